Source: an optimization exercise on an open RTL-to-GDS flow (aim: small area). Production flows keep margins and buffers that such runs may drop. Function was checked by simulation only, so behaviour that the tests miss may differ from the original. Runs are listed by start time; runs that overlapped did not see each other's results, and the first one shown may already differ from the original design. Some runs may be left out. An edit can pass the tests and still lose a function that they never use. No activity file was given, so power comes from the tool's default toggle rates.

==> flow/design.v <==
module converter (
    input wire [15:0] fixed_in,     
    output reg [15:0] float_out     
);
    reg sign;                       
    reg [4:0] exponent;             
    reg [10:0] mantissa;            
    reg [15:0] magnitude;           
    reg [4:0] leading_one;          
    always @(*) begin
        sign = fixed_in[15];                        
        magnitude = sign ? (~fixed_in + 1) : fixed_in;  
        casez (magnitude)
            16'b1???????????????: leading_one = 5'd15;
            16'b01??????????????: leading_one = 5'd14;
            16'b001?????????????: leading_one = 5'd13;
            16'b0001????????????: leading_one = 5'd12;
            16'b00001???????????: leading_one = 5'd11;
            16'b000001??????????: leading_one = 5'd10;
            16'b0000001?????????: leading_one = 5'd9;
            16'b00000001????????: leading_one = 5'd8;
            16'b000000001???????: leading_one = 5'd7;
            16'b0000000001??????: leading_one = 5'd6;
            16'b00000000001?????: leading_one = 5'd5;
            16'b000000000001????: leading_one = 5'd4;
            16'b0000000000001???: leading_one = 5'd3;
            16'b00000000000001??: leading_one = 5'd2;
            16'b000000000000001?: leading_one = 5'd1;
            16'b0000000000000001: leading_one = 5'd0;
            default: leading_one = 5'd0;
        endcase
        if (magnitude == 16'b0) begin
            exponent = 5'd0;     
            mantissa = 10'd0;
        end else begin
            exponent = 5'd15 + leading_one;  
            mantissa = (magnitude << (15 - leading_one)) >> 5; 
        end
        float_out = {sign, exponent, mantissa[9:0]};
    end
endmodule
`timescale 1ns / 1ps
module fifo #(
    parameter DATA_WIDTH = 8,
    parameter FIFO_DEPTH = 16
) (
    input wire clk,               
    input wire write_reset,      
    input wire write_enable,
    input wire [DATA_WIDTH-1:0] write_data,
    input wire fast_clk,          
    input wire read_reset,
    input wire read_enable,
    output reg [DATA_WIDTH-1:0] read_data,
    output reg empty_flag,
    output reg full_flag
);
    localparam POINTER_WIDTH = $clog2(FIFO_DEPTH);
    reg [DATA_WIDTH-1:0] memory[FIFO_DEPTH-1:0];
    reg [POINTER_WIDTH:0] write_pointer;
    reg [POINTER_WIDTH:0] write_pointer_gray;
    reg [POINTER_WIDTH:0] read_pointer_gray_sync_w;
    reg [POINTER_WIDTH:0] read_pointer;
    reg [POINTER_WIDTH:0] read_pointer_gray;
    reg [POINTER_WIDTH:0] write_pointer_gray_sync_r;
    always @(posedge clk or posedge write_reset) begin
        if (write_reset) begin
            write_pointer <= 0;
            write_pointer_gray <= 0;
        end else if (write_enable && !full_flag) begin
            memory[write_pointer[POINTER_WIDTH-1:0]] <= write_data;
            write_pointer <= write_pointer + 1;
            write_pointer_gray <= (write_pointer + 1) ^ ((write_pointer + 1) >> 1);  
        end
    end
    always @(posedge fast_clk or posedge read_reset) begin
        if (read_reset) begin
            read_pointer <= 0;
            read_pointer_gray <= 0;
        end else if (read_enable && !empty_flag) begin
            read_data <= memory[read_pointer[POINTER_WIDTH-1:0]];
            read_pointer <= read_pointer + 1;
            read_pointer_gray <= (read_pointer + 1) ^ ((read_pointer + 1) >> 1);  
        end
    end
    always @(posedge clk) begin
        read_pointer_gray_sync_w <= read_pointer_gray;  
    end
    always @(posedge fast_clk) begin
        write_pointer_gray_sync_r <= write_pointer_gray;  
    end
    always @(*) begin
        empty_flag = (read_pointer_gray == write_pointer_gray_sync_r);
        full_flag = (write_pointer_gray == {~read_pointer_gray_sync_w[POINTER_WIDTH:POINTER_WIDTH-1], read_pointer_gray_sync_w[POINTER_WIDTH-2:0]});
    end
endmodule
module imem (
    input wire clk,                        
    input wire rst,                        
    input wire shift_enable,               
    input wire [15:0] new_value,           
    output reg [1023:0] data_out           
);
    reg [15:0] memory [0:63];
    integer i;
    always @(posedge clk or posedge rst) begin
        if (rst) begin
            for (i = 0; i < 64; i = i + 1) begin
                memory[i] <= 16'b0;
            end
        end else if (shift_enable) begin
            for (i = 63; i > 0; i = i - 1) begin
                memory[i] <= memory[i-1];
            end
            memory[0] <= new_value;
        end
    end
    always @(posedge clk or posedge rst) begin
        if (rst) begin
            data_out <= 1024'b0;
        end else begin
            for (i = 0; i < 64; i = i + 1) begin
                data_out[(i*16) +: 16] <= memory[i];
            end
        end
    end
endmodule
module multiplier (
	input wire [15:0] a,
	input wire [15:0] b,
	output reg [31:0] product
);
	always @(*) begin
    	product = a * b;   
	end
endmodule
module alu_mac (
	input wire clk,
	input wire reset,
	input wire [1023:0] d,    	 
	input wire [1023:0] cmem, 	 
	output reg [31:0] out,    	 
	output reg done           	 
);
	reg [5:0] tap_index;      	 
	reg [31:0] sum;           	 
	wire [31:0] product;      	 
	wire [15:0] d_element;    	 
	wire [15:0] cmem_element; 	 
	assign d_element = d[(tap_index * 16) +: 16];
	assign cmem_element = cmem[(tap_index * 16) +: 16];
	multiplier mult_inst (
    	.a(d_element),
    	.b(cmem_element),
    	.product(product)
	);
	always @(posedge clk or posedge reset) begin
    	if (reset) begin
        	sum <= 32'b0;            
        	tap_index <= 6'b0;      
        	out <= 32'b0;           
        	done <= 1'b0;           
    	end else begin
        	if (tap_index < 63) begin
            	sum <= sum + product;   
            	tap_index <= tap_index + 1;  
            	done <= 1'b0;          
        	end else begin
            	sum <= sum + product;   
            	out <= sum;             
            	tap_index <= 6'b0;      
            	sum <= 32'b0;           
            	done <= 1'b1;           
        	end
    	end
	end
endmodule
module control (
    input wire clk,                  
    input wire fast_clk,             
    input wire reset,                
    input wire fifo_full,            
    input wire fifo_empty,           
    input wire mac_done,             
    output reg write_enable,         
    output reg read_enable,          
    output reg shift_enable,         
    output reg start_mac,            
    output reg done                  
);
    reg reset_sync1_clk, reset_sync2_clk;
    always @(posedge clk) begin
        reset_sync1_clk <= reset;
        reset_sync2_clk <= reset_sync1_clk;
    end
    wire synced_reset_clk = reset_sync2_clk;
    reg reset_sync1_fast, reset_sync2_fast;
    always @(posedge fast_clk) begin
        reset_sync1_fast <= reset;
        reset_sync2_fast <= reset_sync1_fast;
    end
    wire synced_reset_fast = reset_sync2_fast;
    typedef enum logic [1:0] {
        WRITE_IDLE,    
        FIFO_WRITE     
    } write_state_t;
    write_state_t write_state, next_write_state;
    typedef enum logic [2:0] {
        READ_IDLE,     
        FIFO_READ,     
        IMEM_SHIFT,    
        START_MAC,     
        WAIT_DONE      
    } read_state_t;
    read_state_t read_state, next_read_state;
    always @(posedge clk or posedge synced_reset_clk) begin
        if (synced_reset_clk) begin
            write_state <= WRITE_IDLE;
        end else begin
            write_state <= next_write_state;
        end
    end
    always @(*) begin
        case (write_state)
            WRITE_IDLE: begin
                if (!fifo_full)
                    next_write_state = FIFO_WRITE;  
                else
                    next_write_state = WRITE_IDLE;
            end
            FIFO_WRITE: begin
                if (fifo_full)
                    next_write_state = WRITE_IDLE;  
                else
                    next_write_state = FIFO_WRITE;
            end
            default: next_write_state = WRITE_IDLE;
        endcase
    end
    always @(posedge clk or posedge synced_reset_clk) begin
        if (synced_reset_clk) begin
            write_enable <= 1'b0;
        end else begin
            write_enable <= (write_state == FIFO_WRITE);
        end
    end
    always @(posedge fast_clk or posedge synced_reset_fast) begin
        if (synced_reset_fast) begin
            read_state <= READ_IDLE;
        end else begin
            read_state <= next_read_state;
        end
    end
    always @(*) begin
        case (read_state)
            READ_IDLE: begin
                if (!fifo_empty)
                    next_read_state = FIFO_READ;  
                else
                    next_read_state = READ_IDLE;
            end
            FIFO_READ: begin
                next_read_state = IMEM_SHIFT;     
            end
            IMEM_SHIFT: begin
                next_read_state = START_MAC;      
            end
            START_MAC: begin
                next_read_state = WAIT_DONE;      
            end
            WAIT_DONE: begin
                if (mac_done)
                    next_read_state = READ_IDLE;  
                else
                    next_read_state = WAIT_DONE;
            end
            default: next_read_state = READ_IDLE;
        endcase
    end
    always @(posedge fast_clk or posedge synced_reset_fast) begin
        if (synced_reset_fast) begin
            read_enable <= 1'b0;
            shift_enable <= 1'b0;
            start_mac <= 1'b0;
            done <= 1'b0;
        end else begin
            read_enable <= (read_state == FIFO_READ);
            shift_enable <= (read_state == IMEM_SHIFT);
            start_mac <= (read_state == START_MAC);
            done <= (read_state == WAIT_DONE && mac_done);
        end
    end
endmodule
module datapath (
    input wire clk,                   
    input wire fast_clk,              
    input wire reset,                 
    input wire write_enable,          
    input wire read_enable,           
    input wire shift_enable,          
    input wire cen,                   
    input wire wen,                   
    input wire [5:0] addr,            
    input wire [15:0] input_data,     
    input wire [1023:0] cmem_data_in,  
    output wire [31:0] result,        
    output wire fifo_empty,           
    output wire fifo_full,            
    output wire done                  
);
    wire [15:0] fifo_out;             
    wire [15:0] float_data;           
    wire [1023:0] imem_data;          
    wire [1023:0] cmem_flat_data;     
    wire [31:0] alu_out;              
    wire mac_done;                    
    fifo #(
        .DATA_WIDTH(16),
        .FIFO_DEPTH(64)
    ) fifo_inst (
        .clk(clk),
        .write_reset(reset),
        .write_enable(write_enable),
        .write_data(input_data),
        .fast_clk(fast_clk),
        .read_reset(reset),
        .read_enable(read_enable),
        .read_data(fifo_out),
        .empty_flag(fifo_empty),
        .full_flag(fifo_full)
    );
    converter converter_inst (
        .fixed_in(fifo_out),        
        .float_out(float_data)      
    );
    imem imem_inst (
        .clk(clk),
        .rst(reset),
        .shift_enable(shift_enable),
        .new_value(float_data),     
        .data_out(imem_data)
    );
    assign cmem_flat_data = cmem_data_in;
    alu_mac alu_mac_inst (
        .clk(fast_clk),
        .reset(reset),
        .d(imem_data),               
        .cmem(cmem_flat_data),       
        .out(alu_out),
        .done(mac_done)
    );
    assign result = alu_out;
    assign done = mac_done;
endmodule
module top_module (
    input wire clk,                 
    input wire reset,               
    input wire [15:0] input_data,   
    input wire [1023:0] cmem_data_in,  
    output wire [31:0] result,      
    output wire done                
);
    wire write_enable;      
    wire read_enable;       
    wire shift_enable;      
    wire fifo_empty;        
    wire fifo_full;         
    wire mac_done;          
    control control_inst (
        .clk(clk),
        .fast_clk(clk),
        .reset(reset),
        .fifo_full(fifo_full),
        .fifo_empty(fifo_empty),
        .mac_done(mac_done),
        .write_enable(write_enable),
        .read_enable(read_enable),
        .shift_enable(shift_enable),
        .done(done)
    );
    datapath datapath_inst (
        .clk(clk),
        .fast_clk(clk),
        .reset(reset),
        .write_enable(write_enable),
        .read_enable(read_enable),
        .shift_enable(shift_enable),
        .input_data(input_data),
        .cmem_data_in(cmem_data_in),
        .result(result),
        .fifo_empty(fifo_empty),
        .fifo_full(fifo_full),
        .done(mac_done)
    );
endmodule
==> flow/run.sh <==
#!/bin/bash
# synth_recipe.tcl (not shown) runs the flow's synth.tcl, then flattens the netlist and writes it again
# the make line also repeats each setting of config.mk as NAME=value (left out here)
make -C /OpenROAD-flow-scripts/flow DESIGN_CONFIG=/design/flow/config.mk WORK_HOME=/design/flow/orfs CLKGATE_MAP_FILE= SYNTH_SCRIPT=/design/flow/synth_recipe.tcl finish
==> flow/config.mk <==
export PLATFORM = sky130hd
export DESIGN_NAME = top_module
export DESIGN_NICKNAME = top_module
export VERILOG_FILES = /design/flow/design.v
export SDC_FILE = /design/flow/constraint.sdc
export NUM_CORES = 4
export LEC_CHECK = 0
export CAP_MARGIN = 20
export CORE_MARGIN = 2
export CORE_UTILIZATION = 40
export PLACE_DENSITY = 0.6
export SLEW_MARGIN = 20
==> flow/constraint.sdc <==
create_clock -name core_clock -period 12.0 [get_ports {clk}]
set_input_delay 2.4000 -clock core_clock [delete_from_list [all_inputs] [get_ports {clk}]]
set_output_delay 2.4000 -clock core_clock [all_outputs]
set_load 0.01 [all_outputs]
==> impl_metrics.tcl, run 1 <==
set metrics [dict create \
    status "complete, no violations" \
    skew_ps 102 \
    busiest_layer "met2" \
    setup-violations-final 0 \
    use_met3_pct 6.54 \
    ys_ff_latch 3211 \
    io_buffers 1074 \
    holdWs_ps 135 \
    drt-pass1-iter-count 6 \
    slew_viol_final 0 \
    p_leak_nw 68.2 \
    postSynth.asyncResetShare_pct 67.1 \
    post-route-util_pct 49.0 \
    drive_gt1_share_pct 27.2 \
    wirelength_um 476000 \
    setup-tns-final_ps 0 \
    dieHeight_um 579 \
    cp_max_fo 9 \
    post_cts_resized 0 \
    postRouteAntennaNets 0 \
    rows 210 \
    cp-start-kind "input pin" \
    start_util_pct 40.3 \
    yosys_warnings 8 \
    layout_commonest_cell "dfrtp_1" \
    power_density_nw_per_um2 143 \
    most-common-layout-cells "dfrtp_1, clkdlybuf4s50_1, edfxtp_1, mux2_2, mux4_2" \
    avgRoutedWirePerCell_um 34.2 \
    place_inst 13100 \
    ys_seq_area_share_pct 64.7 \
    syn_nets 9232 \
    gp_congestion 0.919 \
    met2_usage_pct 45.9 \
    antenna_found_initial 146 \
    final.period_utilization_pct 86.8 \
    use_met1_pct 34.1 \
    max_freq_ghz 0.0960 \
    clkTransAtPathRegs_ps 60 \
    yosys.cell_types.count 87 \
    finalNetCount 10500 \
    synthToLayoutAreaGrowth_pct 21.7 \
    drtIter0Drc 8910 \
    end_kind "flop" \
    grt_start_max_net_pins 207 \
    hpwl_um 331000 \
    hold_viol 0 \
    finalCriticalPeriod_ps 10410 \
    insertion_delay_ps 950 \
    die_x_um 579 \
    synth_edf_count 1040 \
    grt_pass1_vias 80800 \
    hold_path_class "flop to async pin" \
    htree_num_levels 5 \
    ioPinCount 1075 \
    syn_area_per_cell_um2 16.8 \
    maxSlewHeadroom_pct 14.7 \
    cp.required_ps 12720 \
    peakVddDrop_uv 114 \
    grt_overflow 0 \
    cts_setup_buffers 0 \
    worstSetupPathType "input pin to flop" \
    synthCells 7855 \
    total_power_w 0.0230 \
    holdBufCountCts 0 \
    maxCapViolations 0 \
    grt_pass1_wl_um 651000 \
    drc 0 \
    dieArea_um2 335000 \
    clockBufferDepth 4 \
    cp.arrival_ps 11130 \
    coreArea_um2 328000 \
    final_cells 13900 \
    grt.total_usage_pct 28.2 \
    rsz0062_at_grt "false" \
    cts.sinks 3211 \
    cts_buffers 338 \
    synthFlopType "dfrtp_1" \
    tritoncts "yes" \
    viasPerCell 5.70 \
    vias 79300 \
    root_buffer "clkbuf_16" \
    tightest_slew_ps 1280 \
    syn_area_um2 132000 \
]
[cells in the mapped netlist (69+ instances only)]
library cell / n / area share [%]
inv_1: 378 / 1.1
a22o_1: 119 / 0.79
fa_1: 225 / 3.4
mux4_2: 652 / 11
nor2_1: 281 / 0.80
o21ai_0: 69 / 0.26
nand4_1: 91 / 0.43
mux2_2: 1018 / 8.7
dfrtp_1: 2155 / 41
clkbuf_1: 324 / 0.92
a221oi_1: 122 / 0.81
edfxtp_1: 1040 / 24
ha_1: 110 / 1.0
nand2_1: 294 / 0.84
a21oi_1: 69 / 0.26
a22oi_1: 257 / 1.5
[critical path: stages]
cell	delay [ps]
clkdlybuf4s50_1	920
mux4_2	650
mux4_2	450
mux2_2	340
o21ai_2	650
buf_4	290
nor2_1	80
fa_1	560
inv_1	50
fa_1	460
fa_1	500
fa_1	560
inv_1	60
fa_1	510
inv_1	60
fa_1	480
inv_1	40
ha_1	310
a21o_1	190
a21oi_1	140
nor2b_1	90
a22oi_1	310
a21oi_1	190
a2111o_1	360
a21oi_1	190
xor2_1	180
nor2_1	50
[stage by stage]
stage | cell area (µm²) | setup WS [ps]
2_1_floorplan | 132000 | -20220
3_3_place_gp | 149000 | 725
3_5_place_dp | 149000 | 767
4_1_cts | 160000 | 1690
5_1_grt | 161000 | 1400
6_report | 161000 | 1590
[area by class of cell]
type                    count  area (µm²)
flip-flops and latches   3211       85500
clock buffers             465        9530
repair buffers           1317       12900
well taps                4346        5440
diodes                    218         546
inverters                 386        1460
clock inverters           138        1570
multi-input cells        3839       43800
fillers                 27500      167000
[where the power goes]
group	leakage (nW)	switching (W)	internal [W]
combinational	23.3	0.000709	0.000526
clock	5.45	0.00437	0.00603
sequential	39.5	0.0000345	0.0114
total	68.2	0.00512	0.0179
[sequential cells by signal (all words and copies together) (netlist names), 16 cells and up]
name                               cells
datapath_inst.fifo_inst.memory      1024
datapath_inst.imem_inst.data_out    1024
datapath_inst.imem_inst.memory      1024
datapath_inst.alu_mac_inst.out        32
datapath_inst.alu_mac_inst.sum        32
datapath_inst.fifo_inst.read_data     16
[per-layer routing]
layer	part of all wire, %	routed length, µm
met2	48	230000
met5	0.097	463
met3	8.6	40800
met1	36	172000
met4	6.9	33100
[final timing paths]
kind	from	endpoint	slack [ps]	depth (start not counted)
max reg2reg	datapath_inst.alu_mac_inst.tap_index[1]$_DFF_PP0_	datapath_inst.alu_mac_inst.sum[25]$_DFF_PP0_	2050	27
min in group core_clock	datapath_inst.imem_inst.memory[21][5]$_DFFE_PP0P_	datapath_inst.imem_inst.data_out[341]$_DFF_PP0_	320	0
max	cmem_data_in[84]	datapath_inst.alu_mac_inst.sum[29]$_DFF_PP0_	1590	27
min reg2reg	control_inst.reset_sync2_clk$_DFF_P_	control_inst.write_state[0]$_DFF_PP0_	130	1
min	control_inst.reset_sync2_clk$_DFF_P_	control_inst.write_state[0]$_DFF_PP0_	130	1
max in group asynchronous	reset	datapath_inst.imem_inst.memory[33][9]$_DFFE_PP0P_	7330	5
[cells by family after synthesis]
kind of cell    after synthesis  synth area share [%]
simple gates                897                  3.10
flops                      3211                  64.7
mux                        1704                  20.1
compound gates              816                  4.70
xor+xnor                     87                 0.577
fa+ha+maj                   335                  4.45
buf+inv                     805                  2.35
==> inputs of run 2 (changes only) <==
==> flow/design.v (replaced) <==
module converter (
    input wire [15:0] fixed_in,
    output reg [13:0] code_out
);
    reg sign;
    reg [15:0] magnitude;
    reg [2:0] cls;
    reg [9:0] x;
    always @(*) begin
        sign = fixed_in[15];
        magnitude = sign ? (~fixed_in + 16'd1) : fixed_in;
        casez (magnitude[15:10])
            6'b1?????: begin cls = 3'd6; x = magnitude[14:5]; end
            6'b01????: begin cls = 3'd5; x = magnitude[13:4]; end
            6'b001???: begin cls = 3'd4; x = magnitude[12:3]; end
            6'b0001??: begin cls = 3'd3; x = magnitude[11:2]; end
            6'b00001?: begin cls = 3'd2; x = magnitude[10:1]; end
            6'b000001: begin cls = 3'd1; x = magnitude[9:0]; end
            default:   begin cls = 3'd0; x = magnitude[9:0]; end
        endcase
        code_out = {sign, cls, x};
    end
endmodule
module code_to_fp16 (
    input wire [13:0] code,
    output reg [15:0] fp16
);
    reg [2:0] cls;
    reg [9:0] x;
    reg [4:0] exponent;
    reg [9:0] mantissa;
    always @(*) begin
        cls = code[12:10];
        x = code[9:0];
        if (cls != 3'd0) begin
            exponent = 5'd24 + {2'd0, cls};
            mantissa = x;
        end else begin
            casez (x)
                10'b1?????????: begin exponent = 5'd24; mantissa = {x[8:0], 1'b0}; end
                10'b01????????: begin exponent = 5'd23; mantissa = {x[7:0], 2'b0}; end
                10'b001???????: begin exponent = 5'd22; mantissa = {x[6:0], 3'b0}; end
                10'b0001??????: begin exponent = 5'd21; mantissa = {x[5:0], 4'b0}; end
                10'b00001?????: begin exponent = 5'd20; mantissa = {x[4:0], 5'b0}; end
                10'b000001????: begin exponent = 5'd19; mantissa = {x[3:0], 6'b0}; end
                10'b0000001???: begin exponent = 5'd18; mantissa = {x[2:0], 7'b0}; end
                10'b00000001??: begin exponent = 5'd17; mantissa = {x[1:0], 8'b0}; end
                10'b000000001?: begin exponent = 5'd16; mantissa = {x[0], 9'b0}; end
                10'b0000000001: begin exponent = 5'd15; mantissa = 10'd0; end
                default:        begin exponent = 5'd0;  mantissa = 10'd0; end
            endcase
        end
        fp16 = {code[13], exponent, mantissa};
    end
endmodule
module fifo (
    input wire clk,
    input wire reset,
    input wire write_enable,
    input wire [13:0] write_data,
    input wire read_enable,
    output reg [13:0] read_data,
    output wire empty_flag,
    output wire full_flag
);
    reg [13:0] memory [0:63];
    reg [6:0] write_pointer, read_pointer;
    reg wrap_w, wrap_r;
    reg [6:0] write_pointer_sync, read_pointer_sync;
    wire [6:0] write_code = write_pointer | {7{wrap_w}};
    wire [6:0] read_code  = read_pointer  | {7{wrap_r}};
    assign empty_flag = (read_code == write_pointer_sync);
    assign full_flag  = (write_code == (read_pointer_sync ^ 7'h40));
    wire do_write = write_enable && !full_flag;
    wire do_read  = read_enable && !empty_flag;
    always @(posedge clk or posedge reset) begin
        if (reset) begin
            write_pointer <= 7'd0;
            wrap_w <= 1'b0;
        end else if (do_write) begin
            write_pointer <= write_pointer + 7'd1;
            wrap_w <= (write_pointer == 7'd127);
        end
    end
    always @(posedge clk) begin
        if (do_write)
            memory[write_pointer[5:0]] <= write_data;
    end
    always @(posedge clk or posedge reset) begin
        if (reset) begin
            read_pointer <= 7'd0;
            wrap_r <= 1'b0;
        end else if (do_read) begin
            read_pointer <= read_pointer + 7'd1;
            wrap_r <= (read_pointer == 7'd127);
        end
    end
    always @(posedge clk) begin
        if (!reset && do_read)
            read_data <= memory[read_pointer[5:0]];
    end
    always @(posedge clk) begin
        write_pointer_sync <= write_code;
        read_pointer_sync <= read_code;
    end
endmodule
module imem (
    input wire clk,
    input wire rst,
    input wire shift_enable,
    input wire [13:0] new_value,
    input wire [5:0] tap,
    output wire [13:0] tap_code
);
    reg [13:0] memory [0:62];
    reg shift_d;
    reg [5:0] valid_count;
    integer i;
    always @(posedge clk or posedge rst) begin
        if (rst) begin
            shift_d <= 1'b0;
            valid_count <= 6'd0;
        end else begin
            shift_d <= shift_enable;
            if (shift_d && valid_count != 6'd63)
                valid_count <= valid_count + 6'd1;
        end
    end
    always @(posedge clk) begin
        if (shift_d) begin
            for (i = 62; i > 0; i = i - 1)
                memory[i] <= memory[i-1];
            memory[0] <= new_value;
        end
    end
    wire [13:0] word = (tap == 6'd63) ? 14'd0 : memory[tap];
    assign tap_code = (tap < valid_count) ? word : 14'd0;
endmodule
module alu_mac (
    input wire clk,
    input wire reset,
    input wire [15:0] d_element,
    input wire [1023:0] cmem,
    output reg [5:0] tap_index,
    output reg [31:0] out,
    output reg done
);
    reg [31:0] sum;
    wire [15:0] cmem_element = (tap_index == 6'd63) ? 16'd0 : cmem[(tap_index * 16) +: 16];
    wire [31:0] product = d_element * cmem_element;
    always @(posedge clk or posedge reset) begin
        if (reset) begin
            tap_index <= 6'd0;
            out <= 32'd0;
            done <= 1'b0;
        end else begin
            tap_index <= tap_index + 6'd1;
            done <= (tap_index == 6'd63);
            if (tap_index == 6'd63)
                out <= sum;
        end
    end
    always @(posedge clk) begin
        sum <= ((tap_index == 6'd0) ? 32'd0 : sum) + product;
    end
endmodule
module control (
    input wire clk,
    input wire reset,
    input wire fifo_full,
    input wire fifo_empty,
    input wire mac_done,
    output reg write_enable,
    output reg read_enable,
    output reg shift_enable,
    output reg done
);
    reg reset_sync1, reset_sync2;
    always @(posedge clk) begin
        reset_sync1 <= reset;
        reset_sync2 <= reset_sync1;
    end
    localparam [2:0] READ_IDLE  = 3'd0,
                     FIFO_READ  = 3'd1,
                     IMEM_SHIFT = 3'd2,
                     START_MAC  = 3'd3,
                     WAIT_DONE  = 3'd4;
    reg write_state;
    reg [2:0] read_state;
    reg [2:0] next_read_state;
    always @(*) begin
        case (read_state)
            READ_IDLE:  next_read_state = fifo_empty ? READ_IDLE : FIFO_READ;
            FIFO_READ:  next_read_state = IMEM_SHIFT;
            IMEM_SHIFT: next_read_state = START_MAC;
            START_MAC:  next_read_state = WAIT_DONE;
            WAIT_DONE:  next_read_state = mac_done ? READ_IDLE : WAIT_DONE;
            default:    next_read_state = READ_IDLE;
        endcase
    end
    always @(posedge clk or posedge reset_sync2) begin
        if (reset_sync2) begin
            write_state <= 1'b0;
            write_enable <= 1'b0;
            read_state <= READ_IDLE;
            read_enable <= 1'b0;
            shift_enable <= 1'b0;
            done <= 1'b0;
        end else begin
            write_state <= !fifo_full;
            write_enable <= write_state;
            read_state <= next_read_state;
            read_enable <= (read_state == FIFO_READ);
            shift_enable <= (read_state == IMEM_SHIFT);
            done <= (read_state == WAIT_DONE) && mac_done;
        end
    end
endmodule
module datapath (
    input wire clk,
    input wire reset,
    input wire write_enable,
    input wire read_enable,
    input wire shift_enable,
    input wire [15:0] input_data,
    input wire [1023:0] cmem_data_in,
    output wire [31:0] result,
    output wire fifo_empty,
    output wire fifo_full,
    output wire done
);
    wire [13:0] in_code;
    wire [13:0] fifo_out;
    wire [13:0] tap_code;
    wire [15:0] tap_value;
    wire [5:0]  tap;
    converter converter_inst (
        .fixed_in(input_data),
        .code_out(in_code)
    );
    fifo fifo_inst (
        .clk(clk),
        .reset(reset),
        .write_enable(write_enable),
        .write_data(in_code),
        .read_enable(read_enable),
        .read_data(fifo_out),
        .empty_flag(fifo_empty),
        .full_flag(fifo_full)
    );
    imem imem_inst (
        .clk(clk),
        .rst(reset),
        .shift_enable(shift_enable),
        .new_value(fifo_out),
        .tap(tap),
        .tap_code(tap_code)
    );
    code_to_fp16 decode_inst (
        .code(tap_code),
        .fp16(tap_value)
    );
    alu_mac alu_mac_inst (
        .clk(clk),
        .reset(reset),
        .d_element(tap_value),
        .cmem(cmem_data_in),
        .tap_index(tap),
        .out(result),
        .done(done)
    );
endmodule
module top_module (
    input wire clk,                 
    input wire reset,               
    input wire [15:0] input_data,   
    input wire [1023:0] cmem_data_in,  
    output wire [31:0] result,      
    output wire done                
);
    wire write_enable;
    wire read_enable;
    wire shift_enable;
    wire fifo_empty;
    wire fifo_full;
    wire mac_done;
    control control_inst (
        .clk(clk),
        .reset(reset),
        .fifo_full(fifo_full),
        .fifo_empty(fifo_empty),
        .mac_done(mac_done),
        .write_enable(write_enable),
        .read_enable(read_enable),
        .shift_enable(shift_enable),
        .done(done)
    );
    datapath datapath_inst (
        .clk(clk),
        .reset(reset),
        .write_enable(write_enable),
        .read_enable(read_enable),
        .shift_enable(shift_enable),
        .input_data(input_data),
        .cmem_data_in(cmem_data_in),
        .result(result),
        .fifo_empty(fifo_empty),
        .fifo_full(fifo_full),
        .done(mac_done)
    );
endmodule
==> impl_metrics.tcl, run 2 <==
set metrics [dict create \
    status "complete, no violations" \
    synth_edf_count 1792 \
    slowest_delay_ps 970 \
    syn_area_um2 92300 \
    multi_input_area_um2 33000 \
    drtIter0Drc 9043 \
    p_int_w 0.0112 \
    synth_common_cells "edfxtp_1, mux4_2, nand3_1, inv_1, nand2_1" \
    peakVddDrop_uv 120 \
    synth_top_area_share_pct 58.3 \
    grt_overflow 0 \
    holdBufCountCts 0 \
    finalCriticalPeriod_ps 11250 \
    cts.sinks 1910 \
    slowest_stage "nor2_2" \
    p_comb_share_pct 6.4 \
    setup-violations-final 0 \
    place_ws_ps 697 \
    most-common-layout-cells "edfxtp_1, clkdlybuf4s50_1, mux4_2, nand3_1, inv_1" \
    rsz0062_at_grt "false" \
    regMostFlops "datapath_inst.fifo_inst.memory" \
    maxSlewHeadroom_pct 13.1 \
    drt-pass1-iter-count 6 \
    clkTransAtPathRegs_ps 70 \
    slew_viol_final 0 \
    ff_latch_area_um2 56600 \
    clockBufferDepth 3 \
    grt_start_max_net_pins 219 \
    rows 176 \
    end_kind "flop" \
    post_cts_resized 0 \
    vias 62200 \
    synthFlopType "edfxtp_1" \
    syn_nets 7077 \
    synth_most_common_cell "edfxtp_1" \
    ioPinCount 1075 \
    drive_gt1_share_pct 18.3 \
    grt.total_usage_pct 32.5 \
    grt_pass1_vias 61100 \
    cts_buffers 191 \
    start_util_pct 40.2 \
    clockPowerShare_pct 42.5 \
    syn_area_per_cell_um2 16.2 \
    hold_viol 0 \
    hpwl_um 292000 \
    insertion_delay_ps 860 \
    root_buffer "clkbuf_16" \
    layout_commonest_cell "edfxtp_1" \
    p_seq_share_pct 51.2 \
    cp_max_fo 11 \
    synth_largest_area_cell "edfxtp_1" \
    antenna_found_initial 124 \
    yosys_warnings 7 \
    viasPerCell 6.10 \
    cp.arrival_ps 11930 \
    post-route-worst-setup-slack_ps 752 \
    postRouteAntennaNets 0 \
    p_leak_nw 38.3 \
    synthToLayoutAreaGrowth_pct 23.6 \
    wirelength_um 386000 \
    maxCapViolations 0 \
    io_buffers 1074 \
    postSynth.asyncResetShare_pct 3.66 \
    ys_ff_latch 1910 \
    synthCells 5698 \
    tritoncts "yes" \
    htree_num_levels 4 \
    fillCellCount 19400 \
    yosys.cell_types.count 113 \
    dieArea_um2 235000 \
    swShare_pct 22.0 \
    finalNetCount 8205 \
    ys_seq_area_share_pct 61.2 \
    largest_reg_flops 896 \
    setup-tns-final_ps 0 \
    coreArea_um2 230000 \
    gp_congestion 1.05 \
    cp-start-kind "flop" \
    drc 0 \
    dieHeight_um 484 \
    p_switching_w 0.00317 \
    cp.required_ps 12690 \
    grt_pass1_wl_um 520000 \
    hold_path_class "flop to async pin" \
    cts_setup_buffers 0 \
    skew_ps 60.1 \
    power_density_nw_per_um2 126 \
    die_x_um 484 \
    max_freq_ghz 0.0889 \
    worstSetupPathType "flop to flop" \
    tightest_slew_ps 1300 \
    avgRoutedWirePerCell_um 37.9 \
    synthTopCellsByArea "edfxtp_1, mux4_2, fa_1, dfrtp_1, nand3_1" \
    final.period_utilization_pct 93.7 \
]
-- run 2: routing by layer --
layer	vias to the layer above	wire, µm	track usage [%]
met5	-	346	0
met3	623	39800	8.16
met4	28	21100	15.4
met2	3937	172000	48.6
li1	25000	-	-
met1	32600	153000	44.4
-- run 2: worst paths after layout --
path	startpoint	to	slack (ps)	cells past startpoint
setup / recovery	datapath_inst.alu_mac_inst.tap_index[1]$_DFF_PP0_	datapath_inst.alu_mac_inst.sum[31]$_DFF_P_	750	32
hold / removal	control_inst.reset_sync2$_DFF_P_	control_inst.write_state$_DFF_PP0_	140	1
max in group asynchronous	reset	datapath_inst.fifo_inst.read_pointer[1]$_DFFE_PP0P_	8760	3
hold reg to reg	control_inst.reset_sync2$_DFF_P_	control_inst.write_state$_DFF_PP0_	140	1
min in group core_clock	control_inst.reset_sync1$_DFF_P_	control_inst.reset_sync2$_DFF_P_	330	0
setup reg to reg	datapath_inst.alu_mac_inst.tap_index[1]$_DFF_PP0_	datapath_inst.alu_mac_inst.sum[31]$_DFF_P_	750	32
-- run 2: final cells by class --
cell class	instances	share of cell area [%]
timing repair buffer	1306	11.1
clock buffer	237	4.45
multi-input combinational	3086	28.9
antenna	189	0.414
inverter	331	1.09
clock inverter	118	1.15
sequential	1910	49.5
tap	3026	3.32
-- run 2: kinds of logic after synthesis --
| logic type | count (synthesis) | synth area share, % |
|---|---|---|
| buffers and inverters | 702 | 3.29 |
| AOI/OAI and AO/OA | 573 | 4.69 |
| adders and majority gates | 337 | 6.40 |
| DFF | 1910 | 61.2 |
| muxes | 638 | 15.3 |
| and+or+nand+nor | 1458 | 8.37 |
| xor gates and xnor gates | 80 | 0.759 |
-- run 2: worst max-delay path: cells and delay by family (launching register included) --
kind | cells | cell delay [ps]
compound gates | 9 | 3410
mux | 1 | 230
buf+inv | 6 | 350
simple gates | 8 | 2320
flops | 1 | 510
fa+ha+maj | 8 | 4250
-- run 2: power groups by stage --
stage	Combinational, W	Clock, W	Sequential, W
finish	0.000915	0.00612	0.00737
global route	0.000943	0.00644	0.00737
CTS	0.000903	0.00619	0.00737
detailed placement	0.000899	0	0.00751
global placement	0.000879	0	0.00751
floorplan	0.000221	0	0.00753
-- run 2: metrics by stage --
stage	hold slack [ps]	utilization, %	instance area, µm²	power, W	std cells
final	135	49.7	114000	0.0144	10200
after global routing	170	49.7	114000	0.0147	10200
after CTS	149	49.5	114000	0.0145	10000
after detailed placement	141	46.7	107000	0.00841	9657
after global placement	136	46.7	107000	0.00839	9657
after floorplan	97.8	-	92300	0.00775	5698
==> inputs of run 3 (changes only) <==
--- a/flow/design.v
+++ b/flow/design.v
@@ -114,6 +114,11 @@
 );
-    reg [13:0] memory [0:62];
+    reg [13:0] ring [0:63];
     reg shift_d;
     reg [5:0] valid_count;
+    reg pend0, pend1;
+    reg [13:0] pend_value0, pend_value1;
     integer i;
+    wire use0 = pend0 && (tap == 6'd0);
+    wire use1 = pend1 && (tap == 6'd1);
+    wire [13:0] head = use0 ? pend_value0 : (use1 ? pend_value1 : ring[0]);
     always @(posedge clk or posedge rst) begin
@@ -122,6 +127,15 @@
             valid_count <= 6'd0;
+            pend0 <= 1'b0;
+            pend1 <= 1'b0;
         end else begin
             shift_d <= shift_enable;
-            if (shift_d && valid_count != 6'd63)
-                valid_count <= valid_count + 6'd1;
+            if (shift_d) begin
+                if (valid_count != 6'd63)
+                    valid_count <= valid_count + 6'd1;
+                pend0 <= 1'b1;
+                pend1 <= pend0;
+            end else begin
+                if (use0) pend0 <= 1'b0;
+                if (use1) pend1 <= 1'b0;
+            end
         end
@@ -130,9 +144,14 @@
         if (shift_d) begin
-            for (i = 62; i > 0; i = i - 1)
-                memory[i] <= memory[i-1];
-            memory[0] <= new_value;
+            pend_value0 <= new_value;
+            pend_value1 <= pend_value0;
         end
     end
-    wire [13:0] word = (tap == 6'd63) ? 14'd0 : memory[tap];
-    assign tap_code = (tap < valid_count) ? word : 14'd0;
+    always @(posedge clk) begin
+        if (!shift_d) begin
+            for (i = 0; i < 63; i = i + 1)
+                ring[i] <= ring[i+1];
+            ring[63] <= head;
+        end
+    end
+    assign tap_code = (tap < valid_count) ? head : 14'd0;
 endmodule
==> impl_metrics.tcl, run 3 <==
set metrics [dict create \
    final.period_utilization_pct 88.0 \
    wirelength_um 306000 \
    setup-violations-final 0 \
    cp_max_fo 91 \
    status "complete, no violations" \
    slowest_delay_ps 820 \
    p_leak_nw 35.3 \
    clockBufferDepth 3 \
    most-common-layout-cells "edfxtp_1, clkdlybuf4s50_1, mux4_2, inv_1, fa_1" \
    synth_fa_ha_area_share_pct 6.85 \
    drt-pass1-iter-count 6 \
    syn_area_per_cell_um2 18.8 \
    synthTopCellsByArea "edfxtp_1, mux4_2, fa_1, dfrtp_1, inv_1" \
    slowest_stage "buf_4" \
    yosys.cell_types.count 80 \
    peakVddDrop_uv 159 \
    yosys_warnings 7 \
    finalCriticalPeriod_ps 10560 \
    maxCapViolations 0 \
    end_kind "flop" \
    cp.arrival_ps 11270 \
    rsz0062_at_grt "false" \
    hold_viol 0 \
    synthCells 4575 \
    synth_top_area_share_pct 64.0 \
    grt_overflow 0 \
    worstSetupPathType "flop to flop" \
    skew_ps 23.5 \
    grt_pass1_vias 48100 \
    avgRoutedWirePerCell_um 34.8 \
    maxSlewHeadroom_pct 16.8 \
    synthToLayoutAreaGrowth_pct 24.3 \
    drc 0 \
    max_freq_ghz 0.0947 \
    busiest_layer "met2" \
    synth_xor_area_share_pct 0.723 \
    synth-compound-area-share_pct 2.30 \
    viasPerCell 5.50 \
    grt_start_max_net_pins 193 \
    postSynth.asyncResetShare_pct 3.68 \
    power_density_nw_per_um2 133 \
    htree_num_levels 4 \
    ys_ff_latch 1954 \
    insertion_delay_ps 800 \
    post_cts_resized 0 \
    dpl_cell_area_um2 101000 \
    rows 170 \
    io_buffers 1074 \
    use_met3_pct 6.57 \
    synth_most_common_cell "edfxtp_1" \
    clkTransAtPathRegs_ps 60 \
    postRouteAntennaNets 0 \
    die_x_um 468 \
    cp-start-kind "flop" \
    drtIter0Drc 4977 \
    grt_pass1_wl_um 411000 \
    antenna_found_initial 121 \
    hpwl_um 235000 \
    dieHeight_um 468 \
    path_common_cell "fa_1" \
    cts_setup_buffers 0 \
    coreArea_um2 214000 \
    ioPinCount 1075 \
    drive_gt1_share_pct 19.1 \
    cts.sinks 1954 \
    total_power_w 0.0142 \
    yosys.area_share.simple_pct 3.75 \
    synth_largest_area_cell "edfxtp_1" \
    hold_path_class "flop to async pin" \
    root_buffer "clkbuf_16" \
    start_util_pct 40.2 \
    synth_top_family_by_area "multiplexers" \
    tightest_slew_ps 1240 \
    stdcell_area_um2 107000 \
    dieArea_um2 219000 \
    layout_commonest_cell "edfxtp_1" \
    cts_buffers 181 \
    finalNetCount 7114 \
    synth_edf_count 1834 \
    grt.total_usage_pct 27.8 \
    synth_common_cells "edfxtp_1, mux4_2, inv_1, fa_1, nand2_1" \
    cp.required_ps 12710 \
    synthFlopType "edfxtp_1" \
    synthMuxAreaShare_pct 16.3 \
    ys_seq_area_share_pct 67.2 \
    syn_area_um2 86000 \
    syn_nets 5953 \
    gp_congestion 0.983 \
    holdBufCountCts 0 \
    vias 48400 \
    slew_viol_final 0 \
    met2_usage_pct 42.7 \
    use_met1_pct 38.0 \
    tritoncts "yes" \
]
==> run 3: cell count changes after synthesis, moves of 23 or more <==
cell | previous run | this run
a32oi_1 | 25 | 0
nand2_1 | 308 | 211
a2111oi_0 | 32 | 9
a21oi_1 | 73 | 48
buf_4 | 35 | 12
buf_2 | 103 | 48
and3_1 | 141 | 14
nand4_1 | 107 | 8
clkbuf_1 | 162 | 124
inv_1 | 329 | 372
edfxtp_1 | 1792 | 1834
a22oi_1 | 111 | 2
mux2_2 | 6 | 37
nand3_1 | 334 | 44
==> run 3: metal layers <==
metal,routed length [µm],part of all wire (%),up-vias
li1,-,-,20200
met1,127000,42,25600
met2,141000,46,2070
met3,23300,7.6,448
met4,14500,4.7,36
met5,241,0.079,-
==> run 3: area by class of cell <==
cell class                 count  area [µm²]
clock buffer                 227        4820
fill                       17700      107000
antenna                       65         163
clock inverter               108        1170
tap                         2838        3550
timing repair buffer        1208       11900
inverter                     376        1420
multi-input combinational   2015       26000
sequential                  1954       57900
==> run 3: cell families after synthesis <==
group	after synthesis
and+or+nand+nor	665
AOI/OAI and AO/OA	290
muxes	653
DFF	1954
adders and majority gates	336
buffers and inverters	606
xor gates and xnor gates	71
==> run 3: report_power, final <==
group	internal, W	switching (W)	total [W]
Combinational	0.000416	0.000433	0.000849
Clock	0.00329	0.00250	0.00579
Sequential	0.00752	0.00000185	0.00752
Total	0.0112	0.00293	0.0142
==> run 3: path summary, 6_finish.rpt <==
| path | endpoint | slack (ps) | depth (start not counted) | startpoint |
|---|---|---|---|---|
| min in group core_clock | control_inst.reset_sync2$_DFF_P_ | 330 | 0 | control_inst.reset_sync1$_DFF_P_ |
| min reg2reg | control_inst.write_enable$_DFF_PP0_ | 170 | 1 | control_inst.reset_sync2$_DFF_P_ |
| max | datapath_inst.alu_mac_inst.sum[30]$_DFF_P_ | 1440 | 26 | datapath_inst.alu_mac_inst.tap_index[1]$_DFF_PP0_ |
| min | control_inst.write_enable$_DFF_PP0_ | 170 | 1 | control_inst.reset_sync2$_DFF_P_ |
| max reg2reg | datapath_inst.alu_mac_inst.sum[30]$_DFF_P_ | 1440 | 26 | datapath_inst.alu_mac_inst.tap_index[1]$_DFF_PP0_ |
| max in group asynchronous | datapath_inst.alu_mac_inst.tap_index[1]$_DFF_PP0_ | 8950 | 3 | reset |
==> run 3: per-stage QoR <==
step                      setup TNS (ps)  hold slack [ps]  util [%]  std cells  worst slack [ps]
after floorplan                 -2533900             97.8         -       4575             -2990
after global placement                 0              166      47.0       8388               709
after detailed placement               0              188      47.0       8389               605
after CTS                              0              189      49.8       8724              1280
after global routing                   0              203      49.9       8765               903
final                                  0              165      49.9       8791              1440
==> run 3: critical path: cells and delay by family (launching register included) <==
family,cells,cell delay (ps)
muxes,2,880
buffers and inverters,6,1910
xor gates and xnor gates,1,130
and+or+nand+nor,3,650
AOI/OAI and AO/OA,7,2640
DFF,1,740
adders and majority gates,7,3230
==> inputs of run 4 (changes only) <==
--- a/flow/design.v
+++ b/flow/design.v
@@ -73,2 +73,18 @@
     assign full_flag  = (write_code == (read_pointer_sync ^ 7'h40));
+    reg [7:0] sel_lo, sel_hi;
+    reg [13:0] read_word, group_word;
+    integer g, k;
+    always @(*) begin
+        for (k = 0; k < 8; k = k + 1) begin
+            sel_lo[k] = (read_pointer[2:0] == k);
+            sel_hi[k] = (read_pointer[5:3] == k);
+        end
+        read_word = 14'd0;
+        for (g = 0; g < 8; g = g + 1) begin
+            group_word = 14'd0;
+            for (k = 0; k < 8; k = k + 1)
+                group_word = group_word | ({14{sel_lo[k]}} & memory[g*8+k]);
+            read_word = read_word | ({14{sel_hi[g]}} & group_word);
+        end
+    end
     wire do_write = write_enable && !full_flag;
@@ -99,3 +115,3 @@
         if (!reset && do_read)
-            read_data <= memory[read_pointer[5:0]];
+            read_data <= read_word;
     end
@@ -167,3 +183,19 @@
     reg [31:0] sum;
-    wire [15:0] cmem_element = (tap_index == 6'd63) ? 16'd0 : cmem[(tap_index * 16) +: 16];
+    reg [7:0] sel_lo, sel_hi;
+    reg [15:0] cmem_element, group_word;
+    integer g, k;
+    always @(*) begin
+        for (k = 0; k < 8; k = k + 1) begin
+            sel_lo[k] = (tap_index[2:0] == k);
+            sel_hi[k] = (tap_index[5:3] == k);
+        end
+        cmem_element = 16'd0;
+        for (g = 0; g < 8; g = g + 1) begin
+            group_word = 16'd0;
+            for (k = 0; k < 8; k = k + 1)
+                if (g*8+k != 63)
+                    group_word = group_word | ({16{sel_lo[k]}} & cmem[(g*8+k)*16 +: 16]);
+            cmem_element = cmem_element | ({16{sel_hi[g]}} & group_word);
+        end
+    end
     wire [31:0] product = d_element * cmem_element;
==> impl_metrics.tcl, run 4 <==
set metrics [dict create \
    status "complete, no violations" \
    path_common_cell "fa_1" \
    ys_ff_latch 1954 \
    grt_pass1_vias 54400 \
    dieHeight_um 464 \
    cts.sinks 1954 \
    final.period_utilization_pct 85.9 \
    layout_commonest_cell "edfxtp_1" \
    synthFlopType "edfxtp_1" \
    hold_path_class "flop to async pin" \
    insertion_delay_ps 850 \
    critPathBufInv 4 \
    cp.arrival_ps 11010 \
    syn_area_um2 84500 \
    setup-violations-final 0 \
    rsz0062_at_grt "false" \
    synthCells 5386 \
    yosys_warnings 7 \
    yosys.area_share.simple_pct 4.97 \
    peakVddDrop_uv 150 \
    max_freq_ghz 0.0970 \
    ys_seq_area_share_pct 68.5 \
    synth_largest_area_cell "edfxtp_1" \
    slew_viol_final 0 \
    synth_edf_count 1834 \
    fillCellCount 17900 \
    synthToLayoutAreaGrowth_pct 24.8 \
    ioPinCount 1075 \
    skew_ps 57.6 \
    wirelength_um 330000 \
    gp_congestion 0.962 \
    synthTopCellsByArea "edfxtp_1, fa_1, mux2_2, a222oi_1, dfrtp_1" \
    synth_most_common_cell "edfxtp_1" \
    finalCriticalPeriod_ps 10310 \
    tritoncts "yes" \
    htree_num_levels 4 \
    antenna_found_initial 88 \
    synth-compound-area-share_pct 10.9 \
    end_kind "flop" \
    grt_pass1_wl_um 447000 \
    synth_common_cells "edfxtp_1, mux2_2, nand2_1, a222oi_1, inv_1" \
    path_delay_family "adder cells" \
    io_buffers 1058 \
    drt-pass1-iter-count 10 \
    total_power_w 0.0143 \
    start_util_pct 40.3 \
    rows 168 \
    holdBufCountCts 0 \
    synthMuxAreaShare_pct 5.00 \
    drtIter0Drc 7754 \
    multi_input_area_um2 24700 \
    slowest_delay_ps 620 \
    synth_top_area_share_pct 65.2 \
    maxSlewHeadroom_pct 22.7 \
    grt.total_usage_pct 30.0 \
    slowest_stage "nand3_1" \
    post_cts_resized 0 \
    grt_start_max_net_pins 217 \
    coreArea_um2 210000 \
    drive_gt1_share_pct 14.6 \
    die_x_um 464 \
    most-common-layout-cells "edfxtp_1, clkdlybuf4s50_1, mux2_2, nand2_1, a222oi_1" \
    holdWs_ps 146 \
    viasPerCell 5.87 \
    avgRoutedWirePerCell_um 34.8 \
    clkTransAtPathRegs_ps 60 \
    finalNetCount 7868 \
    hold_viol 0 \
    power_density_nw_per_um2 135 \
    hpwl_um 241000 \
    dieArea_um2 215000 \
    maxCapViolations 0 \
    p_leak_nw 33.9 \
    cts_setup_buffers 0 \
    vias 55700 \
    syn_area_per_cell_um2 15.7 \
    root_buffer "clkbuf_16" \
    synth_top_family_by_area "compound AO/OA/AOI/OAI gates" \
    cp_max_fo 25 \
    ff_latch_area_um2 57800 \
    cts_buffers 191 \
    yosys.cell_types.count 87 \
    grt_overflow 0 \
    postRouteAntennaNets 0 \
    syn_nets 6772 \
    synth_xor_area_share_pct 0.681 \
    cp.required_ps 12700 \
    postSynth.asyncResetShare_pct 3.68 \
    tightest_slew_ps 1150 \
    clockBufferDepth 3 \
    drc 0 \
    synth_fa_ha_area_share_pct 7.10 \
    cp-start-kind "flop" \
    worstSetupPathType "flop to flop" \
]
[run 4: cell count changes in the layout (fill, tap and decap cells not counted), sizes merged, moves of 41 or more]
cell / before / now
a221oi: 2 / 69
a21oi: 50 / 176
a22oi: 2 / 154
nand2: 211 / 340
a31oi: 13 / 65
o21ai: 68 / 120
mux4: 596 / 0
a22o: 0 / 41
buf: 135 / 176
inv: 381 / 274
mux2: 37 / 358
a222oi: 1 / 335
[run 4: layout make-up]
| class | instances | area share [%] |
|---|---|---|
| sequential | 1954 | 54.9 |
| multi-input combinational | 2830 | 23.4 |
| timing repair buffer | 1233 | 11.4 |
| clock buffer | 242 | 4.88 |
| tap | 2805 | 3.33 |
| clock inverter | 113 | 1.04 |
| inverter | 272 | 0.977 |
| antenna | 37 | 0.0878 |
[run 4: worst paths after layout]
kind | slack [ps] | endpoint | start | cells past startpoint
max in group asynchronous | 8870 | datapath_inst.alu_mac_inst.tap_index[2]$_DFF_PP0_ | reset | 3
hold / removal | 150 | control_inst.write_state$_DFF_PP0_ | control_inst.reset_sync2$_DFF_P_ | 1
setup / recovery | 1690 | datapath_inst.alu_mac_inst.sum[30]$_DFF_P_ | datapath_inst.alu_mac_inst.tap_index[0]$_DFF_PP0_ | 28
min in group core_clock | 330 | control_inst.reset_sync2$_DFF_P_ | control_inst.reset_sync1$_DFF_P_ | 0
setup reg to reg | 1690 | datapath_inst.alu_mac_inst.sum[30]$_DFF_P_ | datapath_inst.alu_mac_inst.tap_index[0]$_DFF_PP0_ | 28
hold reg to reg | 150 | control_inst.write_state$_DFF_PP0_ | control_inst.reset_sync2$_DFF_P_ | 1
[run 4: logic make-up after synthesis]
| family | count (synthesis) |
|---|---|
| flip-flops | 1954 |
| AO/OA/AOI/OAI | 1175 |
| AND/OR/NAND/NOR | 870 |
| buffers and inverters | 602 |
| multiplexers | 377 |
| adder cells (fa/ha/maj) | 344 |
| XOR/XNOR | 64 |
[run 4: routing by layer]
layer  up-vias  global-route usage (%)  routed length, µm
li1      23500                       -                  -
met1     28800                    39.3             131000
met2      2832                    49.0             158000
met3       497                    6.06              26500
met4        36                    12.2              14900
met5         -                       0                219
[run 4: report_power, final]
part / internal (W) / leakage, nW / switching, W
logic: 0.000372 / 14.0 / 0.000429
clock network: 0.00332 / 3.05 / 0.00262
registers: 0.00754 / 16.9 / 0.00000206
total: 0.0112 / 33.9 / 0.00305
[run 4: worst reg2reg max path, delay by kind of cell, from the launching register on]
family / cells / cell delay [ps]
AO/OA/AOI/OAI: 9 / 2910
XOR/XNOR: 1 / 150
adder cells (fa/ha/maj): 8 / 3810
buffers and inverters: 4 / 610
flip-flops: 1 / 440
AND/OR/NAND/NOR: 6 / 2220
[run 4: through the flow]
| step | instances | instance area [µm²] | util, % | TNS [ps] | setup WS, ps |
|---|---|---|---|---|---|
| floorplan | 5386 | 84500 | - | -2552180 | -4130 |
| detailed placement | 9093 | 99100 | 47.2 | 0 | 1030 |
| global route | 9459 | 105000 | 50.2 | 0 | 1200 |
| finish | 9486 | 105000 | 50.3 | 0 | 1690 |
| global placement | 9093 | 99100 | 47.2 | 0 | 1070 |
| CTS | 9448 | 105000 | 50.2 | 0 | 1800 |
==> inputs of run 5 (changes only) <==
==> flow/flow/run.sh (new file) <==
#!/bin/bash
# Layout: the standard flow, with single-drive buffers on the ports and
# clock tree synthesis without dummy loads.
set -euo pipefail
export BUFFER_PORTS_ARGS="-buffer_cell sky130_fd_sc_hd__buf_1"
export CTS_ARGS="-sink_clustering_enable -repair_clock_nets -dont_use_dummy_load"
bash standard.sh > standard.log 2>&1
==> flow/standard.sh (new file) <==
#!/bin/bash
# synth_recipe.tcl (not shown) runs the flow's synth.tcl, then flattens the netlist and writes it again
# the make line also repeats each setting of config.mk as NAME=value (left out here)
make -C /OpenROAD-flow-scripts/flow DESIGN_CONFIG=/design/flow/config.mk WORK_HOME=/design/flow/orfs CLKGATE_MAP_FILE= SYNTH_SCRIPT=/design/flow/synth_recipe.tcl "${@:-finish}"
removed: flow/run.sh
==> impl_metrics.tcl, run 5 <==
set metrics [dict create \
    status "complete, no violations" \
    viasPerCell 5.95 \
    end_kind "flop" \
    die_x_um 464 \
    root_buffer "clkbuf_16" \
    most-common-layout-cells "edfxtp_1, buf_1, mux2_2, nand2_1, a222oi_1" \
    setup-violations-final 0 \
    tightest_slew_ps 1260 \
    avgRoutedWirePerCell_um 35.5 \
    p_switching_w 0.00274 \
    power_density_nw_per_um2 135 \
    insertion_delay_ps 830 \
    max_freq_ghz 0.0961 \
    hold_path_class "flop to async pin" \
    synth_largest_area_cell "edfxtp_1" \
    ioPinCount 1075 \
    cp_max_fo 51 \
    syn_area_um2 84500 \
    skew_ps 93.1 \
    multi_input_area_um2 24700 \
    cp.arrival_ps 11040 \
    synthFlopType "edfxtp_1" \
    dieArea_um2 215000 \
    clockBufferDepth 3 \
    swShare_pct 20.8 \
    place_inst 9107 \
    final_cells 9337 \
    ys_ff_latch 1954 \
    post-route-worst-setup-slack_ps 1590 \
    ff_latch_area_um2 57800 \
    holdWs_ps 137 \
    cp.required_ps 12630 \
    slew_viol_final 0 \
    finalNetCount 7881 \
    fillCellCount 18700 \
    maxCapViolations 0 \
    path_common_cell "fa_1" \
    wirelength_um 332000 \
    synth_common_cells "edfxtp_1, mux2_2, nand2_1, a222oi_1, inv_1" \
    synth_edf_count 1834 \
    vias 55600 \
    syn_area_per_cell_um2 15.7 \
    final.period_utilization_pct 86.7 \
    synthCells 5386 \
    clockPowerShare_pct 38.3 \
    dieHeight_um 464 \
    yosys.cell_types.count 87 \
    peakVddDrop_uv 144 \
    place_ws_ps 879 \
    grt_start_max_net_pins 198 \
    io_buffers 1058 \
    yosys_warnings 7 \
    p_seq_share_pct 57.2 \
    cts_buffers 190 \
    tritoncts "yes" \
    syn_nets 6772 \
    maxSlewHeadroom_pct 15.3 \
    antenna_found_initial 103 \
    total_power_w 0.0132 \
    p_comb_share_pct 4.5 \
    cp-start-kind "flop" \
    cts.sinks 1954 \
    post_cts_resized 0 \
    holdBufCountCts 0 \
    postSynth.asyncResetShare_pct 3.68 \
    cts_setup_buffers 0 \
    rows 168 \
    slowest_delay_ps 680 \
    synth_most_common_cell "edfxtp_1" \
    p_int_w 0.0105 \
    grt_pass1_vias 54500 \
    coreArea_um2 210000 \
    synth_top_area_share_pct 65.2 \
    start_util_pct 40.3 \
    hpwl_um 244000 \
    setup-tns-final_ps 0 \
    p_leak_nw 30.4 \
    slowest_stage "ha_4" \
    grt_pass1_wl_um 446000 \
    drc 0 \
    grt.total_usage_pct 30.1 \
    finalCriticalPeriod_ps 10410 \
    drt-pass1-iter-count 10 \
    gp_congestion 0.969 \
    clkTransAtPathRegs_ps 60 \
    postRouteAntennaNets 0 \
    synthToLayoutAreaGrowth_pct 15.4 \
    drive_gt1_share_pct 13.8 \
    drtIter0Drc 8294 \
    htree_num_levels 4 \
    layout_commonest_cell "edfxtp_1" \
    synthTopCellsByArea "edfxtp_1, fa_1, mux2_2, a222oi_1, dfrtp_1" \
    grt_overflow 0 \
    rsz0062_at_grt "false" \
    hold_viol 0 \
    ys_seq_area_share_pct 68.5 \
    worstSetupPathType "flop to flop" \
]
[run 5: worst max-delay path: cells and delay by family, from the launching register on]
family / cells / cell delay (ps)
compound gates: 9 / 3070
xor+xnor: 1 / 160
fa+ha+maj: 8 / 4060
buf+inv: 4 / 610
flops: 1 / 460
simple gates: 6 / 1890
[run 5: cell type report]
| class | count | share of cell area [%] |
|---|---|---|
| diodes | 39 | 0.100 |
| clock buffers | 190 | 4.88 |
| inverters | 272 | 1.06 |
| multi-input cells | 2830 | 25.3 |
| flip-flops and latches | 1954 | 59.4 |
| well taps | 2805 | 3.60 |
| repair buffers | 1247 | 5.65 |
[run 5: worst paths after layout]
check,startpoint,end,slack [ps],cells after the start
min in group core_clock,control_inst.reset_sync1$_DFF_P_,control_inst.reset_sync2$_DFF_P_,330,0
worst min-delay path,control_inst.reset_sync2$_DFF_P_,control_inst.done$_DFF_PP0_,140,1
worst min register to register,control_inst.reset_sync2$_DFF_P_,control_inst.done$_DFF_PP0_,140,1
worst max register to register,datapath_inst.alu_mac_inst.tap_index[0]$_DFF_PP0_,datapath_inst.alu_mac_inst.sum[30]$_DFF_P_,1590,28
worst max-delay path,datapath_inst.alu_mac_inst.tap_index[0]$_DFF_PP0_,datapath_inst.alu_mac_inst.sum[30]$_DFF_P_,1590,28
max in group asynchronous,reset,datapath_inst.alu_mac_inst.tap_index[2]$_DFF_PP0_,9200,3
[run 5: logic make-up after synthesis]
kind of cell,synth area share (%)
buffers and inverters,2.92
multiplexers,5.00
flip-flops,68.5
AO/OA/AOI/OAI,10.9
AND/OR/NAND/NOR,4.97
adder cells (fa/ha/maj),7.10
XOR/XNOR,0.681
[run 5: routing by layer]
layer	GRT usage, %	vias to the layer above	share of wire, %
met5	0	-	0.055
met4	16.6	30	6.5
met3	6.08	549	8.2
met2	47.2	2966	46
met1	39.2	28700	39
li1	-	23400	-
[run 5: through the flow]
| step | cell area [µm²] | util, % |
|---|---|---|
| 2_1_floorplan | 84500 | - |
| 3_3_place_gp | 92500 | 44.1 |
| 3_5_place_dp | 92600 | 44.1 |
| 4_1_cts | 97300 | 46.4 |
| 5_1_grt | 97400 | 46.4 |
| 6_report | 97400 | 46.4 |
[run 5: power by group through the flow]
stage	Sequential [W]	Clock [W]	Combinational, W
6_report	0.00754	0.00506	0.000598
5_1_grt	0.00754	0.00540	0.000625
4_1_cts	0.00754	0.00515	0.000597
3_5_place_dp	0.00768	0	0.000595
3_3_place_gp	0.00768	0	0.000577
2_1_floorplan	0.00770	0	0.000173
==> inputs of run 6 (changes only) <==
--- a/flow/design.v
+++ b/flow/design.v
@@ -130,4 +130,6 @@
 );
-    reg [13:0] ring [0:63];
+    reg [13:0] ring [0:64];
+    reg [13:0] prev_word;
     reg shift_d;
+    reg shifted;
     reg [5:0] valid_count;
@@ -138,3 +140,4 @@
     wire use1 = pend1 && (tap == 6'd1);
-    wire [13:0] head = use0 ? pend_value0 : (use1 ? pend_value1 : ring[0]);
+    wire [13:0] fill = use0 ? pend_value0 : (use1 ? pend_value1 : ring[0]);
+    wire [13:0] head = (use0 || use1) ? fill : (shifted ? prev_word : ring[0]);
     always @(posedge clk or posedge rst) begin
@@ -142,2 +145,3 @@
             shift_d <= 1'b0;
+            shifted <= 1'b0;
             valid_count <= 6'd0;
@@ -152,2 +156,3 @@
                 pend1 <= pend0;
+                shifted <= 1'b1;
             end else begin
@@ -155,2 +160,3 @@
                 if (use1) pend1 <= 1'b0;
+                if (tap == 6'd63) shifted <= 1'b0;
             end
@@ -165,7 +171,6 @@
     always @(posedge clk) begin
-        if (!shift_d) begin
-            for (i = 0; i < 63; i = i + 1)
-                ring[i] <= ring[i+1];
-            ring[63] <= head;
-        end
+        for (i = 0; i < 64; i = i + 1)
+            ring[i] <= ring[i+1];
+        ring[64] <= fill;
+        prev_word <= ring[0];
     end
==> flow/run.sh (new file) <==
#!/bin/bash
# synth_recipe.tcl (not shown) runs the flow's synth.tcl, then flattens the netlist and writes it again
# the make line also repeats each setting of config.mk as NAME=value (left out here)
make -C /OpenROAD-flow-scripts/flow DESIGN_CONFIG=/design/flow/config.mk WORK_HOME=/design/flow/orfs CLKGATE_MAP_FILE= SYNTH_SCRIPT=/design/flow/synth_recipe.tcl finish
removed: flow/flow/run.sh
removed: flow/standard.sh
==> impl_metrics.tcl, run 6 <==
set metrics [dict create \
    layout_commonest_cell "clkdlybuf4s50_1" \
    drtIter0Drc 7923 \
    synth_most_common_cell "dfxtp_1" \
    ys_seq_area_share_pct 64.3 \
    drive_gt1_share_pct 15.3 \
    holdBufCountCts 0 \
    total_power_w 0.0140 \
    clockBufferDepth 3 \
    antenna_found_initial 76 \
    slew_viol_final 0 \
    maxSlewHeadroom_pct 16.7 \
    cts.sinks 1983 \
    grt_pass1_wl_um 428000 \
    syn_area_um2 77000 \
    power_density_nw_per_um2 143 \
    setup-violations-final 0 \
    tritoncts "yes" \
    cp.required_ps 12710 \
    yosys.cell_types.count 89 \
    status "complete, no violations" \
    place_inst 8962 \
    io_buffers 1058 \
    yosys_warnings 7 \
    most-common-layout-cells "clkdlybuf4s50_1, dfxtp_1, edfxtp_1, mux2_2, a222oi_1" \
    synth_common_cells "dfxtp_1, edfxtp_1, mux2_2, a222oi_1, inv_1" \
    grt.total_usage_pct 31.4 \
    hpwl_um 236000 \
    htree_num_levels 4 \
    synthCells 5532 \
    met2_usage_pct 48.1 \
    postSynth.asyncResetShare_pct 3.68 \
    rows 160 \
    peakVddDrop_uv 186 \
    viasPerCell 5.76 \
    dieArea_um2 196000 \
    slowest_stage "or3_1" \
    cp-start-kind "input pin" \
    vias 53800 \
    insertion_delay_ps 850 \
    avgRoutedWirePerCell_um 33.8 \
    synthFlopType "dfxtp_1" \
    cts_setup_buffers 0 \
    use_met3_pct 7.87 \
    skew_ps 73.4 \
    fillCellCount 16300 \
    final_cells 9351 \
    hold_path_class "flop to async pin" \
    root_buffer "clkbuf_16" \
    dieHeight_um 443 \
    hold_viol 0 \
    regMostFlops "datapath_inst.imem_inst.ring" \
    cp_max_fo 13 \
    end_kind "flop" \
    ys_ff_latch 1983 \
    synth_top_area_share_pct 36.6 \
    use_met1_pct 43.2 \
    synthTopCellsByArea "edfxtp_1, dfxtp_1, fa_1, mux2_2, a222oi_1" \
    largest_reg_flops 910 \
    die_x_um 443 \
    busiest_layer "met2" \
    maxCapViolations 0 \
    syn_area_per_cell_um2 13.9 \
    synth_largest_area_cell "edfxtp_1" \
    drc 0 \
    setup-tns-final_ps 0 \
    rsz0062_at_grt "false" \
    finalNetCount 8028 \
    postRouteAntennaNets 0 \
    finalCriticalPeriod_ps 10870 \
    synth_edf_count 938 \
    grt_overflow 0 \
    worstSetupPathType "input pin to flop" \
    ioPinCount 1075 \
    grt_pass1_vias 52300 \
    coreArea_um2 191000 \
    cp.arrival_ps 11580 \
    slowest_delay_ps 730 \
    path_common_cell "fa_1" \
    cts_buffers 189 \
    p_leak_nw 36.6 \
    synthToLayoutAreaGrowth_pct 27.4 \
    grt_start_max_net_pins 117 \
    wirelength_um 316000 \
    final.period_utilization_pct 90.6 \
    drt-pass1-iter-count 10 \
    start_util_pct 40.4 \
    tightest_slew_ps 1250 \
    syn_nets 6918 \
    clkTransAtPathRegs_ps 70 \
    max_freq_ghz 0.0920 \
    gp_congestion 0.969 \
    post_cts_resized 0 \
]
-- run 6: cell count changes in the layout (fill, tap and decap cells not counted), sizes merged, moves of 40 or more --
cell	delta
a21oi	-40
buf	-1037
clkbuf	+60
clkdlybuf4s50	+1057
clkinv	+71
dfxtp	+924
edfxtp	-896
inv	+76
mux2i	+48
nand2	-120
-- run 6: cells by family (layout without fill, tap and decap cells) --
logic type / after synthesis / after routing / share of synthesized area [%]
AOI/OAI and AO/OA: 1199 / 1199 / 12.4
xor gates and xnor gates: 63 / 63 / 0.717
adders and majority gates: 344 / 344 / 7.79
buffers and inverters: 685 / 1954 / 3.40
DFF: 1983 / 1983 / 64.3
muxes: 427 / 427 / 6.14
other: 0 / 39 / 0
and+or+nand+nor: 831 / 831 / 5.28
-- run 6: final cells by class --
| class | instances | area (µm²) | share of cell area (%) |
|---|---|---|---|
| flip-flops and latches | 1983 | 49500 | 50.5 |
| multi-input cells | 2864 | 25400 | 25.9 |
| repair buffers | 1266 | 12200 | 12.5 |
| clock buffers | 251 | 5260 | 5.37 |
| well taps | 2511 | 3140 | 3.20 |
| inverters | 338 | 1270 | 1.30 |
| clock inverters | 99 | 1140 | 1.17 |
| diodes | 39 | 97.6 | 0.0996 |
-- run 6: report_power, final --
part           switching, W  internal (W)  total (W)
Combinational      0.000438      0.000375   0.000813
Clock               0.00261       0.00337    0.00599
Sequential       0.00000194       0.00721    0.00721
-- run 6: metrics by stage --
stage          hold WS, ps  utilization, %  cell area, µm²  setup slack (ps)
6_report               138            51.4           98000              1130
3_5_place_dp           140            48.0           91500               465
4_1_cts                149            51.4           97900              1300
5_1_grt                187            51.4           98000               822
3_3_place_gp           144            48.0           91500               483
2_1_floorplan         97.8               -           77000              2460
-- run 6: worst paths after layout --
| check | start | endpoint | slack [ps] | cells past startpoint |
|---|---|---|---|---|
| max in group asynchronous | reset | datapath_inst.alu_mac_inst.out[18]$_DFFE_PP0P_ | 8660 | 3 |
| worst max-delay path | cmem_data_in[641] | datapath_inst.alu_mac_inst.sum[31]$_DFF_P_ | 1130 | 26 |
| worst max register to register | datapath_inst.alu_mac_inst.tap_index[0]$_DFF_PP0_ | datapath_inst.alu_mac_inst.sum[31]$_DFF_P_ | 1250 | 26 |
| min in group core_clock | datapath_inst.imem_inst.ring[42][0]$_DFF_P_ | datapath_inst.imem_inst.ring[41][0]$_DFF_P_ | 270 | 0 |
| worst min-delay path | control_inst.reset_sync2$_DFF_P_ | control_inst.read_state[0]$_DFF_PP0_ | 140 | 1 |
| worst min register to register | control_inst.reset_sync2$_DFF_P_ | control_inst.read_state[0]$_DFF_PP0_ | 140 | 1 |
-- run 6: worst max-delay path, delay by kind of cell --
| family | cells | cell delay, ps |
|---|---|---|
| simple gates | 4 | 1860 |
| mux | 1 | 160 |
| fa+ha+maj | 7 | 3320 |
| compound gates | 9 | 3000 |
| buf+inv | 5 | 820 |
-- run 6: per-layer routing --
layer  up-vias  wire [µm]  share of wire, %
li1      23200          -                 -
met2      2800     141000                45
met3       418      29800               9.4
met5         -        513              0.16
met4        22      12000               3.8
met1     27400     132000                42
==> inputs of run 7 (changes only) <==
==> flow/flow/run.sh (new file) <==
#!/bin/bash
# Layout: the standard flow, with single-drive buffers on the ports and
# clock tree synthesis with clkbuf_8 buffers and without dummy loads.
set -euo pipefail
export BUFFER_PORTS_ARGS="-buffer_cell sky130_fd_sc_hd__buf_1"
export CTS_ARGS="-sink_clustering_enable -repair_clock_nets -dont_use_dummy_load -buf_list sky130_fd_sc_hd__clkbuf_8"
bash standard.sh > standard.log 2>&1
==> flow/standard.sh (new file) <==
#!/bin/bash
# synth_recipe.tcl (not shown) runs the flow's synth.tcl, then flattens the netlist and writes it again
# the make line also repeats each setting of config.mk as NAME=value (left out here)
make -C /OpenROAD-flow-scripts/flow DESIGN_CONFIG=/design/flow/config.mk WORK_HOME=/design/flow/orfs CLKGATE_MAP_FILE= SYNTH_SCRIPT=/design/flow/synth_recipe.tcl "${@:-finish}"
removed: flow/run.sh
==> impl_metrics.tcl, run 7 <==
set metrics [dict create \
    status "complete, no violations" \
    insertion_delay_ps 1020 \
    ioPinCount 1075 \
    worstSetupPathType "input pin to flop" \
    synth_common_cells "dfxtp_1, edfxtp_1, mux2_2, a222oi_1, inv_1" \
    synthCells 5532 \
    start_util_pct 40.4 \
    peakVddDrop_uv 142 \
    synth_fa_ha_area_share_pct 7.79 \
    drtIter0Drc 7958 \
    vias 54500 \
    hold_viol 0 \
    grt_pass1_vias 53000 \
    syn_nets 6918 \
    stdcell_area_um2 89200 \
    maxSlewHeadroom_pct 9.94 \
    postRouteAntennaNets 0 \
    tritoncts "yes" \
    coreArea_um2 191000 \
    ys_seq_area_share_pct 64.3 \
    hpwl_um 236000 \
    rows 160 \
    post_cts_resized 0 \
    tightest_slew_ps 1350 \
    syn_area_per_cell_um2 13.9 \
    skew_ps 143 \
    dpl_cell_area_um2 84700 \
    synth_edf_count 938 \
    antenna_found_initial 72 \
    synthTopCellsByArea "edfxtp_1, dfxtp_1, fa_1, mux2_2, a222oi_1" \
    hold_path_class "flop to async pin" \
    grt_pass1_wl_um 431000 \
    path_common_cell "fa_1" \
    p_comb_share_pct 4.8 \
    postSynth.asyncResetShare_pct 3.68 \
    avgRoutedWirePerCell_um 34.3 \
    cts.sinks 1983 \
    final.period_utilization_pct 87.8 \
    root_buffer "clkbuf_8" \
    clkTransAtPathRegs_ps 50 \
    holdWs_ps 156 \
    synthMuxAreaShare_pct 6.14 \
    setup-tns-final_ps 0 \
    maxCapViolations 0 \
    cp-start-kind "input pin" \
    clockPowerShare_pct 37.1 \
    holdBufCountCts 0 \
    setup-violations-final 0 \
    synth_top_family_by_area "compound AO/OA/AOI/OAI gates" \
    post-route-util_pct 46.8 \
    swShare_pct 21.8 \
    synthFlopType "dfxtp_1" \
    htree_num_levels 5 \
    clockBufferDepth 4 \
    slowest_delay_ps 1160 \
    dieArea_um2 196000 \
    wl_met3_um 30200 \
    yosys.cell_types.count 89 \
    cp.arrival_ps 11450 \
    grt_start_max_net_pins 116 \
    synth_top_area_share_pct 36.6 \
    largest_reg_flops 910 \
    io_buffers 1058 \
    cp_max_fo 12 \
    synth_most_common_cell "dfxtp_1" \
    drt-pass1-iter-count 14 \
    wirelength_um 318000 \
    ys_ff_latch 1983 \
    max_freq_ghz 0.0949 \
    synth-compound-area-share_pct 12.4 \
    p_int_w 0.00973 \
    finalNetCount 8133 \
    met1Wirelength_um 134000 \
    synth_largest_area_cell "edfxtp_1" \
    fillCellCount 17100 \
    p_seq_share_pct 58.0 \
    yosys.area_share.simple_pct 5.28 \
    syn_area_um2 77000 \
    route.met2.wl_um 139000 \
    die_x_um 443 \
    drc 0 \
    end_kind "flop" \
    regMostFlops "datapath_inst.imem_inst.ring" \
    synthToLayoutAreaGrowth_pct 15.9 \
    dr.max_layer_used "met5" \
    rsz0062_at_grt "false" \
    most-common-layout-cells "buf_1, dfxtp_1, edfxtp_1, mux2_2, a222oi_1" \
    crit_chain "buf_1 -> a222oi_1 -> nand2_1 -> a222oi_1 -> o22ai_1 -> or3_1 -> o211ai_1 -> fa_1 -> fa_1 -> fa_1 -> fa_1 -> inv_1 -> fa_1 -> inv_1 -> fa_1 -> inv_1 -> ha_1 -> and3_1 -> and3_1 -> o221ai_1 -> and2_0 -> o311a_1 -> or4_1 -> o211ai_1" \
    synth_xor_area_share_pct 0.717 \
    p_switching_w 0.00272 \
    grt_overflow 0 \
    yosys_warnings 7 \
    cts_buffers 321 \
    path_delay_family "adder cells" \
    cts_setup_buffers 0 \
    p_leak_nw 32.8 \
    layout_commonest_cell "buf_1" \
    finalCriticalPeriod_ps 10530 \
    power_density_nw_per_um2 140 \
    drive_gt1_share_pct 15.5 \
    critPathBufInv 4 \
    gp_congestion 0.991 \
    dieHeight_um 443 \
    slew_viol_final 0 \
    cp.required_ps 12920 \
    slowest_stage "a222oi_1" \
    grt.total_usage_pct 31.7 \
    viasPerCell 5.87 \
]
[run 7: cell counts after synthesis]
Identical to the previous run, type by type.
[run 7: worst paths after layout]
check / cells after the start / start / end / slack [ps]
worst max-delay path: 24 / cmem_data_in[98] / datapath_inst.alu_mac_inst.sum[31]$_DFF_P_ / 1470
max in group asynchronous: 3 / reset / datapath_inst.alu_mac_inst.tap_index[2]$_DFF_PP0_ / 9170
worst max register to register: 27 / datapath_inst.alu_mac_inst.tap_index[0]$_DFF_PP0_ / datapath_inst.alu_mac_inst.sum[31]$_DFF_P_ / 1720
worst min register to register: 1 / control_inst.reset_sync2$_DFF_P_ / control_inst.write_state$_DFF_PP0_ / 160
min in group core_clock: 0 / datapath_inst.imem_inst.ring[18][9]$_DFF_P_ / datapath_inst.imem_inst.ring[17][9]$_DFF_P_ / 260
worst min-delay path: 1 / control_inst.reset_sync2$_DFF_P_ / control_inst.write_state$_DFF_PP0_ / 160
[run 7: routing by layer]
| metal | track usage (%) | vias up |
|---|---|---|
| met3 | 7.92 | 468 |
| li1 | - | 23200 |
| met2 | 47.3 | 3087 |
| met4 | 13.3 | 16 |
| met1 | 44.0 | 27700 |
| met5 | 0 | - |
[run 7: layout make-up]
type                    count  area [µm²]  share of cell area, %
well taps                2511        3140                   3.52
flip-flops and latches   1983       49500                   55.5
diodes                     26        65.1                 0.0729
multi-input cells        2864       25400                   28.5
repair buffers           1239        5420                   6.07
clock buffers             321        4420                   4.95
inverters                 338        1270                   1.43
[run 7: cells by family after synthesis]
logic type                 count (synthesis)
DFF                                     1983
AOI/OAI and AO/OA                       1199
and+or+nand+nor                          831
buffers and inverters                    685
muxes                                    427
adders and majority gates                344
xor gates and xnor gates                  63
[run 7: stage by stage]
stage | worst slack (ps) | total power, W | instances
final | 1470 | 0.0124 | 9282
after global routing | 1290 | 0.0129 | 9268
after detailed placement | 974 | 0.00795 | 8935
after floorplan | 2460 | 0.00754 | 5532
after CTS | 1880 | 0.0125 | 9256
after global placement | 1070 | 0.00793 | 8934
[run 7: worst register-to-register path: stages (launching register included)]
cell      delay, ps
dfrtp_1         460
inv_1           220
ha_4            490
and3b_1         650
nand2_1         150
buf_4           250
a31o_2          360
o41ai_4         540
a41o_1          660
a22o_1          690
nand2_1         180
fa_1            570
fa_1            520
fa_1            520
inv_1            60
fa_1            470
fa_1            540
inv_1            50
fa_1            470
inv_1            50
ha_1            330
and4_1          330
and3_1          220
o221ai_1        170
and2_0          270
o311a_1         420
or4_1           540
o211ai_1        110
[run 7: power by group through the flow]
stage	logic [W]	clock network (W)	registers, W
2_1_floorplan	0.000172	0	0.00737
3_3_place_gp	0.000576	0	0.00736
3_5_place_dp	0.000590	0	0.00736
4_1_cts	0.000591	0.00473	0.00722
5_1_grt	0.000629	0.00502	0.00721
6_report	0.000603	0.00462	0.00722
==> inputs of run 8 (changes only) <==
--- a/flow/design.v
+++ b/flow/design.v
@@ -62,2 +62,3 @@
     output reg [13:0] read_data,
+    output wire read_strobe,
     output wire empty_flag,
@@ -91,2 +92,3 @@
     wire do_read  = read_enable && !empty_flag;
+    assign read_strobe = !reset && do_read;
     always @(posedge clk or posedge reset) begin
@@ -114,3 +116,3 @@
     always @(posedge clk) begin
-        if (!reset && do_read)
+        if (read_strobe)
             read_data <= read_word;
@@ -126,2 +128,3 @@
     input wire shift_enable,
+    input wire read_strobe,
     input wire [13:0] new_value,
@@ -130,4 +133,4 @@
 );
-    reg [13:0] ring [0:64];
-    reg [13:0] prev_word;
+    reg [13:0] ring [0:63];
+    reg [13:0] last;
     reg shift_d;
@@ -136,3 +139,3 @@
     reg pend0, pend1;
-    reg [13:0] pend_value0, pend_value1;
+    reg [13:0] held_value;
     integer i;
@@ -140,4 +143,4 @@
     wire use1 = pend1 && (tap == 6'd1);
-    wire [13:0] fill = use0 ? pend_value0 : (use1 ? pend_value1 : ring[0]);
-    wire [13:0] head = (use0 || use1) ? fill : (shifted ? prev_word : ring[0]);
+    wire [13:0] fill = use0 ? new_value : (use1 ? held_value : ring[0]);
+    wire [13:0] head = (use0 || use1) ? fill : (shifted ? last : ring[0]);
     always @(posedge clk or posedge rst) begin
@@ -165,12 +168,10 @@
     always @(posedge clk) begin
-        if (shift_d) begin
-            pend_value0 <= new_value;
-            pend_value1 <= pend_value0;
-        end
+        if (read_strobe)
+            held_value <= new_value;
     end
     always @(posedge clk) begin
-        for (i = 0; i < 64; i = i + 1)
+        for (i = 0; i < 63; i = i + 1)
             ring[i] <= ring[i+1];
-        ring[64] <= fill;
-        prev_word <= ring[0];
+        ring[63] <= last;
+        last <= fill;
     end
@@ -205,3 +206,9 @@
     end
-    wire [31:0] product = d_element * cmem_element;
+    wire [31:0] next_sum;
+    mac_tree mac_tree_inst (
+        .d(d_element),
+        .c(cmem_element),
+        .acc((tap_index == 6'd0) ? 32'd0 : sum),
+        .s(next_sum)
+    );
     always @(posedge clk or posedge reset) begin
@@ -219,5 +226,776 @@
     always @(posedge clk) begin
-        sum <= ((tap_index == 6'd0) ? 32'd0 : sum) + product;
+        sum <= next_sum;
     end
 endmodule
+module mac_tree (input wire [15:0] d, input wire [15:0] c, input wire [31:0] acc, output wire [31:0] s);
+    wire p1 = d[0] & c[0];
+    wire p2 = d[0] & c[1];
+    wire p3 = d[0] & c[2];
+    wire p4 = d[0] & c[3];
+    wire p5 = d[0] & c[4];
+    wire p6 = d[0] & c[5];
+    wire p7 = d[0] & c[6];
+    wire p8 = d[0] & c[7];
+    wire p9 = d[0] & c[8];
+    wire p10 = d[0] & c[9];
+    wire p11 = d[0] & c[10];
+    wire p12 = d[0] & c[11];
+    wire p13 = d[0] & c[12];
+    wire p14 = d[0] & c[13];
+    wire p15 = d[0] & c[14];
+    wire p16 = d[0] & c[15];
+    wire p17 = d[1] & c[0];
+    wire p18 = d[1] & c[1];
+    wire p19 = d[1] & c[2];
+    wire p20 = d[1] & c[3];
+    wire p21 = d[1] & c[4];
+    wire p22 = d[1] & c[5];
+    wire p23 = d[1] & c[6];
+    wire p24 = d[1] & c[7];
+    wire p25 = d[1] & c[8];
+    wire p26 = d[1] & c[9];
+    wire p27 = d[1] & c[10];
+    wire p28 = d[1] & c[11];
+    wire p29 = d[1] & c[12];
+    wire p30 = d[1] & c[13];
+    wire p31 = d[1] & c[14];
+    wire p32 = d[1] & c[15];
+    wire p33 = d[2] & c[0];
+    wire p34 = d[2] & c[1];
+    wire p35 = d[2] & c[2];
+    wire p36 = d[2] & c[3];
+    wire p37 = d[2] & c[4];
+    wire p38 = d[2] & c[5];
+    wire p39 = d[2] & c[6];
+    wire p40 = d[2] & c[7];
+    wire p41 = d[2] & c[8];
+    wire p42 = d[2] & c[9];
+    wire p43 = d[2] & c[10];
+    wire p44 = d[2] & c[11];
+    wire p45 = d[2] & c[12];
+    wire p46 = d[2] & c[13];
+    wire p47 = d[2] & c[14];
+    wire p48 = d[2] & c[15];
+    wire p49 = d[3] & c[0];
+    wire p50 = d[3] & c[1];
+    wire p51 = d[3] & c[2];
+    wire p52 = d[3] & c[3];
+    wire p53 = d[3] & c[4];
+    wire p54 = d[3] & c[5];
+    wire p55 = d[3] & c[6];
+    wire p56 = d[3] & c[7];
+    wire p57 = d[3] & c[8];
+    wire p58 = d[3] & c[9];
+    wire p59 = d[3] & c[10];
+    wire p60 = d[3] & c[11];
+    wire p61 = d[3] & c[12];
+    wire p62 = d[3] & c[13];
+    wire p63 = d[3] & c[14];
+    wire p64 = d[3] & c[15];
+    wire p65 = d[4] & c[0];
+    wire p66 = d[4] & c[1];
+    wire p67 = d[4] & c[2];
+    wire p68 = d[4] & c[3];
+    wire p69 = d[4] & c[4];
+    wire p70 = d[4] & c[5];
+    wire p71 = d[4] & c[6];
+    wire p72 = d[4] & c[7];
+    wire p73 = d[4] & c[8];
+    wire p74 = d[4] & c[9];
+    wire p75 = d[4] & c[10];
+    wire p76 = d[4] & c[11];
+    wire p77 = d[4] & c[12];
+    wire p78 = d[4] & c[13];
+    wire p79 = d[4] & c[14];
+    wire p80 = d[4] & c[15];
+    wire p81 = d[5] & c[0];
+    wire p82 = d[5] & c[1];
+    wire p83 = d[5] & c[2];
+    wire p84 = d[5] & c[3];
+    wire p85 = d[5] & c[4];
+    wire p86 = d[5] & c[5];
+    wire p87 = d[5] & c[6];
+    wire p88 = d[5] & c[7];
+    wire p89 = d[5] & c[8];
+    wire p90 = d[5] & c[9];
+    wire p91 = d[5] & c[10];
+    wire p92 = d[5] & c[11];
+    wire p93 = d[5] & c[12];
+    wire p94 = d[5] & c[13];
+    wire p95 = d[5] & c[14];
+    wire p96 = d[5] & c[15];
+    wire p97 = d[6] & c[0];
+    wire p98 = d[6] & c[1];
+    wire p99 = d[6] & c[2];
+    wire p100 = d[6] & c[3];
+    wire p101 = d[6] & c[4];
+    wire p102 = d[6] & c[5];
+    wire p103 = d[6] & c[6];
+    wire p104 = d[6] & c[7];
+    wire p105 = d[6] & c[8];
+    wire p106 = d[6] & c[9];
+    wire p107 = d[6] & c[10];
+    wire p108 = d[6] & c[11];
+    wire p109 = d[6] & c[12];
+    wire p110 = d[6] & c[13];
+    wire p111 = d[6] & c[14];
+    wire p112 = d[6] & c[15];
+    wire p113 = d[7] & c[0];
+    wire p114 = d[7] & c[1];
+    wire p115 = d[7] & c[2];
+    wire p116 = d[7] & c[3];
+    wire p117 = d[7] & c[4];
+    wire p118 = d[7] & c[5];
+    wire p119 = d[7] & c[6];
+    wire p120 = d[7] & c[7];
+    wire p121 = d[7] & c[8];
+    wire p122 = d[7] & c[9];
+    wire p123 = d[7] & c[10];
+    wire p124 = d[7] & c[11];
+    wire p125 = d[7] & c[12];
+    wire p126 = d[7] & c[13];
+    wire p127 = d[7] & c[14];
+    wire p128 = d[7] & c[15];
+    wire p129 = d[8] & c[0];
+    wire p130 = d[8] & c[1];
+    wire p131 = d[8] & c[2];
+    wire p132 = d[8] & c[3];
+    wire p133 = d[8] & c[4];
+    wire p134 = d[8] & c[5];
+    wire p135 = d[8] & c[6];
+    wire p136 = d[8] & c[7];
+    wire p137 = d[8] & c[8];
+    wire p138 = d[8] & c[9];
+    wire p139 = d[8] & c[10];
+    wire p140 = d[8] & c[11];
+    wire p141 = d[8] & c[12];
+    wire p142 = d[8] & c[13];
+    wire p143 = d[8] & c[14];
+    wire p144 = d[8] & c[15];
+    wire p145 = d[9] & c[0];
+    wire p146 = d[9] & c[1];
+    wire p147 = d[9] & c[2];
+    wire p148 = d[9] & c[3];
+    wire p149 = d[9] & c[4];
+    wire p150 = d[9] & c[5];
+    wire p151 = d[9] & c[6];
+    wire p152 = d[9] & c[7];
+    wire p153 = d[9] & c[8];
+    wire p154 = d[9] & c[9];
+    wire p155 = d[9] & c[10];
+    wire p156 = d[9] & c[11];
+    wire p157 = d[9] & c[12];
+    wire p158 = d[9] & c[13];
+    wire p159 = d[9] & c[14];
+    wire p160 = d[9] & c[15];
+    wire p161 = d[10] & c[0];
+    wire p162 = d[10] & c[1];
+    wire p163 = d[10] & c[2];
+    wire p164 = d[10] & c[3];
+    wire p165 = d[10] & c[4];
+    wire p166 = d[10] & c[5];
+    wire p167 = d[10] & c[6];
+    wire p168 = d[10] & c[7];
+    wire p169 = d[10] & c[8];
+    wire p170 = d[10] & c[9];
+    wire p171 = d[10] & c[10];
+    wire p172 = d[10] & c[11];
+    wire p173 = d[10] & c[12];
+    wire p174 = d[10] & c[13];
+    wire p175 = d[10] & c[14];
+    wire p176 = d[10] & c[15];
+    wire p177 = d[11] & c[0];
+    wire p178 = d[11] & c[1];
+    wire p179 = d[11] & c[2];
+    wire p180 = d[11] & c[3];
+    wire p181 = d[11] & c[4];
+    wire p182 = d[11] & c[5];
+    wire p183 = d[11] & c[6];
+    wire p184 = d[11] & c[7];
+    wire p185 = d[11] & c[8];
+    wire p186 = d[11] & c[9];
+    wire p187 = d[11] & c[10];
+    wire p188 = d[11] & c[11];
+    wire p189 = d[11] & c[12];
+    wire p190 = d[11] & c[13];
+    wire p191 = d[11] & c[14];
+    wire p192 = d[11] & c[15];
+    wire p193 = d[12] & c[0];
+    wire p194 = d[12] & c[1];
+    wire p195 = d[12] & c[2];
+    wire p196 = d[12] & c[3];
+    wire p197 = d[12] & c[4];
+    wire p198 = d[12] & c[5];
+    wire p199 = d[12] & c[6];
+    wire p200 = d[12] & c[7];
+    wire p201 = d[12] & c[8];
+    wire p202 = d[12] & c[9];
+    wire p203 = d[12] & c[10];
+    wire p204 = d[12] & c[11];
+    wire p205 = d[12] & c[12];
+    wire p206 = d[12] & c[13];
+    wire p207 = d[12] & c[14];
+    wire p208 = d[12] & c[15];
+    wire p209 = d[13] & c[0];
+    wire p210 = d[13] & c[1];
+    wire p211 = d[13] & c[2];
+    wire p212 = d[13] & c[3];
+    wire p213 = d[13] & c[4];
+    wire p214 = d[13] & c[5];
+    wire p215 = d[13] & c[6];
+    wire p216 = d[13] & c[7];
+    wire p217 = d[13] & c[8];
+    wire p218 = d[13] & c[9];
+    wire p219 = d[13] & c[10];
+    wire p220 = d[13] & c[11];
+    wire p221 = d[13] & c[12];
+    wire p222 = d[13] & c[13];
+    wire p223 = d[13] & c[14];
+    wire p224 = d[13] & c[15];
+    wire p225 = d[14] & c[0];
+    wire p226 = d[14] & c[1];
+    wire p227 = d[14] & c[2];
+    wire p228 = d[14] & c[3];
+    wire p229 = d[14] & c[4];
+    wire p230 = d[14] & c[5];
+    wire p231 = d[14] & c[6];
+    wire p232 = d[14] & c[7];
+    wire p233 = d[14] & c[8];
+    wire p234 = d[14] & c[9];
+    wire p235 = d[14] & c[10];
+    wire p236 = d[14] & c[11];
+    wire p237 = d[14] & c[12];
+    wire p238 = d[14] & c[13];
+    wire p239 = d[14] & c[14];
+    wire p240 = d[14] & c[15];
+    wire p241 = d[15] & c[0];
+    wire p242 = d[15] & c[1];
+    wire p243 = d[15] & c[2];
+    wire p244 = d[15] & c[3];
+    wire p245 = d[15] & c[4];
+    wire p246 = d[15] & c[5];
+    wire p247 = d[15] & c[6];
+    wire p248 = d[15] & c[7];
+    wire p249 = d[15] & c[8];
+    wire p250 = d[15] & c[9];
+    wire p251 = d[15] & c[10];
+    wire p252 = d[15] & c[11];
+    wire p253 = d[15] & c[12];
+    wire p254 = d[15] & c[13];
+    wire p255 = d[15] & c[14];
+    wire p256 = d[15] & c[15];
+    wire a257 = acc[0];
+    wire a258 = acc[1];
+    wire a259 = acc[2];
+    wire a260 = acc[3];
+    wire a261 = acc[4];
+    wire a262 = acc[5];
+    wire a263 = acc[6];
+    wire a264 = acc[7];
+    wire a265 = acc[8];
+    wire a266 = acc[9];
+    wire a267 = acc[10];
+    wire a268 = acc[11];
+    wire a269 = acc[12];
+    wire a270 = acc[13];
+    wire a271 = acc[14];
+    wire a272 = acc[15];
+    wire a273 = acc[16];
+    wire a274 = acc[17];
+    wire a275 = acc[18];
+    wire a276 = acc[19];
+    wire a277 = acc[20];
+    wire a278 = acc[21];
+    wire a279 = acc[22];
+    wire a280 = acc[23];
+    wire a281 = acc[24];
+    wire a282 = acc[25];
+    wire a283 = acc[26];
+    wire a284 = acc[27];
+    wire a285 = acc[28];
+    wire a286 = acc[29];
+    wire a287 = acc[30];
+    wire a288 = acc[31];
+    wire s289 = p13 ^ p28;
+    wire c290 = p13 & p28;
+    wire s291 = p14 ^ p29 ^ p44;
+    wire c292 = (p14 & p29) | (p14 & p44) | (p29 & p44);
+    wire s293 = p59 ^ p74;
+    wire c294 = p59 & p74;
+    wire s295 = p15 ^ p30 ^ p45;
+    wire c296 = (p15 & p30) | (p15 & p45) | (p30 & p45);
+    wire s297 = p60 ^ p75 ^ p90;
+    wire c298 = (p60 & p75) | (p60 & p90) | (p75 & p90);
+    wire s299 = p105 ^ p120;
+    wire c300 = p105 & p120;
+    wire s301 = p16 ^ p31 ^ p46;
+    wire c302 = (p16 & p31) | (p16 & p46) | (p31 & p46);
+    wire s303 = p61 ^ p76 ^ p91;
+    wire c304 = (p61 & p76) | (p61 & p91) | (p76 & p91);
+    wire s305 = p106 ^ p121 ^ p136;
+    wire c306 = (p106 & p121) | (p106 & p136) | (p121 & p136);
+    wire s307 = p151 ^ p166;
+    wire c308 = p151 & p166;
+    wire s309 = p32 ^ p47 ^ p62;
+    wire c310 = (p32 & p47) | (p32 & p62) | (p47 & p62);
+    wire s311 = p77 ^ p92 ^ p107;
+    wire c312 = (p77 & p92) | (p77 & p107) | (p92 & p107);
+    wire s313 = p122 ^ p137 ^ p152;
+    wire c314 = (p122 & p137) | (p122 & p152) | (p137 & p152);
+    wire s315 = p167 ^ p182;
+    wire c316 = p167 & p182;
+    wire s317 = p48 ^ p63 ^ p78;
+    wire c318 = (p48 & p63) | (p48 & p78) | (p63 & p78);
+    wire s319 = p93 ^ p108 ^ p123;
+    wire c320 = (p93 & p108) | (p93 & p123) | (p108 & p123);
+    wire s321 = p138 ^ p153 ^ p168;
+    wire c322 = (p138 & p153) | (p138 & p168) | (p153 & p168);
+    wire s323 = p64 ^ p79 ^ p94;
+    wire c324 = (p64 & p79) | (p64 & p94) | (p79 & p94);
+    wire s325 = p109 ^ p124 ^ p139;
+    wire c326 = (p109 & p124) | (p109 & p139) | (p124 & p139);
+    wire s327 = p80 ^ p95 ^ p110;
+    wire c328 = (p80 & p95) | (p80 & p110) | (p95 & p110);
+    wire s329 = p9 ^ p24;
+    wire c330 = p9 & p24;
+    wire s331 = p10 ^ p25 ^ p40;
+    wire c332 = (p10 & p25) | (p10 & p40) | (p25 & p40);
+    wire s333 = p55 ^ p70;
+    wire c334 = p55 & p70;
+    wire s335 = p11 ^ p26 ^ p41;
+    wire c336 = (p11 & p26) | (p11 & p41) | (p26 & p41);
+    wire s337 = p56 ^ p71 ^ p86;
+    wire c338 = (p56 & p71) | (p56 & p86) | (p71 & p86);
+    wire s339 = p101 ^ p116;
+    wire c340 = p101 & p116;
+    wire s341 = p12 ^ p27 ^ p42;
+    wire c342 = (p12 & p27) | (p12 & p42) | (p27 & p42);
+    wire s343 = p57 ^ p72 ^ p87;
+    wire c344 = (p57 & p72) | (p57 & p87) | (p72 & p87);
+    wire s345 = p102 ^ p117 ^ p132;
+    wire c346 = (p102 & p117) | (p102 & p132) | (p117 & p132);
+    wire s347 = p147 ^ p162;
+    wire c348 = p147 & p162;
+    wire s349 = s289 ^ p43 ^ p58;
+    wire c350 = (s289 & p43) | (s289 & p58) | (p43 & p58);
+    wire s351 = p73 ^ p88 ^ p103;
+    wire c352 = (p73 & p88) | (p73 & p103) | (p88 & p103);
+    wire s353 = p118 ^ p133 ^ p148;
+    wire c354 = (p118 & p133) | (p118 & p148) | (p133 & p148);
+    wire s355 = p163 ^ p178 ^ p193;
+    wire c356 = (p163 & p178) | (p163 & p193) | (p178 & p193);
+    wire s357 = s291 ^ s293 ^ p89;
+    wire c358 = (s291 & s293) | (s291 & p89) | (s293 & p89);
+    wire s359 = p104 ^ p119 ^ p134;
+    wire c360 = (p104 & p119) | (p104 & p134) | (p119 & p134);
+    wire s361 = p149 ^ p164 ^ p179;
+    wire c362 = (p149 & p164) | (p149 & p179) | (p164 & p179);
+    wire s363 = p194 ^ p209 ^ a270;
+    wire c364 = (p194 & p209) | (p194 & a270) | (p209 & a270);
+    wire s365 = s295 ^ s297 ^ s299;
+    wire c366 = (s295 & s297) | (s295 & s299) | (s297 & s299);
+    wire s367 = p135 ^ p150 ^ p165;
+    wire c368 = (p135 & p150) | (p135 & p165) | (p150 & p165);
+    wire s369 = p180 ^ p195 ^ p210;
+    wire c370 = (p180 & p195) | (p180 & p210) | (p195 & p210);
+    wire s371 = p225 ^ a271 ^ c292;
+    wire c372 = (p225 & a271) | (p225 & c292) | (a271 & c292);
+    wire s373 = s301 ^ s303 ^ s305;
+    wire c374 = (s301 & s303) | (s301 & s305) | (s303 & s305);
+    wire s375 = s307 ^ p181 ^ p196;
+    wire c376 = (s307 & p181) | (s307 & p196) | (p181 & p196);
+    wire s377 = p211 ^ p226 ^ p241;
+    wire c378 = (p211 & p226) | (p211 & p241) | (p226 & p241);
+    wire s379 = a272 ^ c296 ^ c298;
+    wire c380 = (a272 & c296) | (a272 & c298) | (c296 & c298);
+    wire s381 = s309 ^ s311 ^ s313;
+    wire c382 = (s309 & s311) | (s309 & s313) | (s311 & s313);
+    wire s383 = s315 ^ p197 ^ p212;
+    wire c384 = (s315 & p197) | (s315 & p212) | (p197 & p212);
+    wire s385 = p227 ^ p242 ^ a273;
+    wire c386 = (p227 & p242) | (p227 & a273) | (p242 & a273);
+    wire s387 = c302 ^ c304 ^ c306;
+    wire c388 = (c302 & c304) | (c302 & c306) | (c304 & c306);
+    wire s389 = s317 ^ s319 ^ s321;
+    wire c390 = (s317 & s319) | (s317 & s321) | (s319 & s321);
+    wire s391 = p183 ^ p198 ^ p213;
+    wire c392 = (p183 & p198) | (p183 & p213) | (p198 & p213);
+    wire s393 = p228 ^ p243 ^ a274;
+    wire c394 = (p228 & p243) | (p228 & a274) | (p243 & a274);
+    wire s395 = c310 ^ c312 ^ c314;
+    wire c396 = (c310 & c312) | (c310 & c314) | (c312 & c314);
+    wire s397 = s323 ^ s325 ^ p154;
+    wire c398 = (s323 & s325) | (s323 & p154) | (s325 & p154);
+    wire s399 = p169 ^ p184 ^ p199;
+    wire c400 = (p169 & p184) | (p169 & p199) | (p184 & p199);
+    wire s401 = p214 ^ p229 ^ p244;
+    wire c402 = (p214 & p229) | (p214 & p244) | (p229 & p244);
+    wire s403 = a275 ^ c318 ^ c320;
+    wire c404 = (a275 & c318) | (a275 & c320) | (c318 & c320);
+    wire s405 = s327 ^ p125 ^ p140;
+    wire c406 = (s327 & p125) | (s327 & p140) | (p125 & p140);
+    wire s407 = p155 ^ p170 ^ p185;
+    wire c408 = (p155 & p170) | (p155 & p185) | (p170 & p185);
+    wire s409 = p200 ^ p215 ^ p230;
+    wire c410 = (p200 & p215) | (p200 & p230) | (p215 & p230);
+    wire s411 = p245 ^ a276 ^ c324;
+    wire c412 = (p245 & a276) | (p245 & c324) | (a276 & c324);
+    wire s413 = p96 ^ p111 ^ p126;
+    wire c414 = (p96 & p111) | (p96 & p126) | (p111 & p126);
+    wire s415 = p141 ^ p156 ^ p171;
+    wire c416 = (p141 & p156) | (p141 & p171) | (p156 & p171);
+    wire s417 = p186 ^ p201 ^ p216;
+    wire c418 = (p186 & p201) | (p186 & p216) | (p201 & p216);
+    wire s419 = p231 ^ p246 ^ a277;
+    wire c420 = (p231 & p246) | (p231 & a277) | (p246 & a277);
+    wire s421 = p112 ^ p127 ^ p142;
+    wire c422 = (p112 & p127) | (p112 & p142) | (p127 & p142);
+    wire s423 = p157 ^ p172 ^ p187;
+    wire c424 = (p157 & p172) | (p157 & p187) | (p172 & p187);
+    wire s425 = p202 ^ p217 ^ p232;
+    wire c426 = (p202 & p217) | (p202 & p232) | (p217 & p232);
+    wire s427 = p128 ^ p143 ^ p158;
+    wire c428 = (p128 & p143) | (p128 & p158) | (p143 & p158);
+    wire s429 = p173 ^ p188 ^ p203;
+    wire c430 = (p173 & p188) | (p173 & p203) | (p188 & p203);
+    wire s431 = p144 ^ p159 ^ p174;
+    wire c432 = (p144 & p159) | (p144 & p174) | (p159 & p174);
+    wire s433 = p6 ^ p21;
+    wire c434 = p6 & p21;
+    wire s435 = p7 ^ p22 ^ p37;
+    wire c436 = (p7 & p22) | (p7 & p37) | (p22 & p37);
+    wire s437 = p52 ^ p67;
+    wire c438 = p52 & p67;
+    wire s439 = p8 ^ p23 ^ p38;
+    wire c440 = (p8 & p23) | (p8 & p38) | (p23 & p38);
+    wire s441 = p53 ^ p68 ^ p83;
+    wire c442 = (p53 & p68) | (p53 & p83) | (p68 & p83);
+    wire s443 = p98 ^ p113;
+    wire c444 = p98 & p113;
+    wire s445 = s329 ^ p39 ^ p54;
+    wire c446 = (s329 & p39) | (s329 & p54) | (p39 & p54);
+    wire s447 = p69 ^ p84 ^ p99;
+    wire c448 = (p69 & p84) | (p69 & p99) | (p84 & p99);
+    wire s449 = p114 ^ p129 ^ a265;
+    wire c450 = (p114 & p129) | (p114 & a265) | (p129 & a265);
+    wire s451 = s331 ^ s333 ^ p85;
+    wire c452 = (s331 & s333) | (s331 & p85) | (s333 & p85);
+    wire s453 = p100 ^ p115 ^ p130;
+    wire c454 = (p100 & p115) | (p100 & p130) | (p115 & p130);
+    wire s455 = p145 ^ a266 ^ c330;
+    wire c456 = (p145 & a266) | (p145 & c330) | (a266 & c330);
+    wire s457 = s335 ^ s337 ^ s339;
+    wire c458 = (s335 & s337) | (s335 & s339) | (s337 & s339);
+    wire s459 = p131 ^ p146 ^ p161;
+    wire c460 = (p131 & p146) | (p131 & p161) | (p146 & p161);
+    wire s461 = a267 ^ c332 ^ c334;
+    wire c462 = (a267 & c332) | (a267 & c334) | (c332 & c334);
+    wire s463 = s341 ^ s343 ^ s345;
+    wire c464 = (s341 & s343) | (s341 & s345) | (s343 & s345);
+    wire s465 = s347 ^ p177 ^ a268;
+    wire c466 = (s347 & p177) | (s347 & a268) | (p177 & a268);
+    wire s467 = c336 ^ c338 ^ c340;
+    wire c468 = (c336 & c338) | (c336 & c340) | (c338 & c340);
+    wire s469 = s349 ^ s351 ^ s353;
+    wire c470 = (s349 & s351) | (s349 & s353) | (s351 & s353);
+    wire s471 = s355 ^ a269 ^ c342;
+    wire c472 = (s355 & a269) | (s355 & c342) | (a269 & c342);
+    wire s473 = c344 ^ c346 ^ c348;
+    wire c474 = (c344 & c346) | (c344 & c348) | (c346 & c348);
+    wire s475 = s357 ^ s359 ^ s361;
+    wire c476 = (s357 & s359) | (s357 & s361) | (s359 & s361);
+    wire s477 = s363 ^ c290 ^ c350;
+    wire c478 = (s363 & c290) | (s363 & c350) | (c290 & c350);
+    wire s479 = c352 ^ c354 ^ c356;
+    wire c480 = (c352 & c354) | (c352 & c356) | (c354 & c356);
+    wire s481 = s365 ^ s367 ^ s369;
+    wire c482 = (s365 & s367) | (s365 & s369) | (s367 & s369);
+    wire s483 = s371 ^ c294 ^ c358;
+    wire c484 = (s371 & c294) | (s371 & c358) | (c294 & c358);
+    wire s485 = c360 ^ c362 ^ c364;
+    wire c486 = (c360 & c362) | (c360 & c364) | (c362 & c364);
+    wire s487 = s373 ^ s375 ^ s377;
+    wire c488 = (s373 & s375) | (s373 & s377) | (s375 & s377);
+    wire s489 = s379 ^ c300 ^ c366;
+    wire c490 = (s379 & c300) | (s379 & c366) | (c300 & c366);
+    wire s491 = c368 ^ c370 ^ c372;
+    wire c492 = (c368 & c370) | (c368 & c372) | (c370 & c372);
+    wire s493 = s381 ^ s383 ^ s385;
+    wire c494 = (s381 & s383) | (s381 & s385) | (s383 & s385);
+    wire s495 = s387 ^ c308 ^ c374;
+    wire c496 = (s387 & c308) | (s387 & c374) | (c308 & c374);
+    wire s497 = c376 ^ c378 ^ c380;
+    wire c498 = (c376 & c378) | (c376 & c380) | (c378 & c380);
+    wire s499 = s389 ^ s391 ^ s393;
+    wire c500 = (s389 & s391) | (s389 & s393) | (s391 & s393);
+    wire s501 = s395 ^ c316 ^ c382;
+    wire c502 = (s395 & c316) | (s395 & c382) | (c316 & c382);
+    wire s503 = c384 ^ c386 ^ c388;
+    wire c504 = (c384 & c386) | (c384 & c388) | (c386 & c388);
+    wire s505 = s397 ^ s399 ^ s401;
+    wire c506 = (s397 & s399) | (s397 & s401) | (s399 & s401);
+    wire s507 = s403 ^ c322 ^ c390;
+    wire c508 = (s403 & c322) | (s403 & c390) | (c322 & c390);
+    wire s509 = c392 ^ c394 ^ c396;
+    wire c510 = (c392 & c394) | (c392 & c396) | (c394 & c396);
+    wire s511 = s405 ^ s407 ^ s409;
+    wire c512 = (s405 & s407) | (s405 & s409) | (s407 & s409);
+    wire s513 = s411 ^ c326 ^ c398;
+    wire c514 = (s411 & c326) | (s411 & c398) | (c326 & c398);
+    wire s515 = c400 ^ c402 ^ c404;
+    wire c516 = (c400 & c402) | (c400 & c404) | (c402 & c404);
+    wire s517 = s413 ^ s415 ^ s417;
+    wire c518 = (s413 & s415) | (s413 & s417) | (s415 & s417);
+    wire s519 = s419 ^ c328 ^ c406;
+    wire c520 = (s419 & c328) | (s419 & c406) | (c328 & c406);
+    wire s521 = c408 ^ c410 ^ c412;
+    wire c522 = (c408 & c410) | (c408 & c412) | (c410 & c412);
+    wire s523 = s421 ^ s423 ^ s425;
+    wire c524 = (s421 & s423) | (s421 & s425) | (s423 & s425);
+    wire s525 = p247 ^ a278 ^ c414;
+    wire c526 = (p247 & a278) | (p247 & c414) | (a278 & c414);
+    wire s527 = c416 ^ c418 ^ c420;
+    wire c528 = (c416 & c418) | (c416 & c420) | (c418 & c420);
+    wire s529 = s427 ^ s429 ^ p218;
+    wire c530 = (s427 & s429) | (s427 & p218) | (s429 & p218);
+    wire s531 = p233 ^ p248 ^ a279;
+    wire c532 = (p233 & p248) | (p233 & a279) | (p248 & a279);
+    wire s533 = c422 ^ c424 ^ c426;
+    wire c534 = (c422 & c424) | (c422 & c426) | (c424 & c426);
+    wire s535 = s431 ^ p189 ^ p204;
+    wire c536 = (s431 & p189) | (s431 & p204) | (p189 & p204);
+    wire s537 = p219 ^ p234 ^ p249;
+    wire c538 = (p219 & p234) | (p219 & p249) | (p234 & p249);
+    wire s539 = a280 ^ c428 ^ c430;
+    wire c540 = (a280 & c428) | (a280 & c430) | (c428 & c430);
+    wire s541 = p160 ^ p175 ^ p190;
+    wire c542 = (p160 & p175) | (p160 & p190) | (p175 & p190);
+    wire s543 = p205 ^ p220 ^ p235;
+    wire c544 = (p205 & p220) | (p205 & p235) | (p220 & p235);
+    wire s545 = p250 ^ a281 ^ c432;
+    wire c546 = (p250 & a281) | (p250 & c432) | (a281 & c432);
+    wire s547 = p176 ^ p191 ^ p206;
+    wire c548 = (p176 & p191) | (p176 & p206) | (p191 & p206);
+    wire s549 = p221 ^ p236 ^ p251;
+    wire c550 = (p221 & p236) | (p221 & p251) | (p236 & p251);
+    wire s551 = p192 ^ p207 ^ p222;
+    wire c552 = (p192 & p207) | (p192 & p222) | (p207 & p222);
+    wire s553 = p4 ^ p19;
+    wire c554 = p4 & p19;
+    wire s555 = p5 ^ p20 ^ p35;
+    wire c556 = (p5 & p20) | (p5 & p35) | (p20 & p35);
+    wire s557 = p50 ^ p65;
+    wire c558 = p50 & p65;
+    wire s559 = s433 ^ p36 ^ p51;
+    wire c560 = (s433 & p36) | (s433 & p51) | (p36 & p51);
+    wire s561 = p66 ^ p81 ^ a262;
+    wire c562 = (p66 & p81) | (p66 & a262) | (p81 & a262);
+    wire s563 = s435 ^ s437 ^ p82;
+    wire c564 = (s435 & s437) | (s435 & p82) | (s437 & p82);
+    wire s565 = p97 ^ a263 ^ c434;
+    wire c566 = (p97 & a263) | (p97 & c434) | (a263 & c434);
+    wire s567 = s439 ^ s441 ^ s443;
+    wire c568 = (s439 & s441) | (s439 & s443) | (s441 & s443);
+    wire s569 = a264 ^ c436 ^ c438;
+    wire c570 = (a264 & c436) | (a264 & c438) | (c436 & c438);
+    wire s571 = s445 ^ s447 ^ s449;
+    wire c572 = (s445 & s447) | (s445 & s449) | (s447 & s449);
+    wire s573 = c440 ^ c442 ^ c444;
+    wire c574 = (c440 & c442) | (c440 & c444) | (c442 & c444);
+    wire s575 = s451 ^ s453 ^ s455;
+    wire c576 = (s451 & s453) | (s451 & s455) | (s453 & s455);
+    wire s577 = c446 ^ c448 ^ c450;
+    wire c578 = (c446 & c448) | (c446 & c450) | (c448 & c450);
+    wire s579 = s457 ^ s459 ^ s461;
+    wire c580 = (s457 & s459) | (s457 & s461) | (s459 & s461);
+    wire s581 = c452 ^ c454 ^ c456;
+    wire c582 = (c452 & c454) | (c452 & c456) | (c454 & c456);
+    wire s583 = s463 ^ s465 ^ s467;
+    wire c584 = (s463 & s465) | (s463 & s467) | (s465 & s467);
+    wire s585 = c458 ^ c460 ^ c462;
+    wire c586 = (c458 & c460) | (c458 & c462) | (c460 & c462);
+    wire s587 = s469 ^ s471 ^ s473;
+    wire c588 = (s469 & s471) | (s469 & s473) | (s471 & s473);
+    wire s589 = c464 ^ c466 ^ c468;
+    wire c590 = (c464 & c466) | (c464 & c468) | (c466 & c468);
+    wire s591 = s475 ^ s477 ^ s479;
+    wire c592 = (s475 & s477) | (s475 & s479) | (s477 & s479);
+    wire s593 = c470 ^ c472 ^ c474;
+    wire c594 = (c470 & c472) | (c470 & c474) | (c472 & c474);
+    wire s595 = s481 ^ s483 ^ s485;
+    wire c596 = (s481 & s483) | (s481 & s485) | (s483 & s485);
+    wire s597 = c476 ^ c478 ^ c480;
+    wire c598 = (c476 & c478) | (c476 & c480) | (c478 & c480);
+    wire s599 = s487 ^ s489 ^ s491;
+    wire c600 = (s487 & s489) | (s487 & s491) | (s489 & s491);
+    wire s601 = c482 ^ c484 ^ c486;
+    wire c602 = (c482 & c484) | (c482 & c486) | (c484 & c486);
+    wire s603 = s493 ^ s495 ^ s497;
+    wire c604 = (s493 & s495) | (s493 & s497) | (s495 & s497);
+    wire s605 = c488 ^ c490 ^ c492;
+    wire c606 = (c488 & c490) | (c488 & c492) | (c490 & c492);
+    wire s607 = s499 ^ s501 ^ s503;
+    wire c608 = (s499 & s501) | (s499 & s503) | (s501 & s503);
+    wire s609 = c494 ^ c496 ^ c498;
+    wire c610 = (c494 & c496) | (c494 & c498) | (c496 & c498);
+    wire s611 = s505 ^ s507 ^ s509;
+    wire c612 = (s505 & s507) | (s505 & s509) | (s507 & s509);
+    wire s613 = c500 ^ c502 ^ c504;
+    wire c614 = (c500 & c502) | (c500 & c504) | (c502 & c504);
+    wire s615 = s511 ^ s513 ^ s515;
+    wire c616 = (s511 & s513) | (s511 & s515) | (s513 & s515);
+    wire s617 = c506 ^ c508 ^ c510;
+    wire c618 = (c506 & c508) | (c506 & c510) | (c508 & c510);
+    wire s619 = s517 ^ s519 ^ s521;
+    wire c620 = (s517 & s519) | (s517 & s521) | (s519 & s521);
+    wire s621 = c512 ^ c514 ^ c516;
+    wire c622 = (c512 & c514) | (c512 & c516) | (c514 & c516);
+    wire s623 = s523 ^ s525 ^ s527;
+    wire c624 = (s523 & s525) | (s523 & s527) | (s525 & s527);
+    wire s625 = c518 ^ c520 ^ c522;
+    wire c626 = (c518 & c520) | (c518 & c522) | (c520 & c522);
+    wire s627 = s529 ^ s531 ^ s533;
+    wire c628 = (s529 & s531) | (s529 & s533) | (s531 & s533);
+    wire s629 = c524 ^ c526 ^ c528;
+    wire c630 = (c524 & c526) | (c524 & c528) | (c526 & c528);
+    wire s631 = s535 ^ s537 ^ s539;
+    wire c632 = (s535 & s537) | (s535 & s539) | (s537 & s539);
+    wire s633 = c530 ^ c532 ^ c534;
+    wire c634 = (c530 & c532) | (c530 & c534) | (c532 & c534);
+    wire s635 = s541 ^ s543 ^ s545;
+    wire c636 = (s541 & s543) | (s541 & s545) | (s543 & s545);
+    wire s637 = c536 ^ c538 ^ c540;
+    wire c638 = (c536 & c538) | (c536 & c540) | (c538 & c540);
+    wire s639 = s547 ^ s549 ^ a282;
+    wire c640 = (s547 & s549) | (s547 & a282) | (s549 & a282);
+    wire s641 = c542 ^ c544 ^ c546;
+    wire c642 = (c542 & c544) | (c542 & c546) | (c544 & c546);
+    wire s643 = s551 ^ p237 ^ p252;
+    wire c644 = (s551 & p237) | (s551 & p252) | (p237 & p252);
+    wire s645 = a283 ^ c548 ^ c550;
+    wire c646 = (a283 & c548) | (a283 & c550) | (c548 & c550);
+    wire s647 = p208 ^ p223 ^ p238;
+    wire c648 = (p208 & p223) | (p208 & p238) | (p223 & p238);
+    wire s649 = p253 ^ a284 ^ c552;
+    wire c650 = (p253 & a284) | (p253 & c552) | (a284 & c552);
+    wire s651 = p224 ^ p239 ^ p254;
+    wire c652 = (p224 & p239) | (p224 & p254) | (p239 & p254);
+    wire s653 = p3 ^ p18;
+    wire c654 = p3 & p18;
+    wire s655 = s553 ^ p34 ^ p49;
+    wire c656 = (s553 & p34) | (s553 & p49) | (p34 & p49);
+    wire s657 = s555 ^ s557 ^ a261;
+    wire c658 = (s555 & s557) | (s555 & a261) | (s557 & a261);
+    wire s659 = s559 ^ s561 ^ c556;
+    wire c660 = (s559 & s561) | (s559 & c556) | (s561 & c556);
+    wire s661 = s563 ^ s565 ^ c560;
+    wire c662 = (s563 & s565) | (s563 & c560) | (s565 & c560);
+    wire s663 = s567 ^ s569 ^ c564;
+    wire c664 = (s567 & s569) | (s567 & c564) | (s569 & c564);
+    wire s665 = s571 ^ s573 ^ c568;
+    wire c666 = (s571 & s573) | (s571 & c568) | (s573 & c568);
+    wire s667 = s575 ^ s577 ^ c572;
+    wire c668 = (s575 & s577) | (s575 & c572) | (s577 & c572);
+    wire s669 = s579 ^ s581 ^ c576;
+    wire c670 = (s579 & s581) | (s579 & c576) | (s581 & c576);
+    wire s671 = s583 ^ s585 ^ c580;
+    wire c672 = (s583 & s585) | (s583 & c580) | (s585 & c580);
+    wire s673 = s587 ^ s589 ^ c584;
+    wire c674 = (s587 & s589) | (s587 & c584) | (s589 & c584);
+    wire s675 = s591 ^ s593 ^ c588;
+    wire c676 = (s591 & s593) | (s591 & c588) | (s593 & c588);
+    wire s677 = s595 ^ s597 ^ c592;
+    wire c678 = (s595 & s597) | (s595 & c592) | (s597 & c592);
+    wire s679 = s599 ^ s601 ^ c596;
+    wire c680 = (s599 & s601) | (s599 & c596) | (s601 & c596);
+    wire s681 = s603 ^ s605 ^ c600;
+    wire c682 = (s603 & s605) | (s603 & c600) | (s605 & c600);
+    wire s683 = s607 ^ s609 ^ c604;
+    wire c684 = (s607 & s609) | (s607 & c604) | (s609 & c604);
+    wire s685 = s611 ^ s613 ^ c608;
+    wire c686 = (s611 & s613) | (s611 & c608) | (s613 & c608);
+    wire s687 = s615 ^ s617 ^ c612;
+    wire c688 = (s615 & s617) | (s615 & c612) | (s617 & c612);
+    wire s689 = s619 ^ s621 ^ c616;
+    wire c690 = (s619 & s621) | (s619 & c616) | (s621 & c616);
+    wire s691 = s623 ^ s625 ^ c620;
+    wire c692 = (s623 & s625) | (s623 & c620) | (s625 & c620);
+    wire s693 = s627 ^ s629 ^ c624;
+    wire c694 = (s627 & s629) | (s627 & c624) | (s629 & c624);
+    wire s695 = s631 ^ s633 ^ c628;
+    wire c696 = (s631 & s633) | (s631 & c628) | (s633 & c628);
+    wire s697 = s635 ^ s637 ^ c632;
+    wire c698 = (s635 & s637) | (s635 & c632) | (s637 & c632);
+    wire s699 = s639 ^ s641 ^ c636;
+    wire c700 = (s639 & s641) | (s639 & c636) | (s641 & c636);
+    wire s701 = s643 ^ s645 ^ c640;
+    wire c702 = (s643 & s645) | (s643 & c640) | (s645 & c640);
+    wire s703 = s647 ^ s649 ^ c644;
+    wire c704 = (s647 & s649) | (s647 & c644) | (s649 & c644);
+    wire s705 = s651 ^ a285 ^ c648;
+    wire c706 = (s651 & a285) | (s651 & c648) | (a285 & c648);
+    wire s707 = p240 ^ p255 ^ a286;
+    wire c708 = (p240 & p255) | (p240 & a286) | (p255 & a286);
+    wire s709 = p2 ^ p17;
+    wire c710 = p2 & p17;
+    wire s711 = s653 ^ p33 ^ a259;
+    wire c712 = (s653 & p33) | (s653 & a259) | (p33 & a259);
+    wire s713 = s655 ^ a260 ^ c654;
+    wire c714 = (s655 & a260) | (s655 & c654) | (a260 & c654);
+    wire s715 = s657 ^ c554 ^ c656;
+    wire c716 = (s657 & c554) | (s657 & c656) | (c554 & c656);
+    wire s717 = s659 ^ c558 ^ c658;
+    wire c718 = (s659 & c558) | (s659 & c658) | (c558 & c658);
+    wire s719 = s661 ^ c562 ^ c660;
+    wire c720 = (s661 & c562) | (s661 & c660) | (c562 & c660);
+    wire s721 = s663 ^ c566 ^ c662;
+    wire c722 = (s663 & c566) | (s663 & c662) | (c566 & c662);
+    wire s723 = s665 ^ c570 ^ c664;
+    wire c724 = (s665 & c570) | (s665 & c664) | (c570 & c664);
+    wire s725 = s667 ^ c574 ^ c666;
+    wire c726 = (s667 & c574) | (s667 & c666) | (c574 & c666);
+    wire s727 = s669 ^ c578 ^ c668;
+    wire c728 = (s669 & c578) | (s669 & c668) | (c578 & c668);
+    wire s729 = s671 ^ c582 ^ c670;
+    wire c730 = (s671 & c582) | (s671 & c670) | (c582 & c670);
+    wire s731 = s673 ^ c586 ^ c672;
+    wire c732 = (s673 & c586) | (s673 & c672) | (c586 & c672);
+    wire s733 = s675 ^ c590 ^ c674;
+    wire c734 = (s675 & c590) | (s675 & c674) | (c590 & c674);
+    wire s735 = s677 ^ c594 ^ c676;
+    wire c736 = (s677 & c594) | (s677 & c676) | (c594 & c676);
+    wire s737 = s679 ^ c598 ^ c678;
+    wire c738 = (s679 & c598) | (s679 & c678) | (c598 & c678);
+    wire s739 = s681 ^ c602 ^ c680;
+    wire c740 = (s681 & c602) | (s681 & c680) | (c602 & c680);
+    wire s741 = s683 ^ c606 ^ c682;
+    wire c742 = (s683 & c606) | (s683 & c682) | (c606 & c682);
+    wire s743 = s685 ^ c610 ^ c684;
+    wire c744 = (s685 & c610) | (s685 & c684) | (c610 & c684);
+    wire s745 = s687 ^ c614 ^ c686;
+    wire c746 = (s687 & c614) | (s687 & c686) | (c614 & c686);
+    wire s747 = s689 ^ c618 ^ c688;
+    wire c748 = (s689 & c618) | (s689 & c688) | (c618 & c688);
+    wire s749 = s691 ^ c622 ^ c690;
+    wire c750 = (s691 & c622) | (s691 & c690) | (c622 & c690);
+    wire s751 = s693 ^ c626 ^ c692;
+    wire c752 = (s693 & c626) | (s693 & c692) | (c626 & c692);
+    wire s753 = s695 ^ c630 ^ c694;
+    wire c754 = (s695 & c630) | (s695 & c694) | (c630 & c694);
+    wire s755 = s697 ^ c634 ^ c696;
+    wire c756 = (s697 & c634) | (s697 & c696) | (c634 & c696);
+    wire s757 = s699 ^ c638 ^ c698;
+    wire c758 = (s699 & c638) | (s699 & c698) | (c638 & c698);
+    wire s759 = s701 ^ c642 ^ c700;
+    wire c760 = (s701 & c642) | (s701 & c700) | (c642 & c700);
+    wire s761 = s703 ^ c646 ^ c702;
+    wire c762 = (s703 & c646) | (s703 & c702) | (c646 & c702);
+    wire s763 = s705 ^ c650 ^ c704;
+    wire c764 = (s705 & c650) | (s705 & c704) | (c650 & c704);
+    wire s765 = s707 ^ c652 ^ c706;
+    wire c766 = (s707 & c652) | (s707 & c706) | (c652 & c706);
+    wire s767 = p256 ^ a287 ^ c708;
+    wire c768 = (p256 & a287) | (p256 & c708) | (a287 & c708);
+    assign s = {a288, s767, s765, s763, s761, s759, s757, s755, s753, s751, s749, s747, s745, s743, s741, s739, s737, s735, s733, s731, s729, s727, s725, s723, s721, s719, s717, s715, s713, s711, s709, p1} + {c768, c766, c764, c762, c760, c758, c756, c754, c752, c750, c748, c746, c744, c742, c740, c738, c736, c734, c732, c730, c728, c726, c724, c722, c720, c718, c716, c714, c712, c710, a258, a257};
+endmodule
 module control (
@@ -292,2 +1070,3 @@
     wire [5:0]  tap;
+    wire        read_strobe;
     converter converter_inst (
@@ -303,2 +1082,3 @@
         .read_data(fifo_out),
+        .read_strobe(read_strobe),
         .empty_flag(fifo_empty),
@@ -310,2 +1090,3 @@
         .shift_enable(shift_enable),
+        .read_strobe(read_strobe),
         .new_value(fifo_out),
==> flow/flow/run.sh (replaced) <==
#!/bin/bash
# Layout: the standard flow, with single-drive buffers on the ports and
# a clock tree of larger sink clusters, without dummy loads.
set -euo pipefail
export BUFFER_PORTS_ARGS="-buffer_cell sky130_fd_sc_hd__buf_1"
export CTS_ARGS="-sink_clustering_enable -repair_clock_nets -dont_use_dummy_load -sink_clustering_size 24 -sink_clustering_max_diameter 110"
bash standard.sh > standard.log 2>&1
==> impl_metrics.tcl, run 8 <==
set metrics [dict create \
    setup-violations-final 0 \
    grt_pass1_wl_um 383000 \
    final.period_utilization_pct 86.2 \
    synthToLayoutAreaGrowth_pct 13.9 \
    synth_most_common_cell "dfxtp_1" \
    cts.sinks 1955 \
    rsz0062_at_grt "false" \
    p_seq_share_pct 64.7 \
    syn_nets 6663 \
    critPathBufInv 8 \
    die_x_um 433 \
    synthFlopType "dfxtp_1" \
    viasPerCell 5.90 \
    p_int_w 0.00864 \
    cp.arrival_ps 10960 \
    post_cts_resized 0 \
    start_util_pct 40.2 \
    tritoncts "yes" \
    coreArea_um2 183000 \
    path_delay_family "adder cells" \
    setup-tns-final_ps 0 \
    most-common-layout-cells "buf_1, dfxtp_1, edfxtp_1, a222oi_1, nand2_1" \
    hpwl_um 205000 \
    grt_start_max_net_pins 103 \
    drc 0 \
    postSynth.asyncResetShare_pct 3.73 \
    multi_input_area_um2 22900 \
    worstSetupStartpoint "cmem_data_in[793]" \
    synthTopCellsByArea "edfxtp_1, dfxtp_1, a222oi_1, fa_1, dfrtp_1" \
    synth_largest_area_cell "edfxtp_1" \
    drive_gt1_share_pct 7.96 \
    power_density_nw_per_um2 131 \
    cts_setup_buffers 0 \
    grt.total_usage_pct 29.0 \
    grt_pass1_vias 49600 \
    layout_commonest_cell "buf_1" \
    p_switching_w 0.00234 \
    fillCellCount 16700 \
    worstSetupPathType "input pin to flop" \
    gp_congestion 0.971 \
    yosys.cell_types.count 91 \
    peakVddDrop_uv 127 \
    dieHeight_um 433 \
    holdBufCountCts 0 \
    clockBufferDepth 3 \
    syn_area_um2 73600 \
    timing.rr.start "datapath_inst.alu_mac_inst.tap_index[1]$_DFF_PP0_" \
    wirelength_um 281000 \
    drt-pass1-iter-count 14 \
    finalCriticalPeriod_ps 10340 \
    avgRoutedWirePerCell_um 31.7 \
    skew_ps 90.7 \
    worstRegToRegCells 31 \
    total_power_w 0.0110 \
    synthCells 5329 \
    antenna_found_initial 74 \
    rows 157 \
    io_buffers 1058 \
    swShare_pct 21.3 \
    htree_num_levels 3 \
    cts_buffers 93 \
    max_freq_ghz 0.0967 \
    ff_latch_area_um2 48800 \
    ioPinCount 1075 \
    dieArea_um2 187000 \
    synth_top_area_share_pct 37.7 \
    slowest_delay_ps 730 \
    vias 52300 \
    synth_edf_count 924 \
    finalNetCount 7658 \
    end_kind "flop" \
    path_depth 30 \
    grt_overflow 0 \
    ys_ff_latch 1955 \
    root_buffer "clkbuf_16" \
    synth_common_cells "dfxtp_1, edfxtp_1, a222oi_1, nand2_1, nor2_1" \
    hold_path_class "flop to async pin" \
    cp_max_fo 10 \
    drtIter0Drc 7816 \
    status "complete, no violations" \
    clkTransAtPathRegs_ps 100 \
    hold_viol 0 \
    syn_area_per_cell_um2 13.8 \
    ys_seq_area_share_pct 66.3 \
    slowest_stage "a222oi_1" \
    insertion_delay_ps 770 \
    tightest_slew_ps 1130 \
    path_common_cell "fa_1" \
    slew_viol_final 0 \
    yosys_warnings 7 \
    cp-start-kind "input pin" \
    cp.required_ps 12620 \
    maxCapViolations 0 \
    maxSlewHeadroom_pct 24.4 \
    clockPowerShare_pct 30.3 \
    p_comb_share_pct 5.0 \
    p_leak_nw 30.0 \
    postRouteAntennaNets 0 \
]
-- run 8: cell types whose count changed in the layout (fill, tap and decap cells not counted), moves of 79 or more --
| cell | delta |
|---|---|
| a221oi_1 | +99 |
| a222oi_1 | +145 |
| a22oi_1 | -126 |
| clkbuf_16 | +93 |
| clkbuf_8 | -321 |
| inv_1 | -81 |
| mux2_2 | -325 |
| nand2_1 | +79 |
| nor2_1 | +84 |
-- run 8: area by class of cell --
class | count | area share (%)
inverters | 255 | 1.15
well taps | 2464 | 3.68
clock buffers | 93 | 2.78
flip-flops and latches | 1955 | 58.2
diodes | 70 | 0.209
repair buffers | 1261 | 6.70
multi-input cells | 2758 | 27.3
-- run 8: power by group through the flow --
stage                     Combinational [W]  Clock, W  Sequential [W]
after floorplan                    0.000173         0         0.00727
after global placement             0.000523         0         0.00726
after detailed placement           0.000537         0         0.00726
after CTS                          0.000539   0.00338         0.00711
after global routing               0.000581   0.00361         0.00711
final                              0.000554   0.00332         0.00711
-- run 8: path summary, 6_finish.rpt --
path | end | slack [ps]
min in group core_clock | datapath_inst.imem_inst.ring[0][13]$_DFF_P_ | 290
worst min-delay path | control_inst.done$_DFF_PP0_ | 160
max in group asynchronous | datapath_inst.alu_mac_inst.tap_index[2]$_DFF_PP0_ | 9040
worst min register to register | control_inst.done$_DFF_PP0_ | 160
worst max register to register | datapath_inst.alu_mac_inst.sum[28]$_DFF_P_ | 1680
worst max-delay path | datapath_inst.alu_mac_inst.sum[28]$_DFF_P_ | 1660
-- run 8: metrics by stage --
stage / util [%] / cells / area (µm²) / setup WS (ps) / hold WS [ps]
floorplan: - / 5329 / 73600 / 2420 / 97.8
global placement: 44.4 / 8687 / 81200 / 938 / 174
detailed placement: 44.4 / 8690 / 81200 / 912 / 175
CTS: 45.7 / 8783 / 83600 / 1670 / 169
global route: 45.8 / 8834 / 83700 / 1030 / 199
finish: 45.8 / 8856 / 83800 / 1660 / 164
-- run 8: cell families (layout without fill, tap and decap cells) --
group | count (synthesis) | count (layout) | share of synthesized area, %
DFF | 1955 | 1955 | 66.3
AOI/OAI and AO/OA | 1310 | 1310 | 14.6
and+or+nand+nor | 1021 | 1021 | 6.74
buffers and inverters | 616 | 1609 | 3.37
adders and majority gates | 292 | 292 | 7.26
muxes | 70 | 70 | 1.01
xor gates and xnor gates | 65 | 65 | 0.774
other | 0 | 70 | 0
-- run 8: worst reg2reg max path, delay by kind of cell, from the launching register on --
family	cells	cell delay [ps]
buffers and inverters	7	590
flip-flops	1	470
AND/OR/NAND/NOR	10	2750
AO/OA/AOI/OAI	6	2390
adder cells (fa/ha/maj)	8	4050
-- run 8: per-layer routing --
metal	global-route usage, %	part of all wire (%)
met1	38.2	40
met2	44.7	45
met3	7.88	9.9
met4	12.9	4.7
met5	0.494	0.11
==> inputs of run 9 (changes only) <==
==> flow/flow/run.sh (replaced) <==
#!/bin/bash
# Layout: the standard flow, with single-drive buffers on the ports, a
# clock tree of larger sink clusters without dummy loads, and ABC mapping
# with relaxed delay targets (less area).
set -euo pipefail
rm -rf scripts
cp -r "$FLOW_HOME/scripts" scripts
sed -i 's/^&nf$/\&nf -R 200/; /upsize/d' scripts/abc_speed.script
export SCRIPTS_DIR="$PWD/scripts"
export BUFFER_PORTS_ARGS="-buffer_cell sky130_fd_sc_hd__buf_1"
export CTS_ARGS="-sink_clustering_enable -repair_clock_nets -dont_use_dummy_load -sink_clustering_size 24 -sink_clustering_max_diameter 110"
bash standard.sh > standard.log 2>&1
==> impl_metrics.tcl, run 9 <==
set metrics [dict create \
    reg2reg_slack_ps 770 \
    dieHeight_um 430 \
    grt.total_usage_pct 31.2 \
    slowest_delay_ps 860 \
    avgRoutedWirePerCell_um 33.9 \
    peakVddDrop_uv 120 \
    tritoncts "yes" \
    yosys_warnings 7 \
    rsz0062_at_grt "false" \
    p_leak_nw 30.0 \
    slowest_stage "a31oi_1" \
    drt-pass1-iter-count 11 \
    synthCells 5266 \
    insertion_delay_ps 780 \
    start_util_pct 40.2 \
    postRouteAntennaNets 0 \
    path_common_cell "fa_1" \
    setup-tns-final_ps 0 \
    gp_congestion 0.973 \
    syn_area_um2 72700 \
    synth_largest_area_cell "edfxtp_1" \
    setup-violations-final 0 \
    stdcell_area_um2 83400 \
    hpwl_um 222000 \
    hold_path_class "flop to async pin" \
    cts_setup_buffers 0 \
    drive_gt1_share_pct 8.50 \
    post_cts_resized 0 \
    die_x_um 430 \
    maxSlewHeadroom_pct 18.8 \
    worstSetupPathType "flop to flop" \
    status "complete, no violations" \
    fillCellCount 16500 \
    synth_top_area_share_pct 38.2 \
    cp_max_fo 16 \
    htree_num_levels 3 \
    root_buffer "clkbuf_16" \
    vias 51600 \
    layout_commonest_cell "buf_1" \
    synthTopCellsByArea "edfxtp_1, dfxtp_1, a222oi_1, fa_1, dfrtp_1" \
    grt_start_max_net_pins 133 \
    syn_area_per_cell_um2 13.8 \
    clockBufferDepth 3 \
    ys_seq_area_share_pct 67.1 \
    drtIter0Drc 7576 \
    wirelength_um 297000 \
    cp.required_ps 12610 \
    slew_viol_final 0 \
    clkTransAtPathRegs_ps 90 \
    rows 156 \
    postSynth.asyncResetShare_pct 3.73 \
    final.period_utilization_pct 93.6 \
    synthToLayoutAreaGrowth_pct 14.7 \
    syn_nets 6600 \
    power_density_nw_per_um2 132 \
    finalNetCount 7662 \
    drc 0 \
    grt_pass1_vias 49600 \
    holdBufCountCts 0 \
    yosys.cell_types.count 61 \
    hold_viol 0 \
    finalCriticalPeriod_ps 11230 \
    synthFlopType "dfxtp_1" \
    io_buffers 1058 \
    synth_most_common_cell "dfxtp_1" \
    synth_common_cells "dfxtp_1, edfxtp_1, a222oi_1, nand2_1, nor2_1" \
    maxCapViolations 0 \
    cp.arrival_ps 11830 \
    most-common-layout-cells "buf_1, dfxtp_1, edfxtp_1, a222oi_1, nand2_1" \
    antenna_found_initial 84 \
    max_freq_ghz 0.0891 \
    end_kind "flop" \
    cp-start-kind "flop" \
    skew_ps 120 \
    viasPerCell 5.90 \
    grt_pass1_wl_um 401000 \
    cts_buffers 94 \
    dpl_cell_area_um2 80900 \
    coreArea_um2 181000 \
    ys_ff_latch 1955 \
    tightest_slew_ps 1220 \
    synth_edf_count 924 \
    grt_overflow 0 \
    dieArea_um2 185000 \
    cts.sinks 1955 \
    ioPinCount 1075 \
]
[run 9: cell types whose count changed in the layout (fill, tap and decap cells not counted), sizes merged, moves of 13 or more]
cell    delta
buf       +48
a21oi     +36
o21ai     +33
nand2     +31
nor3      -27
a221oi    -17
nor2      -16
o31a      -13
[run 9: worst paths after layout]
kind                                                              startpoint                                              to  depth (start not counted)
setup / recovery           datapath_inst.alu_mac_inst.tap_index[4]$_DFF_PP0_      datapath_inst.alu_mac_inst.sum[29]$_DFF_P_                         36
max in group asynchronous                                              reset  datapath_inst.alu_mac_inst.out[21]$_DFFE_PP0P_                          3
min in group core_clock          datapath_inst.imem_inst.ring[51][7]$_DFF_P_     datapath_inst.imem_inst.ring[50][7]$_DFF_P_                          0
hold / removal                              control_inst.reset_sync2$_DFF_P_              control_inst.write_state$_DFF_PP0_                          1
hold reg to reg                             control_inst.reset_sync2$_DFF_P_              control_inst.write_state$_DFF_PP0_                          1
setup reg to reg           datapath_inst.alu_mac_inst.tap_index[4]$_DFF_PP0_      datapath_inst.alu_mac_inst.sum[29]$_DFF_P_                         36
[run 9: critical path, delay by kind of cell (launching register included)]
family	cells	cell delay [ps]
AOI/OAI and AO/OA	12	3720
adders and majority gates	7	3430
and+or+nand+nor	9	2580
buffers and inverters	7	660
DFF	1	560
xor gates and xnor gates	1	130
[run 9: where the power goes]
part / internal (W) / switching [W] / total [W] / leakage [nW]
Sequential: 0.00711 / 0.00000254 / 0.00711 / 16.9
Combinational: 0.000157 / 0.000429 / 0.000587 / 11.9
Clock: 0.00140 / 0.00193 / 0.00332 / 1.16
[run 9: kinds of logic after synthesis]
logic type,count (synthesis),share of synthesized area [%]
flip-flops,1955,67.1
AO/OA/AOI/OAI,1307,14.3
AND/OR/NAND/NOR,972,6.27
buffers and inverters,595,3.07
adder cells (fa/ha/maj),292,7.35
XOR/XNOR,75,0.904
multiplexers,70,1.04
[run 9: layout make-up]
| class | count | area [µm²] | area share [%] |
|---|---|---|---|
| antenna | 60 | 150 | 0.180 |
| clock buffer | 94 | 2350 | 2.82 |
| inverter | 253 | 958 | 1.15 |
| multi-input combinational | 2716 | 22200 | 26.6 |
| sequential | 1955 | 48800 | 58.5 |
| tap | 2370 | 2970 | 3.56 |
| timing repair buffer | 1308 | 6000 | 7.20 |
[run 9: per-stage QoR]
stage / total power, W / std cells / hold slack, ps / setup WS (ps) / utilization (%)
6_report: 0.0110 / 8756 / 141 / 774 / 46.1
5_1_grt: 0.0113 / 8739 / 170 / 250 / 46.1
4_1_cts: 0.0111 / 8695 / 147 / 826 / 46.0
3_5_place_dp: 0.00784 / 8601 / 141 / 381 / 44.7
3_3_place_gp: 0.00783 / 8601 / 132 / 346 / 44.7
2_1_floorplan: 0.00745 / 5266 / 97.8 / 1520 / -
[run 9: per-layer routing]
layer | GRT usage (%) | vias up | share of wire [%]
met5 | 0 | - | 0.064
met4 | 16.7 | 28 | 6.0
met3 | 5.94 | 481 | 8.5
met2 | 49.1 | 2826 | 46
met1 | 41.0 | 26200 | 39
li1 | - | 22100 | -
==> inputs of run 10 (changes only) <==
--- a/flow/design.v
+++ b/flow/design.v
@@ -74,17 +74,8 @@
     assign full_flag  = (write_code == (read_pointer_sync ^ 7'h40));
-    reg [7:0] sel_lo, sel_hi;
-    reg [13:0] read_word, group_word;
-    integer g, k;
+    reg [13:0] read_word;
+    integer k;
     always @(*) begin
-        for (k = 0; k < 8; k = k + 1) begin
-            sel_lo[k] = (read_pointer[2:0] == k);
-            sel_hi[k] = (read_pointer[5:3] == k);
-        end
         read_word = 14'd0;
-        for (g = 0; g < 8; g = g + 1) begin
-            group_word = 14'd0;
-            for (k = 0; k < 8; k = k + 1)
-                group_word = group_word | ({14{sel_lo[k]}} & memory[g*8+k]);
-            read_word = read_word | ({14{sel_hi[g]}} & group_word);
-        end
+        for (k = 0; k < 64; k = k + 1)
+            read_word = read_word | ({14{read_pointer[5:0] == k}} & memory[k]);
     end
@@ -189,18 +180,8 @@
     reg [31:0] sum;
-    reg [7:0] sel_lo, sel_hi;
-    reg [15:0] cmem_element, group_word;
-    integer g, k;
+    reg [15:0] cmem_element;
+    integer k;
     always @(*) begin
-        for (k = 0; k < 8; k = k + 1) begin
-            sel_lo[k] = (tap_index[2:0] == k);
-            sel_hi[k] = (tap_index[5:3] == k);
-        end
         cmem_element = 16'd0;
-        for (g = 0; g < 8; g = g + 1) begin
-            group_word = 16'd0;
-            for (k = 0; k < 8; k = k + 1)
-                if (g*8+k != 63)
-                    group_word = group_word | ({16{sel_lo[k]}} & cmem[(g*8+k)*16 +: 16]);
-            cmem_element = cmem_element | ({16{sel_hi[g]}} & group_word);
-        end
+        for (k = 0; k < 63; k = k + 1)
+            cmem_element = cmem_element | ({16{tap_index == k}} & cmem[k*16 +: 16]);
     end
==> impl_metrics.tcl, run 10 <==
set metrics [dict create \
    synth_largest_area_cell "edfxtp_1" \
    synth_common_cells "dfxtp_1, edfxtp_1, a221oi_1, a22o_1, nor2_1" \
    ys_seq_area_share_pct 68.3 \
    syn_area_um2 71400 \
    dieHeight_um 427 \
    maxCapViolations 0 \
    timing.rr.start "datapath_inst.alu_mac_inst.tap_index[0]$_DFF_PP0_" \
    hold_path_class "flop to async pin" \
    synth_top_area_share_pct 38.8 \
    slowest_stage "o21ai_1" \
    peakVddDrop_uv 136 \
    cp.required_ps 12680 \
    slew_viol_final 0 \
    rsz0062_at_grt "false" \
    htree_num_levels 3 \
    final.period_utilization_pct 95.5 \
    slowest_delay_ps 860 \
    postSynth.asyncResetShare_pct 3.73 \
    cp.arrival_ps 12140 \
    synthTopCellsByArea "edfxtp_1, dfxtp_1, fa_1, a221oi_1, a22o_1" \
    ioPinCount 1075 \
    total_power_w 0.0112 \
    root_buffer "clkbuf_16" \
    setup-violations-final 0 \
    worstRegToRegCells 41 \
    skew_ps 102 \
    hold_viol 0 \
    grt_overflow 0 \
    worstSetupPathType "flop to flop" \
    setup-tns-final_ps 0 \
    reg2reg_slack_ps 540 \
    die_x_um 427 \
    synthCells 5048 \
    synth_edf_count 924 \
    tritoncts "yes" \
    yosys_warnings 7 \
    ys_ff_latch 1955 \
    cts.sinks 1955 \
    rows 155 \
    post_cts_resized 0 \
    most-common-layout-cells "buf_1, dfxtp_1, edfxtp_1, a221oi_1, a22o_1" \
    coreArea_um2 178000 \
    end_kind "flop" \
    finalCriticalPeriod_ps 11460 \
    drc 0 \
    clkTransAtPathRegs_ps 100 \
    gp_congestion 1.25 \
    vias 59200 \
    maxSlewHeadroom_pct 8.44 \
    yosys.cell_types.count 58 \
    grt.total_usage_pct 50.0 \
    max_freq_ghz 0.0873 \
    io_buffers 1058 \
    reg2reg_to "datapath_inst.alu_mac_inst.sum[28]$_DFF_P_" \
    avgRoutedWirePerCell_um 52.2 \
    synthFlopType "dfxtp_1" \
    dieArea_um2 182000 \
    postRouteAntennaNets 0 \
    synth_most_common_cell "dfxtp_1" \
    grt_pass1_vias 51800 \
    drt-pass1-iter-count 10 \
    insertion_delay_ps 800 \
    status "complete, no violations" \
    grt_pass1_wl_um 572000 \
    p_leak_nw 29.8 \
    cp-start-kind "flop" \
    antenna_found_initial 237 \
    grt_start_max_net_pins 75 \
    drive_gt1_share_pct 11.0 \
    finalNetCount 7633 \
    hpwl_um 356000 \
    cts_setup_buffers 0 \
    holdBufCountCts 0 \
    cts_buffers 92 \
    drtIter0Drc 10600 \
    syn_nets 6378 \
    cp_max_fo 33 \
    start_util_pct 40.1 \
    power_density_nw_per_um2 134 \
    wirelength_um 461000 \
    tightest_slew_ps 1370 \
    syn_area_per_cell_um2 14.2 \
    synthToLayoutAreaGrowth_pct 17.4 \
    layout_commonest_cell "buf_1" \
    clockBufferDepth 3 \
    viasPerCell 6.71 \
]
-- run 10: cell count changes in the layout (fill, tap and decap cells not counted), moves of 60 or more --
cell      previous run  this run
buf_4              237       297
a22oi_1             34       245
a22o_1              33       343
a221oi_1           144       344
o21ai_0            173        67
nand4_1              9       138
a21oi_1            178        91
a222oi_1           484        16
nor2_2              31       100
nand2_1            328       190
nor2_4               1        94
diode_2             60       163
nor2_1             237       147
-- run 10: where the power goes --
part	internal, W	leakage (nW)	switching (W)
logic	0.000116	11.7	0.000585
registers	0.00710	16.9	0.00000210
clock network	0.00137	1.13	0.00203
-- run 10: area by class of cell --
type	instances	area (µm²)
Inverter	264	992
Fill cell	16000	94100
Tap cell	2355	2950
Multi-Input combinational cell	2624	22100
Sequential cell	1955	48800
Timing Repair Buffer	1366	6360
Antenna cell	163	408
Clock buffer	92	2300
-- run 10: worst max-delay path by stage --
| stage | startpoint | end | slack, ps |
|---|---|---|---|
| detailed placement | cmem_data_in[60] | datapath_inst.alu_mac_inst.sum[29]$_DFF_P_ | 570 |
| floorplan | cmem_data_in[669] | datapath_inst.alu_mac_inst.sum[28]$_DFF_P_ | 2040 |
| CTS | datapath_inst.alu_mac_inst.tap_index[0]$_DFF_PP0_ | datapath_inst.alu_mac_inst.sum[28]$_DFF_P_ | 900 |
| global placement | cmem_data_in[60] | datapath_inst.alu_mac_inst.sum[31]$_DFF_P_ | 490 |
| finish | datapath_inst.alu_mac_inst.tap_index[0]$_DFF_PP0_ | datapath_inst.alu_mac_inst.sum[28]$_DFF_P_ | 540 |
| global route | datapath_inst.alu_mac_inst.tap_index[0]$_DFF_PP0_ | datapath_inst.alu_mac_inst.sum[28]$_DFF_P_ | 30 |
-- run 10: kinds of logic after synthesis --
kind of cell             Yosys count  share of synthesized area (%)
adder cells (fa/ha/maj)          289                           7.42
buffers and inverters            469                           2.47
XOR/XNOR                          79                          0.969
multiplexers                      57                          0.876
AND/OR/NAND/NOR                 1000                           6.74
AO/OA/AOI/OAI                   1199                           13.3
flip-flops                      1955                           68.3
-- run 10: routing by layer --
metal,GRT usage (%),part of all wire [%],vias to the layer above
li1,-,-,21700
met1,57.1,34,29700
met2,66.7,40,6020
met3,25.8,14,1710
met4,46.5,11,70
met5,1.40,0.24,-
-- run 10: critical path, delay by kind of cell, from the launching register on --
kind                     cells  cell delay (ps)
buffers and inverters        6             1310
adder cells (fa/ha/maj)      7             3440
XOR/XNOR                     1              140
AND/OR/NAND/NOR             14             3110
AO/OA/AOI/OAI               13             2910
flip-flops                   1              430
-- run 10: per-stage QoR --
stage / hold slack, ps / utilization [%] / setup WS [ps] / std cells / cell area [µm²]
final: 85.0 / 47.1 / 539 / 8819 / 83900
after global routing: 147 / 47.0 / 27.6 / 8701 / 83600
after CTS: 112 / 46.8 / 901 / 8647 / 83300
after detailed placement: 174 / 45.5 / 571 / 8555 / 81000
after global placement: 172 / 45.5 / 490 / 8555 / 81000
after floorplan: 97.8 / - / 2040 / 5048 / 71400
==> inputs of run 11 (changes only) <==
--- a/flow/design.v
+++ b/flow/design.v
@@ -74,8 +74,17 @@
     assign full_flag  = (write_code == (read_pointer_sync ^ 7'h40));
-    reg [13:0] read_word;
-    integer k;
+    reg [7:0] sel_lo, sel_hi;
+    reg [13:0] read_word, group_word;
+    integer g, k;
     always @(*) begin
+        for (k = 0; k < 8; k = k + 1) begin
+            sel_lo[k] = (read_pointer[2:0] == k);
+            sel_hi[k] = (read_pointer[5:3] == k);
+        end
         read_word = 14'd0;
-        for (k = 0; k < 64; k = k + 1)
-            read_word = read_word | ({14{read_pointer[5:0] == k}} & memory[k]);
+        for (g = 0; g < 8; g = g + 1) begin
+            group_word = 14'd0;
+            for (k = 0; k < 8; k = k + 1)
+                group_word = group_word | ({14{sel_lo[k]}} & memory[g*8+k]);
+            read_word = read_word | ({14{sel_hi[g]}} & group_word);
+        end
     end
@@ -180,8 +189,18 @@
     reg [31:0] sum;
-    reg [15:0] cmem_element;
-    integer k;
+    reg [7:0] sel_lo, sel_hi;
+    reg [15:0] cmem_element, group_word;
+    integer g, k;
     always @(*) begin
+        for (k = 0; k < 8; k = k + 1) begin
+            sel_lo[k] = (tap_index[2:0] == k);
+            sel_hi[k] = (tap_index[5:3] == k);
+        end
         cmem_element = 16'd0;
-        for (k = 0; k < 63; k = k + 1)
-            cmem_element = cmem_element | ({16{tap_index == k}} & cmem[k*16 +: 16]);
+        for (g = 0; g < 8; g = g + 1) begin
+            group_word = 16'd0;
+            for (k = 0; k < 8; k = k + 1)
+                if (g*8+k != 63)
+                    group_word = group_word | ({16{sel_lo[k]}} & cmem[(g*8+k)*16 +: 16]);
+            cmem_element = cmem_element | ({16{sel_hi[g]}} & group_word);
+        end
     end
--- a/flow/config.mk
+++ b/flow/config.mk
@@ -7,3 +7,3 @@
 export LEC_CHECK = 0
-export CAP_MARGIN = 20
+export CAP_MARGIN = 5
 export CORE_MARGIN = 2
@@ -11,2 +11,2 @@
 export PLACE_DENSITY = 0.6
-export SLEW_MARGIN = 20
+export SLEW_MARGIN = 5
==> impl_metrics.tcl, run 11 <==
set metrics [dict create \
    synth_most_common_cell "dfxtp_1" \
    hold_path_class "flop to async pin" \
    ioPinCount 1075 \
    p_int_w 0.00865 \
    start_util_pct 40.2 \
    path_depth 34 \
    grt_pass1_vias 49800 \
    drc 0 \
    worstRegToRegCells 36 \
    clkTransAtPathRegs_ps 90 \
    drive_gt1_share_pct 8.46 \
    rsz0062_at_grt "false" \
    stdcell_area_um2 83300 \
    p_seq_share_pct 64.6 \
    multi_input_area_um2 22200 \
    drtIter0Drc 7448 \
    postRouteAntennaNets 0 \
    finalNetCount 7660 \
    holdWs_ps 132 \
    cts_setup_buffers 0 \
    cp.arrival_ps 11840 \
    p_comb_share_pct 5.3 \
    drt-pass1-iter-count 13 \
    swShare_pct 21.4 \
    root_buffer "clkbuf_16" \
    grt.total_usage_pct 31.2 \
    total_power_w 0.0110 \
    path_common_cell "fa_1" \
    cp_max_fo 4 \
    wirelength_um 297000 \
    tritoncts "yes" \
    post_cts_resized 0 \
    cp.required_ps 12610 \
    worstSetupPathType "input pin to flop" \
    p_switching_w 0.00235 \
    htree_num_levels 3 \
    io_buffers 1058 \
    p_leak_nw 30.0 \
    final_cells 8758 \
    synth_common_cells "dfxtp_1, edfxtp_1, a222oi_1, nand2_1, nor2_1" \
    path_delay_family "compound AO/OA/AOI/OAI gates" \
    die_x_um 430 \
    postSynth.asyncResetShare_pct 3.73 \
    vias 51700 \
    slew_viol_final 0 \
    yosys.cell_types.count 61 \
    power_density_nw_per_um2 132 \
    dieArea_um2 185000 \
    final.period_utilization_pct 93.6 \
    hpwl_um 222000 \
    layout_commonest_cell "buf_1" \
    peakVddDrop_uv 133 \
    place_inst 8601 \
    tightest_slew_ps 1270 \
    synth_largest_area_cell "edfxtp_1" \
    slowest_stage "or4_1" \
    critPathBufInv 7 \
    rows 156 \
    skew_ps 113 \
    synth_edf_count 924 \
    yosys_warnings 7 \
    clockPowerShare_pct 30.0 \
    maxCapViolations 0 \
    syn_area_per_cell_um2 13.8 \
    hold_viol 0 \
    antenna_found_initial 81 \
    gp_congestion 0.973 \
    grt_pass1_wl_um 401000 \
    holdBufCountCts 0 \
    viasPerCell 5.91 \
    setup-violations-final 0 \
    cts.sinks 1955 \
    synthFlopType "dfxtp_1" \
    grt_start_max_net_pins 133 \
    setup-tns-final_ps 0 \
    dieHeight_um 430 \
    coreArea_um2 181000 \
    ys_seq_area_share_pct 67.1 \
    insertion_delay_ps 750 \
    max_freq_ghz 0.0891 \
    synthCells 5266 \
    synth_top_area_share_pct 38.2 \
    synthToLayoutAreaGrowth_pct 14.6 \
    cp-start-kind "input pin" \
    end_kind "flop" \
    dpl_cell_area_um2 80900 \
    finalCriticalPeriod_ps 11230 \
    status "complete, no violations" \
    grt_overflow 0 \
    syn_nets 6600 \
    most-common-layout-cells "buf_1, dfxtp_1, edfxtp_1, a222oi_1, nand2_1" \
    slowest_delay_ps 750 \
    ys_ff_latch 1955 \
    ff_latch_area_um2 48800 \
    syn_area_um2 72700 \
    clockBufferDepth 3 \
    avgRoutedWirePerCell_um 33.9 \
    synthTopCellsByArea "edfxtp_1, dfxtp_1, a222oi_1, fa_1, dfrtp_1" \
    fillCellCount 16500 \
    cts_buffers 93 \
    maxSlewHeadroom_pct 15.1 \
]
[run 11: routing by layer]
| metal | vias up | track usage (%) | wire, µm |
|---|---|---|---|
| met3 | 519 | 5.81 | 24200 |
| met1 | 26300 | 41.0 | 118000 |
| li1 | 22100 | - | - |
| met2 | 2800 | 48.8 | 135000 |
| met5 | - | 0 | 168 |
| met4 | 24 | 17.6 | 19300 |
[run 11: final cells by class]
cell class	instances	share of cell area [%]
multi-input cells	2716	26.6
clock buffers	93	2.79
well taps	2370	3.56
repair buffers	1307	7.19
inverters	253	1.15
flip-flops and latches	1955	58.5
diodes	64	0.192
[run 11: cell families after synthesis]
group	Yosys count	share of synthesized area, %
multiplexers	70	1.04
AO/OA/AOI/OAI	1307	14.3
buffers and inverters	595	3.07
XOR/XNOR	75	0.904
adder cells (fa/ha/maj)	292	7.35
AND/OR/NAND/NOR	972	6.27
flip-flops	1955	67.1
[run 11: final timing paths]
kind / start / to / slack [ps]
min in group core_clock: datapath_inst.imem_inst.ring[56][3]$_DFF_P_ / datapath_inst.imem_inst.ring[55][3]$_DFF_P_ / 290
worst min register to register: control_inst.reset_sync2$_DFF_P_ / control_inst.read_state[0]$_DFF_PP0_ / 130
worst max-delay path: cmem_data_in[522] / datapath_inst.alu_mac_inst.sum[29]$_DFF_P_ / 770
worst max register to register: datapath_inst.alu_mac_inst.tap_index[4]$_DFF_PP0_ / datapath_inst.alu_mac_inst.sum[29]$_DFF_P_ / 790
max in group asynchronous: reset / datapath_inst.alu_mac_inst.out[31]$_DFFE_PP0P_ / 8980
worst min-delay path: control_inst.reset_sync2$_DFF_P_ / control_inst.read_state[0]$_DFF_PP0_ / 130
[run 11: stage by stage]
stage          utilization (%)  setup slack, ps
2_1_floorplan                -             1520
3_3_place_gp              44.7              346
3_5_place_dp              44.7              322
4_1_cts                   46.0              855
5_1_grt                   46.1              212
6_report                  46.1              772
[run 11: power groups by stage]
stage               Sequential (W)  Clock [W]  Combinational (W)
global placement           0.00726          0           0.000565
global route               0.00711    0.00360           0.000612
finish                     0.00711    0.00330           0.000588
floorplan                  0.00728          0           0.000170
detailed placement         0.00726          0           0.000577
CTS                        0.00711    0.00337           0.000580
==> inputs of run 12 (changes only) <==
--- a/flow/config.mk
+++ b/flow/config.mk
@@ -7,6 +7,6 @@
 export LEC_CHECK = 0
-export CAP_MARGIN = 5
+export CAP_MARGIN = 20
 export CORE_MARGIN = 2
-export CORE_UTILIZATION = 40
-export PLACE_DENSITY = 0.6
-export SLEW_MARGIN = 5
+export CORE_UTILIZATION = 50
+export PLACE_DENSITY = 0.65
+export SLEW_MARGIN = 20
==> impl_metrics.tcl, run 12 <==
set metrics [dict create \
    most-common-layout-cells "buf_1, dfxtp_1, edfxtp_1, a222oi_1, nand2_1" \
    drive_gt1_share_pct 7.86 \
    maxSlewHeadroom_pct 15.5 \
    finalCriticalPeriod_ps 10900 \
    synthTopCellsByArea "edfxtp_1, dfxtp_1, a222oi_1, fa_1, dfrtp_1" \
    yosys.area_share.simple_pct 6.27 \
    status "complete, no violations" \
    insertion_delay_ps 760 \
    synth_most_common_cell "dfxtp_1" \
    drtIter0Drc 8068 \
    setup-violations-final 0 \
    ioPinCount 1075 \
    root_buffer "clkbuf_16" \
    cts_setup_buffers 0 \
    use_met1_pct 49.1 \
    power_density_nw_per_um2 134 \
    cp.required_ps 12660 \
    syn_area_um2 72700 \
    drc 0 \
    postSynth.asyncResetShare_pct 3.73 \
    antenna_found_initial 53 \
    gp_congestion 0.985 \
    ys_ff_latch 1955 \
    setup-tns-final_ps 0 \
    ys_seq_area_share_pct 67.1 \
    worstSetupPathType "flop to flop" \
    dieArea_um2 148000 \
    busiest_layer "met2" \
    io_buffers 1058 \
    dieHeight_um 385 \
    max_freq_ghz 0.0917 \
    grt.total_usage_pct 36.9 \
    grt_pass1_vias 49000 \
    maxCapViolations 0 \
    holdBufCountCts 0 \
    use_met3_pct 9.58 \
    worstRegToRegCells 37 \
    end_kind "flop" \
    skew_ps 58.7 \
    synth_largest_area_cell "edfxtp_1" \
    synthFlopType "dfxtp_1" \
    path_common_cell "fa_1" \
    cts_buffers 93 \
    synth_xor_area_share_pct 0.904 \
    hold_viol 0 \
    ff_latch_area_um2 48800 \
    synthToLayoutAreaGrowth_pct 13.4 \
    synthCells 5266 \
    post_cts_resized 0 \
    vias 51900 \
    cp_max_fo 17 \
    timing.rr.start "datapath_inst.alu_mac_inst.tap_index[3]$_DFF_PP0_" \
    htree_num_levels 3 \
    slowest_stage "nor3_2" \
    syn_nets 6600 \
    syn_area_per_cell_um2 13.8 \
    clockBufferDepth 3 \
    synth_fa_ha_area_share_pct 7.35 \
    layout_commonest_cell "buf_1" \
    coreArea_um2 144000 \
    reg2reg_to "datapath_inst.alu_mac_inst.sum[29]$_DFF_P_" \
    peakVddDrop_uv 114 \
    start_util_pct 50.5 \
    grt_start_max_net_pins 136 \
    hpwl_um 204000 \
    met2_usage_pct 54.8 \
    synth-compound-area-share_pct 14.3 \
    wirelength_um 280000 \
    cp.arrival_ps 11560 \
    clkTransAtPathRegs_ps 100 \
    synth_top_family_by_area "compound AO/OA/AOI/OAI gates" \
    fillCellCount 11900 \
    cts.sinks 1955 \
    p_leak_nw 29.9 \
    viasPerCell 6.29 \
    synth_common_cells "dfxtp_1, edfxtp_1, a222oi_1, nand2_1, nor2_1" \
    synth_top_area_share_pct 38.2 \
    place_ws_ps 619 \
    cp-start-kind "flop" \
    rows 139 \
    synth_edf_count 924 \
    slowest_delay_ps 820 \
    synthMuxAreaShare_pct 1.04 \
    tritoncts "yes" \
    rsz0062_at_grt "false" \
    grt_overflow 0 \
    multi_input_area_um2 22100 \
    die_x_um 385 \
    tightest_slew_ps 1260 \
    grt_pass1_wl_um 377000 \
    post-route-worst-setup-slack_ps 1100 \
    reg2reg_slack_ps 1100 \
    slew_viol_final 0 \
    avgRoutedWirePerCell_um 34.0 \
    postRouteAntennaNets 0 \
    yosys.cell_types.count 61 \
    final.period_utilization_pct 90.8 \
    yosys_warnings 7 \
    drt-pass1-iter-count 14 \
    finalNetCount 7637 \
    hold_path_class "flop to async pin" \
]
-- run 12: cell counts after synthesis --
Identical to the previous run, type by type.
-- run 12: area by class of cell --
type	instances	share of cell area [%]
Sequential cell	1955	59.1
Inverter	253	1.16
Antenna cell	38	0.115
Timing Repair Buffer	1284	7.05
Multi-Input combinational cell	2716	26.8
Tap cell	1903	2.89
Clock buffer	93	2.82
-- run 12: worst max-delay path by stage --
stage / from / end / slack (ps) / cells past startpoint
2_1_floorplan: datapath_inst.alu_mac_inst.tap_index[2]$_DFF_PP0_ / datapath_inst.alu_mac_inst.sum[29]$_DFF_P_ / 1520 / 43
3_3_place_gp: cmem_data_in[1007] / datapath_inst.alu_mac_inst.sum[29]$_DFF_P_ / 120 / 31
3_5_place_dp: cmem_data_in[1007] / datapath_inst.alu_mac_inst.sum[29]$_DFF_P_ / 620 / 33
4_1_cts: datapath_inst.alu_mac_inst.tap_index[3]$_DFF_PP0_ / datapath_inst.alu_mac_inst.sum[29]$_DFF_P_ / 1200 / 37
5_1_grt: datapath_inst.alu_mac_inst.tap_index[3]$_DFF_PP0_ / datapath_inst.alu_mac_inst.sum[29]$_DFF_P_ / 540 / 37
6_report: datapath_inst.alu_mac_inst.tap_index[3]$_DFF_PP0_ / datapath_inst.alu_mac_inst.sum[29]$_DFF_P_ / 1100 / 37
-- run 12: per-stage QoR --
| step | util (%) | hold slack [ps] | instance area, µm² | power [W] | std cells |
|---|---|---|---|---|---|
| detailed placement | 55.6 | 133 | 80000 | 0.00782 | 8110 |
| floorplan | - | 97.8 | 72700 | 0.00745 | 5266 |
| CTS | 57.2 | 117 | 82300 | 0.0110 | 8203 |
| finish | 57.3 | 119 | 82400 | 0.0110 | 8242 |
| global route | 57.2 | 149 | 82400 | 0.0113 | 8232 |
| global placement | 55.6 | 139 | 80000 | 0.00780 | 8109 |
-- run 12: report_power, final --
group | total (W) | leakage (nW) | internal [W] | switching, W
Combinational | 0.000572 | 11.8 | 0.000156 | 0.000416
Clock | 0.00334 | 1.15 | 0.00138 | 0.00196
Sequential | 0.00711 | 16.9 | 0.00711 | 0.00000244
-- run 12: kinds of logic after synthesis --
| group | Yosys count |
|---|---|
| compound gates | 1307 |
| xor+xnor | 75 |
| fa+ha+maj | 292 |
| buf+inv | 595 |
| flops | 1955 |
| mux | 70 |
| simple gates | 972 |
-- run 12: worst max-delay path: cells and delay by family (launching register included) --
| kind | cells | cell delay [ps] |
|---|---|---|
| flip-flops | 1 | 630 |
| adder cells (fa/ha/maj) | 7 | 3500 |
| AND/OR/NAND/NOR | 9 | 2500 |
| AO/OA/AOI/OAI | 15 | 3400 |
| buffers and inverters | 5 | 610 |
| XOR/XNOR | 1 | 140 |
-- run 12: metal layers --
layer  share of wire (%)  vias up
met5               0.061        -
met4                 6.6       26
met3                  11      482
met2                  44     3158
met1                  39    26200
li1                    -    22000
==> inputs of run 13 (changes only) <==
--- a/flow/design.v
+++ b/flow/design.v
@@ -74,17 +74,8 @@
     assign full_flag  = (write_code == (read_pointer_sync ^ 7'h40));
-    reg [7:0] sel_lo, sel_hi;
-    reg [13:0] read_word, group_word;
-    integer g, k;
+    reg [13:0] read_word;
+    integer k;
     always @(*) begin
-        for (k = 0; k < 8; k = k + 1) begin
-            sel_lo[k] = (read_pointer[2:0] == k);
-            sel_hi[k] = (read_pointer[5:3] == k);
-        end
         read_word = 14'd0;
-        for (g = 0; g < 8; g = g + 1) begin
-            group_word = 14'd0;
-            for (k = 0; k < 8; k = k + 1)
-                group_word = group_word | ({14{sel_lo[k]}} & memory[g*8+k]);
-            read_word = read_word | ({14{sel_hi[g]}} & group_word);
-        end
+        for (k = 0; k < 64; k = k + 1)
+            read_word = read_word | ({14{read_pointer[5:0] == k}} & memory[k]);
     end
@@ -189,18 +180,8 @@
     reg [31:0] sum;
-    reg [7:0] sel_lo, sel_hi;
-    reg [15:0] cmem_element, group_word;
-    integer g, k;
+    reg [15:0] cmem_element;
+    integer k;
     always @(*) begin
-        for (k = 0; k < 8; k = k + 1) begin
-            sel_lo[k] = (tap_index[2:0] == k);
-            sel_hi[k] = (tap_index[5:3] == k);
-        end
         cmem_element = 16'd0;
-        for (g = 0; g < 8; g = g + 1) begin
-            group_word = 16'd0;
-            for (k = 0; k < 8; k = k + 1)
-                if (g*8+k != 63)
-                    group_word = group_word | ({16{sel_lo[k]}} & cmem[(g*8+k)*16 +: 16]);
-            cmem_element = cmem_element | ({16{sel_hi[g]}} & group_word);
-        end
+        for (k = 0; k < 63; k = k + 1)
+            cmem_element = cmem_element | ({16{tap_index == k}} & cmem[k*16 +: 16]);
     end
==> flow/flow/run.sh (replaced) <==
#!/bin/bash
# Layout: the standard flow, with single-drive buffers on the ports and
# a clock tree of larger sink clusters, without dummy loads.
set -euo pipefail
export BUFFER_PORTS_ARGS="-buffer_cell sky130_fd_sc_hd__buf_1"
export CTS_ARGS="-sink_clustering_enable -repair_clock_nets -dont_use_dummy_load -sink_clustering_size 24 -sink_clustering_max_diameter 110"
bash standard.sh > standard.log 2>&1
--- a/flow/config.mk
+++ b/flow/config.mk
@@ -9,4 +9,4 @@
 export CORE_MARGIN = 2
-export CORE_UTILIZATION = 50
-export PLACE_DENSITY = 0.65
+export CORE_UTILIZATION = 40
+export PLACE_DENSITY = 0.6
 export SLEW_MARGIN = 20
==> impl_metrics.tcl, run 13 <==
set metrics [dict create \
    htree_num_levels 3 \
    clockPowerShare_pct 30.3 \
    setup-violations-final 0 \
    drtIter0Drc 9987 \
    p_comb_share_pct 6.1 \
    drc 0 \
    ys_ff_latch 1955 \
    insertion_delay_ps 810 \
    slowest_delay_ps 770 \
    swShare_pct 22.9 \
    worstSetupPathType "flop to flop" \
    rows 156 \
    hold_viol 0 \
    grt_start_max_net_pins 74 \
    synthFlopType "dfxtp_1" \
    io_buffers 1058 \
    yosys.cell_types.count 91 \
    ys_seq_area_share_pct 67.0 \
    clockBufferDepth 3 \
    cp.arrival_ps 11110 \
    p_seq_share_pct 63.7 \
    synth_most_common_cell "dfxtp_1" \
    end_kind "flop" \
    root_buffer "clkbuf_16" \
    path_common_cell "fa_1" \
    ff_latch_area_um2 48800 \
    gp_congestion 1.11 \
    syn_area_um2 72800 \
    max_freq_ghz 0.0958 \
    finalNetCount 7780 \
    drive_gt1_share_pct 10.7 \
    setup-tns-final_ps 0 \
    synthTopCellsByArea "edfxtp_1, dfxtp_1, fa_1, a22oi_1, a221oi_1" \
    synth_fa_ha_area_share_pct 7.29 \
    total_power_w 0.0112 \
    power_density_nw_per_um2 132 \
    slowest_stage "nor2_2" \
    cts_setup_buffers 0 \
    holdBufCountCts 0 \
    synthMuxAreaShare_pct 0.803 \
    cts.sinks 1955 \
    cp.required_ps 12680 \
    cp-start-kind "flop" \
    synthCells 5264 \
    skew_ps 128 \
    wirelength_um 456000 \
    ioPinCount 1075 \
    clkTransAtPathRegs_ps 90 \
    p_leak_nw 30.1 \
    slew_viol_final 0 \
    post_cts_resized 0 \
    fillCellCount 16500 \
    postSynth.asyncResetShare_pct 3.73 \
    holdWs_ps 109 \
    synth_xor_area_share_pct 0.842 \
    synth-compound-area-share_pct 13.3 \
    final.period_utilization_pct 87.0 \
    grt_overflow 0 \
    syn_nets 6594 \
    synthToLayoutAreaGrowth_pct 16.3 \
    synth_common_cells "dfxtp_1, edfxtp_1, a22oi_1, nor2_1, inv_1" \
    start_util_pct 40.3 \
    yosys_warnings 7 \
    vias 59000 \
    dieArea_um2 185000 \
    grt_pass1_vias 52600 \
    postRouteAntennaNets 0 \
    p_switching_w 0.00256 \
    cp_max_fo 11 \
    final_cells 8955 \
    synth_largest_area_cell "edfxtp_1" \
    synth_top_family_by_area "compound AO/OA/AOI/OAI gates" \
    yosys.area_share.simple_pct 8.07 \
    maxSlewHeadroom_pct 10.6 \
    most-common-layout-cells "buf_1, dfxtp_1, edfxtp_1, a22oi_1, inv_1" \
    tritoncts "yes" \
    viasPerCell 6.59 \
    grt.total_usage_pct 48.7 \
    peakVddDrop_uv 136 \
    grt_pass1_wl_um 573000 \
    coreArea_um2 181000 \
    hpwl_um 350000 \
    rsz0062_at_grt "false" \
    cts_buffers 93 \
    syn_area_per_cell_um2 13.8 \
    status "complete, no violations" \
    multi_input_area_um2 23200 \
    synth_top_area_share_pct 38.1 \
    tightest_slew_ps 1340 \
    hold_path_class "flop to async pin" \
    dieHeight_um 431 \
    avgRoutedWirePerCell_um 50.9 \
    synth_edf_count 924 \
    die_x_um 431 \
    finalCriticalPeriod_ps 10440 \
    layout_commonest_cell "buf_1" \
    p_int_w 0.00861 \
    antenna_found_initial 228 \
    place_inst 8714 \
    maxCapViolations 0 \
    drt-pass1-iter-count 7 \
]
-- run 13: changes by cell type after synthesis, moves of 50 or more --
cell | previous run | this run
o21ai_0 | 173 | 74
clkbuf_1 | 267 | 176
nand2_1 | 330 | 233
a22o_1 | 33 | 233
a21oi_1 | 185 | 66
a22oi_1 | 34 | 456
nand4_1 | 9 | 137
nand3_1 | 40 | 90
buf_1 | 74 | 9
a222oi_1 | 484 | 8
a221oi_1 | 150 | 244
-- run 13: through the flow --
stage / worst slack (ps) / util, % / cell area (µm²)
3_3_place_gp: 1230 / 45.2 / 81700
3_5_place_dp: 1150 / 45.2 / 81800
5_1_grt: 1190 / 46.7 / 84400
2_1_floorplan: 2830 / - / 72800
4_1_cts: 1850 / 46.5 / 84100
6_report: 1560 / 46.8 / 84600
-- run 13: final timing paths --
path,startpoint,end,slack (ps),depth (start not counted)
min in group core_clock,datapath_inst.imem_inst.ring[27][5]$_DFF_P_,datapath_inst.imem_inst.ring[26][5]$_DFF_P_,260,0
max in group asynchronous,reset,datapath_inst.alu_mac_inst.out[8]$_DFFE_PP0P_,9090,3
hold reg to reg,control_inst.reset_sync2$_DFF_P_,control_inst.write_state$_DFF_PP0_,110,1
hold / removal,control_inst.reset_sync2$_DFF_P_,control_inst.write_state$_DFF_PP0_,110,1
setup / recovery,datapath_inst.alu_mac_inst.tap_index[4]$_DFF_PP0_,datapath_inst.alu_mac_inst.sum[27]$_DFF_P_,1560,27
setup reg to reg,datapath_inst.alu_mac_inst.tap_index[4]$_DFF_PP0_,datapath_inst.alu_mac_inst.sum[27]$_DFF_P_,1560,27
-- run 13: final cells by class --
cell class              count  area share, %
diodes                    137          0.405
clock buffers              93           2.75
inverters                 269           1.19
multi-input cells        2810           27.4
flip-flops and latches   1955           57.6
well taps                2370           3.50
repair buffers           1321           7.11
-- run 13: layer usage --
layer  GRT usage (%)  vias to the layer above  routed length (µm)
li1                -                    22200                   -
met1            60.7                    30100              169000
met2            65.1                     5368              183000
met3            24.0                     1271               65400
met4            34.8                       68               37900
met5               0                        -                 447
-- run 13: logic make-up (layout without fill, tap and decap cells) --
family | after synthesis | after routing
AND/OR/NAND/NOR | 1160 | 1160
adder cells (fa/ha/maj) | 289 | 289
buffers and inverters | 499 | 1683
XOR/XNOR | 70 | 70
multiplexers | 54 | 54
flip-flops | 1955 | 1955
other | 0 | 137
AO/OA/AOI/OAI | 1237 | 1237
-- run 13: critical path: cells and delay by family (launching register included) --
kind | cells | cell delay [ps]
AOI/OAI and AO/OA | 6 | 2050
and+or+nand+nor | 7 | 2630
DFF | 1 | 650
adders and majority gates | 7 | 3580
buffers and inverters | 7 | 1410
-- run 13: power groups by stage --
stage | sequential, W | clock [W] | combinational, W
final | 0.00711 | 0.00338 | 0.000679
after CTS | 0.00711 | 0.00337 | 0.000620
after floorplan | 0.00728 | 0 | 0.000125
after detailed placement | 0.00726 | 0 | 0.000618
after global routing | 0.00711 | 0.00359 | 0.000662
after global placement | 0.00726 | 0 | 0.000608
==> inputs of run 14 (changes only) <==
==> flow/flow/run.sh (replaced) <==
#!/bin/bash
# Layout: the standard flow, with single-drive buffers on the ports, a
# clock tree of larger sink clusters without dummy loads, and ABC mapping
# with a mildly relaxed delay target (less area).
set -euo pipefail
rm -rf scripts
cp -r "$FLOW_HOME/scripts" scripts
sed -i 's/^&nf$/\&nf -R 50/' scripts/abc_speed.script
export SCRIPTS_DIR="$PWD/scripts"
export BUFFER_PORTS_ARGS="-buffer_cell sky130_fd_sc_hd__buf_1"
export CTS_ARGS="-sink_clustering_enable -repair_clock_nets -dont_use_dummy_load -sink_clustering_size 24 -sink_clustering_max_diameter 110"
bash standard.sh > standard.log 2>&1
--- a/flow/config.mk
+++ b/flow/config.mk
@@ -9,4 +9,4 @@
 export CORE_MARGIN = 2
-export CORE_UTILIZATION = 40
-export PLACE_DENSITY = 0.6
+export CORE_UTILIZATION = 50
+export PLACE_DENSITY = 0.65
 export SLEW_MARGIN = 20
==> impl_metrics.tcl, run 14 <==
set metrics [dict create \
    status "finished with violations" \
    so_faults "max-slew violations" \
    cts_setup_buffers 0 \
    tightest_slew_ps 1510 \
    postRouteAntennaNets 0 \
    syn_area_um2 71900 \
    clockBufferDepth 3 \
    drt-pass1-iter-count 10 \
    cp-start-kind "flop" \
    grt_start_max_net_pins 75 \
    cp_max_fo 21 \
    postSynth.asyncResetShare_pct 3.73 \
    cts.sinks 1955 \
    synthCells 5066 \
    clkTransAtPathRegs_ps 100 \
    post_cts_resized 0 \
    max_freq_ghz 0.0909 \
    power_density_nw_per_um2 136 \
    syn_area_per_cell_um2 14.2 \
    cp.arrival_ps 11600 \
    place_inst 8081 \
    start_util_pct 50.2 \
    synth_top_area_share_pct 38.6 \
    reg2reg_to "datapath_inst.alu_mac_inst.sum[29]$_DFF_P_" \
    yosys_warnings 7 \
    dpl_cell_area_um2 80500 \
    most-common-layout-cells "buf_1, dfxtp_1, edfxtp_1, a221oi_1, a22o_1" \
    total_power_w 0.0113 \
    hold_path_class "flop to async pin" \
    antenna_found_initial 194 \
    ioPinCount 1075 \
    ys_seq_area_share_pct 67.8 \
    root_buffer "clkbuf_16" \
    grt.total_usage_pct 60.4 \
    maxSlewHeadroom_pct -0.730 \
    synthTopCellsByArea "edfxtp_1, dfxtp_1, fa_1, a221oi_1, a22o_1" \
    p_leak_nw 29.6 \
    cp.required_ps 12590 \
    drive_gt1_share_pct 10.8 \
    slowest_stage "dfrtp_1" \
    setup-tns-final_ps 0 \
    gp_congestion 1.17 \
    path_common_cell "fa_1" \
    holdBufCountCts 0 \
    dieArea_um2 147000 \
    synth_edf_count 924 \
    finalNetCount 7609 \
    grt_pass1_vias 53200 \
    io_buffers 1058 \
    multi_input_area_um2 22400 \
    yosys.cell_types.count 78 \
    synthFlopType "dfxtp_1" \
    grt_pass1_wl_um 558000 \
    avgRoutedWirePerCell_um 54.2 \
    final_cells 8352 \
    stdcell_area_um2 83300 \
    worstRegToRegCells 31 \
    setup-violations-final 0 \
    layout_commonest_cell "buf_1" \
    post-route-worst-setup-slack_ps 998 \
    synth_largest_area_cell "edfxtp_1" \
    timing.rr.start "datapath_inst.alu_mac_inst.tap_index[2]$_DFF_PP0_" \
    vias 61700 \
    tritoncts "yes" \
    coreArea_um2 143000 \
    wirelength_um 452000 \
    slew_viol_final 2 \
    grt_overflow 0 \
    htree_num_levels 3 \
    syn_nets 6396 \
    fillCellCount 11600 \
    place_ws_ps 1000 \
    final.period_utilization_pct 91.7 \
    maxCapViolations 0 \
    ff_latch_area_um2 48800 \
    slowest_delay_ps 870 \
    end_kind "flop" \
    insertion_delay_ps 770 \
    reg2reg_slack_ps 1000 \
    synth_most_common_cell "dfxtp_1" \
    rsz0062_at_grt "false" \
    synth_common_cells "dfxtp_1, edfxtp_1, a221oi_1, a22o_1, nor2_1" \
    ys_ff_latch 1955 \
    worstSetupPathType "flop to flop" \
    synthToLayoutAreaGrowth_pct 15.9 \
    rows 139 \
    dieHeight_um 383 \
    drtIter0Drc 12000 \
    skew_ps 71.9 \
    die_x_um 383 \
    finalCriticalPeriod_ps 11000 \
    viasPerCell 7.38 \
    hpwl_um 347000 \
    drc 0 \
    hold_viol 0 \
    cts_buffers 96 \
    peakVddDrop_uv 176 \
]
==> run 14: cell families after synthesis <==
family	count (synthesis)	share of synthesized area [%]
buffers and inverters	471	2.59
and+or+nand+nor	1007	6.98
adders and majority gates	289	7.38
AOI/OAI and AO/OA	1203	13.3
muxes	65	0.980
DFF	1955	67.8
xor gates and xnor gates	76	0.926
==> run 14: metal layers <==
metal  vias up  global-route usage (%)  wire length, µm  part of all wire [%]
met5         -                    13.6             2400                  0.53
met2      7404                    75.5           165000                    36
met3      2242                    44.3            93100                    21
met4       116                    49.1            50300                    11
met1     30200                    66.5           142000                    31
li1      21700                       -                -                     -
==> run 14: how the worst max path moves through the flow <==
stage | from | to | cells after the start
6_report | datapath_inst.alu_mac_inst.tap_index[2]$_DFF_PP0_ | datapath_inst.alu_mac_inst.sum[29]$_DFF_P_ | 31
5_1_grt | datapath_inst.alu_mac_inst.tap_index[2]$_DFF_PP0_ | datapath_inst.alu_mac_inst.sum[29]$_DFF_P_ | 31
4_1_cts | datapath_inst.alu_mac_inst.tap_index[2]$_DFF_PP0_ | datapath_inst.alu_mac_inst.sum[29]$_DFF_P_ | 33
3_5_place_dp | cmem_data_in[523] | datapath_inst.alu_mac_inst.sum[29]$_DFF_P_ | 30
3_3_place_gp | cmem_data_in[523] | datapath_inst.alu_mac_inst.sum[29]$_DFF_P_ | 30
2_1_floorplan | cmem_data_in[669] | datapath_inst.alu_mac_inst.sum[29]$_DFF_P_ | 27
==> run 14: worst max-delay path, delay by kind of cell (launching register included) <==
kind,cells,cell delay [ps]
AO/OA/AOI/OAI,10,1940
adder cells (fa/ha/maj),7,3810
buffers and inverters,6,1100
flip-flops,1,870
AND/OR/NAND/NOR,8,3060
==> run 14: through the flow <==
| stage | hold slack [ps] | util, % |
|---|---|---|
| 6_report | 173 | 58.2 |
| 2_1_floorplan | 97.8 | - |
| 5_1_grt | 181 | 58.0 |
| 3_3_place_gp | 170 | 56.2 |
| 3_5_place_dp | 188 | 56.2 |
| 4_1_cts | 160 | 57.9 |
==> run 14: power by group <==
part,internal [W],switching (W)
registers,0.00711,0.00000223
clock network,0.00142,0.00207
logic,0.000116,0.000613
total,0.00865,0.00269
==> run 14: final cells by class <==
type / instances / share of cell area, %
inverter: 267 / 1.20
timing repair buffer: 1319 / 7.13
antenna: 172 / 0.517
multi-input combinational: 2640 / 26.9
clock buffer: 96 / 2.88
tap: 1903 / 2.86
sequential: 1955 / 58.5
==> inputs of run 15 (changes only) <==
--- a/flow/design.v
+++ b/flow/design.v
@@ -74,8 +74,17 @@
     assign full_flag  = (write_code == (read_pointer_sync ^ 7'h40));
-    reg [13:0] read_word;
-    integer k;
+    reg [7:0] sel_lo, sel_hi;
+    reg [13:0] read_word, group_word;
+    integer g, k;
     always @(*) begin
+        for (k = 0; k < 8; k = k + 1) begin
+            sel_lo[k] = (read_pointer[2:0] == k);
+            sel_hi[k] = (read_pointer[5:3] == k);
+        end
         read_word = 14'd0;
-        for (k = 0; k < 64; k = k + 1)
-            read_word = read_word | ({14{read_pointer[5:0] == k}} & memory[k]);
+        for (g = 0; g < 8; g = g + 1) begin
+            group_word = 14'd0;
+            for (k = 0; k < 8; k = k + 1)
+                group_word = group_word | ({14{sel_lo[k]}} & memory[g*8+k]);
+            read_word = read_word | ({14{sel_hi[g]}} & group_word);
+        end
     end
@@ -180,8 +189,18 @@
     reg [31:0] sum;
-    reg [15:0] cmem_element;
-    integer k;
+    reg [7:0] sel_lo, sel_hi;
+    reg [15:0] cmem_element, group_word;
+    integer g, k;
     always @(*) begin
+        for (k = 0; k < 8; k = k + 1) begin
+            sel_lo[k] = (tap_index[2:0] == k);
+            sel_hi[k] = (tap_index[5:3] == k);
+        end
         cmem_element = 16'd0;
-        for (k = 0; k < 63; k = k + 1)
-            cmem_element = cmem_element | ({16{tap_index == k}} & cmem[k*16 +: 16]);
+        for (g = 0; g < 8; g = g + 1) begin
+            group_word = 16'd0;
+            for (k = 0; k < 8; k = k + 1)
+                if (g*8+k != 63)
+                    group_word = group_word | ({16{sel_lo[k]}} & cmem[(g*8+k)*16 +: 16]);
+            cmem_element = cmem_element | ({16{sel_hi[g]}} & group_word);
+        end
     end
==> flow/flow/run.sh (replaced) <==
#!/bin/bash
# Layout: the standard flow, with single-drive buffers on the ports, a
# clock tree of larger sink clusters without dummy loads, and ABC mapping
# with relaxed delay targets (less area).
set -euo pipefail
rm -rf scripts
cp -r "$FLOW_HOME/scripts" scripts
sed -i 's/^&nf$/\&nf -R 200/; /upsize/d' scripts/abc_speed.script
export SCRIPTS_DIR="$PWD/scripts"
export BUFFER_PORTS_ARGS="-buffer_cell sky130_fd_sc_hd__buf_1"
export CTS_ARGS="-sink_clustering_enable -repair_clock_nets -dont_use_dummy_load -sink_clustering_size 28 -sink_clustering_max_diameter 90"
bash standard.sh > standard.log 2>&1
==> impl_metrics.tcl, run 15 <==
set metrics [dict create \
    status "complete, no violations" \
    stdcell_area_um2 82200 \
    coreArea_um2 144000 \
    insertion_delay_ps 750 \
    skew_ps 106 \
    maxSlewHeadroom_pct 5.34 \
    cp.arrival_ps 11630 \
    avgRoutedWirePerCell_um 34.0 \
    synth_most_common_cell "dfxtp_1" \
    postSynth.asyncResetShare_pct 3.73 \
    dieHeight_um 385 \
    cp.required_ps 12640 \
    postRouteAntennaNets 0 \
    clockBufferDepth 3 \
    synth_largest_area_cell "edfxtp_1" \
    io_buffers 1058 \
    cts.sinks 1955 \
    viasPerCell 6.28 \
    end_kind "flop" \
    start_util_pct 50.5 \
    ff_latch_area_um2 48800 \
    cts_setup_buffers 0 \
    place_inst 8110 \
    maxCapViolations 0 \
    setup-tns-final_ps 0 \
    yosys.cell_types.count 61 \
    slew_viol_final 0 \
    peakVddDrop_uv 121 \
    fillCellCount 11900 \
    timing.rr.start "datapath_inst.alu_mac_inst.tap_index[3]$_DFF_PP0_" \
    p_leak_nw 29.8 \
    vias 51700 \
    post_cts_resized 0 \
    syn_area_um2 72700 \
    drive_gt1_share_pct 7.69 \
    final_cells 8235 \
    drt-pass1-iter-count 14 \
    hold_path_class "flop to async pin" \
    holdBufCountCts 0 \
    ys_ff_latch 1955 \
    worstSetupPathType "flop to flop" \
    grt_start_max_net_pins 136 \
    synth_common_cells "dfxtp_1, edfxtp_1, a222oi_1, nand2_1, nor2_1" \
    cts_buffers 82 \
    htree_num_levels 3 \
    wirelength_um 280000 \
    max_freq_ghz 0.0910 \
    tritoncts "yes" \
    finalCriticalPeriod_ps 10990 \
    layout_commonest_cell "buf_1" \
    slowest_stage "nor3_2" \
    ys_seq_area_share_pct 67.1 \
    hold_viol 0 \
    grt_pass1_vias 48900 \
    cp-start-kind "flop" \
    path_common_cell "fa_1" \
    synthTopCellsByArea "edfxtp_1, dfxtp_1, a222oi_1, fa_1, dfrtp_1" \
    dieArea_um2 148000 \
    reg2reg_to "datapath_inst.alu_mac_inst.sum[29]$_DFF_P_" \
    slowest_delay_ps 840 \
    finalNetCount 7626 \
    syn_area_per_cell_um2 13.8 \
    gp_congestion 0.985 \
    busiest_layer "met2" \
    tightest_slew_ps 1410 \
    root_buffer "clkbuf_16" \
    clkTransAtPathRegs_ps 110 \
    die_x_um 385 \
    final.period_utilization_pct 91.6 \
    drtIter0Drc 8069 \
    grt.total_usage_pct 36.8 \
    antenna_found_initial 51 \
    synth_edf_count 924 \
    rows 139 \
    synth_top_area_share_pct 38.2 \
    setup-violations-final 0 \
    most-common-layout-cells "buf_1, dfxtp_1, edfxtp_1, a222oi_1, nand2_1" \
    rsz0062_at_grt "false" \
    grt_pass1_wl_um 377000 \
    ioPinCount 1075 \
    met2_usage_pct 54.9 \
    yosys_warnings 7 \
    hpwl_um 204000 \
    synthCells 5266 \
    syn_nets 6600 \
    grt_overflow 0 \
    power_density_nw_per_um2 132 \
    synthToLayoutAreaGrowth_pct 13.0 \
    reg2reg_slack_ps 1010 \
    drc 0 \
    cp_max_fo 17 \
    use_met1_pct 49.1 \
    use_met3_pct 9.22 \
    synthFlopType "dfxtp_1" \
    dpl_cell_area_um2 80000 \
    worstRegToRegCells 37 \
    multi_input_area_um2 22100 \
]
==> run 15: cell count changes after synthesis, sizes merged, moves of 133 or more <==
cell | before | now
a221oi | 349 | 150
a222oi | 16 | 484
a22o | 342 | 33
a22oi | 250 | 34
nand2 | 189 | 330
nand4 | 142 | 9
==> run 15: power by group <==
group | internal [W] | switching (W) | total (W)
Clock | 0.00123 | 0.00191 | 0.00314
Sequential | 0.00711 | 0.00000242 | 0.00711
Combinational | 0.000156 | 0.000417 | 0.000573
Total | 0.00849 | 0.00233 | 0.0108
==> run 15: worst max-delay path by stage <==
stage,startpoint,endpoint,slack (ps),depth (start not counted)
2_1_floorplan,datapath_inst.alu_mac_inst.tap_index[2]$_DFF_PP0_,datapath_inst.alu_mac_inst.sum[29]$_DFF_P_,1520,43
3_3_place_gp,cmem_data_in[1007],datapath_inst.alu_mac_inst.sum[29]$_DFF_P_,120,31
3_5_place_dp,cmem_data_in[1007],datapath_inst.alu_mac_inst.sum[29]$_DFF_P_,620,33
4_1_cts,datapath_inst.alu_mac_inst.tap_index[4]$_DFF_PP0_,datapath_inst.alu_mac_inst.sum[29]$_DFF_P_,1160,37
5_1_grt,datapath_inst.alu_mac_inst.tap_index[3]$_DFF_PP0_,datapath_inst.alu_mac_inst.sum[29]$_DFF_P_,540,37
6_report,datapath_inst.alu_mac_inst.tap_index[3]$_DFF_PP0_,datapath_inst.alu_mac_inst.sum[29]$_DFF_P_,1010,37
==> run 15: kinds of logic (layout without fill, tap and decap cells) <==
logic type	after synthesis	after routing	synth area share, %
mux	70	70	1.04
buf+inv	595	1619	3.07
other cells	0	42	0
xor+xnor	75	75	0.904
compound gates	1307	1307	14.3
fa+ha+maj	292	292	7.35
flops	1955	1955	67.1
simple gates	972	972	6.27
==> run 15: critical path, delay by kind of cell, from the launching register on <==
kind | cells | cell delay [ps]
xor gates and xnor gates | 1 | 140
buffers and inverters | 5 | 620
DFF | 1 | 640
AOI/OAI and AO/OA | 15 | 3400
adders and majority gates | 7 | 3520
and+or+nand+nor | 9 | 2540
==> run 15: stage by stage <==
stage / hold WS (ps) / setup slack [ps] / power (W) / util [%]
2_1_floorplan: 97.8 / 1520 / 0.00745 / -
6_report: 97.4 / 1010 / 0.0108 / 57.1
4_1_cts: 96.6 / 1160 / 0.0108 / 57.0
5_1_grt: 136 / 545 / 0.0111 / 57.0
3_3_place_gp: 139 / 123 / 0.00780 / 55.6
3_5_place_dp: 133 / 619 / 0.00782 / 55.6
==> run 15: final cells by class <==
cell class | instances | share of cell area (%)
timing repair buffer | 1284 | 7.08
antenna | 42 | 0.128
sequential | 1955 | 59.3
inverter | 253 | 1.16
tap | 1903 | 2.90
multi-input combinational | 2716 | 26.9
clock buffer | 82 | 2.50
==> run 15: per-layer routing <==
metal,vias up,share of wire (%),wire length (µm)
met5,-,0.061,171
met4,28,6.4,18000
met3,477,11,30500
met2,3072,44,123000
met1,26100,39,108000
li1,22000,-,-
==> inputs of run 16 (changes only) <==
--- a/flow/design.v
+++ b/flow/design.v
@@ -74,17 +74,8 @@
     assign full_flag  = (write_code == (read_pointer_sync ^ 7'h40));
-    reg [7:0] sel_lo, sel_hi;
-    reg [13:0] read_word, group_word;
-    integer g, k;
+    reg [13:0] read_word;
+    integer k;
     always @(*) begin
-        for (k = 0; k < 8; k = k + 1) begin
-            sel_lo[k] = (read_pointer[2:0] == k);
-            sel_hi[k] = (read_pointer[5:3] == k);
-        end
         read_word = 14'd0;
-        for (g = 0; g < 8; g = g + 1) begin
-            group_word = 14'd0;
-            for (k = 0; k < 8; k = k + 1)
-                group_word = group_word | ({14{sel_lo[k]}} & memory[g*8+k]);
-            read_word = read_word | ({14{sel_hi[g]}} & group_word);
-        end
+        for (k = 0; k < 64; k = k + 1)
+            read_word = read_word | ({14{read_pointer[5:0] == k}} & memory[k]);
     end
@@ -189,18 +180,8 @@
     reg [31:0] sum;
-    reg [7:0] sel_lo, sel_hi;
-    reg [15:0] cmem_element, group_word;
-    integer g, k;
+    reg [15:0] cmem_element;
+    integer k;
     always @(*) begin
-        for (k = 0; k < 8; k = k + 1) begin
-            sel_lo[k] = (tap_index[2:0] == k);
-            sel_hi[k] = (tap_index[5:3] == k);
-        end
         cmem_element = 16'd0;
-        for (g = 0; g < 8; g = g + 1) begin
-            group_word = 16'd0;
-            for (k = 0; k < 8; k = k + 1)
-                if (g*8+k != 63)
-                    group_word = group_word | ({16{sel_lo[k]}} & cmem[(g*8+k)*16 +: 16]);
-            cmem_element = cmem_element | ({16{sel_hi[g]}} & group_word);
-        end
+        for (k = 0; k < 63; k = k + 1)
+            cmem_element = cmem_element | ({16{tap_index == k}} & cmem[k*16 +: 16]);
     end
==> impl_metrics.tcl, run 16 <==
set metrics [dict create \
    viasPerCell 7.32 \
    rows 138 \
    ys_ff_latch 1955 \
    synthTopCellsByArea "edfxtp_1, dfxtp_1, fa_1, a221oi_1, a22o_1" \
    clockBufferDepth 3 \
    place_ws_ps 911 \
    status "complete, no violations" \
    tritoncts "yes" \
    hpwl_um 346000 \
    start_util_pct 50.4 \
    hold_path_class "flop to async pin" \
    cts_setup_buffers 0 \
    io_buffers 1058 \
    insertion_delay_ps 780 \
    cp.arrival_ps 11840 \
    finalNetCount 7656 \
    postSynth.asyncResetShare_pct 3.73 \
    synth_top_area_share_pct 38.8 \
    grt.total_usage_pct 60.2 \
    htree_num_levels 3 \
    hold_viol 0 \
    post-route-worst-setup-slack_ps 761 \
    holdBufCountCts 0 \
    cts_buffers 84 \
    max_freq_ghz 0.0890 \
    dieArea_um2 146000 \
    finalCriticalPeriod_ps 11240 \
    final.period_utilization_pct 93.7 \
    ioPinCount 1075 \
    syn_area_per_cell_um2 14.2 \
    drive_gt1_share_pct 11.2 \
    most-common-layout-cells "buf_1, dfxtp_1, edfxtp_1, a221oi_1, a22o_1" \
    coreArea_um2 142000 \
    postRouteAntennaNets 0 \
    synthFlopType "dfxtp_1" \
    cp.required_ps 12610 \
    syn_area_um2 71400 \
    clkTransAtPathRegs_ps 100 \
    synthCells 5048 \
    slowest_delay_ps 730 \
    ys_seq_area_share_pct 68.3 \
    gp_congestion 1.19 \
    avgRoutedWirePerCell_um 53.8 \
    tightest_slew_ps 1400 \
    synth_largest_area_cell "edfxtp_1" \
    setup-violations-final 0 \
    drc 0 \
    worstSetupPathType "flop to flop" \
    p_leak_nw 29.8 \
    setup-tns-final_ps 0 \
    syn_nets 6378 \
    dieHeight_um 382 \
    grt_overflow 0 \
    cts.sinks 1955 \
    die_x_um 382 \
    synth_common_cells "dfxtp_1, edfxtp_1, a221oi_1, a22o_1, nor2_1" \
    slowest_stage "nor2_1" \
    skew_ps 112 \
    drtIter0Drc 12400 \
    path_common_cell "fa_1" \
    grt_pass1_wl_um 554000 \
    antenna_found_initial 189 \
    yosys.cell_types.count 58 \
    peakVddDrop_uv 154 \
    drt-pass1-iter-count 13 \
    cp_max_fo 12 \
    grt_pass1_vias 52700 \
    post_cts_resized 0 \
    root_buffer "clkbuf_16" \
    synth_edf_count 924 \
    maxSlewHeadroom_pct 6.49 \
    yosys_warnings 7 \
    power_density_nw_per_um2 134 \
    synthToLayoutAreaGrowth_pct 16.4 \
    vias 61100 \
    grt_start_max_net_pins 75 \
    wirelength_um 449000 \
    end_kind "flop" \
    maxCapViolations 0 \
    layout_commonest_cell "buf_1" \
    slew_viol_final 0 \
    rsz0062_at_grt "false" \
    cp-start-kind "flop" \
    synth_most_common_cell "dfxtp_1" \
]
==> run 16: changes by cell type after synthesis, moves of 94 or more <==
cell      change
a222oi_1    -468
a22o_1      +310
a22oi_1     +215
a221oi_1    +196
nand2_1     -139
nand4_1     +129
o21ai_0     -103
a21oi_1      -94
==> run 16: worst max-delay path: cells and delay by family, from the launching register on <==
| family | cells | cell delay [ps] |
|---|---|---|
| adder cells (fa/ha/maj) | 7 | 3510 |
| AO/OA/AOI/OAI | 15 | 3370 |
| AND/OR/NAND/NOR | 13 | 2710 |
| buffers and inverters | 7 | 880 |
| flip-flops | 1 | 470 |
| XOR/XNOR | 1 | 140 |
==> run 16: cell families (layout without fill, tap and decap cells) <==
logic type / after synthesis / after routing / share of synthesized area [%]
AO/OA/AOI/OAI: 1199 / 1199 / 13.3
buffers and inverters: 469 / 1745 / 2.47
other: 0 / 142 / 0
AND/OR/NAND/NOR: 1000 / 1000 / 6.74
flip-flops: 1955 / 1955 / 68.3
XOR/XNOR: 79 / 79 / 0.969
adder cells (fa/ha/maj): 289 / 289 / 7.42
multiplexers: 57 / 57 / 0.876
==> run 16: layout make-up <==
cell class / instances / area (µm²)
antenna: 142 / 355
clock buffer: 84 / 2100
fill: 11600 / 58600
inverter: 264 / 991
multi-input combinational: 2624 / 22000
sequential: 1955 / 48800
tap: 1890 / 2360
timing repair buffer: 1397 / 6550
==> run 16: path summary, 6_finish.rpt <==
| check | startpoint | to | slack [ps] | depth (start not counted) |
|---|---|---|---|---|
| worst min register to register | control_inst.reset_sync2$_DFF_P_ | control_inst.shift_enable$_DFF_PP0_ | 160 | 1 |
| max in group asynchronous | reset | datapath_inst.alu_mac_inst.tap_index[5]$_DFF_PP0_ | 8860 | 3 |
| min in group core_clock | datapath_inst.imem_inst.ring[58][6]$_DFF_P_ | datapath_inst.imem_inst.ring[57][6]$_DFF_P_ | 270 | 0 |
| worst max-delay path | datapath_inst.alu_mac_inst.tap_index[1]$_DFF_PP0_ | datapath_inst.alu_mac_inst.sum[28]$_DFF_P_ | 760 | 43 |
| worst max register to register | datapath_inst.alu_mac_inst.tap_index[1]$_DFF_PP0_ | datapath_inst.alu_mac_inst.sum[28]$_DFF_P_ | 760 | 43 |
| worst min-delay path | control_inst.reset_sync2$_DFF_P_ | control_inst.shift_enable$_DFF_PP0_ | 160 | 1 |
==> run 16: layer usage <==
metal / vias to the layer above / track usage, % / wire length (µm)
met5: - / 12.7 / 1680
met4: 110 / 49.2 / 50900
met3: 2016 / 42.4 / 90400
met2: 7063 / 76.2 / 165000
met1: 30300 / 66.8 / 142000
li1: 21700 / - / -
==> run 16: power by group <==
part           switching (W)  internal, W
Sequential        0.00000250      0.00711
Clock                0.00203      0.00126
Combinational       0.000611     0.000117
==> run 16: stage by stage <==
stage / cell area (µm²) / hold slack, ps / power, W / instances / utilization (%)
floorplan: 71400 / 97.8 / 0.00740 / 5048 / -
global placement: 80600 / 157 / 0.00789 / 8124 / 56.8
global route: 82900 / 205 / 0.0112 / 8273 / 58.5
CTS: 82700 / 182 / 0.0110 / 8208 / 58.3
finish: 83100 / 165 / 0.0111 / 8356 / 58.6
detailed placement: 80600 / 173 / 0.00790 / 8124 / 56.8
==> inputs of run 17 (changes only) <==
==> flow/flow/run.sh (replaced) <==
#!/bin/bash
# Layout: the standard flow, with single-drive buffers on the ports and
# a clock tree of larger sink clusters, without dummy loads.
set -euo pipefail
export BUFFER_PORTS_ARGS="-buffer_cell sky130_fd_sc_hd__buf_1"
export CTS_ARGS="-sink_clustering_enable -repair_clock_nets -dont_use_dummy_load -sink_clustering_size 28 -sink_clustering_max_diameter 90"
bash standard.sh > standard.log 2>&1
==> impl_metrics.tcl, run 17 <==
set metrics [dict create \
    status "complete, no violations" \
    drive_gt1_share_pct 10.9 \
    htree_num_levels 3 \
    swShare_pct 23.5 \
    viasPerCell 7.28 \
    end_kind "flop" \
    io_buffers 1058 \
    place_inst 8267 \
    postSynth.asyncResetShare_pct 3.73 \
    cts.sinks 1955 \
    finalNetCount 7797 \
    rows 140 \
    ys_ff_latch 1955 \
    post_cts_resized 0 \
    synth_common_cells "dfxtp_1, edfxtp_1, a22oi_1, nor2_1, inv_1" \
    p_switching_w 0.00262 \
    antenna_found_initial 196 \
    clkTransAtPathRegs_ps 100 \
    p_comb_share_pct 6.5 \
    root_buffer "clkbuf_16" \
    cp_max_fo 19 \
    dieArea_um2 149000 \
    hold_path_class "flop to async pin" \
    syn_nets 6594 \
    finalCriticalPeriod_ps 10820 \
    tightest_slew_ps 1410 \
    die_x_um 386 \
    path_common_cell "fa_1" \
    dr.max_layer_used "met5" \
    drc 0 \
    stdcell_area_um2 84200 \
    p_seq_share_pct 63.9 \
    grt_overflow 0 \
    p_int_w 0.00851 \
    ioPinCount 1075 \
    avgRoutedWirePerCell_um 52.7 \
    max_freq_ghz 0.0925 \
    peakVddDrop_uv 217 \
    synth_edf_count 924 \
    drtIter0Drc 12500 \
    worstSetupPathType "flop to flop" \
    final.period_utilization_pct 90.1 \
    grt.total_usage_pct 60.3 \
    synth_largest_area_cell "edfxtp_1" \
    yosys_warnings 7 \
    cp-start-kind "flop" \
    synthToLayoutAreaGrowth_pct 15.7 \
    slew_viol_final 0 \
    layout_commonest_cell "buf_1" \
    maxSlewHeadroom_pct 5.97 \
    route.met2.wl_um 162000 \
    coreArea_um2 145000 \
    cts_buffers 86 \
    wirelength_um 453000 \
    hpwl_um 343000 \
    slowest_stage "or3b_1" \
    setup-violations-final 0 \
    drt-pass1-iter-count 12 \
    clockBufferDepth 3 \
    synthCells 5264 \
    setup-tns-final_ps 0 \
    yosys.cell_types.count 91 \
    cts_setup_buffers 0 \
    postRouteAntennaNets 0 \
    dpl_cell_area_um2 81100 \
    clockPowerShare_pct 29.6 \
    cp.required_ps 12640 \
    synthFlopType "dfxtp_1" \
    vias 62500 \
    tritoncts "yes" \
    ys_seq_area_share_pct 67.0 \
    hold_viol 0 \
    insertion_delay_ps 790 \
    synth_most_common_cell "dfxtp_1" \
    final_cells 8587 \
    wl_met3_um 94100 \
    gp_congestion 1.13 \
    synthTopCellsByArea "edfxtp_1, dfxtp_1, fa_1, a22oi_1, a221oi_1" \
    power_density_nw_per_um2 132 \
    cp.arrival_ps 11460 \
    syn_area_um2 72800 \
    grt_pass1_wl_um 563000 \
    slowest_delay_ps 850 \
    p_leak_nw 30.1 \
    dieHeight_um 386 \
    skew_ps 129 \
    grt_pass1_vias 54000 \
    met1Wirelength_um 146000 \
    most-common-layout-cells "buf_1, dfxtp_1, edfxtp_1, a22oi_1" \
    grt_start_max_net_pins 74 \
    synth_top_area_share_pct 38.1 \
    syn_area_per_cell_um2 13.8 \
    holdBufCountCts 0 \
    maxCapViolations 0 \
    rsz0062_at_grt "false" \
    start_util_pct 50.2 \
]
[run 17: through the flow]
step,hold slack [ps],worst slack [ps],total power [W],utilization [%]
CTS,146,1620,0.0110,57.4
detailed placement,190,949,0.00788,55.9
floorplan,97.8,2830,0.00740,-
global route,169,1120,0.0112,57.9
finish,146,1180,0.0111,58.1
global placement,194,946,0.00787,55.9
[run 17: metal layers]
layer	global-route usage, %	vias up
met4	45.9	112
li1	-	22300
met5	22.3	-
met3	47.7	1950
met2	72.3	7375
met1	67.6	30700
[run 17: layout make-up]
type	count	area, µm²
tap	1917	2400
antenna	205	513
fill	11700	60800
multi-input combinational	2810	23100
clock buffer	86	2150
sequential	1955	48800
inverter	269	1010
timing repair buffer	1345	6260
[run 17: power by group through the flow]
stage / Clock, W / Combinational [W] / Sequential (W)
after global routing: 0.00343 / 0.000687 / 0.00711
final: 0.00329 / 0.000727 / 0.00711
after floorplan: 0 / 0.000125 / 0.00728
after global placement: 0 / 0.000612 / 0.00726
after detailed placement: 0 / 0.000625 / 0.00726
after CTS: 0.00322 / 0.000627 / 0.00711
[run 17: logic make-up after synthesis]
| kind of cell | count (synthesis) | share of synthesized area, % |
|---|---|---|
| AOI/OAI and AO/OA | 1237 | 13.3 |
| and+or+nand+nor | 1160 | 8.07 |
| adders and majority gates | 289 | 7.29 |
| DFF | 1955 | 67.0 |
| buffers and inverters | 499 | 2.70 |
| muxes | 54 | 0.803 |
| xor gates and xnor gates | 70 | 0.842 |
[run 17: path summary, 6_finish.rpt]
kind	slack [ps]	start	cells after the start	endpoint
max in group asynchronous	8750	reset	3	datapath_inst.alu_mac_inst.tap_index[5]$_DFF_PP0_
setup / recovery	1180	datapath_inst.alu_mac_inst.tap_index[1]$_DFF_PP0_	29	datapath_inst.alu_mac_inst.sum[28]$_DFF_P_
hold reg to reg	150	control_inst.reset_sync2$_DFF_P_	1	control_inst.write_enable$_DFF_PP0_
hold / removal	150	control_inst.reset_sync2$_DFF_P_	1	control_inst.write_enable$_DFF_PP0_
min in group core_clock	260	datapath_inst.imem_inst.ring[14][11]$_DFF_P_	0	datapath_inst.imem_inst.ring[13][11]$_DFF_P_
setup reg to reg	1180	datapath_inst.alu_mac_inst.tap_index[1]$_DFF_PP0_	29	datapath_inst.alu_mac_inst.sum[28]$_DFF_P_
[run 17: worst max-delay path: cells and delay by family (launching register included)]
family	cells	cell delay [ps]
compound gates	10	3450
xor+xnor	1	140
fa+ha+maj	8	3950
buf+inv	5	500
flops	1	440
simple gates	5	2190

## afterwards: timing with drivers on the ports
No port has a modelled driver above. Below, the same layouts with a new extraction and two added sets of constraints.
Step 1, drivers: a clkbuf_16 drives clk and a buf_2 each remaining input, both assumed.
Step 2 also shifts input and output timing later by t, the mid clock arrival at the registers, as if the neighbouring blocks saw the same clock.
Three values: ideal ports, drivers, drivers and shift; two values: the first two.
run | t (ns) | slack for setup (ns) | worst setup path after step 2
run 1 | 0.988 | 1.588 / 1.207 / 0.219 | input to register
run 2 | 0.923 | 0.752 / 0.752 / 0.519 | input to register
run 3 | 0.873 | 1.440 / 1.440 / 0.661 | input to register
run 4 | 0.926 | 1.689 / 1.689 / 0.950 | input to register
run 5 | 0.908 | 1.592 / 1.592 / 1.021 | input to register
run 6 | 0.900 | 1.127 / 1.186 / 0.286 | input to register
run 7 | 1.030 | 1.466 / 1.499 / 0.468 | input to register
run 8 | 0.803 | 1.660 / 1.683 / 0.900 | input to register
run 9 | 0.782 | 0.774 / 0.774 / 0.167 | input to register
run 10 | 0.814 | 0.539 / 0.539 / 0.112 | input to register
run 11 | 0.781 | 0.772 / 0.792 / 0.044 | input to register
run 12 | 0.810 | 1.100 / 1.100 / 0.475 | input to register
run 13 | 0.819 | 1.565 / 1.565 / 0.855 | input to register
run 14 | 0.832 | 0.998 / 0.998 / 0.427 | input to register
run 15 | 0.774 | 1.008 / 1.008 / 0.455 | input to register
run 16 | 0.820 | 0.761 / 0.761 / 0.191 | input to register
run 17 | 0.819 | 1.183 / 1.183 / 0.493 | input to register
The setup slack of run 1, which loses most, moves by -0.381 ns with the drivers and by -1.369 ns with both steps.
